From an optimization exercise on the open Yosys and OpenROAD flow, aimed at small area; shortcuts taken in it are not production practice.
Function was checked by simulation only, so behaviour that the tests miss may differ from the original.
The runs stand in the order in which they began. Some may have run side by side, so a run need not build on the results above it, and the first need not be the original design.
Not every run is shown, and edits may drop behaviour that the tests do not exercise.
Power is estimated from default activity; no workload was simulated.

[design/flow/design.v]
module tensor_process_elem (
 	input  logic clk				   
    ,input  logic reset				   
    ,input  logic load_bias            
    ,input  logic [31:0] bias_in       
    ,input  logic stall                
    ,input  logic [31:0] left_in 	   
    ,input  logic [31:0] top_in        
    ,output logic [31:0] sum_out	   
);
	logic signed [15:0] mult0, mult1, mult2, mult3;	 
	logic signed [31:0] sum;						 
	logic signed [31:0] accumulator;				 
    assign mult0 = $signed(left_in[7:0])   * $signed(top_in[7:0]);
    assign mult1 = $signed(left_in[15:8])  * $signed(top_in[15:8]);
    assign mult2 = $signed(left_in[23:16]) * $signed(top_in[23:16]);
    assign mult3 = $signed(left_in[31:24]) * $signed(top_in[31:24]);
    assign sum = accumulator + 32'(mult0) + 32'(mult1) + 32'(mult2) + 32'(mult3);
    always_ff @(posedge clk) begin
    	if (reset) begin
    		accumulator <= 'b0;
    	end else begin
            accumulator <= (load_bias) ? $signed(bias_in) : (stall) ? accumulator : sum;
        end
    end
    assign sum_out = accumulator;
endmodule
module systolic_tensor_array (
    input   logic    clk              
    ,input  logic    reset            
    ,input  logic    stall            
    ,input  logic [31:0]  A0          
    ,input  logic [31:0]  A1          
    ,input  logic [31:0]  A2          
    ,input  logic [31:0]  A3          
    ,input  logic [31:0]  B0          
    ,input  logic [31:0]  B1          
    ,input  logic [31:0]  B2          
    ,input  logic [31:0]  B3          
    ,input  logic [3:0]   load_bias0  
    ,input  logic [3:0]   load_bias1  
    ,input  logic [3:0]   load_bias2  
    ,input  logic [3:0]   load_bias3  
    ,input  logic [127:0] bias0       
    ,input  logic [127:0] bias1       
    ,input  logic [127:0] bias2       
    ,input  logic [127:0] bias3       
    ,output logic [127:0] C0          
    ,output logic [127:0] C1          
    ,output logic [127:0] C2          
    ,output logic [127:0] C3          
    ,output logic   sta_idle          
);
    localparam int N = 4;
    logic [N-1:0][N-1:0][31:0] A_data;
    logic [N-1:0][N-1:0][31:0] B_data;
    logic [N-1:0][N-1:0][31:0] pe_outputs;
    logic [N-1:0][N-1:0]       lb_all;
    logic [N-1:0][N-1:0][31:0] bias_all;
    assign lb_all[0] = load_bias0;  assign bias_all[0] = bias0;
    assign lb_all[1] = load_bias1;  assign bias_all[1] = bias1;
    assign lb_all[2] = load_bias2;  assign bias_all[2] = bias2;
    assign lb_all[3] = load_bias3;  assign bias_all[3] = bias3;
    assign A_data[0][0] = A0;  assign B_data[0][0] = B0;
    assign A_data[1][0] = A1;  assign B_data[0][1] = B1;
    assign A_data[2][0] = A2;  assign B_data[0][2] = B2;
    assign A_data[3][0] = A3;  assign B_data[0][3] = B3;
    generate
        for (genvar row = 0; row < N; row++) begin : gen_rows
            for (genvar col = 0; col < N; col++) begin : gen_cols
                if (col != 0) begin : gen_a_data
                    logic [31:0] a_q;
                    always_ff @(posedge clk) begin
                        if (reset)
                            a_q <= '0;
                        else if (stall)
                            a_q <= a_q;
                        else
                            a_q <= A_data[row][col-1];
                    end
                    assign A_data[row][col] = a_q;
                end
                if (row != 0) begin : gen_b_data
                    logic [31:0] b_q;
                    always_ff @(posedge clk) begin
                        if (reset)
                            b_q <= '0;
                        else if (stall)
                            b_q <= b_q;
                        else
                            b_q <= B_data[row-1][col];
                    end
                    assign B_data[row][col] = b_q;
                end
                tensor_process_elem pe (
                    .clk(clk)
                    ,.reset(reset)
                    ,.load_bias(lb_all[row][col])
                    ,.bias_in(bias_all[row][col])
                    ,.stall(stall)
                    ,.left_in(A_data[row][col])
                    ,.top_in(B_data[row][col])
                    ,.sum_out(pe_outputs[row][col])
                );
            end
        end
    endgenerate
    assign C0 = pe_outputs[0];
    assign C1 = pe_outputs[1];
    assign C2 = pe_outputs[2];
    assign C3 = pe_outputs[3];
    always_comb begin
        sta_idle = 1'b1;  
        for (int row = 0; row < N; row++) begin
            for (int col = 0; col < N; col++) begin
                if (A_data[row][col] != 32'b0) sta_idle = 1'b0;
                if (B_data[row][col] != 32'b0) sta_idle = 1'b0;
                if (lb_all[row][col])          sta_idle = 1'b0;
            end
        end
    end
endmodule
[design/flow/run.sh]
#!/bin/bash
# synth_recipe.tcl (not shown) runs the flow's synth.tcl, then flattens the netlist and writes it again
# the make line also repeats each setting of config.mk as NAME=value (left out here)
make -C /OpenROAD-flow-scripts/flow DESIGN_CONFIG=/design/flow/config.mk WORK_HOME=/design/flow/orfs CLKGATE_MAP_FILE= SYNTH_SCRIPT=/design/flow/synth_recipe.tcl finish
[design/flow/config.mk]
export PLATFORM = sky130hd
export DESIGN_NAME = systolic_tensor_array
export DESIGN_NICKNAME = systolic_tensor_array
export VERILOG_FILES = /design/flow/design.v
export SDC_FILE = /design/flow/constraint.sdc
export NUM_CORES = 4
export LEC_CHECK = 0
export CAP_MARGIN = 20
export CORE_MARGIN = 2
export CORE_UTILIZATION = 40
export SLEW_MARGIN = 20
[design/flow/constraint.sdc]
create_clock -name core_clock -period 12.0 [get_ports {clk}]
set_input_delay 2.4000 -clock core_clock [delete_from_list [all_inputs] [get_ports {clk}]]
set_output_delay 2.4000 -clock core_clock [all_outputs]
set_load 0.01 [all_outputs]
==> run summary, run 1 <==
via/cell ratio=just over 5; post-synthesis async set-or-reset flop share=0%; Post-Syn Area=290300 um^2; IO Port Bufs=about 1300; die width=856.0 um; first-pass GRT wire length=around 1500000 um; H-tree Lvls=4; Max Slew Vio Count=0; Pre-antenna DRT Iters=6; Rel. slew slack=15.44%; clock tree from TritonCTS=yes; vias post-DR=208143; GR Util met1=37.98%; kind of critical path=primary input to flop; Top Ports=1300; R2R Setup Slk=between 2 and 2.5 ns; vias in the first global route=226737; drt drc=0; Starting Density=about 40%; initial DRC count=15606; most frequent cells in the layout=inv_1 (7348), fa_1 (7323), nand2_1 (2384); nets=40361; Final Cycle Share=86.43%; cell taking the most area after synthesis=fa_1; Yosys reg bits=1280; area growth from synthesis to layout=10.35%; DR WL/cell=25.72 um; Antenna Violating Nets Remaining=0; Post-Syn Instances=29723; crit path max-delay cell type=clkdlybuf4s50_1; Worst Hold Class=flop to flop; post-CTS resize count=0; Tightest Pin Transition=1.258 ns; row cnt=between 300 and 400; Period minus WS final=between 10 and 15 ns; met2 usage=44.41%; most frequent CP cell=fa_1; worst-path cell chain=clkdlybuf4s50_1, and2_1, inv_1, buf_4, fa_1, fa_1, inv_1, fa_1, fa_1, inv_1, fa_1, fa_1, fa_1, inv_1, fa_1, ha_1, a211o_1, or3_1, a211oi_1, nor2_1, a21oi_1, o21ai_0, xnor2_1, a2111oi_0; Global Route Usage Sum=28.40%; layout cells sized above 1=2.859%; RSZ-0062 raised after global routing=false; Synth area leaders=fa_1 (51%), inv_1 (9.5%), dfxtp_1 (8.8%); met3 Track Usage GR=5.961%; CTS root buffer=clkbuf_16; crit end category=flop; Die Y=856.0 um; CP bufs+invs=6; CP required=about 13 ns; TritonCTS Sinks=1280; CTS max path bufs=4; f_max=96.41 MHz; setup violators final=0; Main synth FF type=dfxtp_1; outcome=complete, no violations; area of the die=732700 um^2; Max Cap Violations=0; CORE AREA=722600 um^2; WHS=0.5052 ns; worst skew pair latency=1.00 ns; CTS buffer count=about 180; largest net degree at the start of global routing=154; Post-DP HPWL=between 800000 and 900000 um; sequential-to-total area share from yosys stat=8.826%; grt peak-use layer=met2; GPL Wtd Cong=0.9558; Synth Area per Inst=9.768 um^2; arrival time at the worst endpoint=between 10 and 15 ns; Max Fanout on Critical Path=15; Post-synth EDFFs=0; distinct cell type count after synthesis=97; Startpoint Class=primary input; Clock Pin Slew Worst Setup and Hold Paths=0.06 ns; area share of the largest cell type after synthesis=50.53%; Layout Cells excl Fill=about 40000; most common cell after layout, fill and taps aside=inv_1; GRT overflow=0; final hold violations=0; Crit path max-delay family=adder cells; post-CTS setup buffer count=0; Max stage delay on crit path=0.81 ns; wirelength, routed=1031000 um; antenna violations before repair=238; Ys Warns=2; Post-Route Setup TNS=0 ns; Fin Clk Skew=between 0.09 and 0.1 ns; # hold bufs at CTS=0; dpl cells=39637
==> flip-flops by register name, summed over array words and instances, names as in the netlist <==
| register | flops |
|---|---|
| gen_rows.gen_cols.gen_b_data.b_q | 384 |
| gen_rows.gen_cols.gen_a_data.a_q | 384 |
| gen_rows.gen_cols.pe.accumulator | 512 |
==> worst min-delay path, delay by kind of cell, from the launching register on <==
family,cells,cell delay (ns)
AND/OR/NAND/NOR,1,0.07
flip-flops,1,0.33
multiplexers,1,0.07
==> metrics by stage <==
step	setup WS, ns	util, %	cell area (um^2)
2_1_floorplan	1.756	-	290300
3_3_place_gp	0.6586	43.39	313500
3_5_place_dp	0.5823	43.40	313600
4_1_cts	1.674	44.28	320000
5_1_grt	1.246	44.32	320300
6_report	1.628	44.34	320400
==> layout make-up <==
class	count	area, um^2
multi-input combinational	19684	232100
clock inverter	93	1276
tap	9577	11980
antenna	125	312.8
inverter	7356	27620
clock buffer	236	5100
fill	69472	402200
sequential	1280	25630
timing repair buffer	1742	16390
==> synthesized netlist by cell type, drive strengths merged (74+ instances only) <==
cell type	number
fa	7328
clkbuf	1299
nor4	289
ha	2000
a211oi	145
nand2b	378
buf	104
nand2	2399
a221oi	93
nor3	143
a21o	182
o21ai	453
mux2i	896
xor2	169
nand4	98
xnor2	400
nor2	1440
nand3	84
and2	1593
inv	7353
dfxtp	1280
a21oi	687
nor2b	233
o21a	74
==> worst paths after layout <==
kind | start | cells after the start | to
worst max-delay path | A1[31] | 24 | gen_rows[1].gen_cols[0].pe.accumulator[23]
worst min-delay path | gen_rows[2].gen_cols[0].gen_b_data.b_q[12] | 2 | gen_rows[2].gen_cols[0].gen_b_data.b_q[12]
worst max register to register | gen_rows[1].gen_cols[2].gen_a_data.a_q[23] | 25 | gen_rows[1].gen_cols[2].pe.accumulator[28]
worst min register to register | gen_rows[2].gen_cols[0].gen_b_data.b_q[12] | 2 | gen_rows[2].gen_cols[0].gen_b_data.b_q[12]
==> cell families (layout without fill, tap and decap cells) <==
logic type | count (synthesis) | in the layout | share of synthesized area [%]
XOR/XNOR | 569 | 569 | 1.717
buffers and inverters | 8759 | 9427 | 11.33
adder cells (fa/ha/maj) | 9328 | 9328 | 59.15
AO/OA/AOI/OAI | 2088 | 2088 | 4.599
AND/OR/NAND/NOR | 6803 | 6803 | 11.29
other | 0 | 125 | 0
flip-flops | 1280 | 1280 | 8.826
multiplexers | 896 | 896 | 3.089
==> routing by layer <==
metal  routed length, um  up-vias  part of all wire [%]
li1                    -    89235                     -
met1              421600   109492                    41
met2              467400     7741                    45
met3               84540     1601                   8.2
met4               57190       74                   5.5
met5                 492        -                 0.048
Power of run 1 is not shown: the default activity estimate is doubtful for this run.
==> run 2: changes to the inputs <==
==> design/flow/design.v (replaced) <==
module pe_fa (
    input  logic x, y, z,
    output logic s, c
);
    assign s = x ^ y ^ z;
    assign c = (x & y) | (z & (x ^ y));
endmodule
module pe_ha (
    input  logic x, y,
    output logic s, c
);
    assign s = x ^ y;
    assign c = x & y;
endmodule
module tensor_process_elem (
    input  logic reset
    ,input  logic load_bias
    ,input  logic [31:0] bias_in
    ,input  logic en
    ,input  logic [31:0] left_in
    ,input  logic [31:0] top_in
    ,input  logic [31:0] acc
    ,output logic [31:0] acc_d
);
    logic [31:0] a, b;
    logic [18:0] L;
    logic [31:0] nxt;
    assign a = left_in & {32{en}};
    assign b = top_in;
    wire tp1, tp2, tp3, tp4, tp5, tp6, tp7, tp8, tp9, tp10, tp11, tp12, tp13, tp14, tp15, tp16, tp17, tp18, tp19, tp20, tp21, tp22, tp23, tp24, tp25, tp26, tp27, tp28, tp29, tp30, tp31, tp32, tp33, tp34, tp35, tp36, tp37, tp38, tp39, tp40, tp41, tp42, tp43, tp44, tp45, tp46, tp47, tp48, tp49, tp50, tp51, tp52, tp53, tp54, tp55, tp56, tp57, tp58, tp59, tp60, tp61, tp62, tp63, tp64, tp65, tp66, tp67, tp68, tp69, tp70, tp71, tp72, tp73, tp74, tp75, tp76, tp77, tp78, tp79, tp80, tp81, tp82, tp83, tp84, tp85, tp86, tp87, tp88, tp89, tp90, tp91, tp92, tp93, tp94, tp95, tp96, tp97, tp98, tp99, tp100, tp101, tp102, tp103, tp104, tp105, tp106, tp107, tp108, tp109, tp110, tp111, tp112, tp113, tp114, tp115, tp116, tp117, tp118, tp119, tp120, tp121, tp122, tp123, tp124, tp125, tp126, tp127, tp128, tp129, tp130, tp131, tp132, tp133, tp134, tp135, tp136, tp137, tp138, tp139, tp140, tp141, tp142, tp143, tp144, tp145, tp146, tp147, tp148, tp149, tp150, tp151, tp152, tp153, tp154, tp155, tp156, tp157, tp158, tp159, tp160, tp161, tp162, tp163, tp164, tp165, tp166, tp167, tp168, tp169, tp170, tp171, tp172, tp173, tp174, tp175, tp176, tp177, tp178, tp179, tp180, tp181, tp182, tp183, tp184, tp185, tp186, tp187, tp188, tp189, tp190, tp191, tp192, tp193, tp194, tp195, tp196, tp197, tp198, tp199, tp200, tp201, tp202, tp203, tp204, tp205, tp206, tp207, tp208, tp209, tp210, tp211, tp212, tp213, tp214, tp215, tp216, tp217, tp218, tp219, tp220, tp221, tp222, tp223, tp224, tp225, tp226, tp227, tp228, tp229, tp230, tp231, tp232, tp233, tp234, tp235, tp236, tp237, tp238, tp239, tp240, tp241, tp242, tp243, tp244, tp245, tp246, tp247, tp248, tp249, tp250, tp251, tp252, tp253, tp254, tp255, tp256, tq257, tq258, tq259, tq260, tq261, tq262, tq263, tq264, tq265, tq266, tq267, tq268, tq269, tq270, tq271, tq272, tq273, tq274, ts275, tc276, ts277, tc278, ts279, tc280, ts281, tc282, ts283, tc284, ts285, tc286, ts287, tc288, ts289, tc290, ts291, tc292, ts293, tc294, ts295, tc296, ts297, tc298, ts299, tc300, ts301, tc302, ts303, tc304, ts305, tc306, ts307, tc308, ts309, tc310, ts311, tc312, ts313, tc314, ts315, tc316, ts317, tc318, ts319, tc320, ts321, tc322, ts323, tc324, ts325, tc326, ts327, tc328, ts329, tc330, ts331, tc332, ts333, tc334, ts335, tc336, ts337, tc338, ts339, tc340, ts341, tc342, ts343, tc344, ts345, tc346, ts347, tc348, ts349, tc350, ts351, tc352, ts353, tc354, ts355, tc356, ts357, tc358, ts359, tc360, ts361, tc362, ts363, tc364, ts365, tc366, ts367, tc368, ts369, tc370, ts371, tc372, ts373, tc374, ts375, tc376, ts377, tc378, ts379, tc380, ts381, tc382, ts383, tc384, ts385, tc386, ts387, tc388, ts389, tc390, ts391, tc392, ts393, tc394, ts395, tc396, ts397, tc398, ts399, tc400, ts401, tc402, ts403, tc404, ts405, tc406, ts407, tc408, ts409, tc410, ts411, tc412, ts413, tc414, ts415, tc416, ts417, tc418, ts419, tc420, ts421, tc422, ts423, tc424, ts425, tc426, ts427, tc428, ts429, tc430, ts431, tc432, ts433, tc434, ts435, tc436, ts437, tc438, ts439, tc440, ts441, tc442, ts443, tc444, ts445, tc446, ts447, tc448, ts449, tc450, ts451, tc452, ts453, tc454, ts455, tc456, ts457, tc458, ts459, tc460, ts461, tc462, ts463, tc464, ts465, tc466, ts467, tc468, ts469, tc470, ts471, tc472, ts473, tc474, ts475, tc476, ts477, tc478, ts479, tc480, ts481, tc482, ts483, tc484, ts485, tc486, ts487, tc488, ts489, tc490, ts491, tc492, ts493, tc494, ts495, tc496, ts497, tc498, ts499, tc500, ts501, tc502, ts503, tc504, ts505, tc506, ts507, tc508, ts509, tc510, ts511, tc512, ts513, tc514, ts515, tc516, ts517, tc518, ts519, tc520, ts521, tc522, ts523, tc524, ts525, tc526, ts527, tc528, ts529, tc530, ts531, tc532, ts533, tc534, ts535, tc536, ts537, tc538, ts539, tc540, ts541, tc542, ts543, tc544, ts545, tc546, ts547, tc548, ts549, tc550, ts551, tc552, ts553, tc554, ts555, tc556, ts557, tc558, ts559, tc560, ts561, tc562, ts563, tc564, ts565, tc566, ts567, tc568, ts569, tc570, ts571, tc572, ts573, tc574, ts575, tc576, ts577, tc578, ts579, tc580, ts581, tc582, ts583, tc584, ts585, tc586, ts587, tc588, ts589, tc590, ts591, tc592, ts593, tc594, ts595, tc596, ts597, tc598, ts599, tc600, ts601, tc602, ts603, tc604, ts605, tc606, ts607, tc608, ts609, tc610, ts611, tc612, ts613, tc614, ts615, tc616, ts617, tc618, ts619, tc620, ts621, tc622, ts623, tc624, ts625, tc626, ts627, tc628, ts629, tc630, ts631, tc632, ts633, tc634, ts635, tc636, ts637, tc638, ts639, tc640, ts641, tc642, ts643, tc644, ts645, tc646, ts647, tc648, ts649, tc650, ts651, tc652, ts653, tc654, ts655, tc656, ts657, tc658, ts659, tc660, ts661, tc662, ts663, tc664, ts665, tc666, ts667, tc668, ts669, tc670, ts671, tc672, ts673, tc674, ts675, tc676, ts677, tc678, ts679, tc680, ts681, tc682, ts683, tc684, ts685, tc686, ts687, tc688, ts689, tc690, ts691, tc692, ts693, tc694, ts695, tc696, ts697, tc698, ts699, tc700, ts701, tc702, ts703, tc704, ts705, tc706, ts707, tc708, ts709, tc710, ts711, tc712, ts713, tc714, ts715, tc716, ts717, tc718, ts719, tc720, ts721, tc722, ts723, tc724, ts725, tc726, ts727, tc728, ts729, tc730, ts731, tc732, ts733, tc734, ts735, tc736, ts737, tc738, ts739, tc740, ts741, tc742, ts743, tc744, ts745, tc746, ts747, tc748, ts749, tc750, ts751, tc752, ts753, tc754, ts755, tc756, ts757, tc758, ts759, tc760, ts761, tc762, ts763, tc764, ts765, tc766, ts767, tc768, ts769, tc770, ts771, tc772, ts773, tc774, ts775, tc776, ts777, tc778, ts779, tc780, ts781, tc782, ts783, tc784, ts785, tc786, ts787, tc788, ts789, tc790, ts791, tc792, ts793, tc794, ts795, tc796, ts797, tc798, ts799, tc800, ts801, tc802;
    assign tp1 = ~(a[0] & b[0]);
    assign tp2 = ~(a[0] & b[1]);
    assign tp3 = ~(a[0] & b[2]);
    assign tp4 = ~(a[0] & b[3]);
    assign tp5 = ~(a[0] & b[4]);
    assign tp6 = ~(a[0] & b[5]);
    assign tp7 = ~(a[0] & b[6]);
    assign tp8 = a[0] & b[7];
    assign tp9 = ~(a[1] & b[0]);
    assign tp10 = ~(a[1] & b[1]);
    assign tp11 = ~(a[1] & b[2]);
    assign tp12 = ~(a[1] & b[3]);
    assign tp13 = ~(a[1] & b[4]);
    assign tp14 = ~(a[1] & b[5]);
    assign tp15 = ~(a[1] & b[6]);
    assign tp16 = a[1] & b[7];
    assign tp17 = ~(a[2] & b[0]);
    assign tp18 = ~(a[2] & b[1]);
    assign tp19 = ~(a[2] & b[2]);
    assign tp20 = ~(a[2] & b[3]);
    assign tp21 = ~(a[2] & b[4]);
    assign tp22 = ~(a[2] & b[5]);
    assign tp23 = ~(a[2] & b[6]);
    assign tp24 = a[2] & b[7];
    assign tp25 = ~(a[3] & b[0]);
    assign tp26 = ~(a[3] & b[1]);
    assign tp27 = ~(a[3] & b[2]);
    assign tp28 = ~(a[3] & b[3]);
    assign tp29 = ~(a[3] & b[4]);
    assign tp30 = ~(a[3] & b[5]);
    assign tp31 = ~(a[3] & b[6]);
    assign tp32 = a[3] & b[7];
    assign tp33 = ~(a[4] & b[0]);
    assign tp34 = ~(a[4] & b[1]);
    assign tp35 = ~(a[4] & b[2]);
    assign tp36 = ~(a[4] & b[3]);
    assign tp37 = ~(a[4] & b[4]);
    assign tp38 = ~(a[4] & b[5]);
    assign tp39 = ~(a[4] & b[6]);
    assign tp40 = a[4] & b[7];
    assign tp41 = ~(a[5] & b[0]);
    assign tp42 = ~(a[5] & b[1]);
    assign tp43 = ~(a[5] & b[2]);
    assign tp44 = ~(a[5] & b[3]);
    assign tp45 = ~(a[5] & b[4]);
    assign tp46 = ~(a[5] & b[5]);
    assign tp47 = ~(a[5] & b[6]);
    assign tp48 = a[5] & b[7];
    assign tp49 = ~(a[6] & b[0]);
    assign tp50 = ~(a[6] & b[1]);
    assign tp51 = ~(a[6] & b[2]);
    assign tp52 = ~(a[6] & b[3]);
    assign tp53 = ~(a[6] & b[4]);
    assign tp54 = ~(a[6] & b[5]);
    assign tp55 = ~(a[6] & b[6]);
    assign tp56 = a[6] & b[7];
    assign tp57 = a[7] & b[0];
    assign tp58 = a[7] & b[1];
    assign tp59 = a[7] & b[2];
    assign tp60 = a[7] & b[3];
    assign tp61 = a[7] & b[4];
    assign tp62 = a[7] & b[5];
    assign tp63 = a[7] & b[6];
    assign tp64 = ~(a[7] & b[7]);
    assign tp65 = ~(a[8] & b[8]);
    assign tp66 = ~(a[8] & b[9]);
    assign tp67 = ~(a[8] & b[10]);
    assign tp68 = ~(a[8] & b[11]);
    assign tp69 = ~(a[8] & b[12]);
    assign tp70 = ~(a[8] & b[13]);
    assign tp71 = ~(a[8] & b[14]);
    assign tp72 = a[8] & b[15];
    assign tp73 = ~(a[9] & b[8]);
    assign tp74 = ~(a[9] & b[9]);
    assign tp75 = ~(a[9] & b[10]);
    assign tp76 = ~(a[9] & b[11]);
    assign tp77 = ~(a[9] & b[12]);
    assign tp78 = ~(a[9] & b[13]);
    assign tp79 = ~(a[9] & b[14]);
    assign tp80 = a[9] & b[15];
    assign tp81 = ~(a[10] & b[8]);
    assign tp82 = ~(a[10] & b[9]);
    assign tp83 = ~(a[10] & b[10]);
    assign tp84 = ~(a[10] & b[11]);
    assign tp85 = ~(a[10] & b[12]);
    assign tp86 = ~(a[10] & b[13]);
    assign tp87 = ~(a[10] & b[14]);
    assign tp88 = a[10] & b[15];
    assign tp89 = ~(a[11] & b[8]);
    assign tp90 = ~(a[11] & b[9]);
    assign tp91 = ~(a[11] & b[10]);
    assign tp92 = ~(a[11] & b[11]);
    assign tp93 = ~(a[11] & b[12]);
    assign tp94 = ~(a[11] & b[13]);
    assign tp95 = ~(a[11] & b[14]);
    assign tp96 = a[11] & b[15];
    assign tp97 = ~(a[12] & b[8]);
    assign tp98 = ~(a[12] & b[9]);
    assign tp99 = ~(a[12] & b[10]);
    assign tp100 = ~(a[12] & b[11]);
    assign tp101 = ~(a[12] & b[12]);
    assign tp102 = ~(a[12] & b[13]);
    assign tp103 = ~(a[12] & b[14]);
    assign tp104 = a[12] & b[15];
    assign tp105 = ~(a[13] & b[8]);
    assign tp106 = ~(a[13] & b[9]);
    assign tp107 = ~(a[13] & b[10]);
    assign tp108 = ~(a[13] & b[11]);
    assign tp109 = ~(a[13] & b[12]);
    assign tp110 = ~(a[13] & b[13]);
    assign tp111 = ~(a[13] & b[14]);
    assign tp112 = a[13] & b[15];
    assign tp113 = ~(a[14] & b[8]);
    assign tp114 = ~(a[14] & b[9]);
    assign tp115 = ~(a[14] & b[10]);
    assign tp116 = ~(a[14] & b[11]);
    assign tp117 = ~(a[14] & b[12]);
    assign tp118 = ~(a[14] & b[13]);
    assign tp119 = ~(a[14] & b[14]);
    assign tp120 = a[14] & b[15];
    assign tp121 = a[15] & b[8];
    assign tp122 = a[15] & b[9];
    assign tp123 = a[15] & b[10];
    assign tp124 = a[15] & b[11];
    assign tp125 = a[15] & b[12];
    assign tp126 = a[15] & b[13];
    assign tp127 = a[15] & b[14];
    assign tp128 = ~(a[15] & b[15]);
    assign tp129 = ~(a[16] & b[16]);
    assign tp130 = ~(a[16] & b[17]);
    assign tp131 = ~(a[16] & b[18]);
    assign tp132 = ~(a[16] & b[19]);
    assign tp133 = ~(a[16] & b[20]);
    assign tp134 = ~(a[16] & b[21]);
    assign tp135 = ~(a[16] & b[22]);
    assign tp136 = a[16] & b[23];
    assign tp137 = ~(a[17] & b[16]);
    assign tp138 = ~(a[17] & b[17]);
    assign tp139 = ~(a[17] & b[18]);
    assign tp140 = ~(a[17] & b[19]);
    assign tp141 = ~(a[17] & b[20]);
    assign tp142 = ~(a[17] & b[21]);
    assign tp143 = ~(a[17] & b[22]);
    assign tp144 = a[17] & b[23];
    assign tp145 = ~(a[18] & b[16]);
    assign tp146 = ~(a[18] & b[17]);
    assign tp147 = ~(a[18] & b[18]);
    assign tp148 = ~(a[18] & b[19]);
    assign tp149 = ~(a[18] & b[20]);
    assign tp150 = ~(a[18] & b[21]);
    assign tp151 = ~(a[18] & b[22]);
    assign tp152 = a[18] & b[23];
    assign tp153 = ~(a[19] & b[16]);
    assign tp154 = ~(a[19] & b[17]);
    assign tp155 = ~(a[19] & b[18]);
    assign tp156 = ~(a[19] & b[19]);
    assign tp157 = ~(a[19] & b[20]);
    assign tp158 = ~(a[19] & b[21]);
    assign tp159 = ~(a[19] & b[22]);
    assign tp160 = a[19] & b[23];
    assign tp161 = ~(a[20] & b[16]);
    assign tp162 = ~(a[20] & b[17]);
    assign tp163 = ~(a[20] & b[18]);
    assign tp164 = ~(a[20] & b[19]);
    assign tp165 = ~(a[20] & b[20]);
    assign tp166 = ~(a[20] & b[21]);
    assign tp167 = ~(a[20] & b[22]);
    assign tp168 = a[20] & b[23];
    assign tp169 = ~(a[21] & b[16]);
    assign tp170 = ~(a[21] & b[17]);
    assign tp171 = ~(a[21] & b[18]);
    assign tp172 = ~(a[21] & b[19]);
    assign tp173 = ~(a[21] & b[20]);
    assign tp174 = ~(a[21] & b[21]);
    assign tp175 = ~(a[21] & b[22]);
    assign tp176 = a[21] & b[23];
    assign tp177 = ~(a[22] & b[16]);
    assign tp178 = ~(a[22] & b[17]);
    assign tp179 = ~(a[22] & b[18]);
    assign tp180 = ~(a[22] & b[19]);
    assign tp181 = ~(a[22] & b[20]);
    assign tp182 = ~(a[22] & b[21]);
    assign tp183 = ~(a[22] & b[22]);
    assign tp184 = a[22] & b[23];
    assign tp185 = a[23] & b[16];
    assign tp186 = a[23] & b[17];
    assign tp187 = a[23] & b[18];
    assign tp188 = a[23] & b[19];
    assign tp189 = a[23] & b[20];
    assign tp190 = a[23] & b[21];
    assign tp191 = a[23] & b[22];
    assign tp192 = ~(a[23] & b[23]);
    assign tp193 = ~(a[24] & b[24]);
    assign tp194 = ~(a[24] & b[25]);
    assign tp195 = ~(a[24] & b[26]);
    assign tp196 = ~(a[24] & b[27]);
    assign tp197 = ~(a[24] & b[28]);
    assign tp198 = ~(a[24] & b[29]);
    assign tp199 = ~(a[24] & b[30]);
    assign tp200 = a[24] & b[31];
    assign tp201 = ~(a[25] & b[24]);
    assign tp202 = ~(a[25] & b[25]);
    assign tp203 = ~(a[25] & b[26]);
    assign tp204 = ~(a[25] & b[27]);
    assign tp205 = ~(a[25] & b[28]);
    assign tp206 = ~(a[25] & b[29]);
    assign tp207 = ~(a[25] & b[30]);
    assign tp208 = a[25] & b[31];
    assign tp209 = ~(a[26] & b[24]);
    assign tp210 = ~(a[26] & b[25]);
    assign tp211 = ~(a[26] & b[26]);
    assign tp212 = ~(a[26] & b[27]);
    assign tp213 = ~(a[26] & b[28]);
    assign tp214 = ~(a[26] & b[29]);
    assign tp215 = ~(a[26] & b[30]);
    assign tp216 = a[26] & b[31];
    assign tp217 = ~(a[27] & b[24]);
    assign tp218 = ~(a[27] & b[25]);
    assign tp219 = ~(a[27] & b[26]);
    assign tp220 = ~(a[27] & b[27]);
    assign tp221 = ~(a[27] & b[28]);
    assign tp222 = ~(a[27] & b[29]);
    assign tp223 = ~(a[27] & b[30]);
    assign tp224 = a[27] & b[31];
    assign tp225 = ~(a[28] & b[24]);
    assign tp226 = ~(a[28] & b[25]);
    assign tp227 = ~(a[28] & b[26]);
    assign tp228 = ~(a[28] & b[27]);
    assign tp229 = ~(a[28] & b[28]);
    assign tp230 = ~(a[28] & b[29]);
    assign tp231 = ~(a[28] & b[30]);
    assign tp232 = a[28] & b[31];
    assign tp233 = ~(a[29] & b[24]);
    assign tp234 = ~(a[29] & b[25]);
    assign tp235 = ~(a[29] & b[26]);
    assign tp236 = ~(a[29] & b[27]);
    assign tp237 = ~(a[29] & b[28]);
    assign tp238 = ~(a[29] & b[29]);
    assign tp239 = ~(a[29] & b[30]);
    assign tp240 = a[29] & b[31];
    assign tp241 = ~(a[30] & b[24]);
    assign tp242 = ~(a[30] & b[25]);
    assign tp243 = ~(a[30] & b[26]);
    assign tp244 = ~(a[30] & b[27]);
    assign tp245 = ~(a[30] & b[28]);
    assign tp246 = ~(a[30] & b[29]);
    assign tp247 = ~(a[30] & b[30]);
    assign tp248 = a[30] & b[31];
    assign tp249 = a[31] & b[24];
    assign tp250 = a[31] & b[25];
    assign tp251 = a[31] & b[26];
    assign tp252 = a[31] & b[27];
    assign tp253 = a[31] & b[28];
    assign tp254 = a[31] & b[29];
    assign tp255 = a[31] & b[30];
    assign tp256 = ~(a[31] & b[31]);
    assign tq257 = ~acc[0];
    assign tq258 = ~acc[1];
    assign tq259 = ~acc[2];
    assign tq260 = ~acc[3];
    assign tq261 = ~acc[4];
    assign tq262 = ~acc[5];
    assign tq263 = ~acc[6];
    assign tq264 = ~acc[7];
    assign tq265 = ~acc[8];
    assign tq266 = ~acc[9];
    assign tq267 = ~acc[10];
    assign tq268 = ~acc[11];
    assign tq269 = ~acc[12];
    assign tq270 = ~acc[13];
    assign tq271 = ~acc[14];
    assign tq272 = ~acc[15];
    assign tq273 = ~acc[16];
    assign tq274 = ~acc[17];
    pe_fa uts275 (.x(tq257), .y(tp1), .z(tp65), .s(ts275), .c(tc276));
    pe_fa uts277 (.x(tp129), .y(tp193), .z(ts275), .s(ts277), .c(tc278));
    pe_fa uts279 (.x(tq258), .y(tp2), .z(tp9), .s(ts279), .c(tc280));
    pe_fa uts281 (.x(tp66), .y(tp73), .z(tp130), .s(ts281), .c(tc282));
    pe_fa uts283 (.x(tp137), .y(tp194), .z(tp201), .s(ts283), .c(tc284));
    pe_fa uts285 (.x(tc276), .y(ts279), .z(ts281), .s(ts285), .c(tc286));
    pe_fa uts287 (.x(ts283), .y(tc278), .z(ts285), .s(ts287), .c(tc288));
    pe_fa uts289 (.x(tq259), .y(tp3), .z(tp10), .s(ts289), .c(tc290));
    pe_fa uts291 (.x(tp17), .y(tp67), .z(tp74), .s(ts291), .c(tc292));
    pe_fa uts293 (.x(tp81), .y(tp131), .z(tp138), .s(ts293), .c(tc294));
    pe_fa uts295 (.x(tp145), .y(tp195), .z(tp202), .s(ts295), .c(tc296));
    pe_fa uts297 (.x(tp209), .y(tc280), .z(tc282), .s(ts297), .c(tc298));
    pe_fa uts299 (.x(tc284), .y(ts289), .z(ts291), .s(ts299), .c(tc300));
    pe_fa uts301 (.x(ts293), .y(ts295), .z(tc286), .s(ts301), .c(tc302));
    pe_fa uts303 (.x(ts297), .y(ts299), .z(tc288), .s(ts303), .c(tc304));
    assign ts305 = ~(ts301 ^ ts303);
    assign tc306 = ts301 | ts303;
    pe_fa uts307 (.x(tq260), .y(tp4), .z(tp11), .s(ts307), .c(tc308));
    pe_fa uts309 (.x(tp18), .y(tp25), .z(tp68), .s(ts309), .c(tc310));
    pe_fa uts311 (.x(tp75), .y(tp82), .z(tp89), .s(ts311), .c(tc312));
    pe_fa uts313 (.x(tp132), .y(tp139), .z(tp146), .s(ts313), .c(tc314));
    pe_fa uts315 (.x(tp153), .y(tp196), .z(tp203), .s(ts315), .c(tc316));
    pe_fa uts317 (.x(tp210), .y(tp217), .z(tc290), .s(ts317), .c(tc318));
    pe_fa uts319 (.x(tc292), .y(tc294), .z(tc296), .s(ts319), .c(tc320));
    pe_fa uts321 (.x(ts307), .y(ts309), .z(ts311), .s(ts321), .c(tc322));
    pe_fa uts323 (.x(ts313), .y(ts315), .z(tc298), .s(ts323), .c(tc324));
    pe_fa uts325 (.x(tc300), .y(ts317), .z(ts319), .s(ts325), .c(tc326));
    pe_fa uts327 (.x(ts321), .y(tc302), .z(ts323), .s(ts327), .c(tc328));
    pe_fa uts329 (.x(ts325), .y(tc304), .z(ts327), .s(ts329), .c(tc330));
    assign ts331 = ~(tc306 ^ ts329);
    assign tc332 = tc306 | ts329;
    pe_fa uts333 (.x(tq261), .y(tp5), .z(tp12), .s(ts333), .c(tc334));
    pe_fa uts335 (.x(tp19), .y(tp26), .z(tp33), .s(ts335), .c(tc336));
    pe_fa uts337 (.x(tp69), .y(tp76), .z(tp83), .s(ts337), .c(tc338));
    pe_fa uts339 (.x(tp90), .y(tp97), .z(tp133), .s(ts339), .c(tc340));
    pe_fa uts341 (.x(tp140), .y(tp147), .z(tp154), .s(ts341), .c(tc342));
    pe_fa uts343 (.x(tp161), .y(tp197), .z(tp204), .s(ts343), .c(tc344));
    pe_fa uts345 (.x(tp211), .y(tp218), .z(tp225), .s(ts345), .c(tc346));
    pe_fa uts347 (.x(tc308), .y(tc310), .z(tc312), .s(ts347), .c(tc348));
    pe_fa uts349 (.x(tc314), .y(tc316), .z(ts333), .s(ts349), .c(tc350));
    pe_fa uts351 (.x(ts335), .y(ts337), .z(ts339), .s(ts351), .c(tc352));
    pe_fa uts353 (.x(ts341), .y(ts343), .z(ts345), .s(ts353), .c(tc354));
    pe_fa uts355 (.x(tc318), .y(tc320), .z(tc322), .s(ts355), .c(tc356));
    pe_fa uts357 (.x(ts347), .y(ts349), .z(ts351), .s(ts357), .c(tc358));
    pe_fa uts359 (.x(ts353), .y(tc324), .z(tc326), .s(ts359), .c(tc360));
    pe_fa uts361 (.x(ts355), .y(ts357), .z(tc328), .s(ts361), .c(tc362));
    pe_fa uts363 (.x(ts359), .y(tc330), .z(ts361), .s(ts363), .c(tc364));
    assign ts365 = ~(tc332 ^ ts363);
    assign tc366 = tc332 | ts363;
    pe_fa uts367 (.x(tq262), .y(tp6), .z(tp13), .s(ts367), .c(tc368));
    pe_fa uts369 (.x(tp20), .y(tp27), .z(tp34), .s(ts369), .c(tc370));
    pe_fa uts371 (.x(tp41), .y(tp70), .z(tp77), .s(ts371), .c(tc372));
    pe_fa uts373 (.x(tp84), .y(tp91), .z(tp98), .s(ts373), .c(tc374));
    pe_fa uts375 (.x(tp105), .y(tp134), .z(tp141), .s(ts375), .c(tc376));
    pe_fa uts377 (.x(tp148), .y(tp155), .z(tp162), .s(ts377), .c(tc378));
    pe_fa uts379 (.x(tp169), .y(tp198), .z(tp205), .s(ts379), .c(tc380));
    pe_fa uts381 (.x(tp212), .y(tp219), .z(tp226), .s(ts381), .c(tc382));
    pe_fa uts383 (.x(tp233), .y(tc334), .z(tc336), .s(ts383), .c(tc384));
    pe_fa uts385 (.x(tc338), .y(tc340), .z(tc342), .s(ts385), .c(tc386));
    pe_fa uts387 (.x(tc344), .y(tc346), .z(ts367), .s(ts387), .c(tc388));
    pe_fa uts389 (.x(ts369), .y(ts371), .z(ts373), .s(ts389), .c(tc390));
    pe_fa uts391 (.x(ts375), .y(ts377), .z(ts379), .s(ts391), .c(tc392));
    pe_fa uts393 (.x(ts381), .y(tc348), .z(tc350), .s(ts393), .c(tc394));
    pe_fa uts395 (.x(tc352), .y(tc354), .z(ts383), .s(ts395), .c(tc396));
    pe_fa uts397 (.x(ts385), .y(ts387), .z(ts389), .s(ts397), .c(tc398));
    pe_fa uts399 (.x(ts391), .y(tc356), .z(tc358), .s(ts399), .c(tc400));
    pe_fa uts401 (.x(ts393), .y(ts395), .z(ts397), .s(ts401), .c(tc402));
    pe_fa uts403 (.x(tc360), .y(ts399), .z(tc362), .s(ts403), .c(tc404));
    pe_fa uts405 (.x(ts401), .y(tc364), .z(ts403), .s(ts405), .c(tc406));
    assign ts407 = ~(tc366 ^ ts405);
    assign tc408 = tc366 | ts405;
    pe_fa uts409 (.x(tq263), .y(tp7), .z(tp14), .s(ts409), .c(tc410));
    pe_fa uts411 (.x(tp21), .y(tp28), .z(tp35), .s(ts411), .c(tc412));
    pe_fa uts413 (.x(tp42), .y(tp49), .z(tp71), .s(ts413), .c(tc414));
    pe_fa uts415 (.x(tp78), .y(tp85), .z(tp92), .s(ts415), .c(tc416));
    pe_fa uts417 (.x(tp99), .y(tp106), .z(tp113), .s(ts417), .c(tc418));
    pe_fa uts419 (.x(tp135), .y(tp142), .z(tp149), .s(ts419), .c(tc420));
    pe_fa uts421 (.x(tp156), .y(tp163), .z(tp170), .s(ts421), .c(tc422));
    pe_fa uts423 (.x(tp177), .y(tp199), .z(tp206), .s(ts423), .c(tc424));
    pe_fa uts425 (.x(tp213), .y(tp220), .z(tp227), .s(ts425), .c(tc426));
    pe_fa uts427 (.x(tp234), .y(tp241), .z(tc368), .s(ts427), .c(tc428));
    pe_fa uts429 (.x(tc370), .y(tc372), .z(tc374), .s(ts429), .c(tc430));
    pe_fa uts431 (.x(tc376), .y(tc378), .z(tc380), .s(ts431), .c(tc432));
    pe_fa uts433 (.x(tc382), .y(ts409), .z(ts411), .s(ts433), .c(tc434));
    pe_fa uts435 (.x(ts413), .y(ts415), .z(ts417), .s(ts435), .c(tc436));
    pe_fa uts437 (.x(ts419), .y(ts421), .z(ts423), .s(ts437), .c(tc438));
    pe_fa uts439 (.x(ts425), .y(tc384), .z(tc386), .s(ts439), .c(tc440));
    pe_fa uts441 (.x(tc388), .y(tc390), .z(tc392), .s(ts441), .c(tc442));
    pe_fa uts443 (.x(ts427), .y(ts429), .z(ts431), .s(ts443), .c(tc444));
    pe_fa uts445 (.x(ts433), .y(ts435), .z(ts437), .s(ts445), .c(tc446));
    pe_fa uts447 (.x(tc394), .y(tc396), .z(ts439), .s(ts447), .c(tc448));
    pe_fa uts449 (.x(tc398), .y(ts441), .z(ts443), .s(ts449), .c(tc450));
    pe_fa uts451 (.x(ts445), .y(tc400), .z(ts447), .s(ts451), .c(tc452));
    pe_fa uts453 (.x(tc402), .y(ts449), .z(ts451), .s(ts453), .c(tc454));
    pe_fa uts455 (.x(tc404), .y(ts453), .z(tc406), .s(ts455), .c(tc456));
    assign ts457 = ~(tc408 ^ ts455);
    assign tc458 = tc408 | ts455;
    pe_fa uts459 (.x(tq264), .y(tp8), .z(tp15), .s(ts459), .c(tc460));
    pe_fa uts461 (.x(tp22), .y(tp29), .z(tp36), .s(ts461), .c(tc462));
    pe_fa uts463 (.x(tp43), .y(tp50), .z(tp57), .s(ts463), .c(tc464));
    pe_fa uts465 (.x(tp72), .y(tp79), .z(tp86), .s(ts465), .c(tc466));
    pe_fa uts467 (.x(tp93), .y(tp100), .z(tp107), .s(ts467), .c(tc468));
    pe_fa uts469 (.x(tp114), .y(tp121), .z(tp136), .s(ts469), .c(tc470));
    pe_fa uts471 (.x(tp143), .y(tp150), .z(tp157), .s(ts471), .c(tc472));
    pe_fa uts473 (.x(tp164), .y(tp171), .z(tp178), .s(ts473), .c(tc474));
    pe_fa uts475 (.x(tp185), .y(tp200), .z(tp207), .s(ts475), .c(tc476));
    pe_fa uts477 (.x(tp214), .y(tp221), .z(tp228), .s(ts477), .c(tc478));
    pe_fa uts479 (.x(tp235), .y(tp242), .z(tp249), .s(ts479), .c(tc480));
    pe_fa uts481 (.x(tc410), .y(tc412), .z(tc414), .s(ts481), .c(tc482));
    pe_fa uts483 (.x(tc416), .y(tc418), .z(tc420), .s(ts483), .c(tc484));
    pe_fa uts485 (.x(tc422), .y(tc424), .z(tc426), .s(ts485), .c(tc486));
    pe_fa uts487 (.x(ts459), .y(ts461), .z(ts463), .s(ts487), .c(tc488));
    pe_fa uts489 (.x(ts465), .y(ts467), .z(ts469), .s(ts489), .c(tc490));
    pe_fa uts491 (.x(ts471), .y(ts473), .z(ts475), .s(ts491), .c(tc492));
    pe_fa uts493 (.x(ts477), .y(ts479), .z(tc428), .s(ts493), .c(tc494));
    pe_fa uts495 (.x(tc430), .y(tc432), .z(tc434), .s(ts495), .c(tc496));
    pe_fa uts497 (.x(tc436), .y(tc438), .z(ts481), .s(ts497), .c(tc498));
    pe_fa uts499 (.x(ts483), .y(ts485), .z(ts487), .s(ts499), .c(tc500));
    pe_fa uts501 (.x(ts489), .y(ts491), .z(tc440), .s(ts501), .c(tc502));
    pe_fa uts503 (.x(tc442), .y(tc444), .z(ts493), .s(ts503), .c(tc504));
    pe_fa uts505 (.x(tc446), .y(ts495), .z(ts497), .s(ts505), .c(tc506));
    pe_fa uts507 (.x(ts499), .y(tc448), .z(ts501), .s(ts507), .c(tc508));
    pe_fa uts509 (.x(tc450), .y(ts503), .z(ts505), .s(ts509), .c(tc510));
    pe_fa uts511 (.x(tc452), .y(ts507), .z(ts509), .s(ts511), .c(tc512));
    pe_fa uts513 (.x(tc454), .y(ts511), .z(tc456), .s(ts513), .c(tc514));
    assign ts515 = ~(tc458 ^ ts513);
    assign tc516 = tc458 | ts513;
    pe_fa uts517 (.x(tq265), .y(tp16), .z(tp23), .s(ts517), .c(tc518));
    pe_fa uts519 (.x(tp30), .y(tp37), .z(tp44), .s(ts519), .c(tc520));
    pe_fa uts521 (.x(tp51), .y(tp58), .z(tp80), .s(ts521), .c(tc522));
    pe_fa uts523 (.x(tp87), .y(tp94), .z(tp101), .s(ts523), .c(tc524));
    pe_fa uts525 (.x(tp108), .y(tp115), .z(tp122), .s(ts525), .c(tc526));
    pe_fa uts527 (.x(tp144), .y(tp151), .z(tp158), .s(ts527), .c(tc528));
    pe_fa uts529 (.x(tp165), .y(tp172), .z(tp179), .s(ts529), .c(tc530));
    pe_fa uts531 (.x(tp186), .y(tp208), .z(tp215), .s(ts531), .c(tc532));
    pe_fa uts533 (.x(tp222), .y(tp229), .z(tp236), .s(ts533), .c(tc534));
    pe_fa uts535 (.x(tp243), .y(tp250), .z(tc460), .s(ts535), .c(tc536));
    pe_fa uts537 (.x(tc462), .y(tc464), .z(tc466), .s(ts537), .c(tc538));
    pe_fa uts539 (.x(tc468), .y(tc470), .z(tc472), .s(ts539), .c(tc540));
    pe_fa uts541 (.x(tc474), .y(tc476), .z(tc478), .s(ts541), .c(tc542));
    pe_fa uts543 (.x(tc480), .y(ts517), .z(ts519), .s(ts543), .c(tc544));
    pe_fa uts545 (.x(ts521), .y(ts523), .z(ts525), .s(ts545), .c(tc546));
    pe_fa uts547 (.x(ts527), .y(ts529), .z(ts531), .s(ts547), .c(tc548));
    pe_fa uts549 (.x(ts533), .y(tc482), .z(tc484), .s(ts549), .c(tc550));
    pe_fa uts551 (.x(tc486), .y(tc488), .z(tc490), .s(ts551), .c(tc552));
    pe_fa uts553 (.x(tc492), .y(ts535), .z(ts537), .s(ts553), .c(tc554));
    pe_fa uts555 (.x(ts539), .y(ts541), .z(ts543), .s(ts555), .c(tc556));
    pe_fa uts557 (.x(ts545), .y(ts547), .z(tc494), .s(ts557), .c(tc558));
    pe_fa uts559 (.x(tc496), .y(tc498), .z(ts549), .s(ts559), .c(tc560));
    pe_fa uts561 (.x(tc500), .y(ts551), .z(ts553), .s(ts561), .c(tc562));
    pe_fa uts563 (.x(tc502), .y(ts555), .z(tc504), .s(ts563), .c(tc564));
    pe_fa uts565 (.x(ts557), .y(tc506), .z(ts559), .s(ts565), .c(tc566));
    pe_fa uts567 (.x(ts561), .y(tc508), .z(ts563), .s(ts567), .c(tc568));
    pe_fa uts569 (.x(tc510), .y(ts565), .z(ts567), .s(ts569), .c(tc570));
    pe_fa uts571 (.x(tc512), .y(ts569), .z(tc514), .s(ts571), .c(tc572));
    assign ts573 = ~(tc516 ^ ts571);
    assign tc574 = tc516 | ts571;
    pe_fa uts575 (.x(tq266), .y(tp24), .z(tp31), .s(ts575), .c(tc576));
    pe_fa uts577 (.x(tp38), .y(tp45), .z(tp52), .s(ts577), .c(tc578));
    pe_fa uts579 (.x(tp59), .y(tp88), .z(tp95), .s(ts579), .c(tc580));
    pe_fa uts581 (.x(tp102), .y(tp109), .z(tp116), .s(ts581), .c(tc582));
    pe_fa uts583 (.x(tp123), .y(tp152), .z(tp159), .s(ts583), .c(tc584));
    pe_fa uts585 (.x(tp166), .y(tp173), .z(tp180), .s(ts585), .c(tc586));
    pe_fa uts587 (.x(tp187), .y(tp216), .z(tp223), .s(ts587), .c(tc588));
    pe_fa uts589 (.x(tp230), .y(tp237), .z(tp244), .s(ts589), .c(tc590));
    pe_fa uts591 (.x(tp251), .y(tc518), .z(tc520), .s(ts591), .c(tc592));
    pe_fa uts593 (.x(tc522), .y(tc524), .z(tc526), .s(ts593), .c(tc594));
    pe_fa uts595 (.x(tc528), .y(tc530), .z(tc532), .s(ts595), .c(tc596));
    pe_fa uts597 (.x(tc534), .y(ts575), .z(ts577), .s(ts597), .c(tc598));
    pe_fa uts599 (.x(ts579), .y(ts581), .z(ts583), .s(ts599), .c(tc600));
    pe_fa uts601 (.x(ts585), .y(ts587), .z(ts589), .s(ts601), .c(tc602));
    pe_fa uts603 (.x(tc536), .y(tc538), .z(tc540), .s(ts603), .c(tc604));
    pe_fa uts605 (.x(tc542), .y(tc544), .z(tc546), .s(ts605), .c(tc606));
    pe_fa uts607 (.x(tc548), .y(ts591), .z(ts593), .s(ts607), .c(tc608));
    pe_fa uts609 (.x(ts595), .y(ts597), .z(ts599), .s(ts609), .c(tc610));
    pe_fa uts611 (.x(ts601), .y(tc550), .z(tc552), .s(ts611), .c(tc612));
    pe_fa uts613 (.x(tc554), .y(ts603), .z(tc556), .s(ts613), .c(tc614));
    pe_fa uts615 (.x(ts605), .y(ts607), .z(tc558), .s(ts615), .c(tc616));
    pe_fa uts617 (.x(ts609), .y(tc560), .z(tc562), .s(ts617), .c(tc618));
    pe_fa uts619 (.x(ts611), .y(ts613), .z(tc564), .s(ts619), .c(tc620));
    pe_fa uts621 (.x(ts615), .y(tc566), .z(ts617), .s(ts621), .c(tc622));
    pe_fa uts623 (.x(tc568), .y(ts619), .z(ts621), .s(ts623), .c(tc624));
    pe_fa uts625 (.x(tc570), .y(ts623), .z(tc572), .s(ts625), .c(tc626));
    assign ts627 = ~(tc574 ^ ts625);
    assign tc628 = tc574 | ts625;
    pe_fa uts629 (.x(tq267), .y(tp32), .z(tp39), .s(ts629), .c(tc630));
    pe_fa uts631 (.x(tp46), .y(tp53), .z(tp60), .s(ts631), .c(tc632));
    pe_fa uts633 (.x(tp96), .y(tp103), .z(tp110), .s(ts633), .c(tc634));
    pe_fa uts635 (.x(tp117), .y(tp124), .z(tp160), .s(ts635), .c(tc636));
    pe_fa uts637 (.x(tp167), .y(tp174), .z(tp181), .s(ts637), .c(tc638));
    pe_fa uts639 (.x(tp188), .y(tp224), .z(tp231), .s(ts639), .c(tc640));
    pe_fa uts641 (.x(tp238), .y(tp245), .z(tp252), .s(ts641), .c(tc642));
    pe_fa uts643 (.x(tc576), .y(tc578), .z(tc580), .s(ts643), .c(tc644));
    pe_fa uts645 (.x(tc582), .y(tc584), .z(tc586), .s(ts645), .c(tc646));
    pe_fa uts647 (.x(tc588), .y(tc590), .z(ts629), .s(ts647), .c(tc648));
    pe_fa uts649 (.x(ts631), .y(ts633), .z(ts635), .s(ts649), .c(tc650));
    pe_fa uts651 (.x(ts637), .y(ts639), .z(ts641), .s(ts651), .c(tc652));
    pe_fa uts653 (.x(tc592), .y(tc594), .z(tc596), .s(ts653), .c(tc654));
    pe_fa uts655 (.x(tc598), .y(tc600), .z(tc602), .s(ts655), .c(tc656));
    pe_fa uts657 (.x(ts643), .y(ts645), .z(ts647), .s(ts657), .c(tc658));
    pe_fa uts659 (.x(ts649), .y(ts651), .z(tc604), .s(ts659), .c(tc660));
    pe_fa uts661 (.x(tc606), .y(tc608), .z(ts653), .s(ts661), .c(tc662));
    pe_fa uts663 (.x(tc610), .y(ts655), .z(ts657), .s(ts663), .c(tc664));
    pe_fa uts665 (.x(tc612), .y(ts659), .z(tc614), .s(ts665), .c(tc666));
    pe_fa uts667 (.x(ts661), .y(tc616), .z(ts663), .s(ts667), .c(tc668));
    pe_fa uts669 (.x(tc618), .y(ts665), .z(tc620), .s(ts669), .c(tc670));
    pe_fa uts671 (.x(ts667), .y(tc622), .z(ts669), .s(ts671), .c(tc672));
    pe_fa uts673 (.x(tc624), .y(ts671), .z(tc626), .s(ts673), .c(tc674));
    pe_ha uts675 (.x(tc628), .y(ts673), .s(ts675), .c(tc676));
    pe_fa uts677 (.x(tq268), .y(tp40), .z(tp47), .s(ts677), .c(tc678));
    pe_fa uts679 (.x(tp54), .y(tp61), .z(tp104), .s(ts679), .c(tc680));
    pe_fa uts681 (.x(tp111), .y(tp118), .z(tp125), .s(ts681), .c(tc682));
    pe_fa uts683 (.x(tp168), .y(tp175), .z(tp182), .s(ts683), .c(tc684));
    pe_fa uts685 (.x(tp189), .y(tp232), .z(tp239), .s(ts685), .c(tc686));
    pe_fa uts687 (.x(tp246), .y(tp253), .z(tc630), .s(ts687), .c(tc688));
    pe_fa uts689 (.x(tc632), .y(tc634), .z(tc636), .s(ts689), .c(tc690));
    pe_fa uts691 (.x(tc638), .y(tc640), .z(tc642), .s(ts691), .c(tc692));
    pe_fa uts693 (.x(ts677), .y(ts679), .z(ts681), .s(ts693), .c(tc694));
    pe_fa uts695 (.x(ts683), .y(ts685), .z(tc644), .s(ts695), .c(tc696));
    pe_fa uts697 (.x(tc646), .y(tc648), .z(tc650), .s(ts697), .c(tc698));
    pe_fa uts699 (.x(tc652), .y(ts687), .z(ts689), .s(ts699), .c(tc700));
    pe_fa uts701 (.x(ts691), .y(ts693), .z(tc654), .s(ts701), .c(tc702));
    pe_fa uts703 (.x(tc656), .y(ts695), .z(tc658), .s(ts703), .c(tc704));
    pe_fa uts705 (.x(ts697), .y(ts699), .z(tc660), .s(ts705), .c(tc706));
    pe_fa uts707 (.x(tc662), .y(ts701), .z(tc664), .s(ts707), .c(tc708));
    pe_fa uts709 (.x(ts703), .y(ts705), .z(tc666), .s(ts709), .c(tc710));
    pe_fa uts711 (.x(tc668), .y(ts707), .z(ts709), .s(ts711), .c(tc712));
    pe_fa uts713 (.x(tc670), .y(ts711), .z(tc672), .s(ts713), .c(tc714));
    pe_fa uts715 (.x(ts713), .y(tc674), .z(tc676), .s(ts715), .c(tc716));
    pe_fa uts717 (.x(tq269), .y(tp48), .z(tp55), .s(ts717), .c(tc718));
    pe_fa uts719 (.x(tp62), .y(tp112), .z(tp119), .s(ts719), .c(tc720));
    pe_fa uts721 (.x(tp126), .y(tp176), .z(tp183), .s(ts721), .c(tc722));
    pe_fa uts723 (.x(tp190), .y(tp240), .z(tp247), .s(ts723), .c(tc724));
    pe_fa uts725 (.x(tp254), .y(tc678), .z(tc680), .s(ts725), .c(tc726));
    pe_fa uts727 (.x(tc682), .y(tc684), .z(tc686), .s(ts727), .c(tc728));
    pe_fa uts729 (.x(ts717), .y(ts719), .z(ts721), .s(ts729), .c(tc730));
    pe_fa uts731 (.x(ts723), .y(tc688), .z(tc690), .s(ts731), .c(tc732));
    pe_fa uts733 (.x(tc692), .y(tc694), .z(ts725), .s(ts733), .c(tc734));
    pe_fa uts735 (.x(ts727), .y(ts729), .z(tc696), .s(ts735), .c(tc736));
    pe_fa uts737 (.x(tc698), .y(tc700), .z(ts731), .s(ts737), .c(tc738));
    pe_fa uts739 (.x(ts733), .y(tc702), .z(ts735), .s(ts739), .c(tc740));
    pe_fa uts741 (.x(tc704), .y(ts737), .z(tc706), .s(ts741), .c(tc742));
    pe_fa uts743 (.x(ts739), .y(tc708), .z(ts741), .s(ts743), .c(tc744));
    pe_fa uts745 (.x(tc710), .y(ts743), .z(tc712), .s(ts745), .c(tc746));
    pe_fa uts747 (.x(ts745), .y(tc714), .z(tc716), .s(ts747), .c(tc748));
    pe_fa uts749 (.x(tq270), .y(tp56), .z(tp63), .s(ts749), .c(tc750));
    pe_fa uts751 (.x(tp120), .y(tp127), .z(tp184), .s(ts751), .c(tc752));
    pe_fa uts753 (.x(tp191), .y(tp248), .z(tp255), .s(ts753), .c(tc754));
    pe_fa uts755 (.x(tc718), .y(tc720), .z(tc722), .s(ts755), .c(tc756));
    pe_fa uts757 (.x(tc724), .y(ts749), .z(ts751), .s(ts757), .c(tc758));
    pe_fa uts759 (.x(ts753), .y(tc726), .z(tc728), .s(ts759), .c(tc760));
    pe_fa uts761 (.x(tc730), .y(ts755), .z(ts757), .s(ts761), .c(tc762));
    pe_fa uts763 (.x(tc732), .y(tc734), .z(ts759), .s(ts763), .c(tc764));
    pe_fa uts765 (.x(tc736), .y(ts761), .z(tc738), .s(ts765), .c(tc766));
    pe_fa uts767 (.x(ts763), .y(tc740), .z(ts765), .s(ts767), .c(tc768));
    pe_fa uts769 (.x(tc742), .y(ts767), .z(tc744), .s(ts769), .c(tc770));
    pe_fa uts771 (.x(ts769), .y(tc746), .z(tc748), .s(ts771), .c(tc772));
    pe_fa uts773 (.x(tq271), .y(tp64), .z(tp128), .s(ts773), .c(tc774));
    pe_fa uts775 (.x(tp192), .y(tp256), .z(tc750), .s(ts775), .c(tc776));
    pe_fa uts777 (.x(tc752), .y(tc754), .z(ts773), .s(ts777), .c(tc778));
    pe_fa uts779 (.x(tc756), .y(tc758), .z(ts775), .s(ts779), .c(tc780));
    pe_fa uts781 (.x(ts777), .y(tc760), .z(tc762), .s(ts781), .c(tc782));
    pe_fa uts783 (.x(ts779), .y(tc764), .z(ts781), .s(ts783), .c(tc784));
    pe_fa uts785 (.x(tc766), .y(ts783), .z(tc768), .s(ts785), .c(tc786));
    pe_fa uts787 (.x(ts785), .y(tc770), .z(tc772), .s(ts787), .c(tc788));
    pe_fa uts789 (.x(tq272), .y(tc774), .z(tc776), .s(ts789), .c(tc790));
    pe_fa uts791 (.x(tc778), .y(tc780), .z(ts789), .s(ts791), .c(tc792));
    pe_fa uts793 (.x(tc782), .y(ts791), .z(tc784), .s(ts793), .c(tc794));
    pe_fa uts795 (.x(ts793), .y(tc786), .z(tc788), .s(ts795), .c(tc796));
    pe_fa uts797 (.x(tq273), .y(tc790), .z(tc792), .s(ts797), .c(tc798));
    pe_fa uts799 (.x(ts797), .y(tc794), .z(tc796), .s(ts799), .c(tc800));
    pe_fa uts801 (.x(tq274), .y(tc798), .z(tc800), .s(ts801), .c(tc802));
    assign L[0] = ~ts277;
    assign L[1] = ~ts287;
    assign L[2] = ~ts305;
    assign L[3] = ~ts331;
    assign L[4] = ~ts365;
    assign L[5] = ~ts407;
    assign L[6] = ~ts457;
    assign L[7] = ~ts515;
    assign L[8] = ~ts573;
    assign L[9] = ~ts627;
    assign L[10] = ~ts675;
    assign L[11] = ~ts715;
    assign L[12] = ~ts747;
    assign L[13] = ~ts771;
    assign L[14] = ~ts787;
    assign L[15] = ~ts795;
    assign L[16] = ~ts799;
    assign L[17] = ~ts801;
    assign L[18] = ~tc802;
    logic inc, dec;
    logic [31:18] p1, p0;
    assign inc = L[18] & L[17];
    assign dec = ~L[18] & ~L[17];
    assign p1[18] = 1'b1;
    assign p0[18] = 1'b1;
    generate
        for (genvar i = 19; i < 32; i++) begin : gen_pfx
            assign p1[i] = p1[i-1] & acc[i-1];
            assign p0[i] = p0[i-1] & ~acc[i-1];
        end
    endgenerate
    assign nxt[16:0] = L[16:0];
    assign nxt[17] = ~L[17];
    assign nxt[31:18] = acc[31:18] ^ (({14{inc}} & p1) | ({14{dec}} & p0));
    assign acc_d = reset ? 32'd0 : load_bias ? bias_in : nxt;
endmodule
module systolic_tensor_array (
    input   logic    clk              
    ,input  logic    reset            
    ,input  logic    stall            
    ,input  logic [31:0]  A0          
    ,input  logic [31:0]  A1          
    ,input  logic [31:0]  A2          
    ,input  logic [31:0]  A3          
    ,input  logic [31:0]  B0          
    ,input  logic [31:0]  B1          
    ,input  logic [31:0]  B2          
    ,input  logic [31:0]  B3          
    ,input  logic [3:0]   load_bias0  
    ,input  logic [3:0]   load_bias1  
    ,input  logic [3:0]   load_bias2  
    ,input  logic [3:0]   load_bias3  
    ,input  logic [127:0] bias0       
    ,input  logic [127:0] bias1       
    ,input  logic [127:0] bias2       
    ,input  logic [127:0] bias3       
    ,output logic [127:0] C0          
    ,output logic [127:0] C1          
    ,output logic [127:0] C2          
    ,output logic [127:0] C3          
    ,output logic   sta_idle          
);
    localparam int N = 4;
    logic [N-1:0][N-1:0][31:0] A_data;
    logic [N-1:0][N-1:0][31:0] B_data;
    logic [N-1:0][N-1:0]       A_nz;      
    logic [N-1:0][N-1:0]       B_nz;      
    logic [N-1:0][N-1:0][31:0] pe_outputs;
    logic [N-1:0][N-1:0]       lb_all;
    logic [N-1:0][N-1:0][31:0] bias_all;
    assign lb_all[0] = load_bias0;  assign bias_all[0] = bias0;
    assign lb_all[1] = load_bias1;  assign bias_all[1] = bias1;
    assign lb_all[2] = load_bias2;  assign bias_all[2] = bias2;
    assign lb_all[3] = load_bias3;  assign bias_all[3] = bias3;
    assign A_data[0][0] = A0;  assign B_data[0][0] = B0;
    assign A_data[1][0] = A1;  assign B_data[0][1] = B1;
    assign A_data[2][0] = A2;  assign B_data[0][2] = B2;
    assign A_data[3][0] = A3;  assign B_data[0][3] = B3;
    generate
        for (genvar i = 0; i < N; i++) begin : gen_edge
            assign A_nz[i][0] = |A_data[i][0];
            assign B_nz[0][i] = |B_data[0][i];
        end
        for (genvar row = 0; row < N; row++) begin : gen_rows
            for (genvar col = 0; col < N; col++) begin : gen_cols
                if (col != 0) begin : gen_a_data
                    logic [31:0] a_q;
                    logic        a_nz;
                    always_ff @(posedge clk) begin
                        if (!stall)
                            a_q <= A_data[row][col-1];
                    end
                    always_ff @(posedge clk) begin
                        if (reset)
                            a_nz <= 1'b0;
                        else if (!stall)
                            a_nz <= A_nz[row][col-1];
                    end
                    assign A_data[row][col] = a_q;
                    assign A_nz[row][col]   = a_nz;
                end
                if (row != 0) begin : gen_b_data
                    logic [31:0] b_q;
                    logic        b_nz;
                    always_ff @(posedge clk) begin
                        if (!stall)
                            b_q <= B_data[row-1][col];
                    end
                    always_ff @(posedge clk) begin
                        if (reset)
                            b_nz <= 1'b0;
                        else if (!stall)
                            b_nz <= B_nz[row-1][col];
                    end
                    assign B_data[row][col] = b_q;
                    assign B_nz[row][col]   = b_nz;
                end
                logic en;
                if (row == 0 && col == 0) begin : gen_en00
                    assign en = !stall;
                end else if (row == 0) begin : gen_en0c
                    assign en = !stall && A_nz[row][col];
                end else if (col == 0) begin : gen_enr0
                    assign en = !stall && B_nz[row][col];
                end else begin : gen_enrc
                    assign en = !stall && A_nz[row][col] && B_nz[row][col];
                end
                logic [31:0] acc_q, acc_d;
                tensor_process_elem pe (
                    .reset(reset)
                    ,.load_bias(lb_all[row][col])
                    ,.bias_in(bias_all[row][col])
                    ,.en(en)
                    ,.left_in(A_data[row][col])
                    ,.top_in(B_data[row][col])
                    ,.acc(acc_q)
                    ,.acc_d(acc_d)
                );
                always_ff @(posedge clk) begin
                    acc_q <= acc_d;
                end
                assign pe_outputs[row][col] = acc_q;
            end
        end
    endgenerate
    assign C0 = pe_outputs[0];
    assign C1 = pe_outputs[1];
    assign C2 = pe_outputs[2];
    assign C3 = pe_outputs[3];
    assign sta_idle = !(|A_nz || |B_nz || |lb_all);
endmodule
--- a/design/flow/config.mk
+++ b/design/flow/config.mk
@@ -6,6 +6,8 @@
 export NUM_CORES = 4
 export LEC_CHECK = 0
+export ABC_AREA = 1
 export CAP_MARGIN = 20
 export CORE_MARGIN = 2
-export CORE_UTILIZATION = 40
+export CORE_UTILIZATION = 55
 export SLEW_MARGIN = 20
+export SYNTH_HIERARCHICAL = 1
==> run summary, run 2 <==
Post-Syn Instances=15487 (-48%); crit path max-delay cell type=fa_1; DR WL/cell=29.13 um (+13%); nets=23141 (-43%); HP Start=gen_rows[1].gen_cols[2].gen_a_data.a_q[13]; final hold violations=0 (unchanged); vias in the first global route=134132 (-41%); mux cell area share after synthesis=0% (-3.1 points); Leak=71.23 nW; most frequent CP cell=fa_2; CP required=12.77 ns (-0.11 ns); crit end category=flop; RR Endpoint=gen_rows[1].gen_cols[1].acc_q[28]; pre-CTS setup slack=-1.824 ns (-2.407 ns); main combinational cell family by area after synthesis=adder cells; most frequent cells in the layout=nand2_1 (3901), fa_1 (3339), nor2_1 (1716); FILL cells=22156 (-68%); Period minus WS final=12.02 ns (+1.643 ns); Max Cap Violations=0 (unchanged); drt drc=0 (unchanged); Post-DP HPWL=544200 um (-38%); Worst Hold Class=flop to flop; Clock Pin Slew Worst Setup and Hold Paths=0.06 ns (about the same); sequential-to-total area share from yosys stat=21.30% (+12 points); GRT overflow=0 (unchanged); Fin Clk Skew=0.04317 ns (-0.05317 ns); area share of the largest cell type after synthesis=51.48% (+0.95 points); Top Ports=1300 (unchanged); Post-Synth Simple-Gate Area=16.13% (+4.8 points); first-pass GRT wire length=916900 um (-40%); Tightest Pin Transition=1.130 ns (-0.1281 ns); Global Route Usage Sum=44.27% (+16 points); CTS buffer count=164 (-9.9%); Ys Warns=7 (+5); Max Fanout on Critical Path=8 (-7); Worst Hold End=gen_rows[1].gen_cols[3].gen_a_data.a_q[13]; Layout Cells excl Fill=22037 (-45%); VDD IR max=0.9329 mV; Post-synth top cells=nand2_1 (4120), fa_1 (4080), inv_1 (1925), nor2_1 (1734), edfxtp_1 (768); setup violators final=1 (+1); dpl cells=21498 (-46%); Hold Path Cell Cnt=0 (-2); Largest register FFs=512 (unchanged); Final Cycle Share=100.1% (+14 points); Pre-antenna DRT Iters=9 (+3); cell taking the most area after synthesis=fa_1; die width=541.1 um (-37%); TritonCTS Sinks=1304 (+1.9%); CORE AREA=287400 um^2 (-60%); CTS root buffer=clkbuf_16; GPL Wtd Cong=1.087 (+14%); post-synthesis xor/xnor area fraction=0.7066% (-1.0 points); pwr dens=265.1 nW/um^2; kind of critical path=primary input to flop; Max stage delay on crit path=0.54 ns (-0.27 ns); Yosys reg bits=1304 (+1.9%); vias post-DR=126453 (-39%); Top Registers=gen_rows.gen_cols.acc_q x512, gen_rows.gen_cols.gen_a_data.a_q x384, gen_rows.gen_cols.gen_b_data.b_q x384; worst skew pair latency=0.90 ns (-0.10 ns); Die Y=541.1 um (-37%); post-synthesis async set-or-reset flop share=0% (unchanged); initial DRC count=13993 (-10%); Largest Register=gen_rows.gen_cols.acc_q; IO Port Bufs=1299 (unchanged); area growth from synthesis to layout=24.83%; Main synth FF type=edfxtp_1; clock tree from TritonCTS=yes; Max Slew Vio Count=0 (unchanged); row cnt=197 (-37%); RSZ-0062 raised after global routing=true; largest net degree at the start of global routing=178 (+16%); Antenna Violating Nets Remaining=0 (unchanged); # hold bufs at CTS=0 (unchanged); antenna violations before repair=39 (-84%); Synth Area per Inst=10.24 um^2 (+4.9%); setup slack after layout=-0.01520 ns (-1.643 ns); H-tree Lvls=4 (unchanged); most common cell after layout, fill and taps aside=nand2_1; Synth area leaders=fa_1 (51%), edfxtp_1 (15%), nand2_1 (9.7%); outcome=complete, but fails checks; Rel. slew slack=23.88% (+8.4 points); via/cell ratio=5.738 (+11%); Post-Syn Area=158600 um^2 (-45%); post-synthesis compound-gate area fraction=2.704% (-1.9 points); wirelength, routed=641900 um (-38%); RR Startpoint=gen_rows[1].gen_cols[1].gen_a_data.a_nz; f_max=83.23 MHz (-14%); arrival time at the worst endpoint=12.78 ns (+1.53 ns); Post-Synth Adder-Cell Area=52.87% (-6.3 points); layout check faults=negative setup slack; Starting Density=55.20% (+15 points); distinct cell type count after synthesis=33 (-66%); Worst R2R Path Depth=37 (+48%); most frequent cell after synthesis=nand2_1; Post-synth EDFFs=768 (+768); CTS max path bufs=4 (unchanged); layout cells sized above 1=19.75% (+17 points); R2R Setup Slk=1.22 ns (-1.02 ns); area of the die=292800 um^2 (-60%); Startpoint Class=primary input
run 2: cell count changes after synthesis, sizes merged, moves of 378 or more:
cell    previous run  this run
nand2b           378         0
nand2           2399      4136
ha              2000       176
dfxtp           1280       536
fa              7328      4080
xnor2            400        16
edfxtp             0       768
buf              104       503
inv             7353      1926
nor2            1440      1833
mux2i            896         0
and2            1593         0
clkbuf          1299       161
a21oi            687       228
run 2: cell families (layout without fill, tap and decap cells):
family                   count (synthesis)  count (layout)
flip-flops                            1304            1304
AO/OA/AOI/OAI                          808             808
buffers and inverters                 2606            5350
adder cells (fa/ha/maj)               4256            4256
other                                    0              25
XOR/XNOR                               128             128
AND/OR/NAND/NOR                       6385            6385
run 2: Yosys stat by module, one instance, submodules excluded:
| module | flops+latches | cells inside |
|---|---|---|
| pe_ha | 0 | 1 |
| tensor_process_elem | 0 | 609 |
| pe_fa | 0 | 1 |
| systolic_tensor_array | 1304 | 1647 |
run 2: how the worst max path moves through the flow:
stage / startpoint / end / cells past startpoint
2_1_floorplan: stall / gen_rows[0].gen_cols[0].acc_q[28] / 42
3_3_place_gp: stall / gen_rows[3].gen_cols[1].acc_q[28] / 42
3_5_place_dp: stall / gen_rows[0].gen_cols[1].acc_q[28] / 41
4_1_cts: A1[25] / gen_rows[1].gen_cols[0].acc_q[26] / 37
5_1_grt: stall / gen_rows[0].gen_cols[3].acc_q[28] / 45
6_report: stall / gen_rows[3].gen_cols[3].acc_q[26] / 42
run 2: critical path, delay by kind of cell:
kind,cells,cell delay (ns)
adder cells (fa/ha/maj),19,7.56
XOR/XNOR,1,0.08
AO/OA/AOI/OAI,2,0.28
buffers and inverters,12,1.50
AND/OR/NAND/NOR,8,0.88
run 2: stage by stage:
| step | power (mW) | setup TNS, ns | hold WS (ns) | instance area, um^2 | util (%) |
|---|---|---|---|---|---|
| after floorplan | 29.34 | -151.73 | 0.4244 | 160000 | - |
| after global placement | 43.85 | -247.61 | 0.4412 | 187200 | 65.15 |
| after detailed placement | 44.31 | -274.88 | 0.4427 | 187200 | 65.15 |
| after CTS | 51.01 | 0 | 0.4588 | 194300 | 67.60 |
| after global routing | 56.82 | -10.74 | 0.4726 | 198000 | 68.89 |
| final | 52.50 | -0.01520 | 0.4629 | 198000 | 68.91 |
run 2: final cells by class:
type / instances / area, um^2 / area share [%]
antenna: 25 / 62.56 / 0.03159
clock buffer: 213 / 4556 / 2.300
clock inverter: 86 / 978.4 / 0.4940
inverter: 1942 / 7545 / 3.810
multi-input combinational: 11577 / 118300 / 59.75
sequential: 1304 / 33790 / 17.06
tap: 3781 / 4731 / 2.389
timing repair buffer: 3109 / 28050 / 14.16
run 2: power breakdown:
part | leakage (nW) | internal (mW) | total (mW) | switching [mW]
sequential | 12.0 | 5.65 | 6.94 | 1.29
combinational | 56.6 | 19.0 | 40.3 | 21.3
clock | 2.66 | 3.04 | 5.23 | 2.18
run 2: repair_timing:
item,in CTS,in global routing
gates cloned,6,14
pin swaps,153,490
endpoints found under the hold margin,0,0
setup endpoints to repair,172,167
buffers inserted,45,149
gates resized for setup,424,756
run 2: routing by layer:
metal  wire length [um]  part of all wire [%]  track usage, %
met5                270                 0.042               0
met4              58630                   9.1           32.14
met1             223500                    35           55.08
met3              74750                    12           13.11
met2             284800                    44           66.19
==> run 3: changes to the inputs <==
==> design/flow/design.v (replaced) <==
module pe_fa (
    input  logic a, b, ci,
    output logic s, co
);
    assign s  = a ^ b ^ ci;
    assign co = (a & b) | (ci & (a ^ b));
endmodule
module pe_ha (
    input  logic a, b,
    output logic s, co
);
    assign s  = a ^ b;
    assign co = a & b;
endmodule
module pe_pfx (
    input  logic [31:18] acc,
    output logic [31:18] p1, p0
);
    assign p1[18] = 1'b1;
    assign p0[18] = 1'b1;
    generate
        for (genvar i = 19; i < 32; i++) begin : gen_pfx
            assign p1[i] = p1[i-1] & acc[i-1];
            assign p0[i] = p0[i-1] & ~acc[i-1];
        end
    endgenerate
endmodule
module tensor_process_elem (
    input  logic reset
    ,input  logic load_bias
    ,input  logic [31:0] bias_in
    ,input  logic en
    ,input  logic [31:0] left_in
    ,input  logic [31:0] top_in
    ,input  logic [31:0] acc
    ,output logic [31:0] acc_d
);
    logic [31:0] a, b;
    logic [18:0] L;
    logic [31:0] nxt;
    assign a = left_in;
    assign b = top_in & {32{en}};
    wire te1, te2, te3, tp4, tp5, tp6, tp7, tp8, tp9, tp10, tp11, tp12, tp13, te14, te15, te16, tp17, tp18, tp19, tp20, tp21, tp22, tp23, tp24, tp25, tp26, te27, te28, te29, tp30, tp31, tp32, tp33, tp34, tp35, tp36, tp37, tp38, tp39, te40, te41, te42, tp43, tp44, tp45, tp46, tp47, tp48, tp49, tp50, tp51, tp52, te53, te54, te55, tp56, tp57, tp58, tp59, tp60, tp61, tp62, tp63, tp64, tp65, te66, te67, te68, tp69, tp70, tp71, tp72, tp73, tp74, tp75, tp76, tp77, tp78, te79, te80, te81, tp82, tp83, tp84, tp85, tp86, tp87, tp88, tp89, tp90, tp91, te92, te93, te94, tp95, tp96, tp97, tp98, tp99, tp100, tp101, tp102, tp103, tp104, te105, te106, te107, tp108, tp109, tp110, tp111, tp112, tp113, tp114, tp115, tp116, tp117, te118, te119, te120, tp121, tp122, tp123, tp124, tp125, tp126, tp127, tp128, tp129, tp130, te131, te132, te133, tp134, tp135, tp136, tp137, tp138, tp139, tp140, tp141, tp142, tp143, te144, te145, te146, tp147, tp148, tp149, tp150, tp151, tp152, tp153, tp154, tp155, tp156, te157, te158, te159, tp160, tp161, tp162, tp163, tp164, tp165, tp166, tp167, tp168, tp169, te170, te171, te172, tp173, tp174, tp175, tp176, tp177, tp178, tp179, tp180, tp181, tp182, te183, te184, te185, tp186, tp187, tp188, tp189, tp190, tp191, tp192, tp193, tp194, tp195, te196, te197, te198, tp199, tp200, tp201, tp202, tp203, tp204, tp205, tp206, tp207, tp208, ts209, tc210, ts211, tc212, ts213, tc214, ts215, tc216, ts217, tc218, ts219, tc220, ts221, tc222, ts223, tc224, ts225, tc226, ts227, tc228, ts229, tc230, ts231, tc232, ts233, tc234, ts235, tc236, ts237, tc238, ts239, tc240, ts241, tc242, ts243, tc244, ts245, tc246, ts247, tc248, ts249, tc250, ts251, tc252, ts253, tc254, ts255, tc256, ts257, tc258, ts259, tc260, ts261, tc262, ts263, tc264, ts265, tc266, ts267, tc268, ts269, tc270, ts271, tc272, ts273, tc274, ts275, tc276, ts277, tc278, ts279, tc280, ts281, tc282, ts283, tc284, ts285, tc286, ts287, tc288, ts289, tc290, ts291, tc292, ts293, tc294, ts295, tc296, ts297, tc298, ts299, tc300, ts301, tc302, ts303, tc304, ts305, tc306, ts307, tc308, ts309, tc310, ts311, tc312, ts313, tc314, ts315, tc316, ts317, tc318, ts319, tc320, ts321, tc322, ts323, tc324, ts325, tc326, ts327, tc328, ts329, tc330, ts331, tc332, ts333, tc334, ts335, tc336, ts337, tc338, ts339, tc340, ts341, tc342, ts343, tc344, ts345, tc346, ts347, tc348, ts349, tc350, ts351, tc352, ts353, tc354, ts355, tc356, ts357, tc358, ts359, tc360, ts361, tc362, ts363, tc364, ts365, tc366, ts367, tc368, ts369, tc370, ts371, tc372, ts373, tc374, ts375, tc376, ts377, tc378, ts379, tc380, ts381, tc382, ts383, tc384, ts385, tc386, ts387, tc388, ts389, tc390, ts391, tc392, ts393, tc394, ts395, tc396, ts397, tc398, ts399, tc400, ts401, tc402, ts403, tc404, ts405, tc406, ts407, tc408, ts409, tc410, ts411, tc412, ts413, tc414, ts415, tc416, ts417, tc418, ts419, tc420, ts421, tc422, ts423, tc424, ts425, tc426, ts427, tc428, ts429, tc430, ts431, tc432, ts433, tc434, ts435, tc436, ts437, tc438, ts439, tc440, ts441, tc442, ts443, tc444, ts445, tc446, ts447, tc448, ts449, tc450, ts451, tc452, ts453, tc454, ts455, tc456, ts457, tc458, ts459, tc460, ts461, tc462, ts463, tc464, ts465, tc466, ts467, tc468, ts469, tc470, ts471, tc472, ts473, tc474, ts475, tc476, ts477, tc478, ts479, tc480, ts481, tc482, ts483, tc484, ts485, tc486, ts487, tc488, ts489, tc490, ts491, tc492, ts493, tc494, ts495, tc496, ts497, tc498, ts499, tc500, ts501, tc502, ts503, tc504, ts505, tc506, ts507, tc508, ts509, tc510, ts511, tc512, ts513, tc514, ts515, tc516, ts517, tc518, ts519, tc520, ts521, tc522, ts523, tc524, ts525, tc526, ts527, tc528, ts529, tc530, tr531, tg532, tr533, tq534, tk535, ts536, tc537, ts538, tc539, ts540, tc541, ts542, tc543, tr544, tg545, tr546, tq547, tg548, tr549, tq550, tg551, tr552, tq553, tg554, tr555, tq556, tk557;
    assign te1 = a[0] ^ 1'b0;
    assign te2 = (a[1] & ~a[0] & ~1'b0) | (~a[1] & a[0] & 1'b0);
    assign te3 = a[1];
    assign tp4 = ((te1 & b[0]) | (te2 & 1'b0)) ^ te3;
    assign tp5 = ((te1 & b[1]) | (te2 & b[0])) ^ te3;
    assign tp6 = ((te1 & b[2]) | (te2 & b[1])) ^ te3;
    assign tp7 = ((te1 & b[3]) | (te2 & b[2])) ^ te3;
    assign tp8 = ((te1 & b[4]) | (te2 & b[3])) ^ te3;
    assign tp9 = ((te1 & b[5]) | (te2 & b[4])) ^ te3;
    assign tp10 = ((te1 & b[6]) | (te2 & b[5])) ^ te3;
    assign tp11 = ((te1 & b[7]) | (te2 & b[6])) ^ te3;
    assign tp12 = ~(((te1 & b[7]) | (te2 & b[7])) ^ te3);
    assign tp13 = te3;
    assign te14 = a[2] ^ a[1];
    assign te15 = (a[3] & ~a[2] & ~a[1]) | (~a[3] & a[2] & a[1]);
    assign te16 = a[3];
    assign tp17 = ((te14 & b[0]) | (te15 & 1'b0)) ^ te16;
    assign tp18 = ((te14 & b[1]) | (te15 & b[0])) ^ te16;
    assign tp19 = ((te14 & b[2]) | (te15 & b[1])) ^ te16;
    assign tp20 = ((te14 & b[3]) | (te15 & b[2])) ^ te16;
    assign tp21 = ((te14 & b[4]) | (te15 & b[3])) ^ te16;
    assign tp22 = ((te14 & b[5]) | (te15 & b[4])) ^ te16;
    assign tp23 = ((te14 & b[6]) | (te15 & b[5])) ^ te16;
    assign tp24 = ((te14 & b[7]) | (te15 & b[6])) ^ te16;
    assign tp25 = ~(((te14 & b[7]) | (te15 & b[7])) ^ te16);
    assign tp26 = te16;
    assign te27 = a[4] ^ a[3];
    assign te28 = (a[5] & ~a[4] & ~a[3]) | (~a[5] & a[4] & a[3]);
    assign te29 = a[5];
    assign tp30 = ((te27 & b[0]) | (te28 & 1'b0)) ^ te29;
    assign tp31 = ((te27 & b[1]) | (te28 & b[0])) ^ te29;
    assign tp32 = ((te27 & b[2]) | (te28 & b[1])) ^ te29;
    assign tp33 = ((te27 & b[3]) | (te28 & b[2])) ^ te29;
    assign tp34 = ((te27 & b[4]) | (te28 & b[3])) ^ te29;
    assign tp35 = ((te27 & b[5]) | (te28 & b[4])) ^ te29;
    assign tp36 = ((te27 & b[6]) | (te28 & b[5])) ^ te29;
    assign tp37 = ((te27 & b[7]) | (te28 & b[6])) ^ te29;
    assign tp38 = ~(((te27 & b[7]) | (te28 & b[7])) ^ te29);
    assign tp39 = te29;
    assign te40 = a[6] ^ a[5];
    assign te41 = (a[7] & ~a[6] & ~a[5]) | (~a[7] & a[6] & a[5]);
    assign te42 = a[7];
    assign tp43 = ((te40 & b[0]) | (te41 & 1'b0)) ^ te42;
    assign tp44 = ((te40 & b[1]) | (te41 & b[0])) ^ te42;
    assign tp45 = ((te40 & b[2]) | (te41 & b[1])) ^ te42;
    assign tp46 = ((te40 & b[3]) | (te41 & b[2])) ^ te42;
    assign tp47 = ((te40 & b[4]) | (te41 & b[3])) ^ te42;
    assign tp48 = ((te40 & b[5]) | (te41 & b[4])) ^ te42;
    assign tp49 = ((te40 & b[6]) | (te41 & b[5])) ^ te42;
    assign tp50 = ((te40 & b[7]) | (te41 & b[6])) ^ te42;
    assign tp51 = ~(((te40 & b[7]) | (te41 & b[7])) ^ te42);
    assign tp52 = te42;
    assign te53 = a[8] ^ 1'b0;
    assign te54 = (a[9] & ~a[8] & ~1'b0) | (~a[9] & a[8] & 1'b0);
    assign te55 = a[9];
    assign tp56 = ((te53 & b[8]) | (te54 & 1'b0)) ^ te55;
    assign tp57 = ((te53 & b[9]) | (te54 & b[8])) ^ te55;
    assign tp58 = ((te53 & b[10]) | (te54 & b[9])) ^ te55;
    assign tp59 = ((te53 & b[11]) | (te54 & b[10])) ^ te55;
    assign tp60 = ((te53 & b[12]) | (te54 & b[11])) ^ te55;
    assign tp61 = ((te53 & b[13]) | (te54 & b[12])) ^ te55;
    assign tp62 = ((te53 & b[14]) | (te54 & b[13])) ^ te55;
    assign tp63 = ((te53 & b[15]) | (te54 & b[14])) ^ te55;
    assign tp64 = ~(((te53 & b[15]) | (te54 & b[15])) ^ te55);
    assign tp65 = te55;
    assign te66 = a[10] ^ a[9];
    assign te67 = (a[11] & ~a[10] & ~a[9]) | (~a[11] & a[10] & a[9]);
    assign te68 = a[11];
    assign tp69 = ((te66 & b[8]) | (te67 & 1'b0)) ^ te68;
    assign tp70 = ((te66 & b[9]) | (te67 & b[8])) ^ te68;
    assign tp71 = ((te66 & b[10]) | (te67 & b[9])) ^ te68;
    assign tp72 = ((te66 & b[11]) | (te67 & b[10])) ^ te68;
    assign tp73 = ((te66 & b[12]) | (te67 & b[11])) ^ te68;
    assign tp74 = ((te66 & b[13]) | (te67 & b[12])) ^ te68;
    assign tp75 = ((te66 & b[14]) | (te67 & b[13])) ^ te68;
    assign tp76 = ((te66 & b[15]) | (te67 & b[14])) ^ te68;
    assign tp77 = ~(((te66 & b[15]) | (te67 & b[15])) ^ te68);
    assign tp78 = te68;
    assign te79 = a[12] ^ a[11];
    assign te80 = (a[13] & ~a[12] & ~a[11]) | (~a[13] & a[12] & a[11]);
    assign te81 = a[13];
    assign tp82 = ((te79 & b[8]) | (te80 & 1'b0)) ^ te81;
    assign tp83 = ((te79 & b[9]) | (te80 & b[8])) ^ te81;
    assign tp84 = ((te79 & b[10]) | (te80 & b[9])) ^ te81;
    assign tp85 = ((te79 & b[11]) | (te80 & b[10])) ^ te81;
    assign tp86 = ((te79 & b[12]) | (te80 & b[11])) ^ te81;
    assign tp87 = ((te79 & b[13]) | (te80 & b[12])) ^ te81;
    assign tp88 = ((te79 & b[14]) | (te80 & b[13])) ^ te81;
    assign tp89 = ((te79 & b[15]) | (te80 & b[14])) ^ te81;
    assign tp90 = ~(((te79 & b[15]) | (te80 & b[15])) ^ te81);
    assign tp91 = te81;
    assign te92 = a[14] ^ a[13];
    assign te93 = (a[15] & ~a[14] & ~a[13]) | (~a[15] & a[14] & a[13]);
    assign te94 = a[15];
    assign tp95 = ((te92 & b[8]) | (te93 & 1'b0)) ^ te94;
    assign tp96 = ((te92 & b[9]) | (te93 & b[8])) ^ te94;
    assign tp97 = ((te92 & b[10]) | (te93 & b[9])) ^ te94;
    assign tp98 = ((te92 & b[11]) | (te93 & b[10])) ^ te94;
    assign tp99 = ((te92 & b[12]) | (te93 & b[11])) ^ te94;
    assign tp100 = ((te92 & b[13]) | (te93 & b[12])) ^ te94;
    assign tp101 = ((te92 & b[14]) | (te93 & b[13])) ^ te94;
    assign tp102 = ((te92 & b[15]) | (te93 & b[14])) ^ te94;
    assign tp103 = ~(((te92 & b[15]) | (te93 & b[15])) ^ te94);
    assign tp104 = te94;
    assign te105 = a[16] ^ 1'b0;
    assign te106 = (a[17] & ~a[16] & ~1'b0) | (~a[17] & a[16] & 1'b0);
    assign te107 = a[17];
    assign tp108 = ((te105 & b[16]) | (te106 & 1'b0)) ^ te107;
    assign tp109 = ((te105 & b[17]) | (te106 & b[16])) ^ te107;
    assign tp110 = ((te105 & b[18]) | (te106 & b[17])) ^ te107;
    assign tp111 = ((te105 & b[19]) | (te106 & b[18])) ^ te107;
    assign tp112 = ((te105 & b[20]) | (te106 & b[19])) ^ te107;
    assign tp113 = ((te105 & b[21]) | (te106 & b[20])) ^ te107;
    assign tp114 = ((te105 & b[22]) | (te106 & b[21])) ^ te107;
    assign tp115 = ((te105 & b[23]) | (te106 & b[22])) ^ te107;
    assign tp116 = ~(((te105 & b[23]) | (te106 & b[23])) ^ te107);
    assign tp117 = te107;
    assign te118 = a[18] ^ a[17];
    assign te119 = (a[19] & ~a[18] & ~a[17]) | (~a[19] & a[18] & a[17]);
    assign te120 = a[19];
    assign tp121 = ((te118 & b[16]) | (te119 & 1'b0)) ^ te120;
    assign tp122 = ((te118 & b[17]) | (te119 & b[16])) ^ te120;
    assign tp123 = ((te118 & b[18]) | (te119 & b[17])) ^ te120;
    assign tp124 = ((te118 & b[19]) | (te119 & b[18])) ^ te120;
    assign tp125 = ((te118 & b[20]) | (te119 & b[19])) ^ te120;
    assign tp126 = ((te118 & b[21]) | (te119 & b[20])) ^ te120;
    assign tp127 = ((te118 & b[22]) | (te119 & b[21])) ^ te120;
    assign tp128 = ((te118 & b[23]) | (te119 & b[22])) ^ te120;
    assign tp129 = ~(((te118 & b[23]) | (te119 & b[23])) ^ te120);
    assign tp130 = te120;
    assign te131 = a[20] ^ a[19];
    assign te132 = (a[21] & ~a[20] & ~a[19]) | (~a[21] & a[20] & a[19]);
    assign te133 = a[21];
    assign tp134 = ((te131 & b[16]) | (te132 & 1'b0)) ^ te133;
    assign tp135 = ((te131 & b[17]) | (te132 & b[16])) ^ te133;
    assign tp136 = ((te131 & b[18]) | (te132 & b[17])) ^ te133;
    assign tp137 = ((te131 & b[19]) | (te132 & b[18])) ^ te133;
    assign tp138 = ((te131 & b[20]) | (te132 & b[19])) ^ te133;
    assign tp139 = ((te131 & b[21]) | (te132 & b[20])) ^ te133;
    assign tp140 = ((te131 & b[22]) | (te132 & b[21])) ^ te133;
    assign tp141 = ((te131 & b[23]) | (te132 & b[22])) ^ te133;
    assign tp142 = ~(((te131 & b[23]) | (te132 & b[23])) ^ te133);
    assign tp143 = te133;
    assign te144 = a[22] ^ a[21];
    assign te145 = (a[23] & ~a[22] & ~a[21]) | (~a[23] & a[22] & a[21]);
    assign te146 = a[23];
    assign tp147 = ((te144 & b[16]) | (te145 & 1'b0)) ^ te146;
    assign tp148 = ((te144 & b[17]) | (te145 & b[16])) ^ te146;
    assign tp149 = ((te144 & b[18]) | (te145 & b[17])) ^ te146;
    assign tp150 = ((te144 & b[19]) | (te145 & b[18])) ^ te146;
    assign tp151 = ((te144 & b[20]) | (te145 & b[19])) ^ te146;
    assign tp152 = ((te144 & b[21]) | (te145 & b[20])) ^ te146;
    assign tp153 = ((te144 & b[22]) | (te145 & b[21])) ^ te146;
    assign tp154 = ((te144 & b[23]) | (te145 & b[22])) ^ te146;
    assign tp155 = ~(((te144 & b[23]) | (te145 & b[23])) ^ te146);
    assign tp156 = te146;
    assign te157 = a[24] ^ 1'b0;
    assign te158 = (a[25] & ~a[24] & ~1'b0) | (~a[25] & a[24] & 1'b0);
    assign te159 = a[25];
    assign tp160 = ((te157 & b[24]) | (te158 & 1'b0)) ^ te159;
    assign tp161 = ((te157 & b[25]) | (te158 & b[24])) ^ te159;
    assign tp162 = ((te157 & b[26]) | (te158 & b[25])) ^ te159;
    assign tp163 = ((te157 & b[27]) | (te158 & b[26])) ^ te159;
    assign tp164 = ((te157 & b[28]) | (te158 & b[27])) ^ te159;
    assign tp165 = ((te157 & b[29]) | (te158 & b[28])) ^ te159;
    assign tp166 = ((te157 & b[30]) | (te158 & b[29])) ^ te159;
    assign tp167 = ((te157 & b[31]) | (te158 & b[30])) ^ te159;
    assign tp168 = ~(((te157 & b[31]) | (te158 & b[31])) ^ te159);
    assign tp169 = te159;
    assign te170 = a[26] ^ a[25];
    assign te171 = (a[27] & ~a[26] & ~a[25]) | (~a[27] & a[26] & a[25]);
    assign te172 = a[27];
    assign tp173 = ((te170 & b[24]) | (te171 & 1'b0)) ^ te172;
    assign tp174 = ((te170 & b[25]) | (te171 & b[24])) ^ te172;
    assign tp175 = ((te170 & b[26]) | (te171 & b[25])) ^ te172;
    assign tp176 = ((te170 & b[27]) | (te171 & b[26])) ^ te172;
    assign tp177 = ((te170 & b[28]) | (te171 & b[27])) ^ te172;
    assign tp178 = ((te170 & b[29]) | (te171 & b[28])) ^ te172;
    assign tp179 = ((te170 & b[30]) | (te171 & b[29])) ^ te172;
    assign tp180 = ((te170 & b[31]) | (te171 & b[30])) ^ te172;
    assign tp181 = ~(((te170 & b[31]) | (te171 & b[31])) ^ te172);
    assign tp182 = te172;
    assign te183 = a[28] ^ a[27];
    assign te184 = (a[29] & ~a[28] & ~a[27]) | (~a[29] & a[28] & a[27]);
    assign te185 = a[29];
    assign tp186 = ((te183 & b[24]) | (te184 & 1'b0)) ^ te185;
    assign tp187 = ((te183 & b[25]) | (te184 & b[24])) ^ te185;
    assign tp188 = ((te183 & b[26]) | (te184 & b[25])) ^ te185;
    assign tp189 = ((te183 & b[27]) | (te184 & b[26])) ^ te185;
    assign tp190 = ((te183 & b[28]) | (te184 & b[27])) ^ te185;
    assign tp191 = ((te183 & b[29]) | (te184 & b[28])) ^ te185;
    assign tp192 = ((te183 & b[30]) | (te184 & b[29])) ^ te185;
    assign tp193 = ((te183 & b[31]) | (te184 & b[30])) ^ te185;
    assign tp194 = ~(((te183 & b[31]) | (te184 & b[31])) ^ te185);
    assign tp195 = te185;
    assign te196 = a[30] ^ a[29];
    assign te197 = (a[31] & ~a[30] & ~a[29]) | (~a[31] & a[30] & a[29]);
    assign te198 = a[31];
    assign tp199 = ((te196 & b[24]) | (te197 & 1'b0)) ^ te198;
    assign tp200 = ((te196 & b[25]) | (te197 & b[24])) ^ te198;
    assign tp201 = ((te196 & b[26]) | (te197 & b[25])) ^ te198;
    assign tp202 = ((te196 & b[27]) | (te197 & b[26])) ^ te198;
    assign tp203 = ((te196 & b[28]) | (te197 & b[27])) ^ te198;
    assign tp204 = ((te196 & b[29]) | (te197 & b[28])) ^ te198;
    assign tp205 = ((te196 & b[30]) | (te197 & b[29])) ^ te198;
    assign tp206 = ((te196 & b[31]) | (te197 & b[30])) ^ te198;
    assign tp207 = ~(((te196 & b[31]) | (te197 & b[31])) ^ te198);
    assign tp208 = te198;
    pe_fa uts209 (.a(acc[0]), .b(tp13), .ci(tp65), .s(ts209), .co(tc210));
    pe_fa uts211 (.a(tp117), .b(tp169), .ci(tp4), .s(ts211), .co(tc212));
    pe_fa uts213 (.a(tp56), .b(tp108), .ci(tp160), .s(ts213), .co(tc214));
    pe_fa uts215 (.a(ts209), .b(ts211), .ci(ts213), .s(ts215), .co(tc216));
    pe_fa uts217 (.a(acc[1]), .b(tp5), .ci(tp57), .s(ts217), .co(tc218));
    pe_fa uts219 (.a(tp109), .b(tp161), .ci(tc210), .s(ts219), .co(tc220));
    pe_fa uts221 (.a(tc212), .b(tc214), .ci(ts217), .s(ts221), .co(tc222));
    pe_fa uts223 (.a(ts219), .b(tc216), .ci(ts221), .s(ts223), .co(tc224));
    pe_fa uts225 (.a(acc[2]), .b(tp26), .ci(tp78), .s(ts225), .co(tc226));
    pe_fa uts227 (.a(tp130), .b(tp182), .ci(tp6), .s(ts227), .co(tc228));
    pe_fa uts229 (.a(tp17), .b(tp58), .ci(tp69), .s(ts229), .co(tc230));
    pe_fa uts231 (.a(tp110), .b(tp121), .ci(tp162), .s(ts231), .co(tc232));
    pe_fa uts233 (.a(tp173), .b(ts225), .ci(tc218), .s(ts233), .co(tc234));
    pe_fa uts235 (.a(tc220), .b(ts227), .ci(ts229), .s(ts235), .co(tc236));
    pe_fa uts237 (.a(ts231), .b(tc222), .ci(ts233), .s(ts237), .co(tc238));
    pe_fa uts239 (.a(ts235), .b(tc224), .ci(ts237), .s(ts239), .co(tc240));
    pe_fa uts241 (.a(acc[3]), .b(tp7), .ci(tp18), .s(ts241), .co(tc242));
    pe_fa uts243 (.a(tp59), .b(tp70), .ci(tp111), .s(ts243), .co(tc244));
    pe_fa uts245 (.a(tp122), .b(tp163), .ci(tp174), .s(ts245), .co(tc246));
    pe_fa uts247 (.a(tc226), .b(tc228), .ci(tc230), .s(ts247), .co(tc248));
    pe_fa uts249 (.a(tc232), .b(ts241), .ci(ts243), .s(ts249), .co(tc250));
    pe_fa uts251 (.a(ts245), .b(tc234), .ci(tc236), .s(ts251), .co(tc252));
    pe_fa uts253 (.a(ts247), .b(ts249), .ci(tc238), .s(ts253), .co(tc254));
    pe_fa uts255 (.a(ts251), .b(tc240), .ci(ts253), .s(ts255), .co(tc256));
    pe_fa uts257 (.a(acc[4]), .b(tp39), .ci(tp91), .s(ts257), .co(tc258));
    pe_fa uts259 (.a(tp143), .b(tp195), .ci(tp8), .s(ts259), .co(tc260));
    pe_fa uts261 (.a(tp19), .b(tp30), .ci(tp60), .s(ts261), .co(tc262));
    pe_fa uts263 (.a(tp71), .b(tp82), .ci(tp112), .s(ts263), .co(tc264));
    pe_fa uts265 (.a(tp123), .b(tp134), .ci(tp164), .s(ts265), .co(tc266));
    pe_fa uts267 (.a(tp175), .b(tp186), .ci(ts257), .s(ts267), .co(tc268));
    pe_fa uts269 (.a(tc242), .b(tc244), .ci(tc246), .s(ts269), .co(tc270));
    pe_fa uts271 (.a(ts259), .b(ts261), .ci(ts263), .s(ts271), .co(tc272));
    pe_fa uts273 (.a(ts265), .b(ts267), .ci(tc248), .s(ts273), .co(tc274));
    pe_fa uts275 (.a(tc250), .b(ts269), .ci(ts271), .s(ts275), .co(tc276));
    pe_fa uts277 (.a(tc252), .b(ts273), .ci(ts275), .s(ts277), .co(tc278));
    pe_fa uts279 (.a(tc254), .b(ts277), .ci(tc256), .s(ts279), .co(tc280));
    pe_fa uts281 (.a(acc[5]), .b(tp9), .ci(tp20), .s(ts281), .co(tc282));
    pe_fa uts283 (.a(tp31), .b(tp61), .ci(tp72), .s(ts283), .co(tc284));
    pe_fa uts285 (.a(tp83), .b(tp113), .ci(tp124), .s(ts285), .co(tc286));
    pe_fa uts287 (.a(tp135), .b(tp165), .ci(tp176), .s(ts287), .co(tc288));
    pe_fa uts289 (.a(tp187), .b(tc258), .ci(tc260), .s(ts289), .co(tc290));
    pe_fa uts291 (.a(tc262), .b(tc264), .ci(tc266), .s(ts291), .co(tc292));
    pe_fa uts293 (.a(tc268), .b(ts281), .ci(ts283), .s(ts293), .co(tc294));
    pe_fa uts295 (.a(ts285), .b(ts287), .ci(ts289), .s(ts295), .co(tc296));
    pe_fa uts297 (.a(tc270), .b(tc272), .ci(ts291), .s(ts297), .co(tc298));
    pe_fa uts299 (.a(ts293), .b(tc274), .ci(ts295), .s(ts299), .co(tc300));
    pe_fa uts301 (.a(tc276), .b(ts297), .ci(ts299), .s(ts301), .co(tc302));
    pe_fa uts303 (.a(tc278), .b(ts301), .ci(tc280), .s(ts303), .co(tc304));
    pe_fa uts305 (.a(acc[6]), .b(tp52), .ci(tp104), .s(ts305), .co(tc306));
    pe_fa uts307 (.a(tp156), .b(tp208), .ci(tp10), .s(ts307), .co(tc308));
    pe_fa uts309 (.a(tp21), .b(tp32), .ci(tp43), .s(ts309), .co(tc310));
    pe_fa uts311 (.a(tp62), .b(tp73), .ci(tp84), .s(ts311), .co(tc312));
    pe_fa uts313 (.a(tp95), .b(tp114), .ci(tp125), .s(ts313), .co(tc314));
    pe_fa uts315 (.a(tp136), .b(tp147), .ci(tp166), .s(ts315), .co(tc316));
    pe_fa uts317 (.a(tp177), .b(tp188), .ci(tp199), .s(ts317), .co(tc318));
    pe_fa uts319 (.a(ts305), .b(tc282), .ci(tc284), .s(ts319), .co(tc320));
    pe_fa uts321 (.a(tc286), .b(tc288), .ci(ts307), .s(ts321), .co(tc322));
    pe_fa uts323 (.a(ts309), .b(ts311), .ci(ts313), .s(ts323), .co(tc324));
    pe_fa uts325 (.a(ts315), .b(ts317), .ci(tc290), .s(ts325), .co(tc326));
    pe_fa uts327 (.a(tc292), .b(tc294), .ci(ts319), .s(ts327), .co(tc328));
    pe_fa uts329 (.a(ts321), .b(ts323), .ci(tc296), .s(ts329), .co(tc330));
    pe_fa uts331 (.a(ts325), .b(tc298), .ci(ts327), .s(ts331), .co(tc332));
    pe_fa uts333 (.a(tc300), .b(ts329), .ci(ts331), .s(ts333), .co(tc334));
    pe_fa uts335 (.a(tc302), .b(ts333), .ci(tc304), .s(ts335), .co(tc336));
    pe_fa uts337 (.a(acc[7]), .b(tp11), .ci(tp22), .s(ts337), .co(tc338));
    pe_fa uts339 (.a(tp33), .b(tp44), .ci(tp63), .s(ts339), .co(tc340));
    pe_fa uts341 (.a(tp74), .b(tp85), .ci(tp96), .s(ts341), .co(tc342));
    pe_fa uts343 (.a(tp115), .b(tp126), .ci(tp137), .s(ts343), .co(tc344));
    pe_fa uts345 (.a(tp148), .b(tp167), .ci(tp178), .s(ts345), .co(tc346));
    pe_fa uts347 (.a(tp189), .b(tp200), .ci(tc306), .s(ts347), .co(tc348));
    pe_fa uts349 (.a(tc308), .b(tc310), .ci(tc312), .s(ts349), .co(tc350));
    pe_fa uts351 (.a(tc314), .b(tc316), .ci(tc318), .s(ts351), .co(tc352));
    pe_fa uts353 (.a(ts337), .b(ts339), .ci(ts341), .s(ts353), .co(tc354));
    pe_fa uts355 (.a(ts343), .b(ts345), .ci(ts347), .s(ts355), .co(tc356));
    pe_fa uts357 (.a(tc320), .b(tc322), .ci(tc324), .s(ts357), .co(tc358));
    pe_fa uts359 (.a(ts349), .b(ts351), .ci(ts353), .s(ts359), .co(tc360));
    pe_fa uts361 (.a(ts355), .b(tc326), .ci(tc328), .s(ts361), .co(tc362));
    pe_fa uts363 (.a(ts357), .b(ts359), .ci(tc330), .s(ts363), .co(tc364));
    pe_fa uts365 (.a(tc332), .b(ts361), .ci(ts363), .s(ts365), .co(tc366));
    pe_fa uts367 (.a(tc334), .b(ts365), .ci(tc336), .s(ts367), .co(tc368));
    pe_fa uts369 (.a(acc[8]), .b(tp12), .ci(tp23), .s(ts369), .co(tc370));
    pe_fa uts371 (.a(tp34), .b(tp45), .ci(tp64), .s(ts371), .co(tc372));
    pe_fa uts373 (.a(tp75), .b(tp86), .ci(tp97), .s(ts373), .co(tc374));
    pe_fa uts375 (.a(tp116), .b(tp127), .ci(tp138), .s(ts375), .co(tc376));
    pe_fa uts377 (.a(tp149), .b(tp168), .ci(tp179), .s(ts377), .co(tc378));
    pe_fa uts379 (.a(tp190), .b(tp201), .ci(tc338), .s(ts379), .co(tc380));
    pe_fa uts381 (.a(tc340), .b(tc342), .ci(tc344), .s(ts381), .co(tc382));
    pe_fa uts383 (.a(tc346), .b(tc348), .ci(ts369), .s(ts383), .co(tc384));
    pe_fa uts385 (.a(ts371), .b(ts373), .ci(ts375), .s(ts385), .co(tc386));
    pe_fa uts387 (.a(ts377), .b(tc350), .ci(tc352), .s(ts387), .co(tc388));
    pe_fa uts389 (.a(ts379), .b(tc354), .ci(tc356), .s(ts389), .co(tc390));
    pe_fa uts391 (.a(ts381), .b(ts383), .ci(ts385), .s(ts391), .co(tc392));
    pe_fa uts393 (.a(tc358), .b(ts387), .ci(tc360), .s(ts393), .co(tc394));
    pe_fa uts395 (.a(ts389), .b(ts391), .ci(tc362), .s(ts395), .co(tc396));
    pe_fa uts397 (.a(ts393), .b(tc364), .ci(ts395), .s(ts397), .co(tc398));
    pe_fa uts399 (.a(tc366), .b(ts397), .ci(tc368), .s(ts399), .co(tc400));
    pe_fa uts401 (.a(acc[9]), .b(tp24), .ci(tp35), .s(ts401), .co(tc402));
    pe_fa uts403 (.a(tp46), .b(tp76), .ci(tp87), .s(ts403), .co(tc404));
    pe_fa uts405 (.a(tp98), .b(tp128), .ci(tp139), .s(ts405), .co(tc406));
    pe_fa uts407 (.a(tp150), .b(tp180), .ci(tp191), .s(ts407), .co(tc408));
    pe_fa uts409 (.a(tp202), .b(tc370), .ci(tc372), .s(ts409), .co(tc410));
    pe_fa uts411 (.a(tc374), .b(tc376), .ci(tc378), .s(ts411), .co(tc412));
    pe_fa uts413 (.a(ts401), .b(ts403), .ci(ts405), .s(ts413), .co(tc414));
    pe_fa uts415 (.a(ts407), .b(tc380), .ci(tc382), .s(ts415), .co(tc416));
    pe_fa uts417 (.a(tc384), .b(tc386), .ci(ts409), .s(ts417), .co(tc418));
    pe_fa uts419 (.a(ts411), .b(ts413), .ci(tc388), .s(ts419), .co(tc420));
    pe_fa uts421 (.a(ts415), .b(tc390), .ci(tc392), .s(ts421), .co(tc422));
    pe_fa uts423 (.a(ts417), .b(ts419), .ci(tc394), .s(ts423), .co(tc424));
    pe_fa uts425 (.a(ts421), .b(tc396), .ci(ts423), .s(ts425), .co(tc426));
    pe_fa uts427 (.a(tc398), .b(ts425), .ci(tc400), .s(ts427), .co(tc428));
    pe_fa uts429 (.a(acc[10]), .b(tp25), .ci(tp36), .s(ts429), .co(tc430));
    pe_fa uts431 (.a(tp47), .b(tp77), .ci(tp88), .s(ts431), .co(tc432));
    pe_fa uts433 (.a(tp99), .b(tp129), .ci(tp140), .s(ts433), .co(tc434));
    pe_fa uts435 (.a(tp151), .b(tp181), .ci(tp192), .s(ts435), .co(tc436));
    pe_fa uts437 (.a(tp203), .b(tc402), .ci(tc404), .s(ts437), .co(tc438));
    pe_fa uts439 (.a(tc406), .b(tc408), .ci(ts429), .s(ts439), .co(tc440));
    pe_fa uts441 (.a(ts431), .b(ts433), .ci(ts435), .s(ts441), .co(tc442));
    pe_fa uts443 (.a(tc410), .b(tc412), .ci(tc414), .s(ts443), .co(tc444));
    pe_fa uts445 (.a(ts437), .b(ts439), .ci(ts441), .s(ts445), .co(tc446));
    pe_fa uts447 (.a(tc416), .b(tc418), .ci(ts443), .s(ts447), .co(tc448));
    pe_fa uts449 (.a(ts445), .b(tc420), .ci(tc422), .s(ts449), .co(tc450));
    pe_fa uts451 (.a(ts447), .b(tc424), .ci(ts449), .s(ts451), .co(tc452));
    assign ts453 = ~(tc426 ^ ts451);
    assign tc454 = tc426 | ts451;
    pe_fa uts455 (.a(acc[11]), .b(tp37), .ci(tp48), .s(ts455), .co(tc456));
    pe_fa uts457 (.a(tp89), .b(tp100), .ci(tp141), .s(ts457), .co(tc458));
    pe_fa uts459 (.a(tp152), .b(tp193), .ci(tp204), .s(ts459), .co(tc460));
    pe_fa uts461 (.a(tc430), .b(tc432), .ci(tc434), .s(ts461), .co(tc462));
    pe_fa uts463 (.a(tc436), .b(ts455), .ci(ts457), .s(ts463), .co(tc464));
    pe_fa uts465 (.a(ts459), .b(tc438), .ci(tc440), .s(ts465), .co(tc466));
    pe_fa uts467 (.a(tc442), .b(ts461), .ci(ts463), .s(ts467), .co(tc468));
    pe_fa uts469 (.a(tc444), .b(ts465), .ci(tc446), .s(ts469), .co(tc470));
    pe_fa uts471 (.a(ts467), .b(tc448), .ci(ts469), .s(ts471), .co(tc472));
    pe_fa uts473 (.a(tc450), .b(ts471), .ci(tc452), .s(ts473), .co(tc474));
    assign ts475 = ~(tc454 ^ ts473);
    assign tc476 = tc454 | ts473;
    pe_fa uts477 (.a(acc[12]), .b(tp38), .ci(tp49), .s(ts477), .co(tc478));
    pe_fa uts479 (.a(tp90), .b(tp101), .ci(tp142), .s(ts479), .co(tc480));
    pe_fa uts481 (.a(tp153), .b(tp194), .ci(tp205), .s(ts481), .co(tc482));
    pe_fa uts483 (.a(tc456), .b(tc458), .ci(tc460), .s(ts483), .co(tc484));
    pe_fa uts485 (.a(ts477), .b(ts479), .ci(ts481), .s(ts485), .co(tc486));
    pe_fa uts487 (.a(tc462), .b(tc464), .ci(ts483), .s(ts487), .co(tc488));
    pe_fa uts489 (.a(ts485), .b(tc466), .ci(tc468), .s(ts489), .co(tc490));
    pe_fa uts491 (.a(ts487), .b(tc470), .ci(ts489), .s(ts491), .co(tc492));
    pe_fa uts493 (.a(tc472), .b(ts491), .ci(tc474), .s(ts493), .co(tc494));
    pe_fa uts495 (.a(acc[13]), .b(tp50), .ci(tp102), .s(ts495), .co(tc496));
    pe_fa uts497 (.a(tp154), .b(tp206), .ci(tc478), .s(ts497), .co(tc498));
    pe_fa uts499 (.a(tc480), .b(tc482), .ci(ts495), .s(ts499), .co(tc500));
    pe_fa uts501 (.a(tc484), .b(ts497), .ci(tc486), .s(ts501), .co(tc502));
    pe_fa uts503 (.a(ts499), .b(tc488), .ci(ts501), .s(ts503), .co(tc504));
    pe_fa uts505 (.a(tc490), .b(ts503), .ci(tc492), .s(ts505), .co(tc506));
    assign ts507 = ~(ts505 ^ tc494);
    assign tc508 = ts505 | tc494;
    pe_fa uts509 (.a(acc[14]), .b(tp51), .ci(tp103), .s(ts509), .co(tc510));
    pe_fa uts511 (.a(tp155), .b(tp207), .ci(tc496), .s(ts511), .co(tc512));
    pe_fa uts513 (.a(ts509), .b(tc498), .ci(tc500), .s(ts513), .co(tc514));
    pe_fa uts515 (.a(ts511), .b(tc502), .ci(ts513), .s(ts515), .co(tc516));
    pe_fa uts517 (.a(tc504), .b(ts515), .ci(tc506), .s(ts517), .co(tc518));
    pe_fa uts519 (.a(acc[15]), .b(tc510), .ci(tc512), .s(ts519), .co(tc520));
    pe_fa uts521 (.a(tc514), .b(ts519), .ci(tc516), .s(ts521), .co(tc522));
    assign ts523 = ~(ts521 ^ tc518);
    assign tc524 = ts521 | tc518;
    pe_fa uts525 (.a(acc[16]), .b(tc520), .ci(tc522), .s(ts525), .co(tc526));
    pe_ha uts527 (.a(ts453), .b(tc428), .s(ts527), .co(tc528));
    pe_ha uts529 (.a(tc476), .b(ts493), .s(ts529), .co(tc530));
    assign tr531 = ts475 ^ tc528;
    assign tg532 = tc528 & ts475;
    assign tr533 = ts529 ^ tg532;
    assign tq534 = ts475 & ts529;
    assign tk535 = tc530 | (tc528 & tq534);
    pe_ha uts536 (.a(ts517), .b(tc508), .s(ts536), .co(tc537));
    pe_ha uts538 (.a(ts523), .b(tc537), .s(ts538), .co(tc539));
    pe_fa uts540 (.a(ts525), .b(tc524), .ci(tc539), .s(ts540), .co(tc541));
    pe_fa uts542 (.a(acc[17]), .b(tc526), .ci(tc541), .s(ts542), .co(tc543));
    assign tr544 = ts507 ^ tk535;
    assign tg545 = tk535 & ts507;
    assign tr546 = ts536 ^ tg545;
    assign tq547 = ts507 & ts536;
    assign tg548 = tk535 & tq547;
    assign tr549 = ts538 ^ tg548;
    assign tq550 = tq547 & ts538;
    assign tg551 = tk535 & tq550;
    assign tr552 = ts540 ^ tg551;
    assign tq553 = tq550 & ts540;
    assign tg554 = tk535 & tq553;
    assign tr555 = ts542 ^ tg554;
    assign tq556 = tq553 & ts542;
    assign tk557 = tc543 | (tk535 & tq556);
    assign L[0] = ts215;
    assign L[1] = ts223;
    assign L[2] = ts239;
    assign L[3] = ts255;
    assign L[4] = ts279;
    assign L[5] = ts303;
    assign L[6] = ts335;
    assign L[7] = ts367;
    assign L[8] = ts399;
    assign L[9] = ts427;
    assign L[10] = ts527;
    assign L[11] = tr531;
    assign L[12] = tr533;
    assign L[13] = tr544;
    assign L[14] = tr546;
    assign L[15] = tr549;
    assign L[16] = tr552;
    assign L[17] = tr555;
    assign L[18] = tk557;
    logic inc, dec;
    logic [31:18] p1, p0;
    pe_pfx u_pfx (.acc(acc[31:18]), .p1(p1), .p0(p0));
    assign inc = L[18] & L[17];
    assign dec = ~L[18] & ~L[17];
    assign nxt[16:0] = L[16:0];
    assign nxt[17] = ~L[17];
    assign nxt[31:18] = acc[31:18] ^ (({14{inc}} & p1) | ({14{dec}} & p0));
    assign acc_d = reset ? 32'd0 : load_bias ? bias_in : nxt;
endmodule
module systolic_tensor_array (
    input   logic    clk              
    ,input  logic    reset            
    ,input  logic    stall            
    ,input  logic [31:0]  A0          
    ,input  logic [31:0]  A1          
    ,input  logic [31:0]  A2          
    ,input  logic [31:0]  A3          
    ,input  logic [31:0]  B0          
    ,input  logic [31:0]  B1          
    ,input  logic [31:0]  B2          
    ,input  logic [31:0]  B3          
    ,input  logic [3:0]   load_bias0  
    ,input  logic [3:0]   load_bias1  
    ,input  logic [3:0]   load_bias2  
    ,input  logic [3:0]   load_bias3  
    ,input  logic [127:0] bias0       
    ,input  logic [127:0] bias1       
    ,input  logic [127:0] bias2       
    ,input  logic [127:0] bias3       
    ,output logic [127:0] C0          
    ,output logic [127:0] C1          
    ,output logic [127:0] C2          
    ,output logic [127:0] C3          
    ,output logic   sta_idle          
);
    localparam int N = 4;
    logic [N-1:0][N-1:0][31:0] A_data;
    logic [N-1:0][N-1:0][31:0] B_data;
    logic [N-1:0][N-1:0]       A_nz;      
    logic [N-1:0][N-1:0]       B_nz;      
    logic [N-1:0][N-1:0][31:0] pe_outputs;
    logic [N-1:0][N-1:0]       lb_all;
    logic [N-1:0][N-1:0][31:0] bias_all;
    assign lb_all[0] = load_bias0;  assign bias_all[0] = bias0;
    assign lb_all[1] = load_bias1;  assign bias_all[1] = bias1;
    assign lb_all[2] = load_bias2;  assign bias_all[2] = bias2;
    assign lb_all[3] = load_bias3;  assign bias_all[3] = bias3;
    assign A_data[0][0] = A0;  assign B_data[0][0] = B0;
    assign A_data[1][0] = A1;  assign B_data[0][1] = B1;
    assign A_data[2][0] = A2;  assign B_data[0][2] = B2;
    assign A_data[3][0] = A3;  assign B_data[0][3] = B3;
    generate
        for (genvar i = 0; i < N; i++) begin : gen_edge
            assign A_nz[i][0] = |A_data[i][0];
            assign B_nz[0][i] = |B_data[0][i];
        end
        for (genvar row = 0; row < N; row++) begin : gen_rows
            for (genvar col = 0; col < N; col++) begin : gen_cols
                if (col != 0) begin : gen_a_data
                    logic [31:0] a_q;
                    logic        a_nz;
                    always_ff @(posedge clk) begin
                        if (!stall)
                            a_q <= A_data[row][col-1];
                    end
                    always_ff @(posedge clk) begin
                        if (reset)
                            a_nz <= 1'b0;
                        else if (!stall)
                            a_nz <= A_nz[row][col-1];
                    end
                    assign A_data[row][col] = a_q;
                    assign A_nz[row][col]   = a_nz;
                end
                if (row != 0) begin : gen_b_data
                    logic [31:0] b_q;
                    logic        b_nz;
                    always_ff @(posedge clk) begin
                        if (!stall)
                            b_q <= B_data[row-1][col];
                    end
                    always_ff @(posedge clk) begin
                        if (reset)
                            b_nz <= 1'b0;
                        else if (!stall)
                            b_nz <= B_nz[row-1][col];
                    end
                    assign B_data[row][col] = b_q;
                    assign B_nz[row][col]   = b_nz;
                end
                logic en;
                if (row == 0 && col == 0) begin : gen_en00
                    assign en = !stall;
                end else if (row == 0) begin : gen_en0c
                    assign en = !stall && A_nz[row][col];
                end else if (col == 0) begin : gen_enr0
                    assign en = !stall && B_nz[row][col];
                end else begin : gen_enrc
                    assign en = !stall && A_nz[row][col] && B_nz[row][col];
                end
                logic [31:0] acc_q, acc_d;
                tensor_process_elem pe (
                    .reset(reset)
                    ,.load_bias(lb_all[row][col])
                    ,.bias_in(bias_all[row][col])
                    ,.en(en)
                    ,.left_in(A_data[row][col])
                    ,.top_in(B_data[row][col])
                    ,.acc(acc_q)
                    ,.acc_d(acc_d)
                );
                always_ff @(posedge clk) begin
                    acc_q <= acc_d;
                end
                assign pe_outputs[row][col] = acc_q;
            end
        end
    endgenerate
    assign C0 = pe_outputs[0];
    assign C1 = pe_outputs[1];
    assign C2 = pe_outputs[2];
    assign C3 = pe_outputs[3];
    assign sta_idle = !(|A_nz || |B_nz || |lb_all);
endmodule
==> design/flow/flow/run.sh (new file) <==
#!/bin/bash
# Standard ORFS layout, with the port buffers made from the smallest buffer cell.
set -euo pipefail
export BUFFER_PORTS_ARGS="-buffer_cell sky130_fd_sc_hd__buf_1"
bash standard.sh > standard_flow.log 2>&1
==> design/flow/standard.sh (new file) <==
#!/bin/bash
# synth_recipe.tcl (not shown) runs the flow's synth.tcl, then flattens the netlist and writes it again
# the make line also repeats each setting of config.mk as NAME=value (left out here)
make -C /OpenROAD-flow-scripts/flow DESIGN_CONFIG=/design/flow/config.mk WORK_HOME=/design/flow/orfs CLKGATE_MAP_FILE= SYNTH_SCRIPT=/design/flow/synth_recipe.tcl "${@:-finish}"
removed: design/flow/run.sh
==> run summary, run 3 <==
Synth area leaders=fa_1 (32%), edfxtp_1 (15%), xor2_1 (11%); IO Port Bufs=1299 (unchanged); CORE AREA=279900 um^2 (-2.6%); Worst Hold End=gen_rows[3].gen_cols[0].gen_b_data.b_q[22]; Period minus WS final=10.25 ns (-1.766 ns); Max Slew Vio Count=0 (unchanged); Largest register FFs=512 (unchanged); die width=535.0 um (-1.1%); RSZ-0062 raised after global routing=false; Max stage delay on crit path=0.49 ns (-0.05 ns); FILL cells=25092 (+13%); CTS root buffer=clkbuf_16; kind of critical path=primary input to flop; CP required=12.76 ns (about the same); initial DRC count=13371 (-4.4%); cell taking the most area after synthesis=fa_1; Hold Path Cell Cnt=0 (unchanged); Pre-antenna DRT Iters=8 (-1); area of the die=286200 um^2 (-2.2%); crit path max-delay cell type=fa_1; post-CTS resize count=0 (-100%); Synth Area per Inst=9.541 um^2 (-6.9%); final hold violations=0 (unchanged); most frequent cell after synthesis=fa_1; Post-Syn Area=155100 um^2 (-2.2%); wirelength, routed=563400 um (-12%); vias post-DR=125936 (-0.41%); largest net degree at the start of global routing=189 (+6.2%); Fin Clk Skew=0.03976 ns (-0.003410 ns); Ys Warns=7 (unchanged); vias in the first global route=124171 (-7.4%); CTS buffer count=162 (-1.2%); Post-DP HPWL=469100 um (-14%); Placed Area=161500 um^2 (-14%); Final Cycle Share=85.41% (-15 points); crit end category=flop; drt drc=0 (unchanged); Max Cap Violations=0 (unchanged); Die Y=535.0 um (-1.1%); CTS max path bufs=4 (unchanged); Tightest Pin Transition=1.281 ns (+0.1508 ns); most frequent cells in the layout=fa_1 (2512), nand2_1 (2280), xor2_1 (2032); Worst R2R Path Depth=25 (-32%); Global Route Usage Sum=39.07% (-5.2 points); row cnt=194 (-1.5%); # hold bufs at CTS=0 (unchanged); layout cells sized above 1=5.728% (-14 points); TritonCTS Sinks=1304 (unchanged); post-CTS setup buffer count=0 (-100%); Post-synth EDFFs=768 (unchanged); RR Startpoint=gen_rows[1].gen_cols[2].gen_a_data.a_q[11]; clock tree from TritonCTS=yes; first-pass GRT wire length=821000 um (-10%); area share of the largest cell type after synthesis=32.43% (-19 points); antenna violations before repair=57 (+46%); arrival time at the worst endpoint=11.01 ns (-1.77 ns); Yosys reg bits=1304 (unchanged); Max Fanout on Critical Path=51 (+43); post-synthesis async set-or-reset flop share=0% (unchanged); Worst Hold Class=flop to flop; Clock Pin Slew Worst Setup and Hold Paths=0.06 ns (about the same); Main synth FF type=edfxtp_1; Startpoint Class=primary input; DR WL/cell=26.62 um (-8.6%); distinct cell type count after synthesis=36 (+9.1%); Top Ports=1300 (unchanged); worst skew pair latency=0.89 ns (about the same); area growth from synthesis to layout=7.716%; most frequent CP cell=fa_1; nets=20734 (-10%); via/cell ratio=5.952 (+3.7%); most common cell after layout, fill and taps aside=fa_1; GRT overflow=0 (unchanged); H-tree Lvls=4 (unchanged); sequential-to-total area share from yosys stat=21.79% (+0.49 points); HP Start=gen_rows[2].gen_cols[0].gen_b_data.b_q[22]; Largest Register=gen_rows.gen_cols.acc_q; design area=167100 um^2 (-16%); R2R Setup Slk=3.25 ns (+2.03 ns); Post-Route Setup TNS=0 ns (+0.01520 ns); setup violators final=0 (-1); RR Endpoint=gen_rows[1].gen_cols[2].acc_q[31]; Post-Syn Instances=16255 (+5.0%); Rel. slew slack=14.62% (-9.3 points); GPL Wtd Cong=1.056 (-2.9%); Starting Density=55.41% (+0.21 points); Top Registers=gen_rows.gen_cols.acc_q x512, gen_rows.gen_cols.gen_a_data.a_q x384, gen_rows.gen_cols.gen_b_data.b_q x384; outcome=complete, no violations; Antenna Violating Nets Remaining=0 (unchanged); f_max=97.56 MHz (+17%); Post-synth top cells=fa_1 (2512), nand2_1 (2280), xor2_1 (2032), o22ai_1 (1728), inv_1 (1573)
[run 3: cell types whose count changed in the layout (fill, tap and decap cells not counted), sizes merged, moves of 176 or more]
cell           change
o22ai           +1728
inv              -321
xor2            +1920
fa              -1568
nand4            +176
a211oi           +192
clkdlybuf4s50   -1285
o21ai            -320
nand2           -1648
nand3            +432
a21oi            +400
buf              -362
[run 3: cell families after synthesis]
family	Yosys count	share of synthesized area, %
compound gates	2824	10.92
xor+xnor	2032	11.48
fa+ha+maj	2672	33.72
buf+inv	2206	6.693
flops	1304	21.79
other cells	16	0.03873
simple gates	5201	15.36
[run 3: how the worst max path moves through the flow]
stage,end,cells after the start,slack [ns],from
CTS,gen_rows[2].gen_cols[3].acc_q[20],30,1.86,stall
global route,gen_rows[2].gen_cols[3].acc_q[19],30,1.31,stall
finish,gen_rows[2].gen_cols[3].acc_q[20],30,1.75,stall
floorplan,gen_rows[0].gen_cols[0].acc_q[25],33,0.38,stall
global placement,gen_rows[2].gen_cols[3].acc_q[20],30,1.01,stall
detailed placement,gen_rows[2].gen_cols[3].acc_q[31],30,0.96,stall
[run 3: routing by layer]
layer,wire length (um),GRT usage [%],up-vias,share of wire (%)
li1,-,-,56241,-
met1,211600,50.00,62003,38
met2,254500,60.27,6337,45
met3,55660,9.326,1321,9.9
met4,41400,23.84,34,7.3
met5,221,0,-,0.039
[run 3: through the flow]
stage                     setup WS, ns  hold slack, ns  std cells  util, %
after global placement           1.014          0.4335      20835    57.72
after floorplan                 0.3801          0.4268      16271        -
after global routing             1.305          0.4581      21147    59.68
final                            1.750          0.4512      21160    59.69
after CTS                        1.864          0.4479      21130    59.66
after detailed placement        0.9645          0.4347      20835    57.72
[run 3: area by class of cell]
cell class | instances | area (um^2) | area share (%)
repair buffers | 1440 | 6005 | 3.594
multi-input cells | 12761 | 111000 | 66.47
well taps | 3724 | 4659 | 2.789
clock inverters | 89 | 942.2 | 0.5640
diodes | 30 | 75.07 | 0.04494
inverters | 1606 | 6036 | 3.613
clock buffers | 206 | 4498 | 2.693
flip-flops and latches | 1304 | 33790 | 20.23
[run 3: Yosys stat by module, one instance, submodules excluded]
module / flops+latches / cell area [um^2] / cells inside / times used
pe_pfx: 0 / 301.5 / 53 / 16
systolic_tensor_array: 1304 / 35230 / 1647 / 1
pe_ha: 0 / 12.51 / 1 / 64
pe_fa: 0 / 20.02 / 1 / 2512
tensor_process_elem: 0 / 3996 / 699 / 16
[run 3: critical path, delay by kind of cell]
kind | cells | cell delay [ns]
fa+ha+maj | 12 | 4.95
buf+inv | 4 | 1.19
compound gates | 1 | 0.31
xor+xnor | 1 | 0.25
simple gates | 12 | 1.87
Power of run 3 is not shown: default switching activity piles up to over one toggle a cycle in this logic, so the estimate is an artifact.
==> run 4: changes to the inputs <==
==> design/flow/run.sh (new file) <==
#!/bin/bash
# synth_recipe.tcl (not shown) runs the flow's synth.tcl, then flattens the netlist and writes it again
# the make line also repeats each setting of config.mk as NAME=value (left out here)
make -C /OpenROAD-flow-scripts/flow DESIGN_CONFIG=/design/flow/config.mk WORK_HOME=/design/flow/orfs CLKGATE_MAP_FILE= SYNTH_SCRIPT=/design/flow/synth_recipe.tcl finish
removed: design/flow/flow/run.sh
removed: design/flow/standard.sh
==> run summary, run 4 <==
outcome=complete, no violations; TritonCTS Sinks=1304 (unchanged); CTS root buffer=clkbuf_16; Top Registers=gen_rows.gen_cols.acc_q x512, gen_rows.gen_cols.gen_a_data.a_q x384, gen_rows.gen_cols.gen_b_data.b_q x384; R2R Setup Slk=3.35 ns (+0.10 ns); Max Slew Vio Count=0 (unchanged); setup violators final=0 (unchanged); distinct cell type count after synthesis=36 (unchanged); crit end category=flop; Die Y=535.0 um (unchanged); Antenna Violating Nets Remaining=0 (unchanged); die width=535.0 um (unchanged); # hold bufs at CTS=0 (unchanged); Post-Syn Area=155100 um^2 (unchanged); Period minus WS final=10.16 ns (-0.09428 ns); Post-Syn Instances=16255 (unchanged); Max Cap Violations=0 (unchanged); post-CTS resize count=0 (unchanged); Max stage delay on crit path=0.50 ns (about the same); CTS buffer count=164 (+1.2%); worst skew pair latency=0.91 ns (+0.02 ns); most frequent cells in the layout=fa_1 (2512), nand2_1 (2280), xor2_1 (2032); Layout Cells excl Fill=21182 (+0.10%); Post-synth EDFFs=768 (unchanged); RR Startpoint=gen_rows[1].gen_cols[2].gen_a_data.a_q[9]; first-pass GRT wire length=831300 um (+1.3%); Largest Register=gen_rows.gen_cols.acc_q; Pre-antenna DRT Iters=9 (+1); Placed Area=169600 um^2 (+5.0%); GPL Wtd Cong=1.038 (-1.7%); initial DRC count=13596 (+1.7%); most frequent CP cell=fa_1; cell taking the most area after synthesis=fa_1; area share of the largest cell type after synthesis=32.43% (unchanged); Worst Hold Class=flop to flop; CORE AREA=279900 um^2 (unchanged); Post-synth top cells=fa_1 (2512), nand2_1 (2280), xor2_1 (2032), o22ai_1 (1728), inv_1 (1573); Synth area leaders=fa_1 (32%), edfxtp_1 (15%), xor2_1 (11%); Largest register FFs=512 (unchanged); post-CTS setup buffer count=0 (unchanged); Top Ports=1300 (unchanged); via/cell ratio=6.020 (+1.2%); post-synthesis async set-or-reset flop share=0% (unchanged); IO Port Bufs=1299 (unchanged); Synth Area per Inst=9.541 um^2 (unchanged); Crit path max-delay family=adder cells; CP bufs+invs=4 (unchanged); dpl cells=20834 (-0.0048%); crit path max-delay cell type=fa_1; GRT overflow=0 (unchanged); Starting Density=55.41% (unchanged); CTS max path bufs=4 (unchanged); clock tree from TritonCTS=yes; design area=175300 um^2 (+5.0%); area growth from synthesis to layout=13.06%; nets=20735 (+0.0048%); layout cells sized above 1=5.796% (+0.068 points); most common cell after layout, fill and taps aside=fa_1; Global Route Usage Sum=39.51% (+0.43 points); Tightest Pin Transition=1.126 ns (-0.1552 ns); Post-Route Setup TNS=0 ns (unchanged); vias in the first global route=125837 (+1.3%); drt drc=0 (unchanged); wirelength, routed=569800 um (+1.1%); Yosys reg bits=1304 (unchanged); Main synth FF type=edfxtp_1; DR WL/cell=26.90 um (+1.0%); Ys Warns=7 (unchanged); Clock Pin Slew Worst Setup and Hold Paths=0.06 ns (about the same); CP Depth=30 (unchanged); RSZ-0062 raised after global routing=false; f_max=98.47 MHz (+0.93%); arrival time at the worst endpoint=10.92 ns (-0.09 ns); Final Cycle Share=84.63% (-0.79 points); Hold Path Cell Cnt=0 (unchanged); row cnt=194 (unchanged); Max Fanout on Critical Path=71 (+39%); final core utilization=62.65% (+3.0 points); largest net degree at the start of global routing=172 (-9.0%); CP required=12.77 ns (about the same); Worst R2R Path Depth=25 (unchanged); most frequent cell after synthesis=fa_1; crit path launch=stall; HP Start=gen_rows[2].gen_cols[0].gen_b_data.b_q[16]; area of the die=286200 um^2 (unchanged); Startpoint Class=primary input; Fin Clk Skew=0.04495 ns (+0.005190 ns); Rel. slew slack=24.34% (+9.7 points); Post-DP HPWL=472600 um (+0.75%); antenna violations before repair=85 (+49%); vias post-DR=127524 (+1.3%); H-tree Lvls=4 (unchanged); final hold violations=0 (unchanged); sequential-to-total area share from yosys stat=21.79% (unchanged); kind of critical path=primary input to flop
run 4: cell counts after synthesis:
Identical to the previous run, type by type.
run 4: cell families after synthesis:
kind of cell / after synthesis / synth area share, %
and+or+nand+nor: 5201 / 15.36
buffers and inverters: 2206 / 6.693
AOI/OAI and AO/OA: 2824 / 10.92
other: 16 / 0.03873
adders and majority gates: 2672 / 33.72
DFF: 1304 / 21.79
xor gates and xnor gates: 2032 / 11.48
run 4: worst paths after layout:
check                                                to
min reg2reg  gen_rows[3].gen_cols[0].gen_b_data.b_q[16]
max                   gen_rows[1].gen_cols[3].acc_q[20]
max reg2reg           gen_rows[1].gen_cols[2].acc_q[19]
min          gen_rows[3].gen_cols[0].gen_b_data.b_q[16]
run 4: area by class of cell:
cell class	instances	area (um^2)
antenna	48	120.1
clock buffer	204	4457
clock inverter	96	1135
fill	23863	104500
inverter	1606	6036
multi-input combinational	12761	111000
sequential	1304	33790
tap	3724	4659
timing repair buffer	1439	14100
run 4: per-layer routing:
metal / global-route usage [%] / up-vias / part of all wire [%] / routed length, um
li1: - / 56233 / - / -
met1: 50.42 / 62741 / 37 / 210500
met2: 61.04 / 7037 / 45 / 257900
met3: 9.543 / 1471 / 10 / 59370
met4: 24.06 / 42 / 7.3 / 41850
met5: 0 / - / 0.046 / 263
run 4: worst register-to-register path, stage by stage, from the launching register on:
cell	delay (ns)
edfxtp_1	0.99
nor2_1	0.19
a21oi_1	0.68
o22ai_1	0.17
xor2_1	0.20
fa_1	0.63
fa_1	0.45
fa_1	0.42
fa_1	0.40
fa_1	0.46
fa_1	0.39
fa_1	0.39
fa_1	0.36
inv_1	0.06
ha_1	0.14
inv_1	0.04
ha_1	0.17
ha_1	0.19
fa_1	0.51
fa_1	0.71
nor2_4	0.53
nand2_1	0.14
nand3_1	0.11
nand3_1	0.08
nand2_1	0.10
inv_1	0.04
run 4: per-stage QoR:
| stage | hold slack (ns) | setup slack (ns) |
|---|---|---|
| 6_report | 0.4564 | 1.845 |
| 2_1_floorplan | 0.4268 | 0.3801 |
| 5_1_grt | 0.4610 | 1.427 |
| 4_1_cts | 0.4562 | 1.967 |
| 3_3_place_gp | 0.4406 | 1.179 |
| 3_5_place_dp | 0.4442 | 1.080 |
run 4: Yosys stat by module, one instance, submodules excluded:
module                 cells inside  copies in the design  flip-flops and latches
systolic_tensor_array          1647                     1                    1304
tensor_process_elem             699                    16                       0
pe_pfx                           53                    16                       0
pe_ha                             1                    64                       0
pe_fa                             1                  2512                       0
Power of run 4 is left out for the same reason.
==> run 5: changes to the inputs <==
==> design/flow/flow/run.sh (new file) <==
#!/bin/bash
# Standard ORFS layout (standard.sh), with two changes:
#  - the port buffers are made from the smallest buffer cell (buf_1);
#  - clock tree synthesis uses clkbuf_8 and inserts no dummy loads.
set -euo pipefail
export BUFFER_PORTS_ARGS="-buffer_cell sky130_fd_sc_hd__buf_1"
export CTS_ARGS="-sink_clustering_enable -repair_clock_nets -dont_use_dummy_load -buf_list sky130_fd_sc_hd__clkbuf_8"
bash standard.sh > standard_flow.log 2>&1
==> design/flow/standard.sh (new file) <==
#!/bin/bash
# synth_recipe.tcl (not shown) runs the flow's synth.tcl, then flattens the netlist and writes it again
# the make line also repeats each setting of config.mk as NAME=value (left out here)
make -C /OpenROAD-flow-scripts/flow DESIGN_CONFIG=/design/flow/config.mk WORK_HOME=/design/flow/orfs CLKGATE_MAP_FILE= SYNTH_SCRIPT=/design/flow/synth_recipe.tcl "${@:-finish}"
--- a/design/flow/config.mk
+++ b/design/flow/config.mk
@@ -9,5 +9,5 @@
 export CAP_MARGIN = 20
 export CORE_MARGIN = 2
-export CORE_UTILIZATION = 55
+export CORE_UTILIZATION = 65
 export SLEW_MARGIN = 20
 export SYNTH_HIERARCHICAL = 1
removed: design/flow/run.sh
==> run summary, run 5 <==
Top Ports=1300 (unchanged); setup violators final=0 (unchanged); die width=492.5 um (-8.0%); Worst Hold Class=flop to flop; CTS buffer count=228 (+39%); post-CTS setup buffer count=0 (unchanged); IO Port Bufs=1299 (unchanged); most frequent cells in the layout=fa_1 (2512), nand2_1 (2280), xor2_1 (2032); GPL Wtd Cong=1.086 (+4.6%); Startpoint Class=primary input; Starting Density=65.26% (+9.9 points); Clock Pin Slew Worst Setup and Hold Paths=0.06 ns (about the same); arrival time at the worst endpoint=11.21 ns (+0.29 ns); Max Slew Vio Count=0 (unchanged); antenna violations before repair=56 (-34%); area share of the largest cell type after synthesis=32.43% (unchanged); CP required=12.85 ns (+0.08 ns); crit path max-delay cell type=inv_8; Yosys reg bits=1304 (unchanged); CORE AREA=237600 um^2 (-15%); Tightest Pin Transition=1.183 ns (+0.05740 ns); crit end category=flop; CTS root buffer=clkbuf_8; Synth area leaders=fa_1 (32%), edfxtp_1 (15%), xor2_1 (11%); final hold violations=0 (unchanged); TritonCTS Sinks=1304 (unchanged); crit path launch=stall; layout cells sized above 1=5.585% (-0.21 points); # hold bufs at CTS=0 (unchanged); cell taking the most area after synthesis=fa_1; worst skew pair latency=1.04 ns (+0.13 ns); distinct cell type count after synthesis=36 (unchanged); Final Cycle Share=86.30% (+1.7 points); Post-synth EDFFs=768 (unchanged); Fin Clk Skew=0.1295 ns (+0.08459 ns); CTS max path bufs=3 (-1); RR Startpoint=gen_rows[2].gen_cols[1].gen_a_data.a_q[13]; Top Registers=gen_rows.gen_cols.acc_q x512, gen_rows.gen_cols.gen_a_data.a_q x384, gen_rows.gen_cols.gen_b_data.b_q x384; RSZ-0062 raised after global routing=false; Max Cap Violations=0 (unchanged); RR Endpoint=gen_rows[2].gen_cols[1].acc_q[19]; most frequent CP cell=fa_1; via/cell ratio=6.322 (+5.0%); crit path to=gen_rows[1].gen_cols[3].acc_q[20]; Largest register FFs=512 (unchanged); f_max=96.56 MHz (-1.9%); Post-synth top cells=fa_1 (2512), nand2_1 (2280), xor2_1 (2032), o22ai_1 (1728), inv_1 (1573); Main synth FF type=edfxtp_1; Rel. slew slack=21.14% (-3.2 points); post-CTS resize count=0 (unchanged); row cnt=179 (-7.7%); H-tree Lvls=4 (unchanged); Die Y=492.5 um (-8.0%); Post-Syn Area=155100 um^2 (unchanged); Worst R2R Path Depth=25 (unchanged); R2R Setup Slk=3.17 ns (-0.18 ns); Post-Route Setup TNS=0 ns (unchanged); largest net degree at the start of global routing=153 (-11%); Post-Syn Instances=16255 (unchanged); Largest Register=gen_rows.gen_cols.acc_q; nets=20794 (+0.28%); outcome=complete, no violations; initial DRC count=15961 (+17%); clock tree from TritonCTS=yes; kind of critical path=primary input to flop; Ys Warns=7 (unchanged); vias in the first global route=126751 (+0.73%); post-synthesis async set-or-reset flop share=0% (unchanged); wirelength, routed=553900 um (-2.8%); first-pass GRT wire length=808800 um (-2.7%); Pre-antenna DRT Iters=8 (-1); Max stage delay on crit path=0.49 ns (about the same); most frequent cell after synthesis=fa_1; Synth Area per Inst=9.541 um^2 (unchanged); Global Route Usage Sum=45.27% (+5.8 points); drt drc=0 (unchanged); GRT overflow=0 (unchanged); area growth from synthesis to layout=5.752%; vias post-DR=129856 (+1.8%); area of the die=242500 um^2 (-15%); Antenna Violating Nets Remaining=0 (unchanged); DR WL/cell=26.97 um (+0.25%); most common cell after layout, fill and taps aside=fa_1; sequential-to-total area share from yosys stat=21.79% (unchanged); Period minus WS final=10.36 ns (+0.2010 ns); Post-DP HPWL=456900 um (-3.3%); Max Fanout on Critical Path=56 (-21%)
==> run 5: layer usage <==
layer	vias to the layer above	global-route usage (%)	share of wire, %
li1	56183	-	-
met1	63064	56.70	35
met2	8631	67.90	44
met3	1948	12.76	12
met4	30	32.21	9.0
met5	-	0.1761	0.036
==> run 5: cell families (layout without fill, tap and decap cells) <==
group / Yosys count / after routing / share of synthesized area, %
simple gates: 5201 / 5201 / 15.36
compound gates: 2824 / 2824 / 10.92
fa+ha+maj: 2672 / 2672 / 33.72
buf+inv: 2206 / 3268 / 6.693
xor+xnor: 2032 / 2032 / 11.48
flops: 1304 / 1304 / 21.79
other cells: 16 / 71 / 0.03873
==> run 5: final cells by class <==
| cell class | instances | area (um^2) |
|---|---|---|
| tap | 3167 | 3963 |
| antenna | 39 | 97.59 |
| sequential | 1304 | 33790 |
| multi-input combinational | 12761 | 111000 |
| fill | 18934 | 73620 |
| inverter | 1606 | 6036 |
| clock buffer | 228 | 3138 |
| timing repair buffer | 1434 | 5936 |
==> run 5: worst max-delay path: cells and delay by family <==
kind / cells / cell delay (ns)
and+or+nand+nor: 12 / 1.89
adders and majority gates: 12 / 4.93
xor gates and xnor gates: 1 / 0.27
buffers and inverters: 4 / 1.33
AOI/OAI and AO/OA: 1 / 0.33
==> run 5: worst min-delay path by stage <==
stage / start / to / slack, ns / depth (start not counted)
3_3_place_gp: gen_rows[2].gen_cols[0].gen_b_data.b_q[25] / gen_rows[3].gen_cols[0].gen_b_data.b_q[25] / 0.45 / 0
6_report: gen_rows[2].gen_cols[0].gen_b_data.b_q[25] / gen_rows[3].gen_cols[0].gen_b_data.b_q[25] / 0.43 / 0
5_1_grt: gen_rows[2].gen_cols[0].gen_b_data.b_q[30] / gen_rows[3].gen_cols[0].gen_b_data.b_q[30] / 0.45 / 0
3_5_place_dp: gen_rows[2].gen_cols[0].gen_b_data.b_q[25] / gen_rows[3].gen_cols[0].gen_b_data.b_q[25] / 0.46 / 0
2_1_floorplan: gen_rows[1].gen_cols[0].gen_b_data.b_q[0] / gen_rows[2].gen_cols[0].gen_b_data.b_q[0] / 0.43 / 0
4_1_cts: gen_rows[2].gen_cols[0].gen_b_data.b_q[29] / gen_rows[3].gen_cols[0].gen_b_data.b_q[29] / 0.44 / 0
==> run 5: through the flow <==
step / util (%) / area [um^2] / setup slack (ns) / hold WS [ns] / std cells
floorplan: - / 155200 / 0.3801 / 0.4268 / 16271
global placement: 67.66 / 160800 / 0.8974 / 0.4537 / 20272
detailed placement: 67.66 / 160800 / 0.8727 / 0.4582 / 20272
CTS: 68.98 / 163900 / 1.885 / 0.4426 / 20500
global route: 69.00 / 164000 / 1.316 / 0.4512 / 20518
finish: 69.02 / 164000 / 1.644 / 0.4350 / 20539
==> run 5: modules after synthesis, one instance, submodules excluded <==
module                 flip-flops and latches  cells  copies in the design  area, um^2
pe_fa                                       0      1                  2512       20.02
pe_ha                                       0      1                    64       12.51
pe_pfx                                      0     53                    16       301.5
systolic_tensor_array                    1304   1647                     1       35230
tensor_process_elem                         0    699                    16        3996
Power of run 5 is left out for the same reason.
==> run 6: changes to the inputs <==
--- a/design/flow/config.mk
+++ b/design/flow/config.mk
@@ -9,5 +9,5 @@
 export CAP_MARGIN = 20
 export CORE_MARGIN = 2
-export CORE_UTILIZATION = 65
+export CORE_UTILIZATION = 70
 export SLEW_MARGIN = 20
 export SYNTH_HIERARCHICAL = 1
==> run summary, run 6 <==
outcome=complete, no violations; CORE AREA=219900 um^2 (-7.4%); Pre-antenna DRT Iters=14 (+6); Max Fanout on Critical Path=40 (-29%); post-synthesis async set-or-reset flop share=0% (unchanged); RR Endpoint=gen_rows[1].gen_cols[3].acc_q[18]; nets=20782 (-0.058%); largest net degree at the start of global routing=177 (+16%); Final Cycle Share=85.95% (-0.36 points); row cnt=172 (-3.9%); TritonCTS Sinks=1304 (unchanged); met2 usage=71.12% (+3.2 points); most frequent CP cell=fa_1; antenna violations before repair=64 (+14%); R2R Setup Slk=3.23 ns (+0.06 ns); crit path max-delay cell type=nor2_2; Ys Warns=7 (unchanged); Synth Area per Inst=9.541 um^2 (unchanged); Max Cap Violations=0 (unchanged); CTS root buffer=clkbuf_8; RR Startpoint=gen_rows[1].gen_cols[3].gen_a_data.a_q[3]; area share of the largest cell type after synthesis=32.43% (unchanged); crit end category=flop; setup slack after layout=1.687 ns (+0.04290 ns); pre-CTS setup slack=0.7756 ns (-0.09706 ns); most frequent cells in the layout=fa_1 (2512), nand2_1 (2280), xor2_1 (2032); Global Route Usage Sum=48.06% (+2.8 points); FILL cells=16482 (-13%); Largest Register=gen_rows.gen_cols.acc_q; DR WL/cell=26.76 um (-0.79%); Top Ports=1300 (unchanged); # hold bufs at CTS=0 (unchanged); Rel. slew slack=22.25% (+1.1 points); sequential-to-total area share from yosys stat=21.79% (unchanged); design area=163700 um^2 (-0.21%); Antenna Violating Nets Remaining=0 (unchanged); Worst Hold Class=flop to flop; post-CTS setup buffer count=0 (unchanged); Post-synth EDFFs=768 (unchanged); GPL Wtd Cong=1.116 (+2.8%); initial DRC count=17623 (+10%); most common cell after layout, fill and taps aside=fa_1; Tightest Pin Transition=1.166 ns (-0.01666 ns); Clock Pin Slew Worst Setup and Hold Paths=0.06 ns (about the same); Post-synth top cells=fa_1 (2512), nand2_1 (2280), xor2_1 (2032), o22ai_1 (1728), inv_1 (1573); final core utilization=74.41% (+5.4 points); Post-Route Setup TNS=0 ns (unchanged); GRT overflow=0 (unchanged); area growth from synthesis to layout=5.531%; Post-DP HPWL=444800 um (-2.7%); Post-Syn Instances=16255 (unchanged); CTS max path bufs=3 (unchanged); post-CTS resize count=0 (unchanged); most frequent cell after synthesis=fa_1; clock tree from TritonCTS=yes; arrival time at the worst endpoint=11.25 ns (+0.04 ns); vias post-DR=130969 (+0.86%); crit path to=gen_rows[3].gen_cols[2].acc_q[18]; Period minus WS final=10.31 ns (-0.04290 ns); Die Y=474.7 um (-3.6%); Hold Path Cell Cnt=0 (unchanged); wirelength, routed=543800 um (-1.8%); vias in the first global route=127421 (+0.53%); Main synth FF type=edfxtp_1; RSZ-0062 raised after global routing=false; CP required=12.94 ns (+0.09 ns); Max stage delay on crit path=0.74 ns (+0.25 ns); final hold violations=0 (unchanged); die width=474.7 um (-3.6%); Fin Clk Skew=0.1110 ns (-0.01857 ns); drt drc=0 (unchanged); layout cells sized above 1=5.514% (-0.071 points); Starting Density=70.51% (+5.2 points); area of the die=225300 um^2 (-7.1%); Largest register FFs=512 (unchanged); Top Registers=gen_rows.gen_cols.acc_q x512, gen_rows.gen_cols.gen_a_data.a_q x384, gen_rows.gen_cols.gen_b_data.b_q x384; cell taking the most area after synthesis=fa_1; distinct cell type count after synthesis=36 (unchanged); grt peak-use layer=met2; IO Port Bufs=1299 (unchanged); Yosys reg bits=1304 (unchanged); Max Slew Vio Count=0 (unchanged); via/cell ratio=6.443 (+1.9%); Post-Syn Area=155100 um^2 (unchanged); Startpoint Class=primary input; GR Util met1=58.72% (+2.0 points); met3 Track Usage GR=15.69% (+2.9 points); worst skew pair latency=1.09 ns (+0.05 ns); crit path launch=stall; kind of critical path=primary input to flop; setup violators final=0 (unchanged); CTS buffer count=226 (-0.88%); Placed Area=160400 um^2 (-0.21%); f_max=96.96 MHz (+0.42%); Synth area leaders=fa_1 (32%), edfxtp_1 (15%), xor2_1 (11%); Worst R2R Path Depth=25 (unchanged); H-tree Lvls=4 (unchanged); first-pass GRT wire length=795600 um (-1.6%)
==> run 6: area by class of cell <==
cell class / count / area, um^2 / share of cell area (%)
diodes: 47 / 117.6 / 0.07186
well taps: 2958 / 3701 / 2.261
flip-flops and latches: 1304 / 33790 / 20.65
inverters: 1606 / 6036 / 3.688
multi-input cells: 12761 / 111000 / 67.85
clock buffers: 226 / 3110 / 1.901
repair buffers: 1424 / 5863 / 3.582
==> run 6: worst max-delay path: cells and delay by family <==
kind	cells	cell delay [ns]
buf+inv	3	0.88
fa+ha+maj	12	4.81
xor+xnor	1	0.25
simple gates	12	2.47
compound gates	1	0.37
==> run 6: cell families (layout without fill, tap and decap cells) <==
family / after synthesis / count (layout) / synth area share, %
AND/OR/NAND/NOR: 5201 / 5201 / 15.36
other: 16 / 79 / 0.03873
adder cells (fa/ha/maj): 2672 / 2672 / 33.72
XOR/XNOR: 2032 / 2032 / 11.48
AO/OA/AOI/OAI: 2824 / 2824 / 10.92
buffers and inverters: 2206 / 3256 / 6.693
flip-flops: 1304 / 1304 / 21.79
==> run 6: layer usage <==
layer | share of wire, % | wire length, um | vias to the layer above
met5 | 0.057 | 312 | -
met4 | 9.5 | 51700 | 46
met3 | 13 | 71690 | 2202
met2 | 44 | 237300 | 9261
met1 | 34 | 182900 | 63275
li1 | - | - | 56185
==> run 6: modules after synthesis (local to each module, per instance) <==
module,flops+latches,area [um^2],cells
pe_fa,0,20.02,1
pe_ha,0,12.51,1
pe_pfx,0,301.5,53
systolic_tensor_array,1304,35230,1647
tensor_process_elem,0,3996,699
==> run 6: metrics by stage <==
stage               std cells  hold slack (ns)
CTS                     20278           0.4136
global placement        20052           0.4306
floorplan               16271           0.4268
detailed placement      20052           0.4391
global route            20301           0.3950
finish                  20326           0.4112
==> run 6: worst min path at each step <==
stage,start,endpoint,slack (ns)
after floorplan,gen_rows[1].gen_cols[0].gen_b_data.b_q[0],gen_rows[2].gen_cols[0].gen_b_data.b_q[0],0.43
after global placement,gen_rows[2].gen_cols[0].gen_b_data.b_q[19],gen_rows[3].gen_cols[0].gen_b_data.b_q[19],0.43
after detailed placement,gen_rows[2].gen_cols[0].gen_b_data.b_q[19],gen_rows[3].gen_cols[0].gen_b_data.b_q[19],0.44
after CTS,gen_rows[2].gen_cols[0].gen_b_data.b_q[10],gen_rows[3].gen_cols[0].gen_b_data.b_q[10],0.41
after global routing,gen_rows[2].gen_cols[0].gen_b_data.b_q[10],gen_rows[3].gen_cols[0].gen_b_data.b_q[10],0.39
final,gen_rows[2].gen_cols[0].gen_b_data.b_q[10],gen_rows[3].gen_cols[0].gen_b_data.b_q[10],0.41
Power of run 6 is left out for the same reason.
==> run 7: changes to the inputs <==
--- a/design/flow/design.v
+++ b/design/flow/design.v
@@ -13,4 +13,41 @@
     assign co = a & b;
 endmodule
+module pe_benc (
+    input  logic hi, mid, lo,
+    output logic one, two
+);
+    assign one = mid ^ lo;
+    assign two = (hi & ~mid & ~lo) | (~hi & mid & lo);
+endmodule
+module pe_bsel (
+    input  logic one, two, b0, b1, neg,
+    output logic x
+);
+    assign x = ((one & b0) | (two & b1)) ^ neg;
+endmodule
+module pe_bseln (
+    input  logic one, two, b0, b1, neg,
+    output logic x
+);
+    assign x = ~(((one & b0) | (two & b1)) ^ neg);
+endmodule
+module pe_and (
+    input  logic a, b,
+    output logic y
+);
+    assign y = a & b;
+endmodule
+module pe_andn (
+    input  logic a, b,
+    output logic y
+);
+    assign y = a & ~b;
+endmodule
+module pe_out (
+    input  logic reset, load, bias, x,
+    output logic y
+);
+    assign y = ~reset & (load ? bias : x);
+endmodule
 module pe_pfx (
     input  logic [31:18] acc,
@@ -19,8 +56,10 @@
     assign p1[18] = 1'b1;
     assign p0[18] = 1'b1;
+    assign p1[19] = acc[18];
+    assign p0[19] = ~acc[18];
     generate
-        for (genvar i = 19; i < 32; i++) begin : gen_pfx
-            assign p1[i] = p1[i-1] & acc[i-1];
-            assign p0[i] = p0[i-1] & ~acc[i-1];
+        for (genvar i = 20; i < 32; i++) begin : gen_pfx
+            pe_and  u_p1 (.a(p1[i-1]), .b(acc[i-1]), .y(p1[i]));
+            pe_andn u_p0 (.a(p0[i-1]), .b(acc[i-1]), .y(p0[i]));
         end
     endgenerate
@@ -39,6 +78,6 @@
     logic [18:0] L;
     logic [31:0] nxt;
-    assign a = left_in;
-    assign b = top_in & {32{en}};
+    assign a = left_in & {32{en}};
+    assign b = top_in;
     wire te1, te2, te3, tp4, tp5, tp6, tp7, tp8, tp9, tp10, tp11, tp12, tp13, te14, te15, te16, tp17, tp18, tp19, tp20, tp21, tp22, tp23, tp24, tp25, tp26, te27, te28, te29, tp30, tp31, tp32, tp33, tp34, tp35, tp36, tp37, tp38, tp39, te40, te41, te42, tp43, tp44, tp45, tp46, tp47, tp48, tp49, tp50, tp51, tp52, te53, te54, te55, tp56, tp57, tp58, tp59, tp60, tp61, tp62, tp63, tp64, tp65, te66, te67, te68, tp69, tp70, tp71, tp72, tp73, tp74, tp75, tp76, tp77, tp78, te79, te80, te81, tp82, tp83, tp84, tp85, tp86, tp87, tp88, tp89, tp90, tp91, te92, te93, te94, tp95, tp96, tp97, tp98, tp99, tp100, tp101, tp102, tp103, tp104, te105, te106, te107, tp108, tp109, tp110, tp111, tp112, tp113, tp114, tp115, tp116, tp117, te118, te119, te120, tp121, tp122, tp123, tp124, tp125, tp126, tp127, tp128, tp129, tp130, te131, te132, te133, tp134, tp135, tp136, tp137, tp138, tp139, tp140, tp141, tp142, tp143, te144, te145, te146, tp147, tp148, tp149, tp150, tp151, tp152, tp153, tp154, tp155, tp156, te157, te158, te159, tp160, tp161, tp162, tp163, tp164, tp165, tp166, tp167, tp168, tp169, te170, te171, te172, tp173, tp174, tp175, tp176, tp177, tp178, tp179, tp180, tp181, tp182, te183, te184, te185, tp186, tp187, tp188, tp189, tp190, tp191, tp192, tp193, tp194, tp195, te196, te197, te198, tp199, tp200, tp201, tp202, tp203, tp204, tp205, tp206, tp207, tp208, ts209, tc210, ts211, tc212, ts213, tc214, ts215, tc216, ts217, tc218, ts219, tc220, ts221, tc222, ts223, tc224, ts225, tc226, ts227, tc228, ts229, tc230, ts231, tc232, ts233, tc234, ts235, tc236, ts237, tc238, ts239, tc240, ts241, tc242, ts243, tc244, ts245, tc246, ts247, tc248, ts249, tc250, ts251, tc252, ts253, tc254, ts255, tc256, ts257, tc258, ts259, tc260, ts261, tc262, ts263, tc264, ts265, tc266, ts267, tc268, ts269, tc270, ts271, tc272, ts273, tc274, ts275, tc276, ts277, tc278, ts279, tc280, ts281, tc282, ts283, tc284, ts285, tc286, ts287, tc288, ts289, tc290, ts291, tc292, ts293, tc294, ts295, tc296, ts297, tc298, ts299, tc300, ts301, tc302, ts303, tc304, ts305, tc306, ts307, tc308, ts309, tc310, ts311, tc312, ts313, tc314, ts315, tc316, ts317, tc318, ts319, tc320, ts321, tc322, ts323, tc324, ts325, tc326, ts327, tc328, ts329, tc330, ts331, tc332, ts333, tc334, ts335, tc336, ts337, tc338, ts339, tc340, ts341, tc342, ts343, tc344, ts345, tc346, ts347, tc348, ts349, tc350, ts351, tc352, ts353, tc354, ts355, tc356, ts357, tc358, ts359, tc360, ts361, tc362, ts363, tc364, ts365, tc366, ts367, tc368, ts369, tc370, ts371, tc372, ts373, tc374, ts375, tc376, ts377, tc378, ts379, tc380, ts381, tc382, ts383, tc384, ts385, tc386, ts387, tc388, ts389, tc390, ts391, tc392, ts393, tc394, ts395, tc396, ts397, tc398, ts399, tc400, ts401, tc402, ts403, tc404, ts405, tc406, ts407, tc408, ts409, tc410, ts411, tc412, ts413, tc414, ts415, tc416, ts417, tc418, ts419, tc420, ts421, tc422, ts423, tc424, ts425, tc426, ts427, tc428, ts429, tc430, ts431, tc432, ts433, tc434, ts435, tc436, ts437, tc438, ts439, tc440, ts441, tc442, ts443, tc444, ts445, tc446, ts447, tc448, ts449, tc450, ts451, tc452, ts453, tc454, ts455, tc456, ts457, tc458, ts459, tc460, ts461, tc462, ts463, tc464, ts465, tc466, ts467, tc468, ts469, tc470, ts471, tc472, ts473, tc474, ts475, tc476, ts477, tc478, ts479, tc480, ts481, tc482, ts483, tc484, ts485, tc486, ts487, tc488, ts489, tc490, ts491, tc492, ts493, tc494, ts495, tc496, ts497, tc498, ts499, tc500, ts501, tc502, ts503, tc504, ts505, tc506, ts507, tc508, ts509, tc510, ts511, tc512, ts513, tc514, ts515, tc516, ts517, tc518, ts519, tc520, ts521, tc522, ts523, tc524, ts525, tc526, ts527, tc528, ts529, tc530, tr531, tg532, tr533, tq534, tk535, ts536, tc537, ts538, tc539, ts540, tc541, ts542, tc543, tr544, tg545, tr546, tq547, tg548, tr549, tq550, tg551, tr552, tq553, tg554, tr555, tq556, tk557;
     assign te1 = a[0] ^ 1'b0;
--- a/design/flow/config.mk
+++ b/design/flow/config.mk
@@ -9,5 +9,5 @@
 export CAP_MARGIN = 20
 export CORE_MARGIN = 2
-export CORE_UTILIZATION = 70
+export CORE_UTILIZATION = 60
 export SLEW_MARGIN = 20
 export SYNTH_HIERARCHICAL = 1
==> run summary, run 7 <==
Hold Path Cell Cnt=0 (unchanged); Post-Synth Simple-Gate Area=14.40% (-0.96 points); Post-Synth Adder-Cell Area=33.43% (-0.29 points); Startpoint Class=primary input; wirelength, routed=560300 um (+3.0%); RR Endpoint=gen_rows[0].gen_cols[2].acc_q[26]; via/cell ratio=6.036 (-6.3%); arrival time at the worst endpoint=11.48 ns (+0.23 ns); Max Fanout on Critical Path=45 (+13%); H-tree Lvls=4 (unchanged); Yosys reg bits=1304 (unchanged); Rel. slew slack=23.38% (+1.1 points); nets=21556 (+3.7%); kind of critical path=primary input to flop; drt drc=0 (unchanged); Antenna Violating Nets Remaining=0 (unchanged); Post-Syn Instances=16863 (+3.7%); Max Slew Vio Count=0 (unchanged); Max stage delay on crit path=0.56 ns (-0.18 ns); initial DRC count=15279 (-13%); Global Route Usage Sum=41.97% (-6.1 points); Worst Hold End=gen_rows[3].gen_cols[1].gen_b_data.b_q[21]; Post-DP HPWL=472500 um (+6.2%); first-pass GRT wire length=815600 um (+2.5%); Worst Hold Class=flop to flop; RSZ-0062 raised after global routing=false; post-CTS setup buffer count=0 (unchanged); HP Start=gen_rows[2].gen_cols[1].gen_b_data.b_q[21]; Largest Register=gen_rows.gen_cols.acc_q; Top Ports=1300 (unchanged); main combinational cell family by area after synthesis=adder cells; Post-Syn Area=156400 um^2 (+0.86%); most common cell after layout, fill and taps aside=nand2_1; vias in the first global route=126585 (-0.66%); most frequent CP cell=fa_1; Max Cap Violations=0 (unchanged); CORE AREA=259500 um^2 (+18%); cell taking the most area after synthesis=fa_1; R2R Setup Slk=3.02 ns (-0.21 ns); TritonCTS Sinks=1304 (unchanged); area share of the largest cell type after synthesis=32.15% (-0.28 points); largest net degree at the start of global routing=133 (-25%); GPL Wtd Cong=1.094 (-2.0%); Die Y=514.6 um (+8.4%); die width=514.6 um (+8.4%); Layout Cells excl Fill=21582 (+6.2%); Final Cycle Share=88.31% (+2.4 points); area growth from synthesis to layout=7.029%; CTS max path bufs=4 (+1); Period minus WS final=10.60 ns (+0.2836 ns); antenna violations before repair=128 (+100%); IO Port Bufs=1299 (unchanged); Ys Warns=7 (unchanged); # hold bufs at CTS=0 (unchanged); Post-synth EDFFs=768 (unchanged); post-CTS resize count=0 (unchanged); row cnt=187 (+8.7%); Starting Density=60.29% (-10 points); Top Registers=gen_rows.gen_cols.acc_q x512, gen_rows.gen_cols.gen_a_data.a_q x384, gen_rows.gen_cols.gen_b_data.b_q x384; setup violators final=0 (unchanged); Post-Route Setup TNS=0 ns (unchanged); post-synthesis xor/xnor area fraction=12.45% (+0.98 points); most frequent cells in the layout=nand2_1 (2600), fa_1 (2512), xor2_1 (2224); Tightest Pin Transition=1.145 ns (-0.02122 ns); CP required=12.88 ns (-0.06 ns); Main synth FF type=edfxtp_1; Fin Clk Skew=0.1214 ns (+0.01041 ns); outcome=complete, no violations; clock tree from TritonCTS=yes; crit path max-delay cell type=nor2_2; sequential-to-total area share from yosys stat=21.60% (-0.19 points); Largest register FFs=512 (unchanged); CTS buffer count=235 (+4.0%); most frequent cell after synthesis=nand2_1; mux cell area share after synthesis=0% (unchanged); f_max=94.37 MHz (-2.7%); RR Startpoint=gen_rows[0].gen_cols[2].gen_a_data.a_nz; Clock Pin Slew Worst Setup and Hold Paths=0.06 ns (about the same); worst skew pair latency=1.06 ns (-0.03 ns); Synth area leaders=fa_1 (32%), edfxtp_1 (15%), xor2_1 (12%); GRT overflow=0 (unchanged); DR WL/cell=25.96 um (-3.0%); crit end category=flop; final hold violations=0 (unchanged); distinct cell type count after synthesis=30 (-17%); WHS=0.3626 ns (-0.04856 ns); vias post-DR=130272 (-0.53%); area of the die=264800 um^2 (+18%); Worst R2R Path Depth=29 (+16%); Pre-antenna DRT Iters=10 (-4); post-synthesis compound-gate area fraction=10.84% (-0.081 points); CTS root buffer=clkbuf_8; Synth Area per Inst=9.276 um^2 (-2.8%); post-synthesis async set-or-reset flop share=0% (unchanged); dpl cells=21262 (+6.0%); Post-synth top cells=nand2_1 (2600), fa_1 (2512), xor2_1 (2224), inv_1 (1925), o22ai_1 (1760); layout cells sized above 1=6.637% (+1.1 points)
-- run 7: changes by cell type in the layout (fill, tap and decap cells not counted), sizes merged, moves of 192 or more --
cell    change
o21ai     +496
a211oi    -192
xor2      +192
nor2      -304
nand2     +368
a21oi     -320
inv       +415
-- run 7: worst max path at each step --
stage                     start                           endpoint  slack (ns)  cells after the start
after floorplan           stall  gen_rows[0].gen_cols[0].acc_q[21]        0.27                     35
after global placement    stall  gen_rows[1].gen_cols[3].acc_q[31]        0.57                     35
after detailed placement  stall  gen_rows[1].gen_cols[3].acc_q[19]        0.48                     35
after CTS                 stall  gen_rows[1].gen_cols[3].acc_q[29]        1.56                     35
after global routing      stall  gen_rows[1].gen_cols[3].acc_q[24]        0.78                     35
final                     stall  gen_rows[1].gen_cols[3].acc_q[29]        1.40                     35
-- run 7: worst max-delay path: cells and delay by family --
| kind | cells | cell delay (ns) |
|---|---|---|
| fa+ha+maj | 13 | 4.82 |
| xor+xnor | 1 | 0.19 |
| simple gates | 9 | 1.95 |
| compound gates | 3 | 0.58 |
| buf+inv | 9 | 1.48 |
-- run 7: per-module statistics from Yosys, one instance, submodules excluded --
module | cells inside | times used
pe_and | 2 | 192
systolic_tensor_array | 1647 | 1
pe_fa | 1 | 2512
pe_andn | 2 | 192
tensor_process_elem | 737 | 16
pe_pfx | 5 | 16
pe_ha | 1 | 64
-- run 7: per-stage QoR --
step	instance area [um^2]	setup WS, ns	utilization, %
after floorplan	156500	0.2654	-
after global placement	164000	0.5728	63.19
after detailed placement	164000	0.4829	63.19
after CTS	167200	1.557	64.44
after global routing	167400	0.7832	64.50
final	167400	1.403	64.52
-- run 7: logic make-up (layout without fill, tap and decap cells) --
logic type	Yosys count	after routing
AOI/OAI and AO/OA	2792	2792
xor gates and xnor gates	2224	2224
adders and majority gates	2672	2672
buffers and inverters	2590	3806
DFF	1304	1304
other	16	117
and+or+nand+nor	5265	5265
-- run 7: final cells by class --
class	count	area (um^2)
multi-input combinational	12985	111500
fill	22490	92060
sequential	1304	33790
inverter	2022	7597
timing repair buffer	1549	6873
tap	3402	4257
clock buffer	235	3234
antenna	85	212.7
-- run 7: routing by layer --
metal / vias to the layer above / part of all wire, % / global-route usage, % / routed length (um)
met5: - / 0.10 / 0.2557 / 580
met1: 63071 / 36 / 53.01 / 203500
met2: 7751 / 44 / 63.15 / 248100
met3: 1625 / 11 / 11.08 / 61840
met4: 76 / 8.3 / 29.00 / 46260
li1: 57749 / - / - / -
Power of run 7 is not shown: the default activity estimate is doubtful for this run.
==> run 8: changes to the inputs <==
--- a/design/flow/design.v
+++ b/design/flow/design.v
@@ -70,4 +70,5 @@
     ,input  logic [31:0] bias_in
     ,input  logic en
+    ,input  logic anz
     ,input  logic [31:0] left_in
     ,input  logic [31:0] top_in
@@ -78,10 +79,10 @@
     logic [18:0] L;
     logic [31:0] nxt;
-    assign a = left_in & {32{en}};
-    assign b = top_in;
+    assign a = left_in;
+    assign b = top_in & {32{en}};
     wire te1, te2, te3, tp4, tp5, tp6, tp7, tp8, tp9, tp10, tp11, tp12, tp13, te14, te15, te16, tp17, tp18, tp19, tp20, tp21, tp22, tp23, tp24, tp25, tp26, te27, te28, te29, tp30, tp31, tp32, tp33, tp34, tp35, tp36, tp37, tp38, tp39, te40, te41, te42, tp43, tp44, tp45, tp46, tp47, tp48, tp49, tp50, tp51, tp52, te53, te54, te55, tp56, tp57, tp58, tp59, tp60, tp61, tp62, tp63, tp64, tp65, te66, te67, te68, tp69, tp70, tp71, tp72, tp73, tp74, tp75, tp76, tp77, tp78, te79, te80, te81, tp82, tp83, tp84, tp85, tp86, tp87, tp88, tp89, tp90, tp91, te92, te93, te94, tp95, tp96, tp97, tp98, tp99, tp100, tp101, tp102, tp103, tp104, te105, te106, te107, tp108, tp109, tp110, tp111, tp112, tp113, tp114, tp115, tp116, tp117, te118, te119, te120, tp121, tp122, tp123, tp124, tp125, tp126, tp127, tp128, tp129, tp130, te131, te132, te133, tp134, tp135, tp136, tp137, tp138, tp139, tp140, tp141, tp142, tp143, te144, te145, te146, tp147, tp148, tp149, tp150, tp151, tp152, tp153, tp154, tp155, tp156, te157, te158, te159, tp160, tp161, tp162, tp163, tp164, tp165, tp166, tp167, tp168, tp169, te170, te171, te172, tp173, tp174, tp175, tp176, tp177, tp178, tp179, tp180, tp181, tp182, te183, te184, te185, tp186, tp187, tp188, tp189, tp190, tp191, tp192, tp193, tp194, tp195, te196, te197, te198, tp199, tp200, tp201, tp202, tp203, tp204, tp205, tp206, tp207, tp208, ts209, tc210, ts211, tc212, ts213, tc214, ts215, tc216, ts217, tc218, ts219, tc220, ts221, tc222, ts223, tc224, ts225, tc226, ts227, tc228, ts229, tc230, ts231, tc232, ts233, tc234, ts235, tc236, ts237, tc238, ts239, tc240, ts241, tc242, ts243, tc244, ts245, tc246, ts247, tc248, ts249, tc250, ts251, tc252, ts253, tc254, ts255, tc256, ts257, tc258, ts259, tc260, ts261, tc262, ts263, tc264, ts265, tc266, ts267, tc268, ts269, tc270, ts271, tc272, ts273, tc274, ts275, tc276, ts277, tc278, ts279, tc280, ts281, tc282, ts283, tc284, ts285, tc286, ts287, tc288, ts289, tc290, ts291, tc292, ts293, tc294, ts295, tc296, ts297, tc298, ts299, tc300, ts301, tc302, ts303, tc304, ts305, tc306, ts307, tc308, ts309, tc310, ts311, tc312, ts313, tc314, ts315, tc316, ts317, tc318, ts319, tc320, ts321, tc322, ts323, tc324, ts325, tc326, ts327, tc328, ts329, tc330, ts331, tc332, ts333, tc334, ts335, tc336, ts337, tc338, ts339, tc340, ts341, tc342, ts343, tc344, ts345, tc346, ts347, tc348, ts349, tc350, ts351, tc352, ts353, tc354, ts355, tc356, ts357, tc358, ts359, tc360, ts361, tc362, ts363, tc364, ts365, tc366, ts367, tc368, ts369, tc370, ts371, tc372, ts373, tc374, ts375, tc376, ts377, tc378, ts379, tc380, ts381, tc382, ts383, tc384, ts385, tc386, ts387, tc388, ts389, tc390, ts391, tc392, ts393, tc394, ts395, tc396, ts397, tc398, ts399, tc400, ts401, tc402, ts403, tc404, ts405, tc406, ts407, tc408, ts409, tc410, ts411, tc412, ts413, tc414, ts415, tc416, ts417, tc418, ts419, tc420, ts421, tc422, ts423, tc424, ts425, tc426, ts427, tc428, ts429, tc430, ts431, tc432, ts433, tc434, ts435, tc436, ts437, tc438, ts439, tc440, ts441, tc442, ts443, tc444, ts445, tc446, ts447, tc448, ts449, tc450, ts451, tc452, ts453, tc454, ts455, tc456, ts457, tc458, ts459, tc460, ts461, tc462, ts463, tc464, ts465, tc466, ts467, tc468, ts469, tc470, ts471, tc472, ts473, tc474, ts475, tc476, ts477, tc478, ts479, tc480, ts481, tc482, ts483, tc484, ts485, tc486, ts487, tc488, ts489, tc490, ts491, tc492, ts493, tc494, ts495, tc496, ts497, tc498, ts499, tc500, ts501, tc502, ts503, tc504, ts505, tc506, ts507, tc508, ts509, tc510, ts511, tc512, ts513, tc514, ts515, tc516, ts517, tc518, ts519, tc520, ts521, tc522, ts523, tc524, ts525, tc526, ts527, tc528, ts529, tc530, tr531, tg532, tr533, tq534, tk535, ts536, tc537, ts538, tc539, ts540, tc541, ts542, tc543, tr544, tg545, tr546, tq547, tg548, tr549, tq550, tg551, tr552, tq553, tg554, tr555, tq556, tk557;
     assign te1 = a[0] ^ 1'b0;
     assign te2 = (a[1] & ~a[0] & ~1'b0) | (~a[1] & a[0] & 1'b0);
-    assign te3 = a[1];
+    assign te3 = a[1] & anz;
     assign tp4 = ((te1 & b[0]) | (te2 & 1'b0)) ^ te3;
     assign tp5 = ((te1 & b[1]) | (te2 & b[0])) ^ te3;
@@ -96,5 +97,5 @@
     assign te14 = a[2] ^ a[1];
     assign te15 = (a[3] & ~a[2] & ~a[1]) | (~a[3] & a[2] & a[1]);
-    assign te16 = a[3];
+    assign te16 = a[3] & anz;
     assign tp17 = ((te14 & b[0]) | (te15 & 1'b0)) ^ te16;
     assign tp18 = ((te14 & b[1]) | (te15 & b[0])) ^ te16;
@@ -109,5 +110,5 @@
     assign te27 = a[4] ^ a[3];
     assign te28 = (a[5] & ~a[4] & ~a[3]) | (~a[5] & a[4] & a[3]);
-    assign te29 = a[5];
+    assign te29 = a[5] & anz;
     assign tp30 = ((te27 & b[0]) | (te28 & 1'b0)) ^ te29;
     assign tp31 = ((te27 & b[1]) | (te28 & b[0])) ^ te29;
@@ -122,5 +123,5 @@
     assign te40 = a[6] ^ a[5];
     assign te41 = (a[7] & ~a[6] & ~a[5]) | (~a[7] & a[6] & a[5]);
-    assign te42 = a[7];
+    assign te42 = a[7] & anz;
     assign tp43 = ((te40 & b[0]) | (te41 & 1'b0)) ^ te42;
     assign tp44 = ((te40 & b[1]) | (te41 & b[0])) ^ te42;
@@ -135,5 +136,5 @@
     assign te53 = a[8] ^ 1'b0;
     assign te54 = (a[9] & ~a[8] & ~1'b0) | (~a[9] & a[8] & 1'b0);
-    assign te55 = a[9];
+    assign te55 = a[9] & anz;
     assign tp56 = ((te53 & b[8]) | (te54 & 1'b0)) ^ te55;
     assign tp57 = ((te53 & b[9]) | (te54 & b[8])) ^ te55;
@@ -148,5 +149,5 @@
     assign te66 = a[10] ^ a[9];
     assign te67 = (a[11] & ~a[10] & ~a[9]) | (~a[11] & a[10] & a[9]);
-    assign te68 = a[11];
+    assign te68 = a[11] & anz;
     assign tp69 = ((te66 & b[8]) | (te67 & 1'b0)) ^ te68;
     assign tp70 = ((te66 & b[9]) | (te67 & b[8])) ^ te68;
@@ -161,5 +162,5 @@
     assign te79 = a[12] ^ a[11];
     assign te80 = (a[13] & ~a[12] & ~a[11]) | (~a[13] & a[12] & a[11]);
-    assign te81 = a[13];
+    assign te81 = a[13] & anz;
     assign tp82 = ((te79 & b[8]) | (te80 & 1'b0)) ^ te81;
     assign tp83 = ((te79 & b[9]) | (te80 & b[8])) ^ te81;
@@ -174,5 +175,5 @@
     assign te92 = a[14] ^ a[13];
     assign te93 = (a[15] & ~a[14] & ~a[13]) | (~a[15] & a[14] & a[13]);
-    assign te94 = a[15];
+    assign te94 = a[15] & anz;
     assign tp95 = ((te92 & b[8]) | (te93 & 1'b0)) ^ te94;
     assign tp96 = ((te92 & b[9]) | (te93 & b[8])) ^ te94;
@@ -187,5 +188,5 @@
     assign te105 = a[16] ^ 1'b0;
     assign te106 = (a[17] & ~a[16] & ~1'b0) | (~a[17] & a[16] & 1'b0);
-    assign te107 = a[17];
+    assign te107 = a[17] & anz;
     assign tp108 = ((te105 & b[16]) | (te106 & 1'b0)) ^ te107;
     assign tp109 = ((te105 & b[17]) | (te106 & b[16])) ^ te107;
@@ -200,5 +201,5 @@
     assign te118 = a[18] ^ a[17];
     assign te119 = (a[19] & ~a[18] & ~a[17]) | (~a[19] & a[18] & a[17]);
-    assign te120 = a[19];
+    assign te120 = a[19] & anz;
     assign tp121 = ((te118 & b[16]) | (te119 & 1'b0)) ^ te120;
     assign tp122 = ((te118 & b[17]) | (te119 & b[16])) ^ te120;
@@ -213,5 +214,5 @@
     assign te131 = a[20] ^ a[19];
     assign te132 = (a[21] & ~a[20] & ~a[19]) | (~a[21] & a[20] & a[19]);
-    assign te133 = a[21];
+    assign te133 = a[21] & anz;
     assign tp134 = ((te131 & b[16]) | (te132 & 1'b0)) ^ te133;
     assign tp135 = ((te131 & b[17]) | (te132 & b[16])) ^ te133;
@@ -226,5 +227,5 @@
     assign te144 = a[22] ^ a[21];
     assign te145 = (a[23] & ~a[22] & ~a[21]) | (~a[23] & a[22] & a[21]);
-    assign te146 = a[23];
+    assign te146 = a[23] & anz;
     assign tp147 = ((te144 & b[16]) | (te145 & 1'b0)) ^ te146;
     assign tp148 = ((te144 & b[17]) | (te145 & b[16])) ^ te146;
@@ -239,5 +240,5 @@
     assign te157 = a[24] ^ 1'b0;
     assign te158 = (a[25] & ~a[24] & ~1'b0) | (~a[25] & a[24] & 1'b0);
-    assign te159 = a[25];
+    assign te159 = a[25] & anz;
     assign tp160 = ((te157 & b[24]) | (te158 & 1'b0)) ^ te159;
     assign tp161 = ((te157 & b[25]) | (te158 & b[24])) ^ te159;
@@ -252,5 +253,5 @@
     assign te170 = a[26] ^ a[25];
     assign te171 = (a[27] & ~a[26] & ~a[25]) | (~a[27] & a[26] & a[25]);
-    assign te172 = a[27];
+    assign te172 = a[27] & anz;
     assign tp173 = ((te170 & b[24]) | (te171 & 1'b0)) ^ te172;
     assign tp174 = ((te170 & b[25]) | (te171 & b[24])) ^ te172;
@@ -265,5 +266,5 @@
     assign te183 = a[28] ^ a[27];
     assign te184 = (a[29] & ~a[28] & ~a[27]) | (~a[29] & a[28] & a[27]);
-    assign te185 = a[29];
+    assign te185 = a[29] & anz;
     assign tp186 = ((te183 & b[24]) | (te184 & 1'b0)) ^ te185;
     assign tp187 = ((te183 & b[25]) | (te184 & b[24])) ^ te185;
@@ -278,5 +279,5 @@
     assign te196 = a[30] ^ a[29];
     assign te197 = (a[31] & ~a[30] & ~a[29]) | (~a[31] & a[30] & a[29]);
-    assign te198 = a[31];
+    assign te198 = a[31] & anz;
     assign tp199 = ((te196 & b[24]) | (te197 & 1'b0)) ^ te198;
     assign tp200 = ((te196 & b[25]) | (te197 & b[24])) ^ te198;
@@ -597,4 +598,10 @@
                     assign en = !stall && A_nz[row][col] && B_nz[row][col];
                 end
+                logic anz;
+                if (col == 0) begin : gen_anz0
+                    assign anz = 1'b1;
+                end else begin : gen_anzc
+                    assign anz = A_nz[row][col];
+                end
                 logic [31:0] acc_q, acc_d;
                 tensor_process_elem pe (
@@ -603,4 +610,5 @@
                     ,.bias_in(bias_all[row][col])
                     ,.en(en)
+                    ,.anz(anz)
                     ,.left_in(A_data[row][col])
                     ,.top_in(B_data[row][col])
--- a/design/flow/config.mk
+++ b/design/flow/config.mk
@@ -9,5 +9,5 @@
 export CAP_MARGIN = 20
 export CORE_MARGIN = 2
-export CORE_UTILIZATION = 60
+export CORE_UTILIZATION = 65
 export SLEW_MARGIN = 20
 export SYNTH_HIERARCHICAL = 1
==> run summary, run 8 <==
outcome=complete, no violations; crit end category=flop; crit path max-delay cell type=inv_8; Synth Area per Inst=9.337 um^2 (+0.66%); area of the die=243400 um^2 (-8.1%); Max stage delay on crit path=0.56 ns (about the same); Top Registers=gen_rows.gen_cols.acc_q x512, gen_rows.gen_cols.gen_a_data.a_q x384, gen_rows.gen_cols.gen_b_data.b_q x384; area share of the largest cell type after synthesis=32.30% (+0.16 points); Placed Area=162200 um^2 (-1.1%); Max Cap Violations=0 (unchanged); vias in the first global route=127948 (+1.1%); first-pass GRT wire length=801200 um (-1.8%); Post-Syn Area=155700 um^2 (-0.48%); GPL Wtd Cong=1.118 (+2.2%); vias post-DR=130776 (+0.39%); Global Route Usage Sum=44.56% (+2.6 points); Startpoint Class=primary input; final hold violations=0 (unchanged); Period minus WS final=10.43 ns (-0.1652 ns); most frequent CP cell=fa_1; Max Fanout on Critical Path=56 (+24%); Antenna Violating Nets Remaining=0 (unchanged); distinct cell type count after synthesis=34 (+13%); RR Startpoint=gen_rows[3].gen_cols[3].gen_a_data.a_nz; nets=21392 (-0.76%); most frequent cells in the layout=nand2_1 (2664), fa_1 (2512), xor2_1 (2288); R2R Setup Slk=2.57 ns (-0.45 ns); clock tree from TritonCTS=yes; CTS root buffer=clkbuf_8; Synth area leaders=fa_1 (32%), edfxtp_1 (15%), xor2_1 (13%); sequential-to-total area share from yosys stat=21.71% (+0.11 points); RR Endpoint=gen_rows[3].gen_cols[3].acc_q[19]; arrival time at the worst endpoint=11.30 ns (-0.18 ns); design area=165400 um^2 (-1.2%); RSZ-0062 raised after global routing=false; # hold bufs at CTS=0 (unchanged); Worst Hold Class=flop to flop; post-synthesis async set-or-reset flop share=0% (unchanged); Fin Clk Skew=0.08842 ns (-0.03296 ns); crit path launch=stall; Tightest Pin Transition=1.064 ns (-0.08135 ns); TritonCTS Sinks=1304 (unchanged); antenna violations before repair=50 (-61%); CP required=12.87 ns (about the same); Post-synth EDFFs=768 (unchanged); DR WL/cell=25.76 um (-0.79%); cell taking the most area after synthesis=fa_1; Yosys reg bits=1304 (unchanged); most common cell after layout, fill and taps aside=nand2_1; Rel. slew slack=29.01% (+5.6 points); CTS max path bufs=3 (-1); Worst R2R Path Depth=28 (-3.4%); CTS buffer count=226 (-3.8%); Largest register FFs=512 (unchanged); GRT overflow=0 (unchanged); Largest Register=gen_rows.gen_cols.acc_q; FILL cells=19137 (-15%); Hold Path Cell Cnt=0 (unchanged); largest net degree at the start of global routing=181 (+36%); Die Y=493.4 um (-4.1%); Post-Syn Instances=16672 (-1.1%); Pre-antenna DRT Iters=14 (+4); Ys Warns=7 (unchanged); layout cells sized above 1=6.358% (-0.28 points); Clock Pin Slew Worst Setup and Hold Paths=0.06 ns (about the same); HP Start=gen_rows[1].gen_cols[0].gen_b_data.b_q[13]; drt drc=0 (unchanged); final core utilization=69.49% (+5.0 points); Main synth FF type=edfxtp_1; CORE AREA=238100 um^2 (-8.2%); Max Slew Vio Count=0 (unchanged); f_max=95.86 MHz (+1.6%); post-CTS resize count=0 (unchanged); Final Cycle Share=86.93% (-1.4 points); via/cell ratio=6.188 (+2.5%); IO Port Bufs=1299 (unchanged); worst skew pair latency=1.01 ns (-0.05 ns); setup violators final=0 (unchanged); area growth from synthesis to layout=6.268%; Post-Route Setup TNS=0 ns (unchanged); row cnt=179 (-4.3%); die width=493.4 um (-4.1%); Top Ports=1300 (unchanged); kind of critical path=primary input to flop; Starting Density=65.39% (+5.1 points); wirelength, routed=544400 um (-2.8%); post-CTS setup buffer count=0 (unchanged); H-tree Lvls=4 (unchanged); most frequent cell after synthesis=nand2_1; initial DRC count=16271 (+6.5%); Post-DP HPWL=458400 um (-3.0%); Worst Hold End=gen_rows[2].gen_cols[0].gen_b_data.b_q[13]; Post-synth top cells=nand2_1 (2664), fa_1 (2512), xor2_1 (2288), o22ai_1 (1600), nor2_1 (1526)
-- run 8: cells by family (layout without fill, tap and decap cells) --
kind of cell             Yosys count  after routing  share of synthesized area [%]
AND/OR/NAND/NOR                 5585           5585                          15.70
adder cells (fa/ha/maj)         2672           2672                          33.59
AO/OA/AOI/OAI                   2632           2632                          9.751
XOR/XNOR                        2288           2288                          12.87
buffers and inverters           2174           3414                          6.334
flip-flops                      1304           1304                          21.71
other                             17             73                        0.04099
-- run 8: worst max path at each step --
| stage | end | depth (start not counted) |
|---|---|---|
| 3_5_place_dp | gen_rows[1].gen_cols[1].acc_q[20] | 26 |
| 4_1_cts | gen_rows[1].gen_cols[1].acc_q[20] | 26 |
| 6_report | gen_rows[3].gen_cols[2].acc_q[31] | 30 |
| 3_3_place_gp | gen_rows[1].gen_cols[1].acc_q[20] | 26 |
| 5_1_grt | gen_rows[3].gen_cols[2].acc_q[31] | 30 |
| 2_1_floorplan | gen_rows[0].gen_cols[0].acc_q[24] | 32 |
-- run 8: cell type report --
cell class,count,area (um^2),area share (%)
Timing Repair Buffer,1374,5507,3.329
Sequential cell,1304,33790,20.43
Antenna cell,37,92.59,0.05597
Inverter,1814,6817,4.121
Tap cell,3167,3963,2.395
Multi-Input combinational cell,13213,112100,67.79
Clock buffer,226,3110,1.880
-- run 8: modules after synthesis, one instance, submodules excluded --
module	flip-flops and latches	cell area, um^2
systolic_tensor_array	1304	35230
tensor_process_elem	0	4094
pe_pfx	0	30.03
pe_fa	0	20.02
pe_ha	0	12.51
pe_andn	0	10.01
pe_and	0	7.507
-- run 8: per-stage QoR --
step / hold WS [ns] / cells / worst slack, ns
6_report: 0.4339 / 21135 / 1.568
4_1_cts: 0.4353 / 21098 / 1.746
5_1_grt: 0.4502 / 21120 / 1.296
2_1_floorplan: 0.4262 / 16691 / 0.5366
3_5_place_dp: 0.4325 / 20872 / 0.6696
3_3_place_gp: 0.4304 / 20872 / 0.8521
-- run 8: critical path, delay by kind of cell --
kind	cells	cell delay, ns
adder cells (fa/ha/maj)	12	4.93
AND/OR/NAND/NOR	12	1.85
buffers and inverters	4	1.44
XOR/XNOR	1	0.33
AO/OA/AOI/OAI	1	0.27
-- run 8: per-layer routing --
metal	GRT usage [%]	vias up	part of all wire, %
met4	28.60	36	7.9
met1	56.95	63409	36
li1	-	57222	-
met3	13.37	1727	12
met2	66.38	8382	44
met5	0	-	0.046
Power of run 8 is not shown: the default activity estimate is doubtful for this run.

==> re-timing with driven ports <==
The flow's constraints put no driver on any port. The routed layouts listed below were extracted and timed again, unchanged, in two steps. Step 1, drivers: a clkbuf_16 drives clk and a buf_2 each remaining input, both assumed. Step 2 also shifts input and output timing later by t, the mid clock arrival at the registers, as if the neighbouring blocks saw the same clock. a / b / c = no drivers / after step 1 / after step 2; a / b = the first two.
run	t (ns)	slack for setup (ns)	latest minus earliest clock arrival (ns)	worst data-port slew with drivers (ns)	pins driven straight from the clock port
run 1	1.104	1.628 / 1.405 / 0.301	0.112 / 0.112	0.58	1
run 2	0.986	-0.015 / -0.026 / -1.013	0.055 / 0.055	0.26	1
run 3	0.992	1.750 / 1.745 / 0.753	0.054 / 0.054	0.19	1
run 4	0.985	1.845 / 1.825 / 0.840	0.064 / 0.064	0.20	1
run 5	1.063	1.644 / 1.728 / 0.665	0.167 / 0.168	0.23	1
run 6	1.125	1.687 / 1.774 / 0.648	0.137 / 0.137	0.24	1
run 7	1.118	1.403 / 1.392 / 0.274	0.147 / 0.146	0.26	1
run 8	1.090	1.568 / 1.656 / 0.566	0.108 / 0.107	0.27	1
The setup slack of run 1, which loses most, moves by -0.223 ns with the drivers and by -1.327 ns with both steps.
